Source: an optimization exercise on an open RTL-to-GDS flow (aim: small area). Production flows keep margins and buffers that such runs may drop.
At most, simulation tests tie the RTL to the original design; equivalence was not proved.
Order is by start time. A run may have started before the one above it ended, and the first run may already hold edits.
The series may have gaps, and a smaller design here may also do less where the tests do not look.
Function not checked in runs 1 and 2: the RTL went through the layout flow alone.
Power and IR drop assume default switching activity.

<file path="flow/run.sh">
#!/bin/bash
# synth_recipe.tcl (not shown) runs the flow's synth.tcl, then flattens the netlist and writes it again
# the make line also repeats each setting of config.mk as NAME=value (left out here)
make -C /OpenROAD-flow-scripts/flow DESIGN_CONFIG=/design/flow/config.mk WORK_HOME=/design/flow/orfs CLKGATE_MAP_FILE= SYNTH_SCRIPT=/design/flow/synth_recipe.tcl finish
</file>
<file path="flow/config.mk">
export PLATFORM = sky130hd
export DESIGN_NAME = breakout
export DESIGN_NICKNAME = breakout
export VERILOG_FILES = /design/flow/design.v
export SDC_FILE = /design/flow/constraint.sdc
export NUM_CORES = 4
export LEC_CHECK = 0
export CAP_MARGIN = 20
export CORE_MARGIN = 2
export CORE_UTILIZATION = 40
export SLEW_MARGIN = 20
</file>
<file path="flow/constraint.sdc">
create_clock -name core_clock -period 8.0 [get_ports {clk}]
set_input_delay 1.6000 -clock core_clock [delete_from_list [all_inputs] [get_ports {clk}]]
set_output_delay 1.6000 -clock core_clock [all_outputs]
set_load 0.01 [all_outputs]
</file>
<file path="flow/design.v">
module breakout(
    input  logic clk,
    input  logic right,
    input  logic left,
    input  logic reset,
    output logic [2:0] red,
    output logic [2:0] green,
    output logic [2:0] blue,
    output logic hsync,
    output logic vsync
    );
function automatic logic geq(input logic [9:0] x, input logic [9:0] k);
  geq = 1'b1;
  for (int i = 0; i < 10; i++) geq = k[i] ? (x[i] & geq) : (x[i] | geq);
endfunction
function automatic logic leq(input logic [9:0] x, input logic [9:0] k);
  leq = !geq(x, k + 10'd1);
endfunction
logic [9:0] hc, vc;
wire hend = hc[9] & hc[8] & (&hc[4:0]);         
wire vend = vc[9] & vc[3];                      
always_ff @(posedge clk)
  if (reset) begin
    hc <= 0; vc <= 0;
  end else if (hend) begin
    hc <= 0;
    vc <= vend ? 10'd0 : vc + 10'd1;
  end else
    hc <= hc + 10'd1;
assign hsync = (|hc[9:7]) | (hc[6] & hc[5]);    
assign vsync = |vc[9:1];                        
wire ax = !(hc[9] & (hc[8] | hc[7]));            
wire ay = !(vc[9] | (&vc[8:5]));                 
wire area = ax & ay;
wire top    = ax & !geq(vc, 10'd11);
wire bottom = ax & (vc[9:2] == 8'b01110111);     
wire lft    = ay & (hc[9:2] == 8'd0);            
wire rgt    = ay & (hc[9:2] == 8'b10011111) & (hc[1] | hc[0]);   
wire border = lft | rgt | top;
wire h0     = (hc == 10'd0);
wire eof    = h0 & (vc == 10'd480);
logic [8:0] padp;
logic [9:0] nbx;       
logic [8:0] ballY;
logic xdir, ydir, xb, yb;
logic [5:0] mt;
logic [95:0] q;
logic hitflag;     
logic filling;     
wire wide = !q[35];    
wire fast = !q[43];    
always_ff @(posedge clk)
  if (reset) padp <= 9'd280;
  else if (right) padp <= padp + 9'd3;
  else if (left) padp <= padp - 9'd3;
logic [10:0] pd;
logic pc;
wire [10:0] pa = {1'b0, hc};
wire [10:0] pb = {2'b11, ~padp};
always_comb begin
  pc = 1'b1;
  for (int i = 0; i < 11; i++) begin
    pd[i] = pa[i] ^ pb[i] ^ pc;
    pc = (pa[i] & pb[i]) | (pa[i] & pc) | (pb[i] & pc);
  end
end
wire pge4 = !pd[10] & (|pd[9:2]);
wire ple  = pd[10] | (wide ? !geq(pd[9:0], 10'd121) : !geq(pd[9:0], 10'd85));
wire paddle = (vc[9:3] == 7'b0110111) & pge4 & ple;
wire xplus = xdir ^ xb;
wire yplus = ydir ^ yb;
wire [9:0] delta = xplus ? (fast ? 10'h3FB : 10'h3FD) : (fast ? 10'd5 : 10'd3);
wire [9:0] xop = eof ? delta : hc;
logic [10:0] xs;
logic xc;
always_comb begin
  xc = !eof;
  for (int i = 0; i < 10; i++) begin
    xs[i] = xop[i] ^ nbx[i] ^ xc;
    xc = (xop[i] & nbx[i]) | (xop[i] & xc) | (nbx[i] & xc);
  end
  xs[10] = xc;
end
wire bx0 = &nbx;                                   
wire xwin = h0 ? bx0 : (xs[10] & (xs[9:3] == 7'd0) & !(xs[2] & xs[1]));
logic [10:0] yd;
logic yc;
wire [10:0] ya = {1'b0, vc};
wire [10:0] yb_ = {2'b11, ~ballY};
always_comb begin
  yc = 1'b1;
  for (int i = 0; i < 11; i++) begin
    yd[i] = ya[i] ^ yb_[i] ^ yc;
    yc = (ya[i] & yb_[i]) | (ya[i] & yc) | (yb_[i] & yc);
  end
end
wire ywin = !yd[10] & (yd[9:3] == 7'd0) & !(yd[2] & yd[1]);
wire ball = xwin & ywin;
logic [7:0] row;
logic incol, tickw, c56;
always_comb begin
  for (int r = 0; r < 8; r++) row[r] = geq(vc, 30 + 30*r) && leq(vc, 50 + 30*r);
  incol = 1'b0;
  tickw = 1'b0;
  for (int c = 0; c < 12; c++) begin
    incol = incol | (geq(hc, 13 + 52*c) && leq(hc, 55 + 52*c));
    tickw = tickw | (geq(hc, 57 + 52*c) && leq(hc, 64 + 52*c));
  end
  c56 = (geq(hc, 273) && leq(hc, 315)) || (geq(hc, 325) && leq(hc, 367));
end
wire inrow = |row;
wire adv = h0 & ((vc == 10'd51) | (vc == 10'd81) | (vc == 10'd111) | (vc == 10'd141) |
                 (vc == 10'd171) | (vc == 10'd201) | (vc == 10'd231));
wire adj = (vc == 10'd0) & !geq(hc, 10'd89);
wire tick = filling | (inrow & tickw) | adv | adj;
wire inbrick = inrow & incol;
wire hit = ball & inbrick;
wire bpix = q[0] & !hitflag & inbrick;
wire bR = bpix & (row[0] | row[1] | row[6] | row[7]);
wire bB = bpix & (row[2] | row[3]);
wire bG = bpix & !row[0] & !row[1] & !(row[2] & c56);
always_ff @(posedge clk) begin
  filling <= reset | (filling & !hend);
  hitflag <= hit | (hitflag & !tick);
  if (tick) q <= {filling | (q[0] & !hitflag), q[95:1]};
end
wire missed = area & (mt != 0);
wire common = missed | border | paddle | ball;
wire ri = common | bR;
wire gi = common | bG;
wire bi = common | bB;
assign red = {3{ri}};
assign green = {3{gi}};
assign blue = {3{bi}};
wire zero = bx0 & (ballY == 0);
wire [8:0] ystep = fast ? 9'd5 : 9'd3;
always_ff @(posedge clk)
  if (reset) begin
    nbx <= 10'h3FF; ballY <= 0;
  end else if (eof) begin
    if (zero) begin
      nbx <= ~10'd25; ballY <= 9'd280;
    end else begin
      nbx <= xs[9:0];
      ballY <= yplus ? ballY + ystep : ballY - ystep;
    end
  end
always_ff @(posedge clk)
  if (reset) begin
    xb <= 0; yb <= 0; mt <= 0; xdir <= 1; ydir <= 1;
  end else if (!eof) begin
    if (ball & (lft | rgt)) xb <= 1;
    if (ball & (top | bottom | (paddle & ydir))) yb <= 1;
    if (ball & bottom) mt <= 6'd60;
  end else if (zero) begin
    xdir <= 1; ydir <= 1; xb <= 0; yb <= 0;
  end else begin
    if (xb) xdir <= ~xdir;
    if (yb) ydir <= ~ydir;
    xb <= 0; yb <= 0;
    if (mt != 0) mt <= mt - 6'd1;
  end
endmodule
</file>
==> results of run 1 <==
[final cells by class]
cell class,count,share of cell area (%)
clock inverter,15,1.868
multi-input combinational,509,40.49
inverter,51,2.056
timing repair buffer,44,3.521
tap,270,3.628
sequential,156,43.87
clock buffer,17,4.569
[flip-flops by register name (all words and copies together), names as in the netlist]
signal   cells
ballY        9
hitflag      1
filling      1
nbx         10
hc          10
xdir         1
ydir         1
vc          10
q           96
mt           6
xb           1
yb           1
padp         9
[what timing repair did]
action                                  CTS  global route
hold endpoints to repair                  0             0
gates resized for setup                  45            25
setup buffers                             0             3
endpoints found under the setup margin    9             9
pin swaps                                 1             4
[cell families after synthesis]
group,after synthesis,share of synthesized area (%)
adder cells (fa/ha/maj),53,10.60
multiplexers,2,0.2450
flip-flops,156,49.98
buffers and inverters,99,5.160
XOR/XNOR,31,3.323
AO/OA/AOI/OAI,168,13.89
AND/OR/NAND/NOR,255,16.81
[path summary, 6_finish.rpt]
path	startpoint	endpoint	depth (start not counted)	slack, ns
min reg2reg	q[20]	q[19]	0	0.42
max reg2reg	vc[0]	mt[1]	26	1.68
min	q[20]	q[19]	0	0.42
max	vc[0]	blue[0]	25	0.19
[cell usage in the layout (no fill, tap or decap), types with 20 or more instances in the layout]
cell type | netlist | final
nand2_1 | 52 | 51
inv_1 | 48 | 44
xnor2_1 | 25 | 24
ha_1 | 26 | 25
nor2_1 | 63 | 63
o21ai_0 | 33 | 32
fa_1 | 27 | 20
buf_4 | 9 | 29
edfxtp_1 | 96 | 96
dfxtp_1 | 60 | 59
a21oi_1 | 39 | 39
[through the flow]
stage	TNS [ns]	power, mW
2_1_floorplan	0	1.006
3_3_place_gp	0	1.038
3_5_place_dp	-1.042	1.045
4_1_cts	0	1.845
5_1_grt	-0.2460	1.902
6_report	0	1.825
[per-layer routing]
metal	GRT usage (%)	wire length [um]
met5	0	0
met4	6.202	376
met3	4.534	831
met2	28.15	8811
met1	23.95	8683
[where the power goes]
group / switching, mW / internal (mW)
registers: 0.0149 / 0.855
clock network: 0.372 / 0.420
logic: 0.0900 / 0.0719
total: 0.477 / 1.35
==> metrics.csv, run 1 <==
stage,metric,value,unit
synth,synth_flop_cell,edfxtp_1,
route,drt-total-wl,18700,um
synth,synth_seq_cells,156,
synth,synth_top_area_share,35.28,%
global_route,grt_usage,17.80,%
finish,drive_above_1_share,14.27,%
cts,h-tree-depth,4,
setup_path,crit_type,register to output port,
synth,synth_nets,821,
synth,ys_warn_count,1,
synth,ys_seq_area_share,49.98,%
synth,synthDistinctLibCells,78,
synth,synth_area_leaders,"edfxtp_1 (35%), dfxtp_1 (15%), fa_1 (6.6%)",
finish,fillers,1875,
cts,cts_tree,yes,
placed_design,placed_area,0.008625,mm2
finish,final_nets,836,
die,boundaryPins,15,
global_route,grt_max_degree,55,
power_and_ir_drop,p_leak,3.391,nW
synth,avgSynthCellArea,10.70,um2
setup_path,slowest_delay,0.44,ns
setup_path,arrival,6.21,ns
setup_path,path_buf_inv,6,
setup_path,crit_path_frequent_cell,fa_2,
setup_path,crit_path_start_kind,register,
setup_path,crit_path_max_fanout,3,
global_route,grt_antenna_before_repair,0,
die,dieArea,0.02159,mm2
synth,synth_cells,764,
finish,antenna_cells,0,
sta,finalCriticalPeriod,7.805,ns
sta,slew_viol_final,0,
synth,synth_edf_count,96,
cts,clk_pin_slew,0.07,ns
placed_design,place_ws,-0.1330,ns
cts,ctsHoldBuffers,0,
placed_design,dpl.hpwl,12820,um
die,coreArea,0.02017,mm2
sta,holdWs,0.4150,ns
sta,clock.fmax,128.1,MHz
die,die_x,146.9,um
setup_path,critPathSlowestCell,or4_4,
route,initialDrtViolationCount,491,
route,drc,0,
sta,worst_pin_slew,0.9243,ns
die,rows,52,
sta,hold_viol_final,0,
placed_design,place_congestion,0.8980,
cts,cts_buffers,17,
setup_path,worstPathRequired,6.40,ns
synth,synth_common_cells,"edfxtp_1 (96), nor2_1 (63), dfxtp_1 (60)",
power_and_ir_drop,power.density,195.9,mW/mm2
route,postRouteAntennaNets,0,
cts,cts.sinks,156,
sta,setup_viol,0,
worst_hold_path,min_path_type,register to register,
flow_run,drv_cap,0,
route,vias,5956,
global_route,grt_pass1_wl,30770,um
finish,utilization,46.17,%
outcome,status,"complete, no violations",
synth,synth.most_common_cell,edfxtp_1,
synth,synth-async-reset-ratio,0,%
sta,rsz0062_at_grt,true,
die,chipHeight,146.9,um
cts,clk_path_buf_depth,2,
cts,cts_root_buffer,clkbuf_16,
die,initial_core_util,40.51,%
finish,layout.cells.non_filler,1062,
global_route,gr-total-overflow,0,
sta,period_share,97.56,%
setup_path,cp_top_family,adder cells,
sta,slew-limit-headroom,38.15,%
route,viasPerCell,5.608,
finish,post-route-cell-area,0.009311,mm2
finish,regArea,0.004085,mm2
placed_design,dpl.cell_count,1027,
sta,worst_slack,0.1950,ns
placed_design,io_buffer_count,14,
setup_path,end_kind,output port,
cts,clock_latency,0.42,ns
power_and_ir_drop,peakVddDrop,0.1301,mV
global_route,grt_pass1_vias,5973,
route,drt_pass1_iterations,5,
route,drt-wirelength-per-cell,17.61,um
finish,area_delta_synth_final,13.95,%
finish,multiInputGateArea,0.003770,mm2
synth,synth_area_leader_cell,edfxtp_1,
synth,synth_area,0.008172,mm2
sta,fin_skew,0.008329,ns
==> run 2: changes to the inputs <==
--- a/flow/design.v
+++ b/flow/design.v
@@ -46,7 +46,7 @@
 logic [5:0] mt;
-logic [95:0] q;
+logic [99:0] q;
+logic cur;         
 logic hitflag;     
 logic filling;     
-wire wide = !q[35];    
-wire fast = !q[43];    
+logic wide, fast;  
 always_ff @(posedge clk)
@@ -99,3 +99,3 @@
 logic [7:0] row;
-logic incol, tickw, c56;
+logic incol, c5, c6;
 always_comb begin
@@ -103,24 +103,36 @@
   incol = 1'b0;
-  tickw = 1'b0;
-  for (int c = 0; c < 12; c++) begin
+  for (int c = 0; c < 12; c++)
     incol = incol | (geq(hc, 13 + 52*c) && leq(hc, 55 + 52*c));
-    tickw = tickw | (geq(hc, 57 + 52*c) && leq(hc, 64 + 52*c));
-  end
-  c56 = (geq(hc, 273) && leq(hc, 315)) || (geq(hc, 325) && leq(hc, 367));
+  c5 = geq(hc, 273) && leq(hc, 315);
+  c6 = geq(hc, 325) && leq(hc, 367);
 end
 wire inrow = |row;
-wire adv = h0 & ((vc == 10'd51) | (vc == 10'd81) | (vc == 10'd111) | (vc == 10'd141) |
-                 (vc == 10'd171) | (vc == 10'd201) | (vc == 10'd231));
-wire adj = (vc == 10'd0) & !geq(hc, 10'd89);
-wire tick = filling | (inrow & tickw) | adv | adj;
 wire inbrick = inrow & incol;
 wire hit = ball & inbrick;
-wire bpix = q[0] & !hitflag & inbrick;
+wire tap = (row[0] & q[0])  | (row[1] & q[1])  | (row[2] & q[2])  | (row[3] & q[3]) |
+           (row[4] & q[24]) | (row[5] & q[25]) | (row[6] & q[26]) | (row[7] & q[27]);
+wire wb = hitflag & !incol;    
+wire bpix = cur & !hitflag & inbrick;
 wire bR = bpix & (row[0] | row[1] | row[6] | row[7]);
 wire bB = bpix & (row[2] | row[3]);
-wire bG = bpix & !row[0] & !row[1] & !(row[2] & c56);
+wire bG = bpix & !row[0] & !row[1] & !(row[2] & (c5 | c6));
+logic [99:0] qn;
+always_comb begin
+  qn = {q[0] | filling, q[99:1]};
+  qn[55] = q[56] & !(wb & row[0]);
+  qn[56] = q[57] & !(wb & row[1]);
+  qn[57] = q[58] & !(wb & row[2]);
+  qn[58] = q[59] & !(wb & row[3]);
+  qn[79] = q[80] & !(wb & row[4]);
+  qn[80] = q[81] & !(wb & row[5]);
+  qn[81] = q[82] & !(wb & row[6]);
+  qn[82] = q[83] & !(wb & row[7]);
+end
 always_ff @(posedge clk) begin
   filling <= reset | (filling & !hend);
-  hitflag <= hit | (hitflag & !tick);
-  if (tick) q <= {filling | (q[0] & !hitflag), q[95:1]};
+  hitflag <= hit | (hitflag & incol);
+  q <= qn;
+  if (!incol) cur <= tap;
+  wide <= !filling & (wide | (hit & row[2] & c5));
+  fast <= !filling & (fast | (hit & row[2] & c6));
 end
==> run 2 against run 1 <==
Maximum frequency fell by 0.77%. First-iteration DRC count fell by 19%. Sequential cell count is 7 higher. Global-route usage increased by 0.32 points. Via count is 10% lower. Wire length decreased by 15%. Total power shrank 1.9%. Non-clock buffer count rose by 9. Critical path depth rose by 3. Clock-buffer cell count is 1 higher. Critical endpoint is now red[2]. Largest cell class is now multi-input gates. Largest power group unchanged. Highest routed layer unchanged.
==> metrics.csv, run 2 <==
stage,metric,value,unit,change
outcome,status,"complete, no violations",,
die,die_x,136.9,um,-6.8%
finish,largest_reg_flops,100,,+4.2%
setup_path,worstReg2RegStart,vc[0],,
synth,synth_common_cells,"dfxtp_1 (162), nor2_1 (66), inv_1 (55)",,
worst_hold_path,min_path_type,register to register,,
setup_path,crit_path_frequent_cell,fa_2,,
power_and_ir_drop,swShare,26.34,%,+0.17 points
route,drt-total-wl,15960,um,-15%
route,postRouteAntennaNets,0,,unchanged
cts,clk_pin_slew,0.07,ns,about the same
route,drt-wirelength-per-cell,16.01,um,-9.1%
finish,final_nets,815,,-2.5%
placed_design,place_congestion,0.9085,,+1.2%
finish,drive_above_1_share,16.06,%,+1.8 points
power_and_ir_drop,power.density,216.8,mW/mm2,+11%
route,drt_pass1_iterations,5,,unchanged
synth,synth_area_leaders,"dfxtp_1 (46%), fa_1 (7.6%), ha_1 (4.4%)",,
finish,largest-register,q,,
setup_path,end_kind,output port,,
route,viasPerCell,5.356,,-4.5%
sta,setup_viol,0,,unchanged
sta,slew_viol_final,0,,unchanged
power_and_ir_drop,pwr-share-seq,46.7,%,-1.0 points
worst_hold_path,hp-start,q[17],,
setup_path,worstPathRequired,6.40,ns,about the same
synth,synth-async-reset-ratio,0,%,unchanged
die,boundaryPins,15,,unchanged
setup_path,critPathSlowestCell,fa_1,,
cts,cts_tree,yes,,
synth,ys_warn_count,1,,unchanged
route,vias,5340,,-10%
power_and_ir_drop,combPwrFrac,8.4,%,-0.5 points
power_and_ir_drop,p_leak,3.245,nW,-4.3%
power_and_ir_drop,peakVddDrop,0.1486,mV,+14%
worst_hold_path,hold_path_end,q[16],,
global_route,grt_pass1_wl,26490,um,-14%
synth,synth.most_common_cell,dfxtp_1,,
setup_path,crit_type,register to output port,,
synth,avgSynthCellArea,9.856,um2,-7.9%
finish,utilization,47.74,%,+1.6 points
global_route,grt_usage,18.12,%,+0.32 points
global_route,grt_max_degree,30,,-45%
synth,synth_cells,717,,-6.2%
setup_path,crit_path_max_fanout,9,,+6
finish,area_delta_synth_final,16.86,%,
placed_design,io_buffer_count,14,,unchanged
die,rows,48,,-7.7%
synth,synth_mux_area_share,0.2833,%,+0.038 points
finish,layout_commonest_cell,dfxtp_1,,
setup_path,r2r_cells,28,,+7.7%
synth,synth-compound-area-share,14.55,%,+0.67 points
finish,layout.cells.non_filler,997,,-6.1%
placed_design,dpl.hpwl,11330,um,-12%
synth,synth_xor_area_share,3.966,%,+0.64 points
finish,antenna_cells,0,,unchanged
cts,cts.sinks,163,,+4.5%
synth,synth_flop_cell,dfxtp_1,,
sta,fin_skew,0.01037,ns,+0.002040 ns
worst_hold_path,worstHoldPathCells,0,,unchanged
cts,cts_root_buffer,clkbuf_16,,
sta,clock.fmax,127.1,MHz,-0.77%
die,coreArea,0.01730,mm2,-14%
sta,hold_viol_final,0,,unchanged
sta,worst_pin_slew,0.9826,ns,+0.05827 ns
power_and_ir_drop,p_int,1.319,mW,-2.1%
synth,ys_seq_area_share,46.32,%,-3.7 points
synth,synth_top_area_share,45.89,%,+11 points
sta,worst_slack,0.1346,ns,-0.06038 ns
route,initialDrtViolationCount,398,,-19%
global_route,grt_pass1_vias,5354,,-10%
synth,synth_nets,773,,-5.8%
sta,slew-limit-headroom,34.02,%,-4.1 points
setup_path,r2r_end,mt[0],,
synth,synth_top_family_by_area,simple AND/OR/NAND/NOR gates,,
global_route,gr-total-overflow,0,,unchanged
setup_path,slowest_delay,0.55,ns,+0.11 ns
cts,clock_latency,0.43,ns,about the same
sta,rsz0062_at_grt,true,,
synth,synth_seq_cells,163,,+4.5%
synth,synthDistinctLibCells,78,,unchanged
cts,clk_path_buf_depth,2,,unchanged
synth,synth_area_leader_cell,dfxtp_1,,
setup_path,worst-r2r-setup-slack,1.71,ns,+0.03 ns
sta,period_share,98.32,%,+0.75 points
synth,yosys.area_share.simple,17.48,%,+0.66 points
placed_design,dpl.cell_count,957,,-6.8%
flow_run,drv_cap,0,,unchanged
sta,tns,0,ns,unchanged
synth,synth_fa_ha_area_share,12.08,%,+1.5 points
power_and_ir_drop,switchingPower,471.5,uW,-1.2%
power_and_ir_drop,clkPwrFrac,44.9,%,+1.5 points
synth,synth_area,0.007067,mm2,-14%
finish,final_cell_mix,"dfxtp_1 (160), nor2_1 (64), inv_1 (49)",,
sta,finalCriticalPeriod,7.865,ns,+0.06038 ns
cts,ctsHoldBuffers,0,,unchanged
sta,holdWs,0.3182,ns,-0.09684 ns
setup_path,arrival,6.27,ns,+0.06 ns
route,drc,0,,unchanged
die,chipHeight,136.9,um,-6.8%
placed_design,place_ws,-0.1762,ns,-0.04320 ns
cts,h-tree-depth,4,,unchanged
die,initial_core_util,40.86,%,+0.34 points
global_route,grt_antenna_before_repair,0,,unchanged
cts,cts_buffers,17,,unchanged
synth,synth_edf_count,1,,-99%
setup_path,crit_path_start_kind,register,,
die,dieArea,0.01875,mm2,-13%
[run 2: repair_timing]
action / 4_1_cts / 5_1_grt
gates cloned: 0 / 0
hold endpoints to repair: 0 / 0
setup endpoints to repair: 9 / 9
resized for setup: 56 / 14
buffers inserted: 4 / 4
pin swaps: 3 / 5
[run 2: layer usage]
layer	wire length [um]	GRT usage, %	part of all wire [%]
met1	7341	23.95	46
met2	7759	29.11	49
met3	609	4.259	3.8
met4	250	6.357	1.6
met5	0	0	0
[run 2: power groups by stage]
stage	registers, mW	logic, mW	clock network [mW]
final	0.836	0.151	0.804
after global routing	0.838	0.173	0.856
after CTS	0.836	0.150	0.827
after detailed placement	0.855	0.148	0
after global placement	0.855	0.142	0
after floorplan	0.852	0.114	0
[run 2: worst max-delay path: cells and delay by family, from the launching register on]
family | cells | cell delay [ns]
AOI/OAI and AO/OA | 3 | 0.69
buffers and inverters | 8 | 0.70
and+or+nand+nor | 6 | 1.28
DFF | 1 | 0.32
adders and majority gates | 10 | 2.67
muxes | 1 | 0.20
[run 2: cells by family after synthesis]
group / after synthesis
buffers and inverters: 85
flip-flops: 163
multiplexers: 2
AO/OA/AOI/OAI: 155
AND/OR/NAND/NOR: 228
adder cells (fa/ha/maj): 52
XOR/XNOR: 32
[run 2: through the flow]
step | area (um2) | power (mW)
floorplan | 7067 | 0.9664
global placement | 7551 | 0.9965
detailed placement | 7551 | 1.003
CTS | 8182 | 1.814
global route | 8258 | 1.867
finish | 8258 | 1.790
[run 2: layout make-up]
class	count	area (um2)
clock buffers	18	439.2
clock inverters	14	161.4
fillers	1615	9039
inverters	55	206.4
multi-input cells	469	3490
flip-flops and latches	163	3276
well taps	225	281.5
repair buffers	53	404.1
[run 2: how the worst max path moves through the flow]
stage	startpoint	endpoint	slack, ns	depth (start not counted)
floorplan	vc[1]	green[0]	0.34	27
global placement	vc[0]	green[0]	0.005	26
detailed placement	vc[0]	red[2]	-0.18	26
CTS	vc[0]	red[2]	-0.05	27
global route	vc[0]	red[2]	-0.06	28
finish	vc[0]	red[2]	0.13	28
==> run 3: changes to the inputs <==
--- a/flow/design.v
+++ b/flow/design.v
@@ -34,3 +34,3 @@
 wire area = ax & ay;
-wire top    = ax & !geq(vc, 10'd11);
+wire top    = ax & !geq(vc, 10'd11);             
 wire bottom = ax & (vc[9:2] == 8'b01110111);     
@@ -40,8 +40,9 @@
 wire h0     = (hc == 10'd0);
-wire eof    = h0 & (vc == 10'd480);
-logic [8:0] padp;
+wire v480   = (vc == 10'd480);
+wire eof    = h0 & v480;
+logic [8:0] padp;      
 logic [9:0] nbx;       
-logic [8:0] ballY;
+logic [8:0] nby;       
 logic xdir, ydir, xb, yb;
-logic [5:0] mt;
+logic [5:0] mt;        
 logic [99:0] q;
@@ -51,24 +52,39 @@
 logic wide, fast;  
+wire pup = right;
+wire pdn = left & !right;
+logic [8:0] pt;
+logic pones, pzeros;
+always_comb begin
+  pt[0] = pup | pdn;
+  pt[1] = pup ? !padp[0] : (pdn & padp[0]);
+  pones  = pup & (padp[1] | padp[0]);
+  pzeros = pdn & !(padp[1] & padp[0]);
+  for (int i = 2; i < 9; i++) begin
+    pt[i] = pones | pzeros;
+    pones  = pones & padp[i];
+    pzeros = pzeros & !padp[i];
+  end
+end
 always_ff @(posedge clk)
   if (reset) padp <= 9'd280;
-  else if (right) padp <= padp + 9'd3;
-  else if (left) padp <= padp - 9'd3;
-logic [10:0] pd;
+  else padp <= padp ^ pt;
+logic [6:0] pe;
 logic pc;
-wire [10:0] pa = {1'b0, hc};
-wire [10:0] pb = {2'b11, ~padp};
 always_comb begin
   pc = 1'b1;
-  for (int i = 0; i < 11; i++) begin
-    pd[i] = pa[i] ^ pb[i] ^ pc;
-    pc = (pa[i] & pb[i]) | (pa[i] & pc) | (pb[i] & pc);
+  for (int i = 0; i < 7; i++) begin
+    pe[i] = hc[i] ^ !padp[i] ^ pc;
+    pc = (hc[i] & !padp[i]) | (hc[i] & pc) | (!padp[i] & pc);
   end
 end
-wire pge4 = !pd[10] & (|pd[9:2]);
-wire ple  = pd[10] | (wide ? !geq(pd[9:0], 10'd121) : !geq(pd[9:0], 10'd85));
-wire paddle = (vc[9:3] == 7'b0110111) & pge4 & ple;
+wire [2:0] phi = {1'b0, padp[8:7]} + {2'b0, !pc};
+wire prange = (|pe[6:2]) & (wide ? !(pe[6] & pe[5] & pe[4] & pe[3] & (pe[2] | pe[1] | pe[0]))
+                                 : !geq({3'b0, pe}, 10'd85));
+wire paddle = (vc[9:3] == 7'b0110111) & (hc[9:7] == phi) & prange;
 wire xplus = xdir ^ xb;
 wire yplus = ydir ^ yb;
-wire [9:0] delta = xplus ? (fast ? 10'h3FB : 10'h3FD) : (fast ? 10'd5 : 10'd3);
-wire [9:0] xop = eof ? delta : hc;
+wire [9:0] xdelta = xplus ? (fast ? 10'h3FB : 10'h3FD) : (fast ? 10'd5 : 10'd3);
+wire [8:0] ydelta = yplus ? (fast ? 9'h1FB : 9'h1FD) : (fast ? 9'd5 : 9'd3);
+wire [9:0] xop = hc | (eof ? xdelta : 10'd0);           
+wire [9:0] yop = eof ? {1'b0, ydelta} : vc;
 logic [10:0] xs;
@@ -83,12 +99,10 @@
 end
-wire bx0 = &nbx;                                   
-wire xwin = h0 ? bx0 : (xs[10] & (xs[9:3] == 7'd0) & !(xs[2] & xs[1]));
-logic [10:0] yd;
+logic [10:0] ys;
 logic yc;
-wire [10:0] ya = {1'b0, vc};
-wire [10:0] yb_ = {2'b11, ~ballY};
+wire [10:0] ya = {1'b0, yop};
+wire [10:0] yb_ = {2'b11, nby};
 always_comb begin
-  yc = 1'b1;
+  yc = !eof;
   for (int i = 0; i < 11; i++) begin
-    yd[i] = ya[i] ^ yb_[i] ^ yc;
+    ys[i] = ya[i] ^ yb_[i] ^ yc;
     yc = (ya[i] & yb_[i]) | (ya[i] & yc) | (yb_[i] & yc);
@@ -96,4 +110,9 @@
 end
-wire ywin = !yd[10] & (yd[9:3] == 7'd0) & !(yd[2] & yd[1]);
+wire bx0 = &nbx;                                   
+wire by0 = &nby;                                   
+wire xwin = h0 ? bx0 : (xs[10] & (xs[9:3] == 7'd0) & !(xs[2] & xs[1]));
+wire ywin = eof ? (geq({1'b0, nby}, 10'd31) & !geq({1'b0, nby}, 10'd37))
+                : (!ys[10] & (ys[9:3] == 7'd0) & !(ys[2] & ys[1]));
 wire ball = xwin & ywin;
+wire zero = bx0 & by0;
 logic [7:0] row;
@@ -146,13 +165,11 @@
 assign blue = {3{bi}};
-wire zero = bx0 & (ballY == 0);
-wire [8:0] ystep = fast ? 9'd5 : 9'd3;
 always_ff @(posedge clk)
   if (reset) begin
-    nbx <= 10'h3FF; ballY <= 0;
+    nbx <= 10'h3FF; nby <= 9'h1FF;
   end else if (eof) begin
     if (zero) begin
-      nbx <= ~10'd25; ballY <= 9'd280;
+      nbx <= ~10'd25; nby <= ~9'd280;
     end else begin
       nbx <= xs[9:0];
-      ballY <= yplus ? ballY + ystep : ballY - ystep;
+      nby <= ys[8:0];
     end
==> run 3 against run 2 <==
Still clean on timing, DRC and antenna. Clock skew decreased by 0.0013 ns. Wire length decreased by 7.3%. Largest cell class is now sequential cells. Final area decreased by 5.8%. Total power decreased by 2.4%. Clock power increased by 5.1%. Die area decreased by 4.3%. Sequential share of layout area increased by 2.5 points. Worst setup slack improved by 0.21 ns. Global-route usage decreased by 0.65 points. Largest power group is now clock. Synthesized cell count decreased by 2.9%. Via count decreased by 6.7%.
==> metrics.csv, run 3 <==
stage,metric,value,unit,change
route,drt-wirelength-per-cell,15.63,um,-2.4%
outcome,status,"complete, no violations",,
synth,synth_area,0.006756,mm2,-4.4%
synth,avgSynthCellArea,9.708,um2,-1.5%
sta,holdWs,0.3228,ns,+0.004653 ns
route,drt_pass1_iterations,7,,+2
die,rows,47,,-2.1%
cts,cts_root_buffer,clkbuf_16,,
sta,finalCriticalPeriod,7.655,ns,-0.2104 ns
global_route,grt_usage,17.47,%,-0.65 points
cts,cts_tree,yes,,
setup_path,path_depth,23,,-18%
setup_path,worstPathCellList,nor3b_2 > nand4_1 > or2_4 > o21ai_2 > fa_1 > inv_1 > fa_1 > inv_1 > fa_1 > fa_1 > inv_1 > fa_1 > fa_1 > fa_2 > fa_1 > inv_1 > fa_1 > or4bb_1 > nor3_2 > mux2_2 > a21oi_2 > o21ai_2 > clkdlybuf4s15_2,,
finish,area_delta_synth_final,15.13,%,
route,initialDrtViolationCount,348,,-13%
sta,rsz0062_at_grt,false,,
route,drc,0,,unchanged
synth,synth_area_leaders,"dfxtp_1 (48%), fa_1 (6.8%), a21oi_1 (3.8%)",,
synth,synth_xor_area_share,4.019,%,+0.053 points
synth,synth_common_cells,"dfxtp_1 (162), nor2_1 (67), inv_1 (54)",,
cts,cts_buffers,17,,unchanged
setup_path,startpoint,vc[9],,
power_and_ir_drop,power,1.747,mW,-2.4%
sta,clock.fmax,130.6,MHz,+2.7%
setup_path,cp_top_family,adder cells,,
synth,synthDistinctLibCells,76,,-2.6%
finish,layout_commonest_cell,dfxtp_1,,
global_route,grt_pass1_wl,24980,um,-5.7%
setup_path,crit_type,register to output port,,
die,die_x,134.0,um,-2.2%
setup_path,end_kind,output port,,
placed_design,place_ws,0.06346,ns,+0.2397 ns
setup_path,worstPathRequired,6.40,ns,about the same
setup_path,r2r_cells,24,,-14%
flow_run,drv_cap,0,,unchanged
synth,synth-async-reset-ratio,0,%,unchanged
synth,synth-compound-area-share,13.06,%,-1.5 points
placed_design,dpl.hpwl,10370,um,-8.5%
power_and_ir_drop,pwr-share-seq,47.4,%,+0.7 points
synth,synth_nets,735,,-4.9%
setup_path,arrival,6.06,ns,-0.21 ns
placed_design,place_congestion,0.8951,,-1.5%
synth,synth_fa_ha_area_share,9.037,%,-3.0 points
sta,fin_skew,0.009097,ns,-0.001273 ns
sta,slew_viol_final,0,,unchanged
cts,clock_latency,0.43,ns,about the same
setup_path,worstReg2RegStart,vc[9],,
cts,clk_path_buf_depth,2,,unchanged
sta,period_share,95.69,%,-2.6 points
power_and_ir_drop,power.density,224.6,mW/mm2,+3.6%
finish,drive_above_1_share,13.89,%,-2.2 points
global_route,grt_pass1_vias,5081,,-5.1%
finish,final_cell_mix,"dfxtp_1 (158), nor2_1 (67), inv_1 (53)",,
die,coreArea,0.01652,mm2,-4.5%
cts,h-tree-depth,4,,unchanged
finish,largest-register,q,,
die,initial_core_util,40.89,%,about the same
sta,setup_viol,0,,unchanged
synth,synth_area_leader_cell,dfxtp_1,,
synth,synth_cells,696,,-2.9%
synth,synth_top_family_by_area,simple AND/OR/NAND/NOR gates,,
setup_path,critPathSlowestCell,or4bb_1,,
synth,ys_seq_area_share,48.44,%,+2.1 points
finish,largest_reg_flops,100,,unchanged
power_and_ir_drop,clkPwrFrac,48.4,%,+3.5 points
global_route,gr-total-overflow,0,,unchanged
route,drt-total-wl,14800,um,-7.3%
synth,ys_warn_count,1,,unchanged
synth,synth.most_common_cell,dfxtp_1,,
route,postRouteAntennaNets,0,,unchanged
placed_design,io_buffer_count,14,,unchanged
synth,synth_seq_cells,163,,unchanged
setup_path,worst-r2r-setup-slack,2.05,ns,+0.34 ns
die,boundaryPins,15,,unchanged
sta,tns,0,ns,unchanged
global_route,grt_max_degree,24,,-20%
power_and_ir_drop,p_leak,3.150,nW,-2.9%
setup_path,r2r_end,mt[1],,
setup_path,crit_end,red[0],,
cts,cts.sinks,163,,unchanged
power_and_ir_drop,p_int,1.335,mW,+1.2%
synth,synth_mux_area_share,0.6852,%,+0.40 points
setup_path,crit_path_start_kind,register,,
worst_hold_path,min_path_type,register to register,,
power_and_ir_drop,switchingPower,412.2,uW,-13%
power_and_ir_drop,peakVddDrop,0.1935,mV,+30%
synth,synth_top_area_share,48.00,%,+2.1 points
die,chipHeight,134.0,um,-2.2%
route,viasPerCell,5.262,,-1.8%
sta,hold_viol_final,0,,unchanged
sta,worst_slack,0.3450,ns,+0.2104 ns
route,vias,4983,,-6.7%
global_route,grt_antenna_before_repair,0,,unchanged
die,dieArea,0.01795,mm2,-4.3%
sta,worst_pin_slew,0.8615,ns,-0.1211 ns
setup_path,path_buf_inv,5,,-3
finish,antenna_cells,0,,unchanged
setup_path,slowest_delay,0.52,ns,-0.03 ns
power_and_ir_drop,combPwrFrac,4.2,%,-4.2 points
sta,slew-limit-headroom,42.04,%,+8.0 points
synth,yosys.area_share.simple,18.13,%,+0.65 points
cts,clk_pin_slew,0.07,ns,about the same
synth,synth_flop_cell,dfxtp_1,,
finish,final_nets,753,,-7.6%
synth,synth_edf_count,1,,unchanged
setup_path,crit_path_frequent_cell,fa_1,,
setup_path,crit_path_max_fanout,8,,-1
power_and_ir_drop,swShare,23.59,%,-2.7 points
## run 3: cell count changes after synthesis, sizes merged, moves of 7 or more
cell    before  now
a21boi       9    2
a21oi       35   51
a31oi        0   11
buf         18   36
ha          25   12
nand3       15   24
o21ai       42   17
## run 3: stage by stage
stage	instance area (um2)	utilization, %	instances
after floorplan	6756	-	696
after global placement	7127	43.13	913
after detailed placement	7127	43.13	913
after CTS	7750	46.90	945
after global routing	7779	47.07	947
final	7779	47.07	947
## run 3: worst min-delay path by stage
stage | from | to | slack, ns | depth (start not counted)
6_report | q[23] | q[22] | 0.32 | 0
3_3_place_gp | q[79] | q[78] | 0.31 | 0
5_1_grt | q[95] | q[94] | 0.33 | 0
3_5_place_dp | q[44] | q[43] | 0.31 | 0
2_1_floorplan | q[11] | q[10] | 0.31 | 0
4_1_cts | q[23] | q[22] | 0.32 | 0
## run 3: power by group through the flow
| stage | logic (mW) | clock network [mW] | registers [mW] |
|---|---|---|---|
| final | 0.0733 | 0.845 | 0.829 |
| after global routing | 0.0831 | 0.892 | 0.830 |
| after CTS | 0.0719 | 0.860 | 0.828 |
| after detailed placement | 0.0710 | 0 | 0.847 |
| after global placement | 0.0687 | 0 | 0.846 |
| after floorplan | 0.0535 | 0 | 0.844 |
## run 3: cells by family (layout without fill, tap and decap cells)
group / Yosys count / count (layout)
adder cells (fa/ha/maj): 35 / 35
multiplexers: 4 / 4
AND/OR/NAND/NOR: 233 / 233
AO/OA/AOI/OAI: 133 / 133
flip-flops: 163 / 163
buffers and inverters: 97 / 128
XOR/XNOR: 31 / 31
## run 3: worst reg2reg max path: stages (launching register included)
cell and delay, ns:
dfxtp_2 0.36, nor3b_2 0.22, nand4_1 0.17, or2_4 0.28, o21ai_2 0.16, fa_1 0.18
inv_1 0.05, fa_1 0.36, inv_1 0.08, fa_1 0.19, fa_1 0.17, inv_1 0.05
fa_1 0.37, fa_1 0.39, fa_2 0.36, fa_1 0.37, inv_1 0.09, fa_1 0.44
or4bb_1 0.52, nor3_2 0.19, mux2_2 0.19, buf_4 0.16, nand3_1 0.24, nand3_1 0.18
a21oi_1 0.08
## run 3: cell type report
class	count	area (um2)
multi-input combinational	436	3082
sequential	163	3278
inverter	54	202.7
clock inverter	14	180.2
timing repair buffer	42	321.6
clock buffer	18	439.2
tap	220	275.3
fill	1500	8746
## run 3: metal layers
layer,GRT usage [%],wire length [um],up-vias
met1,22.71,6703,2381
li1,-,-,2445
met5,0,0,-
met4,7.270,227,0
met3,3.930,685,26
met2,28.15,7183,131
## run 3: what timing repair did
action / 4_1_cts / 5_1_grt
setup buffers: 0 / 2
endpoints found under the setup margin: 9 / 9
gates resized for setup: 23 / 24
pin swaps: 0 / 3
hold buffers: 0 / 0
==> run 4: changes to the inputs <==
--- a/flow/config.mk
+++ b/flow/config.mk
@@ -10,2 +10,3 @@
 export CORE_UTILIZATION = 40
+export CTS_BUF_LIST = sky130_fd_sc_hd__clkbuf_8
 export SLEW_MARGIN = 20
==> run 4 against run 3 <==
Total power is 12% lower. Hold slack better by 0.0011 ns. Wire length fell by 0.74%. Via count barely moved. Critical path depth rose by 1. Maximum frequency about the same.
==> metrics.csv, run 4 <==
stage,metric,value,unit,change
synth,synth_top_area_share,48.00,%,unchanged
power_and_ir_drop,switchingPower,387.1,uW,-6.1%
sta,worst_pin_slew,0.8607,ns,-0.0008475 ns
synth,ys_seq_area_share,48.44,%,unchanged
sta,worst_slack,0.3379,ns,-0.007106 ns
power_and_ir_drop,power.density,202.5,mW/mm2,-9.8%
global_route,grt_pass1_wl,24840,um,-0.55%
setup_path,path_buf_inv,6,,+1
sta,hold_viol_final,0,,unchanged
route,drc,0,,unchanged
power_and_ir_drop,combPwrFrac,4.7,%,+0.5 points
global_route,grt_pass1_vias,5058,,-0.45%
setup_path,worstPathRequired,6.40,ns,about the same
route,vias,4986,,+0.060%
synth,synth_area,0.006756,mm2,unchanged
setup_path,slowest_delay,0.52,ns,about the same
cts,clk_path_buf_depth,2,,unchanged
route,drt_pass1_iterations,5,,-2
placed_design,placed_area,0.007127,mm2,unchanged
synth,synth_common_cells,"dfxtp_1 (162), nor2_1 (67), inv_1 (54)",,
setup_path,crit_path_start_kind,register,,
placed_design,io_buffer_count,14,,unchanged
finish,drive_above_1_share,14.15,%,+0.26 points
setup_path,startpoint,vc[0],,
setup_path,arrival,6.06,ns,about the same
synth,synth_area_leader_cell,dfxtp_1,,
die,dieArea,0.01795,mm2,unchanged
sta,finalCriticalPeriod,7.662,ns,+0.007106 ns
synth,yosys.area_share.simple,18.13,%,unchanged
finish,antenna_cells,0,,unchanged
die,initial_core_util,40.89,%,unchanged
setup_path,worst-r2r-setup-slack,2.10,ns,+0.05 ns
synth,synth_area_leaders,"dfxtp_1 (48%), fa_1 (6.8%), a21oi_1 (3.8%)",,
synth,synth_xor_area_share,4.019,%,unchanged
synth,synth_top_family_by_area,simple AND/OR/NAND/NOR gates,,
setup_path,crit_path_max_fanout,5,,-3
synth,synth-async-reset-ratio,0,%,unchanged
route,postRouteAntennaNets,0,,unchanged
route,viasPerCell,5.259,,about the same
route,highest-signal-layer,met4,,
sta,fin_skew,0.01472,ns,+0.005625 ns
setup_path,worstPathCellList,inv_2 > ha_4 > nand4_1 > or2_1 > o21ai_2 > fa_1 > inv_1 > fa_1 > inv_1 > fa_1 > fa_1 > inv_1 > fa_1 > fa_1 > fa_2 > fa_1 > inv_1 > fa_1 > or4bb_1 > nor3_2 > mux2_4 > a21oi_2 > o21ai_2 > clkdlybuf4s15_2,,
finish,layout_commonest_cell,dfxtp_1,,
placed_design,place_congestion,0.8951,,unchanged
power_and_ir_drop,swShare,25.15,%,+1.6 points
synth,synth_edf_count,1,,unchanged
sta,period_share,95.78,%,about the same
cts,cts_buffers,17,,unchanged
finish,post-route-cell-area,0.007599,mm2,-2.3%
setup_path,worstReg2RegStart,vc[0],,
sta,slew_viol_final,0,,unchanged
setup_path,crit_type,register to output port,,
setup_path,critPathSlowestCell,or4bb_1,,
power_and_ir_drop,pwr-share-seq,53.8,%,+6.4 points
sta,clock.fmax,130.5,MHz,about the same
setup_path,end_kind,output port,,
power_and_ir_drop,p_leak,3.067,nW,-2.7%
synth,synthDistinctLibCells,76,,unchanged
route,drt-total-wl,14690,um,-0.74%
synth,ys_warn_count,1,,unchanged
cts,clk_pin_slew,0.09,ns,+0.02 ns
die,boundaryPins,15,,unchanged
synth,synth.most_common_cell,dfxtp_1,,
cts,cts.sinks,163,,unchanged
cts,cts_root_buffer,clkbuf_8,,
cts,h-tree-depth,4,,unchanged
finish,area_delta_synth_final,12.46,%,
setup_path,r2r_cells,25,,+4.2%
die,coreArea,0.01652,mm2,unchanged
power_and_ir_drop,peakVddDrop,0.1176,mV,-39%
setup_path,crit_end,red[1],,
placed_design,dpl.hpwl,10370,um,unchanged
synth,synth_seq_cells,163,,unchanged
worst_hold_path,hp-start,q[23],,
finish,final_nets,754,,+0.13%
global_route,gr-total-overflow,0,,unchanged
power_and_ir_drop,power,1.539,mW,-12%
sta,slew-limit-headroom,42.09,%,+0.057 points
finish,final_cell_mix,"dfxtp_1 (158), nor2_1 (66), inv_1 (52)",,
flow_run,drv_cap,0,,unchanged
route,initialDrtViolationCount,346,,-0.57%
worst_hold_path,min_path_type,register to register,,
die,die_x,134.0,um,unchanged
outcome,status,"complete, no violations",,
synth,synth_flop_cell,dfxtp_1,,
route,met1Wirelength,6667,um,-0.54%
placed_design,place_ws,0.06346,ns,unchanged
die,rows,47,,unchanged
synth,synth_fa_ha_area_share,9.037,%,unchanged
cts,clock_latency,0.46,ns,+0.03 ns
setup_path,path_depth,24,,+4.3%
synth,synth_cells,696,,unchanged
setup_path,r2r_end,mt[1],,
synth,synth_nets,735,,unchanged
sta,setup_viol,0,,unchanged
finish,largest_reg_flops,100,,unchanged
global_route,grt_max_degree,24,,unchanged
sta,holdWs,0.3239,ns,+0.001098 ns
global_route,grt_usage,17.27,%,-0.20 points
route,wl_met3,818,um,+19%
route,drt-wirelength-per-cell,15.49,um,-0.85%
synth,synth-compound-area-share,13.06,%,unchanged
cts,cts_tree,yes,,
setup_path,cp_top_family,adder cells,,
synth,avgSynthCellArea,9.708,um2,unchanged
synth,synth_mux_area_share,0.6852,%,unchanged
route,routed-wl-met2,6990,um,-2.7%
power_and_ir_drop,p_int,1.152,mW,-14%
setup_path,crit_path_frequent_cell,fa_1,,
die,chipHeight,134.0,um,unchanged
global_route,grt_antenna_before_repair,0,,unchanged
power_and_ir_drop,clkPwrFrac,41.4,%,-7.0 points
finish,largest-register,q,,
[run 4: cell counts after synthesis]
Identical to the previous run, type by type.
[run 4: power by group through the flow]
stage	Sequential, mW	Combinational, mW	Clock [mW]
floorplan	0.844	0.0535	0
global placement	0.846	0.0687	0
detailed placement	0.847	0.0710	0
CTS	0.828	0.0721	0.649
global route	0.830	0.0830	0.685
finish	0.828	0.0731	0.638
[run 4: routing by layer]
| metal | vias to the layer above | GRT usage (%) |
|---|---|---|
| met3 | 25 | 4.611 |
| met5 | - | 0 |
| li1 | 2442 | - |
| met4 | 0 | 4.846 |
| met2 | 141 | 28.03 |
| met1 | 2378 | 22.76 |
[run 4: cells by family after synthesis]
family                   after synthesis
flip-flops                           163
multiplexers                           4
AO/OA/AOI/OAI                        133
adder cells (fa/ha/maj)               35
AND/OR/NAND/NOR                      233
buffers and inverters                 97
XOR/XNOR                              31
[run 4: worst min-delay path by stage]
stage	cells past startpoint	slack, ns	endpoint
3_3_place_gp	0	0.31	q[78]
3_5_place_dp	0	0.31	q[43]
5_1_grt	0	0.33	q[78]
4_1_cts	0	0.32	q[22]
6_report	0	0.32	q[22]
2_1_floorplan	0	0.31	q[10]
[run 4: per-stage QoR]
stage               instances  setup TNS [ns]  util (%)
floorplan                 696               0         -
global placement          913               0     43.13
detailed placement        913               0     43.13
CTS                       945               0     45.82
global route              948       -0.009946     45.98
finish                    948               0     45.98
[run 4: timing repair]
item,CTS,global route
pin swaps,1,3
setup buffers,0,3
endpoints found under the setup margin,9,9
hold buffers,0,0
resized for setup,30,22
hold endpoints to repair,0,0
[run 4: area by class of cell]
type / instances / area, um2
Inverter: 54 / 202.7
Tap cell: 220 / 275.3
Clock buffer: 18 / 247.7
Clock inverter: 14 / 180.2
Multi-Input combinational cell: 436 / 3085
Sequential cell: 163 / 3278
Fill cell: 1516 / 8926
Timing Repair Buffer: 43 / 329.1
==> run 5: changes to the inputs <==
==> flow/flow/run.sh (new file) <==
#!/bin/bash
# Layout flow: the standard synthesis, then the combinational logic is
# mapped again with an area-oriented ABC script (every register, its name and
# its cell are kept), then the standard layout from the floorplan on.
set -euo pipefail
F=$(cd "$(dirname "${BASH_SOURCE[0]}")" && pwd)
W=$(pwd)
R=$W/orfs/results/$FLOW_PLATFORM/breakout/base
LIB=$FLOW_HOME/platforms/sky130hd/lib/sky130_fd_sc_hd__tt_025C_1v80.lib

bash standard.sh synth > synth_standard.log 2>&1
cp $R/1_2_yosys.v $W/netlist_standard.v

python3 $F/gen_models.py $LIB $W/comb_models.v > gen_models.log 2>&1
sed -e "s#LIBFILE#$LIB#g" -e "s#MODELS#$W/comb_models.v#" -e "s#NETLIST#$W/netlist_standard.v#" \
    -e "s#SCRIPT#$F/area.abc#" -e "s#STATFILE#$W/remap_stat.txt#" -e "s#OUTFILE#$W/netlist_remapped.v#" \
    $F/remap.ys.tmpl > $W/remap.ys
yosys -s $W/remap.ys > remap_yosys.log 2>&1

cp $W/netlist_remapped.v $R/1_2_yosys.v
rm -f $R/1_synth.odb $R/1_synth.sdc
bash standard.sh finish > layout.log 2>&1
==> flow/flow/area.abc (new file) <==
strash; dch -f; amap; strash; dch -f; amap; topo
==> flow/flow/gen_models.py (new file) <==
#!/usr/bin/env python3
# Writes Verilog models of the combinational cells of a liberty file.
import re, sys
lib = open(sys.argv[1]).read()
out = open(sys.argv[2], 'w')
i = 0
n = len(lib)
def block_end(s, start):
    depth = 0
    j = start
    while j < len(s):
        c = s[j]
        if c == '{': depth += 1
        elif c == '}':
            depth -= 1
            if depth == 0: return j
        j += 1
    return -1
count = 0
for m in re.finditer(r'\n\s*cell\s*\(\s*"?([\w]+)"?\s*\)\s*\{', lib):
    name = m.group(1)
    b0 = lib.index('{', m.start())
    b1 = block_end(lib, b0)
    body = lib[b0+1:b1]
    if re.search(r'\n\s*(ff|latch|statetable|ff_bank)\s*\(', body): continue
    if 'three_state' in body: continue
    pins = []
    for pm in re.finditer(r'\n\s*pin\s*\(\s*"?([\w]+)"?\s*\)\s*\{', body):
        p0 = body.index('{', pm.start()); p1 = block_end(body, p0)
        pb = body[p0+1:p1]
        d = re.search(r'direction\s*:\s*"?(\w+)"?', pb)
        f = re.search(r'\n\s*function\s*:\s*"([^"]*)"', pb)
        pins.append((pm.group(1), d.group(1) if d else None, f.group(1) if f else None))
    outs = [p for p in pins if p[1] == 'output']
    ins = [p for p in pins if p[1] == 'input']
    if not outs or any(p[2] is None for p in outs): continue
    ports = [p[0] for p in ins] + [p[0] for p in outs]
    out.write('module %s(%s);\n' % (name, ', '.join(ports)))
    for p in ins: out.write('  input %s;\n' % p[0])
    for p in outs:
        e = p[2].replace('+', '|').replace('*', '&')
        out.write('  output %s;\n  assign %s = %s;\n' % (p[0], p[0], e))
    out.write('endmodule\n')
    count += 1
print(count, 'combinational cells')
==> flow/flow/remap.ys.tmpl (new file) <==
read_liberty -lib LIBFILE
read_verilog -overwrite MODELS
read_verilog NETLIST
hierarchy -top breakout
flatten
techmap
opt -purge
abc -liberty LIBFILE -dont_use sky130_fd_sc_hd__probe_p_8 -dont_use sky130_fd_sc_hd__probec_p_8 -dont_use *lpflow* -script SCRIPT
opt_clean -purge
hilomap -singleton -hicell sky130_fd_sc_hd__conb_1 HI -locell sky130_fd_sc_hd__conb_1 LO
splitnets
opt_clean -purge
tee -o STATFILE stat -liberty LIBFILE
write_verilog -noattr -nohex -nodec OUTFILE
==> flow/standard.sh (new file) <==
#!/bin/bash
# synth_recipe.tcl (not shown) runs the flow's synth.tcl, then flattens the netlist and writes it again
# the make line also repeats each setting of config.mk as NAME=value (left out here)
make -C /OpenROAD-flow-scripts/flow DESIGN_CONFIG=/design/flow/config.mk WORK_HOME=/design/flow/orfs CLKGATE_MAP_FILE= SYNTH_SCRIPT=/design/flow/synth_recipe.tcl "${@:-finish}"
removed: flow/run.sh
==> run 5 against run 4 <==
Register-to-register slack gained 0.83 ns. Critical path depth shrank 1. Clock skew shrank 0.0021 ns. Sequential power shrank 0.6%. Clock-buffer cell count is the same. Largest power group unchanged. Total power shrank 4.1%. Synthesized cell count grew 8.8%. Core utilization grew 1.2 points. Maximum frequency grew 2.5%. Via count grew 9.8%.
==> metrics.csv, run 5 <==
stage,metric,value,unit,change
global_route,grt_antenna_before_repair,0,,unchanged
route,highest-signal-layer,met4,,
sta,holdWs,0.3175,ns,-0.006378 ns
finish,final_nets,806,,+6.9%
global_route,gr-total-overflow,0,,unchanged
worst_hold_path,worstHoldPathCells,0,,unchanged
route,met1Wirelength,7542,um,+13%
sta,fin_skew,0.01262,ns,-0.002097 ns
cts,clk_pin_slew,0.10,ns,about the same
cts,cts_buffers,17,,unchanged
global_route,grt_pass1_vias,5064,,+0.12%
setup_path,crit_path_start_kind,register,,
setup_path,worstPathRequired,6.40,ns,about the same
cts,cts_tree,yes,,
die,chipHeight,128.3,um,-4.2%
setup_path,worst-r2r-setup-slack,2.93,ns,+0.83 ns
cts,clk_path_buf_depth,2,,unchanged
sta,setup_viol,0,,unchanged
synth,avgSynthCellArea,8.168,um2,-16%
global_route,grt_usage,19.53,%,+2.3 points
die,dieArea,0.01647,mm2,-8.2%
finish,final_cell_mix,"nor2_1 (167), dfxtp_1 (161), clkinv_1 (73)",,
worst_hold_path,hold_path_end,q[90],,
cts,cts_root_buffer,clkbuf_8,,
finish,antenna_cells,0,,unchanged
power_and_ir_drop,peakVddDrop,0.1246,mV,+6.0%
placed_design,place_ws,0.4606,ns,+0.3971 ns
synth,synth_cells,757,,+8.8%
power_and_ir_drop,power.density,206.6,mW/mm2,+2.0%
setup_path,crit_type,register to output port,,
placed_design,io_buffer_count,14,,unchanged
finish,largest-register,q,,
sta,tns,0,ns,unchanged
setup_path,r2r_end,mt[1],,
route,vias,5477,,+9.8%
route,postRouteAntennaNets,0,,unchanged
sta,worst_pin_slew,0.6539,ns,-0.2068 ns
outcome,status,"complete, no violations",,
setup_path,crit_path_frequent_cell,o21ai_0,,
sta,finalCriticalPeriod,7.475,ns,-0.1867 ns
route,drt-total-wl,15610,um,+6.2%
synth,synth_area,0.006183,mm2,-8.5%
worst_hold_path,min_path_type,register to register,,
synth,synth_nets,761,,+3.5%
route,initialDrtViolationCount,506,,+46%
placed_design,dpl.cell_count,968,,+6.0%
finish,area_delta_synth_final,15.52,%,
global_route,grt_max_degree,22,,-8.3%
route,drc,0,,unchanged
route,viasPerCell,5.461,,+3.8%
cts,clock_latency,0.45,ns,about the same
setup_path,worstReg2RegStart,hc[2],,
route,drt_pass1_iterations,5,,unchanged
sta,rsz0062_at_grt,false,,
setup_path,worstPathCellList,nor2_1 > nand2_1 > or3_4 > nor4_2 > clkinv_1 > o21ai_1 > nor2_1 > o21ai_1 > o21ai_0 > o22ai_1 > nand2_1 > o21ai_0 > nand2_1 > o21ai_0 > o21ai_0 > or4b_1 > or4_1 > o21a_1 > a221oi_2 > buf_4 > nor4_2 > o21ai_0 > clkdlybuf4s50_1,,
route,drt-wirelength-per-cell,15.56,um,+0.41%
setup_path,slowest_delay,0.60,ns,+0.08 ns
setup_path,end_kind,output port,,
setup_path,r2r_cells,22,,-12%
die,die_x,128.3,um,-4.2%
synth,ys_warn_count,1,,unchanged
die,coreArea,0.01515,mm2,-8.3%
placed_design,place_congestion,0.8991,,+0.45%
die,rows,45,,-4.3%
finish,layout_commonest_cell,nor2_1,,
finish,layout.cells.non_filler,1003,,+5.8%
cts,h-tree-depth,4,,unchanged
flow_run,drv_cap,0,,unchanged
setup_path,crit_path_max_fanout,9,,+4
cts,cts.sinks,163,,unchanged
route,routed-wl-met2,6710,um,-4.0%
sta,slew-limit-headroom,56.01,%,+14 points
setup_path,arrival,5.88,ns,-0.18 ns
setup_path,path_buf_inv,3,,-3
finish,largest_reg_flops,100,,unchanged
sta,hold_viol_final,0,,unchanged
sta,period_share,93.44,%,-2.3 points
sta,worst_slack,0.5245,ns,+0.1867 ns
sta,clock.fmax,133.8,MHz,+2.5%
route,wl_met3,905,um,+11%
worst_hold_path,hp-start,q[91],,
finish,fillers,1439,,-5.1%
power_and_ir_drop,p_leak,2.613,nW,-15%
sta,slew_viol_final,0,,unchanged
setup_path,cp_top_family,simple AND/OR/NAND/NOR gates,,
global_route,grt_pass1_wl,25050,um,+0.86%
finish,drive_above_1_share,6.994,%,-7.2 points
setup_path,critPathSlowestCell,clkdlybuf4s50_1,,
placed_design,dpl.hpwl,11500,um,+11%
die,initial_core_util,40.83,%,-0.061 points
die,boundaryPins,15,,unchanged
run 5: cell types whose count changed in the layout (fill, tap and decap cells not counted), sizes merged, moves of 12 or more:
cell | before | now
buf | 32 | 12
clkinv | 3 | 80
fa | 23 | 0
ha | 12 | 0
inv | 63 | 7
nand2 | 44 | 64
nor2 | 68 | 171
o21ai | 17 | 57
xnor2 | 21 | 0
run 5: power breakdown:
group          internal, mW  switching, mW  leakage, nW
logic                0.0206         0.0374         1.08
clock network         0.246          0.349        0.207
registers             0.817        0.00625         1.33
total                  1.08          0.393         2.61
run 5: layer usage:
| layer | up-vias | track usage (%) |
|---|---|---|
| met1 | 2500 | 26.54 |
| met4 | 0 | 7.886 |
| met2 | 179 | 29.72 |
| li1 | 2760 | - |
| met3 | 38 | 5.073 |
| met5 | - | 0 |
run 5: repair_timing:
item	CTS	global route
setup endpoints to repair	9	9
hold buffers	0	0
buffers inserted	0	3
pin swaps	0	2
resized for setup	1	24
run 5: worst max path at each step:
stage / from / endpoint / slack, ns / depth (start not counted)
floorplan: hc[8] / blue[0] / 0.56 / 21
global placement: hc[8] / green[2] / 0.72 / 23
detailed placement: hc[0] / green[0] / 0.46 / 23
CTS: hc[0] / green[0] / 0.01 / 23
global route: hc[6] / red[2] / 0.03 / 27
finish: hc[2] / red[1] / 0.52 / 23
run 5: layout make-up:
type | count | area (um2) | share of cell area, %
Clock buffer | 18 | 247.7 | 3.468
Clock inverter | 14 | 162.7 | 2.277
Inverter | 74 | 281.5 | 3.941
Multi-Input combinational cell | 520 | 2694 | 37.71
Sequential cell | 163 | 3274 | 45.84
Tap cell | 188 | 235.2 | 3.293
Timing Repair Buffer | 26 | 247.7 | 3.468
run 5: metrics by stage:
stage	area, um2	power, mW	util (%)
2_1_floorplan	6183	0.8790	-
6_report	7143	1.476	47.16
3_3_place_gp	6633	0.8970	43.79
3_5_place_dp	6633	0.8974	43.79
4_1_cts	7049	1.492	46.54
5_1_grt	7143	1.538	47.16
==> run 6: changes to the inputs <==
--- a/flow/design.v
+++ b/flow/design.v
@@ -51,3 +51,4 @@
 logic filling;     
-logic wide, fast;  
+logic wide;        
+wire fast = !q[26];    
 wire pup = right;
@@ -99,9 +100,9 @@
 end
-logic [10:0] ys;
+logic [9:0] ys;
 logic yc;
-wire [10:0] ya = {1'b0, yop};
-wire [10:0] yb_ = {2'b11, nby};
+wire [9:0] ya = yop;
+wire [9:0] yb_ = {1'b1, nby};
 always_comb begin
   yc = !eof;
-  for (int i = 0; i < 11; i++) begin
+  for (int i = 0; i < 10; i++) begin
     ys[i] = ya[i] ^ yb_[i] ^ yc;
@@ -114,3 +115,3 @@
 wire ywin = eof ? (geq({1'b0, nby}, 10'd31) & !geq({1'b0, nby}, 10'd37))
-                : (!ys[10] & (ys[9:3] == 7'd0) & !(ys[2] & ys[1]));
+                : ((ys[9:3] == 7'd0) & !(ys[2] & ys[1]));
 wire ball = xwin & ywin;
@@ -118,3 +119,3 @@
 logic [7:0] row;
-logic incol, c5, c6;
+logic incol, c56;
 always_comb begin
@@ -124,4 +125,3 @@
     incol = incol | (geq(hc, 13 + 52*c) && leq(hc, 55 + 52*c));
-  c5 = geq(hc, 273) && leq(hc, 315);
-  c6 = geq(hc, 325) && leq(hc, 367);
+  c56 = geq(hc, 273) && leq(hc, 367);
 end
@@ -136,3 +136,3 @@
 wire bB = bpix & (row[2] | row[3]);
-wire bG = bpix & !row[0] & !row[1] & !(row[2] & (c5 | c6));
+wire bG = bpix & !row[0] & !row[1] & !(row[2] & c56);
 logic [99:0] qn;
@@ -154,4 +154,3 @@
   if (!incol) cur <= tap;
-  wide <= !filling & (wide | (hit & row[2] & c5));
-  fast <= !filling & (fast | (hit & row[2] & c6));
+  if (h0) wide <= !q[74];
 end
--- a/flow/flow/run.sh
+++ b/flow/flow/run.sh
@@ -3,3 +3,4 @@
 # mapped again with an area-oriented ABC script (every register, its name and
-# its cell are kept), then the standard layout from the floorplan on.
+# its cell are kept), then the standard layout from the floorplan on,
+# with the make settings listed in make_args.txt (one per line).
 set -euo pipefail
@@ -21,2 +22,6 @@
 rm -f $R/1_synth.odb $R/1_synth.sdc
-bash standard.sh finish > layout.log 2>&1
+ARGS=()
+if [[ -f $F/make_args.txt ]]; then
+  while IFS= read -r line; do [[ -n "$line" ]] && ARGS+=("$line"); done < $F/make_args.txt
+fi
+bash standard.sh "${ARGS[@]}" finish > layout.log 2>&1
==> flow/flow/make_args.txt (new file) <==
CTS_ARGS=-sink_clustering_enable -repair_clock_nets -buf_list sky130_fd_sc_hd__clkbuf_8 -dont_use_dummy_load
BUFFER_PORTS_ARGS=-buffer_cell sky130_fd_sc_hd__buf_1
==> run 6 against run 5 <==
Critical path depth up 4. Die area fell by 0.23%. Cell count shrank 1.6%. Combinational power about the same. Clock power down 26%. Hold slack better by 0.0023 ns. Maximum frequency grew 3.1%. Largest cell class unchanged. Via count down 0.51%. Sequential power is essentially flat. Clock-buffer cell count decreased by 1.
==> metrics.csv, run 6 <==
stage,metric,value,unit,change
setup_path,worstPathRequired,6.40,ns,about the same
finish,final_nets,805,,-0.12%
route,drt-wirelength-per-cell,15.47,um,-0.56%
setup_path,r2r_cells,27,,+23%
cts,clk_pin_slew,0.10,ns,about the same
worst_hold_path,hold_path_end,q[29],,
finish,layout_commonest_cell,dfxtp_1,,
flow_run,drv_cap,0,,unchanged
sta,setup_viol,0,,unchanged
setup_path,arrival,5.65,ns,-0.23 ns
global_route,grt_antenna_before_repair,0,,unchanged
setup_path,crit_path_max_fanout,12,,+3
cts,cts_root_buffer,clkbuf_8,,
finish,utilization,45.11,%,-2.0 points
cts,clock_latency,0.46,ns,about the same
die,coreArea,0.01515,mm2,unchanged
cts,clk_path_buf_depth,2,,unchanged
setup_path,r2r_end,mt[1],,
sta,finalCriticalPeriod,7.254,ns,-0.2218 ns
worst_hold_path,hp-start,q[30],,
global_route,grt_usage,19.26,%,-0.27 points
cts,cts_buffers,17,,unchanged
cts,cts_tree,yes,,
die,rows,45,,unchanged
finish,final_cell_mix,"dfxtp_1 (159), nor2_1 (154), clkinv_1 (79)",,
finish,largest-register,q,,
cts,h-tree-depth,4,,unchanged
setup_path,cp_top_family,compound AO/OA/AOI/OAI gates,,
placed_design,dpl.cell_count,963,,-0.52%
sta,worst_slack,0.7464,ns,+0.2218 ns
synth,synth_nets,760,,-0.13%
route,drc,0,,unchanged
power_and_ir_drop,power.density,192.4,mW/mm2,-6.9%
worst_hold_path,worstHoldPathCells,0,,unchanged
setup_path,worstReg2RegStart,hc[4],,
die,die_x,128.2,um,-0.12%
synth,avgSynthCellArea,8.159,um2,-0.11%
setup_path,crit_type,register to output port,,
sta,period_share,90.67,%,-2.8 points
placed_design,place_congestion,0.9060,,+0.77%
finish,drive_above_1_share,5.131,%,-1.9 points
placed_design,io_buffer_count,14,,unchanged
setup_path,critPathSlowestCell,or4b_1,,
synth,synth_area,0.006168,mm2,-0.24%
setup_path,end_kind,output port,,
finish,area_delta_synth_final,10.77,%,
sta,worst_pin_slew,0.8210,ns,+0.1671 ns
synth,synth_cells,756,,-0.13%
die,dieArea,0.01643,mm2,-0.23%
sta,clock.fmax,137.9,MHz,+3.1%
die,chipHeight,128.2,um,-0.12%
route,vias,5449,,-0.51%
setup_path,crit_path_start_kind,register,,
power_and_ir_drop,p_leak,2.510,nW,-3.9%
global_route,grt_pass1_wl,24740,um,-1.3%
placed_design,dpl.hpwl,11090,um,-3.6%
global_route,grt_max_degree,21,,-4.5%
setup_path,worst-r2r-setup-slack,2.26,ns,-0.67 ns
setup_path,path_buf_inv,4,,+1
global_route,grt_pass1_vias,5018,,-0.91%
sta,hold_viol_final,0,,unchanged
setup_path,crit_path_frequent_cell,o21ai_0,,
route,drt-total-wl,15270,um,-2.1%
sta,slew_viol_final,0,,unchanged
finish,antenna_cells,0,,unchanged
synth,ys_warn_count,1,,unchanged
route,postRouteAntennaNets,0,,unchanged
cts,cts.sinks,162,,-0.61%
die,boundaryPins,15,,unchanged
sta,tns,0,ns,unchanged
route,initialDrtViolationCount,496,,-2.0%
route,viasPerCell,5.521,,+1.1%
finish,fillers,1471,,+2.2%
sta,slew-limit-headroom,44.76,%,-11 points
finish,largest_reg_flops,100,,unchanged
finish,layout.cells.non_filler,987,,-1.6%
die,initial_core_util,40.73,%,-0.099 points
global_route,gr-total-overflow,0,,unchanged
sta,fin_skew,0.03738,ns,+0.02475 ns
route,drt_pass1_iterations,5,,unchanged
placed_design,place_ws,0.5695,ns,+0.1090 ns
worst_hold_path,min_path_type,register to register,,
sta,holdWs,0.3198,ns,+0.002293 ns
outcome,status,"complete, no violations",,
setup_path,slowest_delay,0.49,ns,-0.11 ns
power_and_ir_drop,peakVddDrop,0.1434,mV,+15%
run 6: cell types whose count changed in the layout (fill, tap and decap cells not counted), sizes merged, moves of 7 or more:
cell | before | now
nor2 | 171 | 159
a31oi | 13 | 6
o21ai | 57 | 69
a21oi | 55 | 48
buf | 12 | 26
dlymetal6s2s | 7 | 0
inv | 7 | 0
clkdlybuf4s50 | 7 | 0
run 6: worst max-delay path by stage:
stage	startpoint	endpoint	slack, ns	cells after the start
finish	hc[4]	blue[2]	0.75	27
global route	hc[4]	green[1]	-0.003	27
CTS	hc[5]	red[0]	0.07	29
detailed placement	hc[5]	red[0]	0.57	29
global placement	hc[5]	blue[1]	0.81	29
floorplan	vc[5]	blue[0]	0.98	24
run 6: through the flow:
step                cell area [um2]  power [mW]
global route                   6833       1.374
detailed placement             6494      0.8939
global placement               6494      0.8926
finish                         6833       1.315
floorplan                      6168      0.8769
CTS                            6728       1.333
run 6: routing by layer:
layer	vias up	part of all wire, %	global-route usage, %
met2	153	45	30.98
li1	2735	-	-
met5	-	0	0
met4	0	3.3	8.662
met1	2524	47	24.49
met3	37	4.7	4.716
run 6: where the power goes:
group          leakage (nW)  internal (mW)  switching (mW)
Combinational          1.07         0.0186          0.0392
Sequential             1.32          0.814         0.00606
Clock                 0.122          0.188           0.250
run 6: final cells by class:
cell class | instances | area (um2) | share of cell area [%]
inverters | 82 | 319.1 | 4.669
repair buffers | 26 | 142.6 | 2.088
clock buffers | 17 | 234.0 | 3.424
flip-flops and latches | 162 | 3264 | 47.78
multi-input cells | 512 | 2638 | 38.60
well taps | 188 | 235.2 | 3.443
run 6: what timing repair did:
item,4_1_cts,5_1_grt
setup endpoints to repair,0,9
resized for setup,0,17
hold buffers,0,0
buffers inserted,0,7
run 6: worst register-to-register path, delay by kind of cell, from the launching register on:
family,cells,cell delay (ns)
simple gates,12,2.41
compound gates,12,2.21
buf+inv,3,0.55
flops,1,0.44
==> run 7: changes to the inputs <==
==> flow/flow/make_args.txt (replaced) <==
CTS_ARGS=-sink_clustering_enable -sink_clustering_size 30 -sink_clustering_max_diameter 100 -repair_clock_nets -buf_list sky130_fd_sc_hd__clkbuf_8 -dont_use_dummy_load
BUFFER_PORTS_ARGS=-buffer_cell sky130_fd_sc_hd__buf_1
==> run 7 against run 6 <==
Still clean. Maximum frequency unchanged. Sequential power hardly changed. Final area unchanged. Critical endpoint unchanged.
==> metrics.csv, run 7 <==
stage,metric,value,unit,change
sta,tns,0,ns,unchanged
global_route,grt_pass1_vias,5018,,unchanged
finish,final_nets,805,,unchanged
global_route,grt_pass1_wl,24740,um,unchanged
cts,clock_latency,0.46,ns,about the same
cts,h-tree-depth,4,,unchanged
cts,cts.sinks,162,,unchanged
worst_hold_path,hold_path_end,q[29],,
setup_path,worst-r2r-setup-slack,2.26,ns,about the same
outcome,status,"complete, no violations",,
power_and_ir_drop,p_leak,2.510,nW,unchanged
finish,drive_above_1_share,5.131,%,unchanged
route,viasPerCell,5.521,,unchanged
setup_path,worstReg2RegStart,hc[4],,
placed_design,dpl.cell_count,963,,unchanged
sta,clock.fmax,137.9,MHz,unchanged
route,postRouteAntennaNets,0,,unchanged
power_and_ir_drop,power.density,192.4,mW/mm2,unchanged
sta,slew-limit-headroom,44.76,%,unchanged
finish,post-route-cell-area,0.006833,mm2,unchanged
synth,ys_warn_count,1,,unchanged
setup_path,crit_path_frequent_cell,o21ai_0,,
setup_path,r2r_cells,27,,unchanged
route,drc,0,,unchanged
global_route,grt_max_degree,21,,unchanged
setup_path,path_buf_inv,4,,unchanged
cts,clk_path_buf_depth,2,,unchanged
synth,synth_nets,760,,unchanged
route,drt-total-wl,15270,um,unchanged
worst_hold_path,hp-start,q[30],,
cts,cts_buffers,17,,unchanged
sta,finalCriticalPeriod,7.254,ns,unchanged
synth,synth_area,0.006168,mm2,unchanged
die,initial_core_util,40.73,%,unchanged
placed_design,dpl.hpwl,11090,um,unchanged
sta,period_share,90.67,%,unchanged
setup_path,worstPathRequired,6.40,ns,about the same
global_route,grt_antenna_before_repair,0,,unchanged
flow_run,drv_cap,0,,unchanged
sta,hold_viol_final,0,,unchanged
setup_path,end_kind,output port,,
finish,layout_commonest_cell,dfxtp_1,,
sta,setup_viol,0,,unchanged
setup_path,slowest_delay,0.49,ns,about the same
finish,layout.cells.non_filler,987,,unchanged
finish,antenna_cells,0,,unchanged
cts,cts_tree,yes,,
setup_path,arrival,5.65,ns,about the same
die,boundaryPins,15,,unchanged
power_and_ir_drop,power,1.315,mW,unchanged
die,chipHeight,128.2,um,unchanged
setup_path,cp_top_family,compound AO/OA/AOI/OAI gates,,
finish,largest-register,q,,
setup_path,crit_path_start_kind,register,,
placed_design,place_ws,0.5695,ns,unchanged
cts,clk_pin_slew,0.10,ns,about the same
global_route,gr-total-overflow,0,,unchanged
setup_path,r2r_end,mt[1],,
sta,worst_pin_slew,0.8210,ns,unchanged
route,initialDrtViolationCount,496,,unchanged
setup_path,crit_path_max_fanout,12,,unchanged
placed_design,io_buffer_count,14,,unchanged
sta,worst_slack,0.7464,ns,unchanged
placed_design,placed_area,0.006494,mm2,unchanged
route,drt-wirelength-per-cell,15.47,um,unchanged
die,rows,45,,unchanged
power_and_ir_drop,peakVddDrop,0.1434,mV,unchanged
placed_design,place_congestion,0.9060,,unchanged
cts,cts_root_buffer,clkbuf_8,,
route,drt_pass1_iterations,5,,unchanged
finish,largest_reg_flops,100,,unchanged
die,coreArea,0.01515,mm2,unchanged
setup_path,crit_type,register to output port,,
sta,slew_viol_final,0,,unchanged
route,vias,5449,,unchanged
finish,final_cell_mix,"dfxtp_1 (159), nor2_1 (154), clkinv_1 (79)",,
global_route,grt_usage,19.26,%,unchanged
synth,avgSynthCellArea,8.159,um2,unchanged
die,die_x,128.2,um,unchanged
synth,synth_cells,756,,unchanged
worst_hold_path,min_path_type,register to register,,
die,dieArea,0.01643,mm2,unchanged
worst_hold_path,worstHoldPathCells,0,,unchanged
setup_path,critPathSlowestCell,or4b_1,,
finish,area_delta_synth_final,10.77,%,unchanged
sta,fin_skew,0.03738,ns,unchanged
cts,ctsHoldBuffers,0,,unchanged
-- run 7: timing repair --
| item | in CTS | in global routing |
|---|---|---|
| setup endpoints to repair | 0 | 9 |
| setup buffers | 0 | 7 |
| gates resized for setup | 0 | 17 |
-- run 7: worst max path at each step --
stage	start	to	slack, ns	cells past startpoint
after global routing	hc[4]	green[1]	-0.003	27
after global placement	hc[5]	blue[1]	0.81	29
final	hc[4]	blue[2]	0.75	27
after CTS	hc[5]	red[0]	0.07	29
after detailed placement	hc[5]	red[0]	0.57	29
after floorplan	vc[5]	blue[0]	0.98	24
-- run 7: layer usage --
layer	global-route usage [%]	vias to the layer above	wire length [um]
li1	-	2735	-
met1	24.49	2524	7121
met2	30.98	153	6928
met3	4.716	37	720
met4	8.662	0	500
met5	0	-	0
-- run 7: layout make-up --
cell class / instances / area [um2]
fill: 1471 / 8313
sequential: 162 / 3264
multi-input combinational: 512 / 2638
inverter: 82 / 319.1
tap: 188 / 235.2
clock buffer: 17 / 234.0
timing repair buffer: 26 / 142.6
-- run 7: per-stage QoR --
stage | util, % | hold WS [ns]
after floorplan | - | 0.3096
after global placement | 42.87 | 0.3098
after detailed placement | 42.87 | 0.3121
after CTS | 44.42 | 0.3233
after global routing | 45.11 | 0.3153
final | 45.11 | 0.3198
-- run 7: power by group --
part / internal [mW] / switching (mW)
Combinational: 0.0186 / 0.0392
Sequential: 0.814 / 0.00606
Clock: 0.188 / 0.250
==> run 8: changes to the inputs <==
==> flow/flow/make_args.txt (replaced) <==
CTS_ARGS=-sink_clustering_enable -sink_clustering_size 40 -sink_clustering_max_diameter 200 -repair_clock_nets -buf_list sky130_fd_sc_hd__clkbuf_16 -dont_use_dummy_load
BUFFER_PORTS_ARGS=-buffer_cell sky130_fd_sc_hd__buf_1
==> run 8 against run 7 <==
Register-to-register slack about the same. Core utilization grew 1.3 points. Global-route usage increased by 0.071 points. Wire length rose by 0.86%. Critical path type unchanged. Critical endpoint unchanged. Highest routed layer unchanged.
==> metrics.csv, run 8 <==
stage,metric,value,unit,change
outcome,status,"complete, no violations",,
cts,cts_root_buffer,clkbuf_16,,
power_and_ir_drop,p_int,1.202,mW,+18%
die,rows,45,,unchanged
power_and_ir_drop,combPwrFrac,3.8,%,-0.6 points
die,initial_core_util,40.73,%,unchanged
setup_path,crit_path_frequent_cell,o21ai_0,,
route,drc,0,,unchanged
finish,fillers,1438,,-2.2%
power_and_ir_drop,pwr-share-seq,53.9,%,-8.4 points
cts,cts.sinks,162,,unchanged
route,postRouteAntennaNets,0,,unchanged
placed_design,placed_area,0.006494,mm2,unchanged
sta,tns,0,ns,unchanged
synth,avgSynthCellArea,8.159,um2,unchanged
global_route,grt_pass1_vias,5056,,+0.76%
cts,h-tree-depth,4,,unchanged
sta,period_share,90.18,%,-0.49 points
sta,rsz0062_at_grt,false,,
setup_path,r2r_end,mt[1],,
placed_design,io_buffer_count,14,,unchanged
worst_hold_path,hp-start,q[79],,
sta,hold_viol_final,0,,unchanged
finish,post-route-cell-area,0.007024,mm2,+2.8%
worst_hold_path,hold_path_end,q[78],,
sta,finalCriticalPeriod,7.215,ns,-0.03899 ns
die,boundaryPins,15,,unchanged
setup_path,slowest_delay,0.49,ns,about the same
worst_hold_path,worstHoldPathCells,0,,unchanged
route,drt-wirelength-per-cell,15.60,um,+0.86%
power_and_ir_drop,power.density,216.8,mW/mm2,+13%
die,coreArea,0.01515,mm2,unchanged
setup_path,crit_path_max_fanout,12,,unchanged
finish,final_cell_mix,"dfxtp_1 (159), nor2_1 (154), clkinv_1 (79)",,
power_and_ir_drop,clkPwrFrac,42.3,%,+9.0 points
worst_hold_path,min_path_type,register to register,,
synth,synth_nets,760,,unchanged
placed_design,dpl.cell_count,963,,unchanged
setup_path,crit_type,register to output port,,
sta,clock.fmax,138.6,MHz,+0.54%
global_route,grt_pass1_wl,24960,um,+0.89%
power_and_ir_drop,p_leak,2.598,nW,+3.5%
finish,largest_reg_flops,100,,unchanged
cts,cts_buffers,17,,unchanged
placed_design,dpl.hpwl,11090,um,unchanged
finish,drive_above_1_share,5.131,%,unchanged
cts,cts_tree,yes,,
sta,slew_viol_final,0,,unchanged
setup_path,worstReg2RegStart,hc[4],,
cts,clock_latency,0.42,ns,-0.04 ns
die,dieArea,0.01643,mm2,unchanged
sta,holdWs,0.3198,ns,-0.00005900 ns
setup_path,worst-r2r-setup-slack,2.27,ns,about the same
finish,final_nets,805,,unchanged
finish,largest-register,q,,
global_route,grt_antenna_before_repair,0,,unchanged
cts,clk_path_buf_depth,2,,unchanged
setup_path,critPathSlowestCell,or4b_1,,
sta,worst_pin_slew,0.8271,ns,+0.006095 ns
route,viasPerCell,5.550,,+0.53%
finish,antenna_cells,0,,unchanged
cts,clk_pin_slew,0.06,ns,-0.04 ns
route,initialDrtViolationCount,504,,+1.6%
synth,synth_cells,756,,unchanged
synth,synth_area,0.006168,mm2,unchanged
placed_design,place_congestion,0.9060,,unchanged
setup_path,arrival,5.61,ns,-0.04 ns
global_route,grt_max_degree,21,,unchanged
finish,area_delta_synth_final,13.87,%,
die,chipHeight,128.2,um,unchanged
setup_path,crit_path_start_kind,register,,
route,drt-total-wl,15400,um,+0.86%
global_route,gr-total-overflow,0,,unchanged
setup_path,end_kind,output port,,
die,die_x,128.2,um,unchanged
finish,layout.cells.non_filler,987,,unchanged
cts,ctsHoldBuffers,0,,unchanged
setup_path,r2r_cells,27,,unchanged
setup_path,path_buf_inv,4,,unchanged
route,drt_pass1_iterations,6,,+1
route,vias,5478,,+0.53%
power_and_ir_drop,power,1.523,mW,+16%
sta,fin_skew,0.02477,ns,-0.01261 ns
finish,layout_commonest_cell,dfxtp_1,,
setup_path,worstPathRequired,6.40,ns,about the same
setup_path,startpoint,hc[4],,
global_route,grt_usage,19.33,%,+0.071 points
sta,slew-limit-headroom,44.35,%,-0.41 points
power_and_ir_drop,peakVddDrop,0.1491,mV,+4.0%
synth,ys_warn_count,1,,unchanged
flow_run,drv_cap,0,,unchanged
power_and_ir_drop,switchingPower,321.4,uW,+9.0%
power_and_ir_drop,swShare,21.10,%,-1.3 points
setup_path,cp_top_family,compound AO/OA/AOI/OAI gates,,
sta,setup_viol,0,,unchanged
==> run 8: power groups by stage <==
stage	Clock [mW]	Combinational (mW)	Sequential [mW]
final	0.644	0.0582	0.821
after global routing	0.694	0.0662	0.821
after CTS	0.662	0.0567	0.820
after detailed placement	0	0.0561	0.838
after global placement	0	0.0551	0.838
after floorplan	0	0.0404	0.837
==> run 8: metal layers <==
metal / vias to the layer above / share of wire (%) / GRT usage [%]
met1: 2528 / 46 / 24.57
li1: 2736 / - / -
met4: 0 / 3.3 / 7.951
met3: 37 / 5.0 / 4.341
met2: 177 / 46 / 31.76
met5: - / 0 / 0
==> run 8: timing repair <==
item	CTS	global route
endpoints found under the setup margin	0	9
gates resized for setup	0	17
setup buffers	0	7
==> run 8: final cells by class <==
type / count / area, um2 / area share [%]
sequential: 162 / 3264 / 46.47
multi-input combinational: 512 / 2638 / 37.55
clock buffer: 17 / 425.4 / 6.056
inverter: 82 / 319.1 / 4.542
tap: 188 / 235.2 / 3.349
timing repair buffer: 26 / 142.6 / 2.031
==> run 8: worst register-to-register path, stage by stage, from the launching register on <==
cell and delay, ns:
dfxtp_1 0.44, nor2_4 0.23, nand4_1 0.15, nor2_2 0.22, clkinv_1 0.13, nor3_1 0.16, buf_4 0.23, clkinvlp_4 0.20
o21ai_1 0.23, nor2_1 0.06, o21ai_1 0.17, o21ai_0 0.16, o22ai_1 0.22, nand2_1 0.08, o21ai_0 0.12, nand2_1 0.08
o21ai_0 0.13, nand2_1 0.08, o21ai_0 0.14, o21ai_0 0.17, or4b_1 0.49, a2111oi_1 0.28, o211ai_1 0.16, o22a_1 0.22
nor4_1 0.64, nor2_1 0.17, a21oi_1 0.20, nor2_1 0.05
==> run 8: worst max-delay path by stage <==
stage | end | slack [ns] | cells after the start
floorplan | blue[0] | 0.98 | 24
global placement | blue[1] | 0.81 | 29
detailed placement | red[0] | 0.57 | 29
CTS | red[0] | 0.12 | 29
global route | green[1] | 0.04 | 27
finish | blue[2] | 0.79 | 27
==> run 8: stage by stage <==
| step | setup WS [ns] | utilization, % |
|---|---|---|
| after detailed placement | 0.5695 | 42.87 |
| after CTS | 0.1178 | 45.68 |
| after global placement | 0.8092 | 42.87 |
| after floorplan | 0.9798 | - |
| after global routing | 0.04407 | 46.38 |
| final | 0.7854 | 46.38 |
==> run 9: changes to the inputs <==
==> flow/flow/make_args.txt (replaced) <==
CTS_ARGS=-sink_clustering_enable -repair_clock_nets -buf_list sky130_fd_sc_hd__clkbuf_8 -dont_use_dummy_load
BUFFER_PORTS_ARGS=-buffer_cell sky130_fd_sc_hd__buf_1
--- a/flow/config.mk
+++ b/flow/config.mk
@@ -9,4 +9,5 @@
 export CORE_MARGIN = 2
-export CORE_UTILIZATION = 40
+export CORE_UTILIZATION = 60
 export CTS_BUF_LIST = sky130_fd_sc_hd__clkbuf_8
+export GPL_TIMING_DRIVEN = 0
 export SLEW_MARGIN = 20
==> run 9 against run 8 <==
Synthesized area is the same. Cell count shrank 6.0%. Synthesized cell count is the same. Maximum frequency shrank 3.8%. Clock-buffer cell count is the same. Combinational power shrank 2%. Critical path type unchanged.
==> metrics.csv, run 9 <==
stage,metric,value,unit,change
setup_path,crit_path_start_kind,register,,
synth,synth_cells,756,,unchanged
finish,largest_reg_flops,100,,unchanged
outcome,status,"complete, no violations",,
route,drt-wirelength-per-cell,15.11,um,-3.2%
setup_path,worstPathRequired,6.40,ns,about the same
finish,largest-register,q,,
placed_design,io_buffer_count,14,,unchanged
power_and_ir_drop,pwr-share-seq,62.8,%,+8.9 points
cts,clk_path_buf_depth,2,,unchanged
global_route,grt_usage,26.05,%,+6.7 points
setup_path,arrival,5.90,ns,+0.29 ns
route,postRouteAntennaNets,0,,unchanged
cts,clock_latency,0.45,ns,+0.03 ns
route,drt-total-wl,14020,um,-9.0%
route,drt_pass1_iterations,6,,unchanged
sta,period_share,93.70,%,+3.5 points
die,die_x,105.4,um,-18%
route,drc,0,,unchanged
global_route,grt_pass1_vias,4995,,-1.2%
global_route,grt_pass1_wl,23000,um,-7.8%
die,rows,37,,-18%
power_and_ir_drop,combPwrFrac,4.3,%,+0.5 points
global_route,gr-total-overflow,0,,unchanged
finish,final_nets,798,,-0.87%
power_and_ir_drop,peakVddDrop,0.2859,mV,+92%
die,boundaryPins,15,,unchanged
cts,clk_pin_slew,0.09,ns,+0.03 ns
sta,hold_viol_final,0,,unchanged
sta,fin_skew,0.02556,ns,+0.0007924 ns
power_and_ir_drop,p_int,1.019,mW,-15%
sta,clock.fmax,133.4,MHz,-3.8%
global_route,grt_max_degree,20,,-4.8%
setup_path,crit_type,register to output port,,
worst_hold_path,min_path_type,register to register,,
placed_design,place_congestion,0.9344,,+3.1%
synth,ys_warn_count,1,,unchanged
finish,area_delta_synth_final,9.331,%,
die,dieArea,0.01111,mm2,-32%
cts,cts_buffers,17,,unchanged
sta,slew-limit-headroom,37.44,%,-6.9 points
cts,cts_tree,yes,,
sta,worst_pin_slew,0.9253,ns,+0.09827 ns
synth,avgSynthCellArea,8.159,um2,unchanged
finish,layout_commonest_cell,dfxtp_1,,
placed_design,dpl.hpwl,10000,um,-9.8%
setup_path,end_kind,output port,,
synth,synth_area,0.006168,mm2,unchanged
power_and_ir_drop,p_leak,2.496,nW,-3.9%
route,viasPerCell,5.869,,+5.7%
cts,cts.sinks,162,,unchanged
global_route,grt_antenna_before_repair,0,,unchanged
finish,drive_above_1_share,4.798,%,-0.33 points
power_and_ir_drop,power.density,193.5,mW/mm2,-11%
sta,finalCriticalPeriod,7.496,ns,+0.2815 ns
sta,setup_viol,0,,unchanged
die,initial_core_util,60.84,%,+20 points
power_and_ir_drop,swShare,21.93,%,+0.83 points
die,coreArea,0.01014,mm2,-33%
cts,cts_root_buffer,clkbuf_8,,
die,chipHeight,105.4,um,-18%
route,initialDrtViolationCount,469,,-6.9%
power_and_ir_drop,power,1.305,mW,-14%
finish,antenna_cells,0,,unchanged
route,vias,5446,,-0.58%
cts,h-tree-depth,4,,unchanged
cts,ctsHoldBuffers,0,,unchanged
power_and_ir_drop,switchingPower,286.3,uW,-11%
synth,synth_nets,760,,unchanged
finish,final_cell_mix,"dfxtp_1 (159), nor2_1 (156), clkinv_1 (79)",,
power_and_ir_drop,clkPwrFrac,32.8,%,-9.5 points
sta,slew_viol_final,0,,unchanged
setup_path,crit_path_max_fanout,12,,unchanged
flow_run,drv_cap,0,,unchanged
sta,tns,0,ns,unchanged
-- run 9: cell count changes in the layout (fill, tap and decap cells not counted), sizes merged --
cell  previous run  this run
buf             26        19
-- run 9: final timing paths --
| check | from | end | slack [ns] | cells after the start |
|---|---|---|---|---|
| max | hc[6] | green[1] | 0.50 | 26 |
| min | q[63] | q[62] | 0.31 | 0 |
| max reg2reg | hc[6] | mt[1] | 2.00 | 26 |
| min reg2reg | q[63] | q[62] | 0.31 | 0 |
-- run 9: stage by stage --
step / cell area, um2 / util (%) / worst slack [ns] / cells / hold WS (ns)
floorplan: 6168 / - / 0.9798 / 756 / 0.3096
detailed placement: 6409 / 63.21 / -0.2886 / 907 / 0.3121
finish: 6744 / 66.52 / 0.5039 / 928 / 0.3149
global route: 6744 / 66.52 / -0.01834 / 928 / 0.3153
global placement: 6391 / 63.04 / -0.7458 / 906 / 0.3098
CTS: 6661 / 65.70 / 0.02100 / 925 / 0.3156
-- run 9: routing by layer --
layer	global-route usage (%)	wire length, um	up-vias
li1	-	-	2721
met1	33.80	6354	2475
met2	41.34	6391	199
met3	6.122	854	51
met4	11.81	418	0
met5	0	0	-
-- run 9: timing repair --
action,in CTS,in global routing
gates resized for setup,3,19
pin swaps,1,0
buffers inserted,1,3
endpoints found under the setup margin,9,9
-- run 9: final cells by class --
class                      count  area [um2]
tap                          136       170.2
fill                         879        3395
sequential                   162        3264
inverter                      82       319.1
clock buffer                  17       234.0
timing repair buffer          19       87.58
multi-input combinational    512        2669
-- run 9: critical path, cell delays in order, from the launching register on --
cell	delay, ns
dfxtp_1	0.48
clkinvlp_4	0.24
nand4_1	0.19
nor2_4	0.22
clkinv_1	0.18
nor3_4	0.27
clkinvlp_4	0.22
o21ai_1	0.24
nor2_1	0.05
o21ai_0	0.23
o21ai_0	0.23
o22ai_2	0.20
nand2_1	0.08
o21ai_0	0.14
nand2_1	0.08
o21ai_0	0.14
nand2_1	0.08
o21ai_0	0.14
o21ai_0	0.17
or4b_1	0.51
a2111oi_1	0.31
o211ai_1	0.15
o22a_1	0.22
nor3_2	0.19
nor4b_2	0.13
o21ai_2	0.17
buf_1	0.19
-- run 9: power groups by stage --
| stage | Sequential, mW | Combinational (mW) | Clock [mW] |
|---|---|---|---|
| 2_1_floorplan | 0.837 | 0.0404 | 0 |
| 3_3_place_gp | 0.838 | 0.0510 | 0 |
| 3_5_place_dp | 0.838 | 0.0536 | 0 |
| 4_1_cts | 0.820 | 0.0544 | 0.443 |
| 5_1_grt | 0.821 | 0.0630 | 0.468 |
| 6_report | 0.820 | 0.0568 | 0.428 |
==> run 10: changes to the inputs <==
==> flow/flow/area.abc (replaced) <==
strash; dc2; &get -n; &deepsyn -T 30; &put; dc2; dch -f; amap; topo
==> run 10 against run 9 <==
Still clean on timing, DRC and antenna. Non-clock buffer count up 1. Global-route usage is essentially flat. Clock power about the same. Clock skew up 0.0033 ns. Worst setup slack got worse by 0.11 ns. Sequential cell count unchanged. Via count is 4.8% lower. Clock-buffer cell count is the same. Sequential share of layout area up 0.39 points. Critical path depth grew 11. Maximum frequency down 1.4%. Critical endpoint is now blue[2]. Largest power group unchanged.
==> metrics.csv, run 10 <==
stage,metric,value,unit,change
cts,clk_path_buf_depth,2,,unchanged
sta,fin_skew,0.02882,ns,+0.003258 ns
route,postRouteAntennaNets,0,,unchanged
setup_path,crit_type,register to output port,,
synth,ys_warn_count,1,,unchanged
placed_design,dpl.hpwl,9533,um,-4.7%
finish,layout.cells.non_filler,886,,-4.5%
die,chipHeight,104.1,um,-1.2%
route,drt-wirelength-per-cell,15.51,um,+2.7%
sta,slew-limit-headroom,28.97,%,-8.5 points
setup_path,crit_path_max_fanout,11,,-1
outcome,status,"complete, no violations",,
die,boundaryPins,15,,unchanged
cts,cts.sinks,162,,unchanged
placed_design,dpl.cell_count,863,,-4.9%
finish,fillers,821,,-6.6%
route,drc,0,,unchanged
sta,slew_viol_final,0,,unchanged
setup_path,worstPathRequired,6.40,ns,about the same
route,drt-total-wl,13750,um,-1.9%
setup_path,crit_path_start_kind,register,,
sta,setup_viol,0,,unchanged
cts,clk_pin_slew,0.08,ns,about the same
flow_run,drv_cap,0,,unchanged
setup_path,crit_path_frequent_cell,o21ai_2,,
cts,cts_tree,yes,,
sta,worst_pin_slew,1.065,ns,+0.1400 ns
power_and_ir_drop,power,1.332,mW,+2.1%
setup_path,worst-r2r-setup-slack,1.93,ns,-0.07 ns
die,initial_core_util,61.81,%,+0.96 points
worst_hold_path,min_path_type,register to register,,
die,dieArea,0.01084,mm2,-2.4%
finish,layout_commonest_cell,dfxtp_1,,
finish,final_cell_mix,"dfxtp_1 (156), nor2_1 (132), clkinv_1 (77)",,
global_route,grt_usage,26.06,%,about the same
finish,area_delta_synth_final,11.46,%,
route,vias,5186,,-4.8%
synth,synth_area,0.006013,mm2,-2.5%
setup_path,critPathSlowestCell,dfxtp_4,,
setup_path,arrival,6.00,ns,+0.10 ns
finish,antenna_cells,0,,unchanged
cts,clock_latency,0.45,ns,about the same
global_route,grt_pass1_wl,22500,um,-2.2%
route,initialDrtViolationCount,392,,-16%
cts,cts_buffers,17,,unchanged
route,viasPerCell,5.853,,-0.26%
route,drt_pass1_iterations,6,,unchanged
setup_path,slowest_delay,0.39,ns,-0.12 ns
die,coreArea,0.009729,mm2,-4.0%
setup_path,end_kind,output port,,
sta,hold_viol_final,0,,unchanged
cts,cts_root_buffer,clkbuf_8,,
placed_design,io_buffer_count,14,,unchanged
finish,final_nets,759,,-4.9%
synth,synth_cells,716,,-5.3%
synth,synth_nets,720,,-5.3%
finish,largest-register,q,,
global_route,gr-total-overflow,0,,unchanged
sta,clock.fmax,131.6,MHz,-1.4%
power_and_ir_drop,peakVddDrop,0.1808,mV,-37%
sta,finalCriticalPeriod,7.601,ns,+0.1053 ns
global_route,grt_antenna_before_repair,1,,+1
finish,largest_reg_flops,100,,unchanged
power_and_ir_drop,power.density,198.8,mW/mm2,+2.7%
cts,h-tree-depth,4,,unchanged
global_route,grt_pass1_vias,4741,,-5.1%
die,rows,36,,-2.7%
die,die_x,104.1,um,-1.2%
global_route,grt_max_degree,22,,+10%
sta,period_share,95.02,%,+1.3 points
placed_design,place_congestion,0.9130,,-2.3%
power_and_ir_drop,p_leak,2.444,nW,-2.1%
synth,avgSynthCellArea,8.398,um2,+2.9%
finish,drive_above_1_share,9.031,%,+4.2 points
run 10: cell count changes in the layout (fill, tap and decap cells not counted), moves of 7 or more:
cell / before / now
o21ai_0: 65 / 47
o21ai_2: 3 / 10
nand2_1: 64 / 56
nor2_1: 156 / 132
nand3_1: 17 / 10
buf_1: 14 / 7
a31oi_1: 6 / 15
run 10: final timing paths:
kind,cells after the start,end,start
min,0,q[59],q[60]
min reg2reg,0,q[59],q[60]
max reg2reg,35,mt[0],hc[9]
max,37,blue[2],hc[9]
run 10: final cells by class:
| class | count | area, um2 | area share, % |
|---|---|---|---|
| inverters | 81 | 316.6 | 4.723 |
| clock buffers | 17 | 234.0 | 3.491 |
| multi-input cells | 473 | 2609 | 38.92 |
| repair buffers | 20 | 106.4 | 1.587 |
| flip-flops and latches | 162 | 3271 | 48.80 |
| well taps | 133 | 166.4 | 2.483 |
run 10: where the power goes:
group | internal [mW] | switching [mW] | total, mW
clock network | 0.187 | 0.244 | 0.431
registers | 0.814 | 0.00642 | 0.820
logic | 0.0286 | 0.0526 | 0.0813
total | 1.03 | 0.303 | 1.33
run 10: repair_timing:
action                                  in CTS  in global routing
endpoints found under the setup margin       9                  9
pin swaps                                    3                 11
buffers inserted                             3                  3
gates resized for setup                     18                 51
hold buffers                                 0                  0
gates cloned                                 0                  0
run 10: worst max-delay path: cells and delay by family (launching register included):
kind	cells	cell delay (ns)
AOI/OAI and AO/OA	17	2.25
and+or+nand+nor	15	2.24
buffers and inverters	5	0.66
DFF	1	0.39
run 10: routing by layer:
layer | wire, um | global-route usage (%) | vias to the layer above
met5 | 13 | 0 | -
met4 | 374 | 11.10 | 2
met3 | 837 | 7.519 | 42
met2 | 6280 | 39.99 | 171
met1 | 6240 | 34.50 | 2375
li1 | - | - | 2596
run 10: through the flow:
| step | setup WS, ns | setup TNS [ns] | hold WS, ns | cell area [um2] | util, % |
|---|---|---|---|---|---|
| 6_report | 0.3986 | 0 | 0.3070 | 6703 | 68.89 |
| 2_1_floorplan | 0.2940 | 0 | 0.3096 | 6013 | - |
| 5_1_grt | -0.08369 | -0.7018 | 0.3200 | 6703 | 68.89 |
| 3_5_place_dp | -0.9932 | -8.869 | 0.3121 | 6243 | 64.17 |
| 4_1_cts | 0.01361 | 0 | 0.3123 | 6535 | 67.17 |
| 3_3_place_gp | -1.472 | -13.39 | 0.3109 | 6232 | 64.06 |
==> run 11: changes to the inputs <==
--- a/flow/design.v
+++ b/flow/design.v
@@ -43,4 +43,4 @@
 logic [8:0] padp;      
-logic [9:0] nbx;       
-logic [8:0] nby;       
+logic [10:0] xcnt;
+logic [9:0] ycnt;
 logic xdir, ydir, xb, yb;
@@ -86,34 +86,23 @@
 wire yplus = ydir ^ yb;
-wire [9:0] xdelta = xplus ? (fast ? 10'h3FB : 10'h3FD) : (fast ? 10'd5 : 10'd3);
-wire [8:0] ydelta = yplus ? (fast ? 9'h1FB : 9'h1FD) : (fast ? 9'd5 : 9'd3);
-wire [9:0] xop = hc | (eof ? xdelta : 10'd0);           
-wire [9:0] yop = eof ? {1'b0, ydelta} : vc;
-logic [10:0] xs;
-logic xc;
-always_comb begin
-  xc = !eof;
-  for (int i = 0; i < 10; i++) begin
-    xs[i] = xop[i] ^ nbx[i] ^ xc;
-    xc = (xop[i] & nbx[i]) | (xop[i] & xc) | (nbx[i] & xc);
-  end
-  xs[10] = xc;
-end
-logic [9:0] ys;
-logic yc;
-wire [9:0] ya = yop;
-wire [9:0] yb_ = {1'b1, nby};
-always_comb begin
-  yc = !eof;
-  for (int i = 0; i < 10; i++) begin
-    ys[i] = ya[i] ^ yb_[i] ^ yc;
-    yc = (ya[i] & yb_[i]) | (ya[i] & yc) | (yb_[i] & yc);
-  end
-end
-wire bx0 = &nbx;                                   
-wire by0 = &nby;                                   
-wire xwin = h0 ? bx0 : (xs[10] & (xs[9:3] == 7'd0) & !(xs[2] & xs[1]));
-wire ywin = eof ? (geq({1'b0, nby}, 10'd31) & !geq({1'b0, nby}, 10'd37))
-                : ((ys[9:3] == 7'd0) & !(ys[2] & ys[1]));
+wire bx0 = (xcnt == 11'd1023);                     
+wire by0 = (ycnt == 10'd480);                      
+wire zero = bx0 & by0;
+wire [9:0] xk = zero ? 10'd1000 : xplus ? (fast ? 10'd1020 : 10'd1022) : (fast ? 10'd6 : 10'd4);
+wire [10:0] xadd = eof ? {1'b0, xk} : hend ? 11'd1249 : 11'd1;    
+wire [10:0] xsum = xcnt + xadd;
+always_ff @(posedge clk)
+  if (reset) xcnt <= 11'd1023;
+  else if (eof) xcnt <= {xsum[9:0] == 10'd0, xsum[9:0]};
+  else xcnt <= xsum;
+wire ywrap = yplus ? (ycnt[9:3] == 7'b1111100) & (fast ? !(ycnt[2] & ycnt[1]) : !ycnt[2])
+                   : (fast ? (ycnt >= 10'd476) & (ycnt <= 10'd480) : (ycnt >= 10'd478) & (ycnt <= 10'd480));
+wire [9:0] yk = zero ? 10'd744 :
+                {ywrap ^ yplus, {6{yplus}}, yplus ? (fast ? 3'b011 : 3'b101) : (fast ? 3'b101 : 3'b011)};
+wire [9:0] yadd = eof ? yk : hend ? (vend ? 10'd504 : 10'd1) : 10'd0;    
+always_ff @(posedge clk)
+  if (reset) ycnt <= 10'd0;
+  else ycnt <= ycnt + yadd;
+wire xwin = (xcnt == 11'd1023) | ((xcnt[10:3] == 8'b10000000) & !(xcnt[2] & (xcnt[1] | xcnt[0])));    
+wire ywin = (ycnt[9:3] == 7'd0) & !(ycnt[2] & ycnt[1]);    
 wire ball = xwin & ywin;
-wire zero = bx0 & by0;
 logic [7:0] row;
@@ -166,13 +155,2 @@
   if (reset) begin
-    nbx <= 10'h3FF; nby <= 9'h1FF;
-  end else if (eof) begin
-    if (zero) begin
-      nbx <= ~10'd25; nby <= ~9'd280;
-    end else begin
-      nbx <= xs[9:0];
-      nby <= ys[8:0];
-    end
-  end
-always_ff @(posedge clk)
-  if (reset) begin
     xb <= 0; yb <= 0; mt <= 0; xdir <= 1; ydir <= 1;
==> run 11 against run 10 <==
Combinational power up 62%. Sequential cell count is 2 higher. Register-to-register slack better by 0.13 ns. Clock-buffer cell count did not move. Global-route usage down 1.4 points. Cell count shrank 1.8%. Via count decreased by 4.9%.
==> metrics.csv, run 11 <==
stage,metric,value,unit,change
die,coreArea,0.009729,mm2,unchanged
placed_design,dpl.cell_count,853,,-1.2%
worst_hold_path,min_path_type,register to register,,
global_route,grt_max_degree,38,,+73%
cts,cts_root_buffer,clkbuf_8,,
power_and_ir_drop,switchingPower,347.3,uW,+15%
setup_path,cp_top_family,simple AND/OR/NAND/NOR gates,,
route,drc,0,,unchanged
setup_path,path_buf_inv,5,,unchanged
placed_design,place_congestion,0.9248,,+1.3%
global_route,gr-total-overflow,0,,unchanged
setup_path,slowest_delay,0.63,ns,+0.24 ns
cts,ctsHoldBuffers,0,,unchanged
finish,post-route-cell-area,0.006450,mm2,-3.8%
global_route,grt_usage,24.65,%,-1.4 points
cts,clk_pin_slew,0.08,ns,about the same
cts,h-tree-depth,4,,unchanged
setup_path,startpoint,hc[7],,
finish,drive_above_1_share,2.442,%,-6.6 points
setup_path,r2r_end,ycnt[7],,
placed_design,placed_area,0.006216,mm2,-0.44%
route,drt_pass1_iterations,5,,-1
cts,cts_tree,yes,,
power_and_ir_drop,swShare,24.47,%,+1.7 points
cts,clock_latency,0.44,ns,about the same
cts,clk_path_buf_depth,2,,unchanged
sta,period_share,74.23,%,-21 points
synth,synth_nets,710,,-1.4%
power_and_ir_drop,p_int,1.072,mW,+4.1%
power_and_ir_drop,clkPwrFrac,30.2,%,-2.2 points
setup_path,crit_end,ycnt[7],,
finish,area_delta_synth_final,7.575,%,
cts,cts_buffers,17,,unchanged
synth,synth_area,0.005996,mm2,-0.29%
sta,clock.fmax,168.4,MHz,+28%
synth,ys_warn_count,1,,unchanged
finish,top_regs,"q: 100 flops, xcnt: 11 flops",,
global_route,grt_pass1_vias,4798,,+1.2%
die,die_x,104.0,um,-0.14%
sta,hold_viol_final,0,,unchanged
route,viasPerCell,5.667,,-3.2%
global_route,grt_pass1_wl,21620,um,-3.9%
sta,finalCriticalPeriod,5.938,ns,-1.663 ns
finish,antenna_cells,0,,unchanged
setup_path,worst-r2r-setup-slack,2.06,ns,+0.13 ns
power_and_ir_drop,p_leak,2.259,nW,-7.6%
setup_path,crit_path_max_fanout,6,,-5
route,drt-wirelength-per-cell,14.24,um,-8.2%
sta,slew-limit-headroom,49.35,%,+20 points
setup_path,worstPathRequired,8.33,ns,+1.93 ns
die,chipHeight,104.0,um,-0.14%
cts,cts.sinks,164,,+1.2%
route,initialDrtViolationCount,276,,-30%
synth,synth_cells,706,,-1.4%
sta,holdWs,0.3213,ns,+0.01430 ns
route,drt-total-wl,12390,um,-9.9%
finish,final_nets,743,,-2.1%
cts,post_cts_buffers,0,,-3
sta,setup_viol,0,,unchanged
finish,layout_commonest_cell,dfxtp_1,,
power_and_ir_drop,peakVddDrop,0.1851,mV,+2.4%
setup_path,worstReg2RegStart,hc[7],,
die,dieArea,0.01081,mm2,-0.28%
cts,cts_resized,0,,-18
sta,tns,0,ns,unchanged
die,rows,36,,unchanged
sta,worst_pin_slew,0.7495,ns,-0.3159 ns
setup_path,r2r_cells,27,,-23%
setup_path,end_kind,register,,
worst_hold_path,worstHoldPathCells,0,,unchanged
setup_path,crit_path_frequent_cell,nor2_1,,
power_and_ir_drop,power.density,220.0,mW/mm2,+11%
flow_run,drv_cap,0,,unchanged
finish,largest-register,q,,
finish,largest_reg_flops,100,,unchanged
die,initial_core_util,61.63,%,-0.18 points
sta,fin_skew,0.02393,ns,-0.004883 ns
setup_path,arrival,6.27,ns,+0.27 ns
setup_path,crit_path_start_kind,register,,
route,vias,4930,,-4.9%
sta,rsz0062_at_grt,false,,
route,postRouteAntennaNets,0,,unchanged
setup_path,path_depth,27,,-27%
power_and_ir_drop,pwr-share-seq,60.5,%,-1.0 points
die,boundaryPins,15,,unchanged
outcome,status,"complete, no violations",,
finish,final_cell_mix,"dfxtp_1 (162), nor2_1 (134), clkinv_1 (86)",,
placed_design,dpl.hpwl,9049,um,-5.1%
setup_path,crit_type,register to register,,
setup_path,critPathSlowestCell,nor4bb_1,,
global_route,grt_antenna_before_repair,0,,-1
finish,layout.cells.non_filler,870,,-1.8%
placed_design,io_buffer_count,14,,unchanged
sta,slew_viol_final,0,,unchanged
power_and_ir_drop,combPwrFrac,9.3,%,+3.2 points
synth,avgSynthCellArea,8.493,um2,+1.1%
-- run 11: power by group through the flow --
stage	registers (mW)	clock network, mW	logic, mW
CTS	0.858	0.441	0.131
global route	0.861	0.472	0.154
global placement	0.875	0	0.124
detailed placement	0.876	0	0.130
finish	0.858	0.429	0.132
floorplan	0.871	0	0.102
-- run 11: worst min path at each step --
stage	from	to	slack [ns]
floorplan	q[11]	q[10]	0.31
global placement	q[85]	q[84]	0.31
detailed placement	q[7]	q[6]	0.31
CTS	q[30]	q[29]	0.32
global route	q[86]	q[85]	0.33
finish	q[21]	q[20]	0.32
-- run 11: per-layer routing --
layer	track usage, %	up-vias	part of all wire [%]
met2	40.41	103	47
li1	-	2528	-
met5	0	-	0
met1	31.57	2275	47
met3	6.328	24	4.0
met4	8.977	0	2.0
-- run 11: layout make-up --
type                       count  area [um2]
sequential                   164        3303
fill                         871        3279
multi-input combinational    456        2370
inverter                      86       322.8
clock buffer                  17       234.0
tap                          133       166.4
timing repair buffer          14       53.80
-- run 11: metrics by stage --
stage                     util, %  setup WS (ns)  total power, mW
after global placement      63.88          2.384           0.9984
after CTS                   66.29          2.109            1.429
after detailed placement    63.89          2.206            1.006
after global routing        66.29          1.349            1.488
after floorplan                 -          3.403           0.9736
final                       66.29          2.062            1.419
==> run 12: changes to the inputs <==
==> flow/flow/make_args.txt (replaced) <==
CTS_ARGS=-repair_clock_nets -buf_list sky130_fd_sc_hd__clkbuf_8 -dont_use_dummy_load
BUFFER_PORTS_ARGS=-buffer_cell sky130_fd_sc_hd__buf_1
==> run 12 against run 11 <==
Still clean. Final area unchanged. Clock power hardly changed. Critical path depth is the same. Clock skew did not move. Register-to-register slack hardly changed.
==> metrics.csv, run 12 <==
stage,metric,value,unit,change
setup_path,crit_type,register to register,,
cts,cts_resized,0,,unchanged
setup_path,cp_top_family,simple AND/OR/NAND/NOR gates,,
cts,ctsHoldBuffers,0,,unchanged
die,boundaryPins,15,,unchanged
global_route,grt_pass1_wl,21620,um,unchanged
route,drt-wirelength-per-cell,14.24,um,unchanged
worst_hold_path,min_path_type,register to register,,
finish,antenna_cells,0,,unchanged
sta,slew_viol_final,0,,unchanged
cts,cts.sinks,164,,unchanged
route,viasPerCell,5.667,,unchanged
sta,finalCriticalPeriod,5.938,ns,unchanged
global_route,gr-total-overflow,0,,unchanged
sta,fin_skew,0.02393,ns,unchanged
finish,final_nets,743,,unchanged
global_route,grt_usage,24.65,%,unchanged
sta,hold_viol_final,0,,unchanged
synth,synth_cells,706,,unchanged
route,drc,0,,unchanged
cts,clk_path_buf_depth,2,,unchanged
synth,avgSynthCellArea,8.493,um2,unchanged
setup_path,slowest_delay,0.63,ns,about the same
sta,setup_viol,0,,unchanged
power_and_ir_drop,p_leak,2.259,nW,unchanged
setup_path,critPathSlowestCell,nor4bb_1,,
setup_path,arrival,6.27,ns,about the same
route,postRouteAntennaNets,0,,unchanged
route,initialDrtViolationCount,276,,unchanged
synth,ys_warn_count,1,,unchanged
global_route,grt_antenna_before_repair,0,,unchanged
route,drt_pass1_iterations,5,,unchanged
global_route,grt_max_degree,38,,unchanged
cts,cts_tree,yes,,
sta,worst_pin_slew,0.7495,ns,unchanged
setup_path,end_kind,register,,
setup_path,crit_path_frequent_cell,nor2_1,,
cts,h-tree-depth,4,,unchanged
cts,clock_latency,0.44,ns,about the same
cts,cts_root_buffer,clkbuf_8,,
placed_design,place_ws,2.206,ns,unchanged
flow_run,drv_cap,0,,unchanged
finish,largest_reg_flops,100,,unchanged
setup_path,path_buf_inv,5,,unchanged
cts,clk_pin_slew,0.08,ns,about the same
route,vias,4930,,unchanged
sta,rsz0062_at_grt,false,,
finish,layout_commonest_cell,dfxtp_1,,
sta,worst_slack,2.062,ns,unchanged
power_and_ir_drop,power.density,220.0,mW/mm2,unchanged
synth,synth_area,0.005996,mm2,unchanged
die,die_x,104.0,um,unchanged
die,rows,36,,unchanged
outcome,status,"complete, no violations",,
sta,clock.fmax,168.4,MHz,unchanged
cts,post_cts_buffers,0,,unchanged
setup_path,crit_path_max_fanout,6,,unchanged
sta,tns,0,ns,unchanged
setup_path,worstPathRequired,8.33,ns,about the same
finish,area_delta_synth_final,7.575,%,unchanged
die,coreArea,0.009729,mm2,unchanged
placed_design,place_congestion,0.9248,,unchanged
finish,top_regs,"q: 100 flops, xcnt: 11 flops",,
finish,final_cell_mix,"dfxtp_1 (162), nor2_1 (134), clkinv_1 (86)",,
sta,period_share,74.23,%,unchanged
finish,drive_above_1_share,2.442,%,unchanged
die,chipHeight,104.0,um,unchanged
route,drt-total-wl,12390,um,unchanged
die,initial_core_util,61.63,%,unchanged
finish,utilization,66.29,%,unchanged
sta,slew-limit-headroom,49.35,%,unchanged
finish,fillers,871,,unchanged
placed_design,io_buffer_count,14,,unchanged
finish,largest-register,q,,
power_and_ir_drop,peakVddDrop,0.1851,mV,unchanged
die,dieArea,0.01081,mm2,unchanged
synth,synth_nets,710,,unchanged
placed_design,dpl.hpwl,9049,um,unchanged
global_route,grt_pass1_vias,4798,,unchanged
cts,cts_buffers,17,,unchanged
setup_path,crit_path_start_kind,register,,
-- run 12: cell counts in the layout (fill, tap and decap cells not counted) --
Identical to the previous run, type by type.
-- run 12: area by class of cell --
cell class              count  area, um2  area share [%]
clock buffers              17      234.0           3.628
repair buffers             14      53.80          0.8341
multi-input cells         456       2370           36.74
flip-flops and latches    164       3303           51.21
inverters                  86      322.8           5.005
well taps                 133      166.4           2.580
-- run 12: worst reg2reg max path: stages, from the launching register on --
cell and delay, ns:
dfxtp_1 0.38, nor2_1 0.17, clkinv_1 0.10, nor2_1 0.18, nand3_1 0.12, nor2_1 0.17
nor4bb_1 0.63, clkinv_1 0.35, a31oi_1 0.53, or2_0 0.21, and2_0 0.19, o21ai_0 0.11
and2_0 0.17, nor2_1 0.19, nor2_1 0.07, a21oi_1 0.18, nand2_1 0.09, o21ai_0 0.12
clkinv_1 0.19, o32ai_1 0.35, clkinv_1 0.20, nor2_1 0.22, clkinv_1 0.11, o21ai_0 0.10
nor2b_1 0.18, or2_0 0.16, o31ai_1 0.10, a211oi_1 0.24
-- run 12: per-stage QoR --
stage | hold slack, ns | cell area [um2] | power, mW | cells
6_report | 0.3213 | 6450 | 1.419 | 870
5_1_grt | 0.3317 | 6450 | 1.488 | 870
4_1_cts | 0.3248 | 6450 | 1.429 | 870
3_5_place_dp | 0.3121 | 6216 | 1.006 | 853
3_3_place_gp | 0.3105 | 6215 | 0.9984 | 853
2_1_floorplan | 0.3096 | 5996 | 0.9736 | 706
-- run 12: path summary, 6_finish.rpt --
| check | from | endpoint | cells past startpoint | slack, ns |
|---|---|---|---|---|
| setup / recovery | hc[7] | ycnt[7] | 27 | 2.06 |
| hold / removal | q[21] | q[20] | 0 | 0.32 |
| setup reg to reg | hc[7] | ycnt[7] | 27 | 2.06 |
| hold reg to reg | q[21] | q[20] | 0 | 0.32 |
-- run 12: routing by layer --
metal	vias to the layer above	track usage (%)	part of all wire [%]
li1	2528	-	-
met1	2275	31.57	47
met2	103	40.41	47
met3	24	6.328	4.0
met4	0	8.977	2.0
met5	-	0	0
-- run 12: power breakdown --
group          switching (mW)  internal (mW)
Sequential             0.0191          0.839
Combinational          0.0863         0.0453
Clock                   0.242          0.187
Total                   0.347           1.07
==> run 13: changes to the inputs <==
==> flow/flow/run.sh (replaced) <==
#!/bin/bash
# Layout flow: the standard synthesis; then the combinational logic is
# mapped again with area-oriented ABC scripts (every register, its name and
# its cell are kept), trying several ABC random seeds and keeping the
# smallest netlist; then the standard layout from the floorplan on, with
# the make settings listed in make_args.txt (one per line).
set -euo pipefail
F=$(cd "$(dirname "${BASH_SOURCE[0]}")" && pwd)
W=$(pwd)
R=$W/orfs/results/$FLOW_PLATFORM/breakout/base
LIB=$FLOW_HOME/platforms/sky130hd/lib/sky130_fd_sc_hd__tt_025C_1v80.lib

bash standard.sh synth > synth_standard.log 2>&1
cp $R/1_2_yosys.v $W/netlist_standard.v

python3 $F/gen_models.py $LIB $W/comb_models.v > gen_models.log 2>&1

remap() {
  local S=$1
  sed -e "s#SEED#$S#" $F/area.abc.tmpl > $W/area_$S.abc
  sed -e "s#LIBFILE#$LIB#g" -e "s#MODELS#$W/comb_models.v#" -e "s#NETLIST#$W/netlist_standard.v#" \
      -e "s#SCRIPT#$W/area_$S.abc#" -e "s#STATFILE#$W/remap_stat_$S.txt#" -e "s#OUTFILE#$W/netlist_remapped_$S.v#" \
      $F/remap.ys.tmpl > $W/remap_$S.ys
  yosys -s $W/remap_$S.ys > remap_yosys_$S.log 2>&1
}
for S in 0 1 2 3; do remap $S & done; wait
for S in 4 5 6 7; do remap $S & done; wait

BEST=""; BESTA=""
for S in 0 1 2 3 4 5 6 7; do
  A=$(awk '/Chip area/ {print $NF}' $W/remap_stat_$S.txt)
  echo "seed $S area $A" >> remap_choice.log
  if [[ -z "$BEST" ]] || awk -v a="$A" -v b="$BESTA" 'BEGIN {exit !(a < b)}'; then BEST=$S; BESTA=$A; fi
done
echo "chosen seed $BEST area $BESTA" >> remap_choice.log

cp $W/netlist_remapped_$BEST.v $R/1_2_yosys.v
rm -f $R/1_synth.odb $R/1_synth.sdc
ARGS=()
if [[ -f $F/make_args.txt ]]; then
  while IFS= read -r line; do [[ -n "$line" ]] && ARGS+=("$line"); done < $F/make_args.txt
fi
bash standard.sh "${ARGS[@]}" finish > layout.log 2>&1
==> flow/flow/area.abc.tmpl (new file) <==
strash; dc2; &get -n; &deepsyn -T 40 -S SEED; &put; dc2; dch -f; amap; topo
==> flow/flow/make_args.txt (replaced) <==
CTS_ARGS=-sink_clustering_enable -repair_clock_nets -buf_list sky130_fd_sc_hd__clkbuf_8 -dont_use_dummy_load
BUFFER_PORTS_ARGS=-buffer_cell sky130_fd_sc_hd__buf_1
removed: flow/flow/area.abc
==> run 13 against run 12 <==
Still clean. First-iteration DRC count decreased by 13%. Synthesized area decreased by 1.4%. Wire length decreased by 1.4%. Register-to-register slack improved by 0.35 ns. Hold slack got worse by 0.032 ns. Sequential power increased by 0.5%. Clock skew increased by 0.0080 ns. Maximum frequency increased by 6.3%.
==> metrics.csv, run 13 <==
stage,metric,value,unit,change
outcome,status,"complete, no violations",,
worst_hold_path,min_path_type,register to register,,
route,postRouteAntennaNets,0,,unchanged
finish,drive_above_1_share,2.473,%,+0.030 points
cts,cts_resized,0,,unchanged
setup_path,arrival,5.91,ns,-0.36 ns
die,die_x,103.3,um,-0.65%
finish,final_nets,734,,-1.2%
sta,finalCriticalPeriod,5.584,ns,-0.3544 ns
finish,area_delta_synth_final,7.679,%,about the same
power_and_ir_drop,peakVddDrop,0.2347,mV,+27%
synth,synth_cells,697,,-1.3%
synth,avgSynthCellArea,8.486,um2,about the same
sta,period_share,69.80,%,-4.4 points
setup_path,worst-r2r-setup-slack,2.42,ns,+0.35 ns
placed_design,place_congestion,0.9447,,+2.2%
finish,largest_reg_flops,100,,unchanged
cts,ctsHoldBuffers,0,,unchanged
global_route,grt_pass1_wl,20460,um,-5.4%
global_route,gr-total-overflow,0,,unchanged
die,coreArea,0.009684,mm2,-0.46%
cts,clock_latency,0.45,ns,about the same
finish,fillers,844,,-3.1%
cts,cts_tree,yes,,
sta,hold_viol_final,0,,unchanged
sta,rsz0062_at_grt,false,,
global_route,grt_max_degree,29,,-24%
route,vias,4834,,-1.9%
sta,setup_viol,0,,unchanged
route,drt_pass1_iterations,7,,+2
die,boundaryPins,15,,unchanged
route,initialDrtViolationCount,241,,-13%
sta,tns,0,ns,unchanged
finish,top_regs,"q: 100 flops, xcnt: 11 flops",,
die,chipHeight,103.3,um,-0.65%
cts,post_cts_buffers,0,,unchanged
sta,slew-limit-headroom,30.85,%,-18 points
die,initial_core_util,61.07,%,-0.55 points
power_and_ir_drop,p_leak,2.273,nW,+0.63%
sta,fin_skew,0.03191,ns,+0.007979 ns
finish,antenna_cells,0,,unchanged
die,rows,36,,unchanged
finish,largest-register,q,,
route,drt-total-wl,12220,um,-1.4%
setup_path,crit_type,register to register,,
cts,clk_pin_slew,0.09,ns,about the same
cts,h-tree-depth,4,,unchanged
flow_run,drv_cap,0,,unchanged
sta,slew_viol_final,0,,unchanged
setup_path,end_kind,register,,
sta,worst_slack,2.416,ns,+0.3544 ns
setup_path,worstPathRequired,8.33,ns,about the same
power_and_ir_drop,power.density,224.2,mW/mm2,+1.9%
cts,clk_path_buf_depth,2,,unchanged
sta,worst_pin_slew,1.028,ns,+0.2782 ns
setup_path,crit_path_max_fanout,10,,+4
finish,final_cell_mix,"dfxtp_1 (162), nor2_1 (127), clkinv_1 (81)",,
sta,clock.fmax,179.1,MHz,+6.3%
synth,ys_warn_count,1,,unchanged
placed_design,dpl.hpwl,8942,um,-1.2%
setup_path,crit_path_start_kind,register,,
die,dieArea,0.01067,mm2,-1.3%
placed_design,place_ws,2.484,ns,+0.2771 ns
cts,cts.sinks,164,,unchanged
placed_design,io_buffer_count,14,,unchanged
route,viasPerCell,5.614,,-0.92%
cts,cts_buffers,17,,unchanged
synth,synth_area,0.005914,mm2,-1.4%
cts,cts_root_buffer,clkbuf_8,,
finish,layout_commonest_cell,dfxtp_1,,
route,drt-wirelength-per-cell,14.19,um,-0.37%
global_route,grt_antenna_before_repair,0,,unchanged
route,drc,0,,unchanged
synth,synth_nets,701,,-1.3%
global_route,grt_usage,24.92,%,+0.27 points
global_route,grt_pass1_vias,4424,,-7.8%
-- run 13: final timing paths --
path	startpoint	to	cells past startpoint
setup / recovery	hc[2]	xcnt[10]	23
hold / removal	q[41]	q[40]	0
setup reg to reg	hc[2]	xcnt[10]	23
hold reg to reg	q[41]	q[40]	0
-- run 13: per-stage QoR --
step                      power [mW]  instances  hold WS (ns)  cell area, um2  util (%)
after floorplan               0.9831        697        0.3096            5914         -
after global placement         1.007        844        0.3119            6133     63.33
after detailed placement       1.015        844        0.3121            6135     63.35
after CTS                      1.439        861        0.2958            6369     65.76
after global routing           1.494        861        0.2973            6369     65.76
final                          1.428        861        0.2894            6369     65.76
-- run 13: power by group --
group          total (mW)  internal, mW  switching (mW)
Combinational       0.136        0.0495          0.0861
Clock               0.430         0.187           0.243
Sequential          0.862         0.842          0.0208
-- run 13: metal layers --
layer | track usage (%) | wire, um
met2 | 38.76 | 5629
met1 | 32.79 | 5773
met3 | 7.997 | 583
met4 | 9.008 | 230
met5 | 0 | 0
-- run 13: final cells by class --
cell class	instances	area, um2	share of cell area (%)
Sequential cell	164	3303	51.87
Tap cell	133	166.4	2.613
Timing Repair Buffer	14	53.80	0.8448
Inverter	81	304.0	4.774
Multi-Input combinational cell	452	2307	36.23
Clock buffer	17	234.0	3.674
-- run 13: critical path: stages, from the launching register on --
cell	delay [ns]
dfxtp_1	0.37
nor2_1	0.33
nand2_1	0.09
nor3_1	0.27
nand2_1	0.17
nor4_1	0.81
o21ai_1	0.56
o22ai_1	0.33
nand2_1	0.14
o22ai_1	0.18
clkinv_1	0.13
a22oi_1	0.29
nor3_1	0.12
nor2_1	0.12
o21ai_0	0.17
or2_0	0.28
o21ai_0	0.08
a21oi_1	0.08
o21ai_0	0.32
nand2_1	0.15
nor2_1	0.22
o21ai_0	0.13
nand2_1	0.07
o21ai_0	0.09
==> run 14: changes to the inputs <==
==> flow/flow/run.sh (replaced) <==
#!/bin/bash
# Layout flow: the standard synthesis, then the combinational logic is
# mapped again with an area-oriented ABC script (every register, its name and
# its cell are kept), then the standard layout from the floorplan on,
# with the make settings listed in make_args.txt (one per line).
set -euo pipefail
F=$(cd "$(dirname "${BASH_SOURCE[0]}")" && pwd)
W=$(pwd)
R=$W/orfs/results/$FLOW_PLATFORM/breakout/base
LIB=$FLOW_HOME/platforms/sky130hd/lib/sky130_fd_sc_hd__tt_025C_1v80.lib

bash standard.sh synth > synth_standard.log 2>&1
cp $R/1_2_yosys.v $W/netlist_standard.v

python3 $F/gen_models.py $LIB $W/comb_models.v > gen_models.log 2>&1
sed -e "s#LIBFILE#$LIB#g" -e "s#MODELS#$W/comb_models.v#" -e "s#NETLIST#$W/netlist_standard.v#" \
    -e "s#SCRIPT#$F/area.abc#" -e "s#STATFILE#$W/remap_stat.txt#" -e "s#OUTFILE#$W/netlist_remapped.v#" \
    $F/remap.ys.tmpl > $W/remap.ys
yosys -s $W/remap.ys > remap_yosys.log 2>&1

cp $W/netlist_remapped.v $R/1_2_yosys.v
rm -f $R/1_synth.odb $R/1_synth.sdc
ARGS=()
if [[ -f $F/make_args.txt ]]; then
  while IFS= read -r line; do [[ -n "$line" ]] && ARGS+=("$line"); done < $F/make_args.txt
fi
bash standard.sh "${ARGS[@]}" finish > layout.log 2>&1
==> flow/flow/area.abc (new file) <==
strash; dc2; &get -n; &deepsyn -T 30; &put; dc2; dch -f; amap; topo
==> flow/flow/make_args.txt (replaced) <==
CTS_ARGS=-sink_clustering_enable -repair_clock_nets -buf_list "sky130_fd_sc_hd__clkbuf_4 sky130_fd_sc_hd__clkbuf_8" -dont_use_dummy_load
BUFFER_PORTS_ARGS=-buffer_cell sky130_fd_sc_hd__buf_1
removed: flow/flow/area.abc.tmpl
==> run 14 against run 13 <==
The flow now stops in clock tree synthesis (4_1_cts). Synthesized area is 1.4% higher. Synthesized cell count is 1.3% higher.
==> metrics.csv, run 14 <==
stage,metric,value,unit,change
die,chipHeight,104.0,um,+0.66%
outcome,error_line,[ERROR STA-0564] clock_tree_synthesis positional arguments not supported.,,
placed_design,io_buffer_count,14,,unchanged
die,initial_core_util,61.63,%,+0.55 points
die,die_x,104.0,um,+0.66%
outcome,status,aborted with a tool error,,
die,boundaryPins,15,,unchanged
placed_design,dpl.cell_count,853,,+1.1%
synth,synth_cells,706,,+1.3%
placed_design,dpl.hpwl,9049,um,+1.2%
outcome,stop_stage,clock tree synthesis (4_1_cts),,
synth,synth_area,0.005996,mm2,+1.4%
synth,avgSynthCellArea,8.493,um2,about the same
placed_design,place_congestion,0.9248,,-2.1%
synth,ys_warn_count,1,,unchanged
die,rows,36,,unchanged
placed_design,place_ws,2.206,ns,-0.2771 ns
placed_design,placed_area,0.006216,mm2,+1.3%
synth,synth_nets,710,,+1.3%
-- run 14: how the worst max path moves through the flow --
stage	from	endpoint	slack (ns)	depth (start not counted)
floorplan	hc[7]	ycnt[7]	3.40	27
global placement	hc[7]	ycnt[7]	2.38	28
detailed placement	hc[7]	ycnt[7]	2.21	27
-- run 14: power by group through the flow --
stage	clock network [mW]	logic [mW]	registers (mW)
after floorplan	0	0.102	0.871
after detailed placement	0	0.130	0.876
after global placement	0	0.124	0.875
==> run 15: changes to the inputs <==
==> flow/flow/run.sh (replaced) <==
#!/bin/bash
# Layout flow: the standard synthesis; then the combinational logic is
# mapped again with area-oriented ABC scripts (every register, its name and
# its cell are kept), trying several ABC random seeds and keeping the
# smallest netlist; then the standard layout from the floorplan on, with
# the make settings listed in make_args.txt (one per line).
set -euo pipefail
F=$(cd "$(dirname "${BASH_SOURCE[0]}")" && pwd)
W=$(pwd)
R=$W/orfs/results/$FLOW_PLATFORM/breakout/base
LIB=$FLOW_HOME/platforms/sky130hd/lib/sky130_fd_sc_hd__tt_025C_1v80.lib

bash standard.sh synth > synth_standard.log 2>&1
cp $R/1_2_yosys.v $W/netlist_standard.v

python3 $F/gen_models.py $LIB $W/comb_models.v > gen_models.log 2>&1

remap() {
  local S=$1 V=$2
  sed -e "s#SEED#$S#" $F/area_$V.abc.tmpl > $W/area_$V$S.abc
  sed -e "s#LIBFILE#$LIB#g" -e "s#MODELS#$W/comb_models.v#" -e "s#NETLIST#$W/netlist_standard.v#" \
      -e "s#SCRIPT#$W/area_$V$S.abc#" -e "s#STATFILE#$W/remap_stat_$V$S.txt#" -e "s#OUTFILE#$W/netlist_remapped_$V$S.v#" \
      $F/remap.ys.tmpl > $W/remap_$V$S.ys
  yosys -s $W/remap_$V$S.ys > remap_yosys_$V$S.log 2>&1
}
CANDS=""
for V in a b; do
  for S in 0 1 2 3; do remap $S $V & done; wait
  for S in 4 5 6 7; do remap $S $V & done; wait
  for S in 0 1 2 3 4 5 6 7; do CANDS="$CANDS $V$S"; done
done

# area of the standard netlist, to reject a candidate that lost logic
yosys -p "read_liberty -lib $LIB; read_verilog $W/netlist_standard.v; hierarchy -top $FLOW_TOP; tee -o $W/standard_stat.txt stat -liberty $LIB" > standard_stat.log 2>&1
STDA=$(awk '/Chip area/ {print $NF}' $W/standard_stat.txt)
echo "standard area $STDA" >> remap_choice.log
BEST=""; BESTA=""
for C in $CANDS; do
  A=$(awk '/Chip area/ {print $NF}' $W/remap_stat_$C.txt 2>/dev/null || true)
  echo "candidate $C area $A" >> remap_choice.log
  [[ -n "$A" ]] || continue
  awk -v a="$A" -v s="$STDA" 'BEGIN {exit !(a > 0.7 * s)}' || continue
  if [[ -z "$BEST" ]] || awk -v a="$A" -v b="$BESTA" 'BEGIN {exit !(a < b)}'; then BEST=$C; BESTA=$A; fi
done
if [[ -z "$BEST" ]]; then
  echo "no usable candidate; keeping the standard netlist" >> remap_choice.log
  bash standard.sh finish > layout.log 2>&1
  exit 0
fi
echo "chosen $BEST area $BESTA" >> remap_choice.log

cp $W/netlist_remapped_$BEST.v $R/1_2_yosys.v
rm -f $R/1_synth.odb $R/1_synth.sdc
ARGS=()
if [[ -f $F/make_args.txt ]]; then
  while IFS= read -r line; do [[ -n "$line" ]] && ARGS+=("$line"); done < $F/make_args.txt
fi
bash standard.sh "${ARGS[@]}" finish > layout.log 2>&1
==> flow/flow/area_a.abc.tmpl (new file) <==
strash; dc2; &get -n; &deepsyn -T 40 -S SEED; &put; dc2; dch -f; amap; topo
==> flow/flow/area_b.abc.tmpl (new file) <==
strash; dc2; &get -n; &deepsyn -T 40 -S SEED; &put; dch -f; amap; topo
==> flow/flow/make_args.txt (replaced) <==
CTS_ARGS=-sink_clustering_enable -repair_clock_nets -buf_list sky130_fd_sc_hd__clkbuf_8 -dont_use_dummy_load
BUFFER_PORTS_ARGS=-buffer_cell sky130_fd_sc_hd__buf_1
removed: flow/flow/area.abc
==> run 15 against run 14 <==
The run now finishes clean. Synthesized area fell by 1.4%. Synthesized cell count fell by 1.3%.
==> metrics.csv, run 15 <==
stage,metric,value,unit,change
setup_path,crit_type,register to register,,
setup_path,end_kind,register,,
global_route,met1_usage,32.79,%,
die,die_x,103.3,um,-0.65%
global_route,use_met3,7.997,%,
sta,clock.fmax,179.1,MHz,
setup_path,crit_path_start_kind,register,,
sta,hold_viol_final,0,,
cts,clk_path_buf_depth,2,,
sta,worst_pin_slew,1.028,ns,
synth,synth_cells,697,,-1.3%
die,rows,36,,unchanged
die,boundaryPins,15,,unchanged
die,initial_core_util,61.07,%,-0.55 points
route,viasPerCell,5.614,,
setup_path,worstPathCellList,nor2_1 > nand2_1 > nor3_1 > nand2_1 > nor4_1 > o21ai_1 > o22ai_1 > nand2_1 > o22ai_1 > clkinv_1 > a22oi_1 > nor3_1 > nor2_1 > o21ai_0 > or2_0 > o21ai_0 > a21oi_1 > o21ai_0 > nand2_1 > nor2_1 > o21ai_0 > nand2_1 > o21ai_0,,
setup_path,cp_top_family,simple AND/OR/NAND/NOR gates,,
finish,layout_commonest_cell,dfxtp_1,,
cts,cts_root_buffer,clkbuf_8,,
cts,post_cts_buffers,0,,
route,postRouteAntennaNets,0,,
global_route,grt_usage,24.92,%,
finish,antenna_cells,0,,
setup_path,startpoint,hc[2],,
sta,tns,0,ns,
finish,final_nets,734,,
global_route,gr-total-overflow,0,,
sta,slew-limit-headroom,30.85,%,
synth,synth_nets,701,,-1.3%
die,coreArea,0.009684,mm2,
setup_path,slowest_delay,0.81,ns,
die,chipHeight,103.3,um,-0.65%
synth,avgSynthCellArea,8.486,um2,about the same
sta,setup_viol,0,,
setup_path,worstPathRequired,8.33,ns,
setup_path,crit_path_max_fanout,10,,
route,drc,0,,
global_route,busiest_layer,met2,,
synth,synth_area,0.005914,mm2,-1.4%
setup_path,arrival,5.91,ns,
finish,largest_reg_flops,100,,
cts,cts_resized,0,,
sta,rsz0062_at_grt,false,,
outcome,status,"complete, no violations",,
setup_path,worstReg2RegStart,hc[2],,
route,vias,4834,,
placed_design,dpl.hpwl,8942,um,-1.2%
route,drt-total-wl,12220,um,
cts,cts_buffers,17,,
global_route,grt_use_met2,38.76,%,
global_route,grt_pass1_wl,20460,um,
global_route,grt_pass1_vias,4424,,
finish,area_delta_synth_final,7.679,%,
setup_path,critPathSlowestCell,nor4_1,,
synth,ys_warn_count,1,,unchanged
placed_design,place_congestion,0.9447,,+2.2%
placed_design,io_buffer_count,14,,unchanged
cts,cts.sinks,164,,
finish,top_regs,"q: 100 flops, xcnt: 11 flops",,
finish,largest-register,q,,
cts,h-tree-depth,4,,
cts,cts_tree,yes,,
worst_hold_path,hp-start,q[41],,
sta,slew_viol_final,0,,
route,drt-wirelength-per-cell,14.19,um,
sta,period_share,69.80,%,
cts,clock_latency,0.45,ns,
setup_path,path_buf_inv,1,,
sta,fin_skew,0.03191,ns,
die,dieArea,0.01067,mm2,
global_route,grt_antenna_before_repair,0,,
cts,clk_pin_slew,0.09,ns,
flow_run,drv_cap,0,,
sta,finalCriticalPeriod,5.584,ns,
route,drt_pass1_iterations,7,,
power_and_ir_drop,power.density,224.2,mW/mm2,
finish,drive_above_1_share,2.473,%,
route,initialDrtViolationCount,241,,
cts,ctsHoldBuffers,0,,
global_route,grt_max_degree,29,,
power_and_ir_drop,p_leak,2.273,nW,
worst_hold_path,min_path_type,register to register,,
finish,final_cell_mix,"dfxtp_1 (162), nor2_1 (127), clkinv_1 (81)",,
power_and_ir_drop,power,1.428,mW,
power_and_ir_drop,peakVddDrop,0.2347,mV,
-- run 15: final cells by class --
cell class	instances	area, um2
Multi-Input combinational cell	452	2307
Fill cell	844	3316
Clock buffer	17	234.0
Sequential cell	164	3303
Tap cell	133	166.4
Timing Repair Buffer	14	53.80
Inverter	81	304.0
-- run 15: metrics by stage --
stage	cell area (um2)	instances	util, %	worst slack [ns]	hold slack [ns]
3_5_place_dp	6135	844	63.35	2.484	0.3121
4_1_cts	6369	861	65.76	2.472	0.2958
3_3_place_gp	6133	844	63.33	2.412	0.3119
6_report	6369	861	65.76	2.416	0.2894
2_1_floorplan	5914	697	-	3.655	0.3096
5_1_grt	6369	861	65.76	1.785	0.2973
-- run 15: metal layers --
layer / routed length [um] / up-vias
met2: 5629 / 106
met5: 0 / -
met3: 583 / 21
met1: 5773 / 2216
li1: - / 2491
met4: 230 / 0
-- run 15: final timing paths --
check | endpoint | slack [ns] | cells after the start
worst max-delay path | xcnt[10] | 2.42 | 23
worst min-delay path | q[40] | 0.29 | 0
worst max register to register | xcnt[10] | 2.42 | 23
worst min register to register | q[40] | 0.29 | 0
-- run 15: power by group --
group | internal [mW] | switching, mW | leakage, nW
Combinational | 0.0495 | 0.0861 | 0.813
Clock | 0.187 | 0.243 | 0.122
Sequential | 0.842 | 0.0208 | 1.34
==> run 16: changes to the inputs <==
--- a/flow/design.v
+++ b/flow/design.v
@@ -154,8 +154,12 @@
 always_ff @(posedge clk)
-  if (reset) begin
-    xb <= 0; yb <= 0; mt <= 0; xdir <= 1; ydir <= 1;
-  end else if (!eof) begin
+  if (reset) mt <= 0;
+  else if (!eof) begin
+    if (ball & bottom) mt <= 6'd60;
+  end else if (!zero) begin
+    if (mt != 0) mt <= mt - 6'd1;
+  end
+always_ff @(posedge clk)
+  if (!eof) begin
     if (ball & (lft | rgt)) xb <= 1;
     if (ball & (top | bottom | (paddle & ydir))) yb <= 1;
-    if (ball & bottom) mt <= 6'd60;
   end else if (zero) begin
@@ -166,3 +170,2 @@
     xb <= 0; yb <= 0;
-    if (mt != 0) mt <= mt - 6'd1;
   end
==> run 16 against run 15 <==
Still clean on timing, DRC and antenna. Critical path depth rose by 4. Global-route usage fell by 0.62 points. Via count fell by 2.0%. Die area fell by 0.57%. Total power fell by 3.6%. First-iteration DRC count rose by 46%. Sequential cell count did not move. Sequential share of layout area rose by 0.59 points. Synthesized cell count fell by 1.6%. Maximum frequency fell by 4.0%. Clock-buffer cell count did not move. Critical endpoint unchanged. Largest power group unchanged.
==> metrics.csv, run 16 <==
stage,metric,value,unit,change
outcome,status,"complete, no violations",,
finish,largest_reg_flops,100,,unchanged
route,vias,4735,,-2.0%
finish,final_nets,723,,-1.5%
route,drt-total-wl,12080,um,-1.1%
cts,clock_latency,0.45,ns,about the same
synth,ys_warn_count,1,,unchanged
power_and_ir_drop,peakVddDrop,0.1848,mV,-21%
sta,setup_viol,0,,unchanged
synth,avgSynthCellArea,8.571,um2,+1.0%
global_route,grt_usage,24.30,%,-0.62 points
setup_path,crit_path_max_fanout,9,,-1
die,coreArea,0.009639,mm2,-0.47%
sta,tns,0,ns,unchanged
sta,slew-limit-headroom,41.04,%,+10 points
cts,h-tree-depth,4,,unchanged
die,dieArea,0.01061,mm2,-0.57%
cts,cts.sinks,164,,unchanged
cts,clk_pin_slew,0.09,ns,about the same
placed_design,place_congestion,0.9015,,-4.6%
route,viasPerCell,5.571,,-0.78%
global_route,gr-total-overflow,0,,unchanged
die,rows,36,,unchanged
setup_path,crit_path_start_kind,register,,
cts,cts_resized,0,,unchanged
worst_hold_path,min_path_type,register to register,,
die,die_x,103.0,um,-0.29%
placed_design,io_buffer_count,14,,unchanged
global_route,grt_pass1_vias,4218,,-4.7%
synth,synth_nets,690,,-1.6%
finish,utilization,65.72,%,about the same
power_and_ir_drop,power.density,217.3,mW/mm2,-3.1%
synth,synth_area,0.005879,mm2,-0.59%
sta,clock.fmax,172.0,MHz,-4.0%
route,drt-wirelength-per-cell,14.21,um,+0.17%
die,chipHeight,103.0,um,-0.29%
placed_design,placed_area,0.006100,mm2,-0.57%
finish,area_delta_synth_final,7.746,%,about the same
die,initial_core_util,60.99,%,-0.078 points
sta,slew_viol_final,0,,unchanged
power_and_ir_drop,power,1.377,mW,-3.6%
cts,cts_root_buffer,clkbuf_8,,
sta,fin_skew,0.03262,ns,+0.0007081 ns
cts,post_cts_buffers,0,,unchanged
global_route,grt_max_degree,31,,+6.9%
global_route,grt_pass1_wl,19780,um,-3.3%
setup_path,crit_type,register to register,,
sta,rsz0062_at_grt,false,,
finish,top_regs,"q: 100 flops, xcnt: 11 flops",,
finish,drive_above_1_share,2.510,%,+0.038 points
route,drt_pass1_iterations,4,,-3
setup_path,end_kind,register,,
finish,largest-register,q,,
sta,period_share,72.68,%,+2.9 points
setup_path,worstPathRequired,8.36,ns,+0.03 ns
sta,holdWs,0.2928,ns,+0.003456 ns
global_route,grt_antenna_before_repair,0,,unchanged
finish,post-route-cell-area,0.006335,mm2,-0.53%
die,boundaryPins,15,,unchanged
setup_path,arrival,6.18,ns,+0.27 ns
route,drc,0,,unchanged
route,initialDrtViolationCount,352,,+46%
finish,antenna_cells,0,,unchanged
sta,worst_pin_slew,0.8821,ns,-0.1456 ns
power_and_ir_drop,p_leak,2.285,nW,+0.52%
cts,ctsHoldBuffers,0,,unchanged
sta,finalCriticalPeriod,5.814,ns,+0.2306 ns
sta,hold_viol_final,0,,unchanged
placed_design,dpl.hpwl,8755,um,-2.1%
synth,synth_cells,686,,-1.6%
cts,clk_path_buf_depth,2,,unchanged
cts,cts_tree,yes,,
cts,cts_buffers,17,,unchanged
route,postRouteAntennaNets,0,,unchanged
finish,layout_commonest_cell,dfxtp_1,,
finish,final_cell_mix,"dfxtp_1 (160), nor2_1 (130), clkinv_1 (82)",,
flow_run,drv_cap,0,,unchanged
run 16: cell types whose count changed in the layout (fill, tap and decap cells not counted), moves of 4 or more:
| cell | delta |
|---|---|
| a21oi_1 | -5 |
| a2111oi_0 | +4 |
| nand2_1 | -5 |
| and3_1 | +4 |
| o211ai_1 | +5 |
| nor3_1 | -4 |
| or4_1 | -4 |
| nor4_1 | -6 |
| or3_1 | +6 |
| nor2b_1 | -5 |
run 16: worst paths after layout:
path,start,endpoint,slack [ns],depth (start not counted)
worst min-delay path,q[15],q[14],0.29,0
worst max register to register,hc[5],xcnt[10],2.19,27
worst min register to register,q[15],q[14],0.29,0
worst max-delay path,hc[5],xcnt[10],2.19,27
run 16: final cells by class:
| class | instances | area [um2] |
|---|---|---|
| flip-flops and latches | 164 | 3323 |
| fillers | 811 | 3304 |
| multi-input cells | 440 | 2250 |
| inverters | 82 | 307.8 |
| clock buffers | 17 | 234.0 |
| well taps | 133 | 166.4 |
| repair buffers | 14 | 53.80 |
run 16: report_power, final:
part | internal (mW) | switching, mW | leakage (nW)
Combinational | 0.0347 | 0.0571 | 0.820
Clock | 0.187 | 0.244 | 0.122
Sequential | 0.836 | 0.0175 | 1.34
Total | 1.06 | 0.319 | 2.28
run 16: worst max-delay path: stages (launching register included):
cell and delay (ns):
dfxtp_1 0.36, nor2_1 0.22, clkinv_1 0.16, nor2_1 0.16, nand2_1 0.07, nor2_1 0.13
nand2_1 0.13, nor3_1 0.52, clkinv_1 0.42, nor2_1 0.42, clkinv_1 0.28, o21ai_0 0.30
nand2_1 0.14, nand2_1 0.16, o21ai_0 0.14, nor2_1 0.17, clkinv_1 0.12, and3_1 0.19
nor2_1 0.15, clkinv_1 0.09, o21ai_0 0.11, nor2_1 0.08, nor2_1 0.21, o221a_1 0.27
and3_1 0.21, nor2_1 0.05, a2111oi_0 0.35, o21bai_1 0.16
run 16: stage by stage:
step           instances  setup slack, ns
5_1_grt              850            1.457
3_5_place_dp         833            2.271
4_1_cts              850            2.273
2_1_floorplan        686            3.487
6_report             850            2.186
3_3_place_gp         833            2.448
run 16: metal layers:
metal | track usage [%] | vias up | wire (um)
met5 | 0 | - | 0
met4 | 9.413 | 0 | 170
met3 | 6.441 | 13 | 527
met2 | 37.96 | 118 | 5696
met1 | 32.40 | 2162 | 5685
li1 | - | 2442 | -
==> run 17: changes to the inputs <==
==> flow/flow/run.sh (replaced) <==
#!/bin/bash
# Layout flow: the standard synthesis, then the combinational logic is
# mapped again with an area-oriented ABC script (every register, its name and
# its cell are kept), then the standard layout from the floorplan on,
# with the make settings listed in make_args.txt (one per line).
set -euo pipefail
F=$(cd "$(dirname "${BASH_SOURCE[0]}")" && pwd)
W=$(pwd)
R=$W/orfs/results/$FLOW_PLATFORM/breakout/base
LIB=$FLOW_HOME/platforms/sky130hd/lib/sky130_fd_sc_hd__tt_025C_1v80.lib

bash standard.sh synth > synth_standard.log 2>&1
cp $R/1_2_yosys.v $W/netlist_standard.v

python3 $F/gen_models.py $LIB $W/comb_models.v > gen_models.log 2>&1
sed -e "s#LIBFILE#$LIB#g" -e "s#MODELS#$W/comb_models.v#" -e "s#NETLIST#$W/netlist_standard.v#" \
    -e "s#SCRIPT#$F/area.abc#" -e "s#STATFILE#$W/remap_stat.txt#" -e "s#OUTFILE#$W/netlist_remapped.v#" \
    $F/remap.ys.tmpl > $W/remap.ys
yosys -s $W/remap.ys > remap_yosys.log 2>&1

cp $W/netlist_remapped.v $R/1_2_yosys.v
rm -f $R/1_synth.odb $R/1_synth.sdc
ARGS=()
if [[ -f $F/make_args.txt ]]; then
  while IFS= read -r line; do [[ -n "$line" ]] && ARGS+=("$line"); done < $F/make_args.txt
fi
bash standard.sh "${ARGS[@]}" finish > layout.log 2>&1
==> flow/flow/area.abc (new file) <==
strash; dc2; &get -n; &deepsyn -T 30; &put; dc2; dch -f; amap; topo
==> flow/flow/make_args.txt (replaced) <==
CTS_ARGS=-repair_clock_nets -buf_list sky130_fd_sc_hd__clkbuf_8 -sink_clustering_enable -balance_levels -sink_clustering_size 25 -sink_clustering_max_diameter 200 -dont_use_dummy_load
BUFFER_PORTS_ARGS=-buffer_cell sky130_fd_sc_hd__buf_1
removed: flow/flow/area_a.abc.tmpl
removed: flow/flow/area_b.abc.tmpl
==> run 17 against run 16 <==
Die area is 1.2% higher. Total power is 2.0% higher. Worst setup slack improved by 0.068 ns. Sequential power rose by 0.6%. Global-route usage decreased by 0.68 points. Synthesized area rose by 1.3%. Non-clock buffer count did not move. Register-to-register slack improved by 0.85 ns. Critical path depth down 11. Sequential cell count unchanged. Critical endpoint is now blue[0]. Largest power group unchanged.
==> metrics.csv, run 17 <==
stage,metric,value,unit,change
outcome,status,"complete, no violations",,
worst_hold_path,hold_path_end,q[84],,
worst_hold_path,worstHoldPathCells,0,,unchanged
sta,worst_pin_slew,0.6746,ns,-0.2075 ns
route,drt-wirelength-per-cell,14.08,um,-0.90%
cts,ctsHoldBuffers,0,,unchanged
finish,layout_commonest_cell,dfxtp_1,,
synth,avgSynthCellArea,8.519,um2,-0.61%
route,drt_pass1_iterations,5,,+1
finish,utilization,66.18,%,+0.46 points
sta,hold_viol_final,0,,unchanged
synth,synth_nets,703,,+1.9%
global_route,grt_pass1_vias,4478,,+6.2%
sta,fin_skew,0.02511,ns,-0.007507 ns
die,initial_core_util,61.49,%,+0.49 points
die,boundaryPins,15,,unchanged
finish,top_regs,"q: 100 flops, xcnt: 11 flops",,
sta,tns,0,ns,unchanged
route,viasPerCell,5.691,,+2.2%
setup_path,arrival,4.15,ns,-2.03 ns
power_and_ir_drop,power,1.404,mW,+2.0%
placed_design,place_congestion,0.9450,,+4.8%
global_route,grt_usage,23.62,%,-0.68 points
sta,slew-limit-headroom,54.55,%,+14 points
sta,clock.fmax,174.0,MHz,+1.2%
cts,post_cts_buffers,0,,unchanged
die,coreArea,0.009684,mm2,+0.47%
placed_design,io_buffer_count,14,,unchanged
synth,synth_cells,699,,+1.9%
route,postRouteAntennaNets,0,,unchanged
worst_hold_path,min_path_type,register to register,,
worst_hold_path,hp-start,q[85],,
setup_path,r2r_cells,24,,-11%
global_route,grt_pass1_wl,20510,um,+3.7%
cts,cts_resized,0,,unchanged
die,die_x,103.6,um,+0.61%
sta,period_share,71.83,%,-0.85 points
setup_path,r2r_end,xcnt[9],,
setup_path,crit_path_start_kind,register,,
sta,worst_slack,2.254,ns,+0.06802 ns
synth,synth_area,0.005954,mm2,+1.3%
cts,cts.sinks,164,,unchanged
finish,largest_reg_flops,100,,unchanged
route,vias,4911,,+3.7%
power_and_ir_drop,power.density,219.1,mW/mm2,+0.83%
route,initialDrtViolationCount,381,,+8.2%
cts,cts_buffers,17,,unchanged
global_route,grt_max_degree,33,,+6.5%
die,chipHeight,103.6,um,+0.61%
setup_path,worstPathRequired,6.40,ns,-1.96 ns
die,rows,36,,unchanged
finish,regArea,0.003323,mm2,unchanged
cts,clk_path_buf_depth,2,,unchanged
finish,final_cell_mix,"dfxtp_1 (160), nor2_1 (144), clkinv_1 (78)",,
finish,fillers,828,,+2.1%
power_and_ir_drop,peakVddDrop,0.1705,mV,-7.8%
sta,finalCriticalPeriod,5.746,ns,-0.06802 ns
power_and_ir_drop,p_leak,2.314,nW,+1.3%
cts,clk_pin_slew,0.08,ns,about the same
global_route,gr-total-overflow,0,,unchanged
finish,largest-register,q,,
setup_path,worstReg2RegStart,hc[8],,
setup_path,worst-r2r-setup-slack,3.04,ns,+0.85 ns
die,dieArea,0.01074,mm2,+1.2%
finish,final_nets,736,,+1.8%
sta,rsz0062_at_grt,false,,
placed_design,place_ws,2.631,ns,+0.3603 ns
finish,multiInputGateArea,0.002338,mm2,+3.9%
cts,h-tree-depth,4,,unchanged
cts,cts_root_buffer,clkbuf_8,,
cts,cts_tree,yes,,
setup_path,crit_path_max_fanout,10,,+1
sta,holdWs,0.3118,ns,+0.01899 ns
finish,area_delta_synth_final,7.628,%,
route,drt-total-wl,12150,um,+0.61%
cts,clock_latency,0.44,ns,about the same
sta,setup_viol,0,,unchanged
route,drc,0,,unchanged
global_route,grt_antenna_before_repair,0,,unchanged
placed_design,dpl.hpwl,8784,um,+0.33%
setup_path,crit_type,register to output port,,
finish,antenna_cells,0,,unchanged
finish,drive_above_1_share,2.466,%,-0.045 points
setup_path,end_kind,output port,,
flow_run,drv_cap,0,,unchanged
synth,ys_warn_count,1,,unchanged
sta,slew_viol_final,0,,unchanged
## run 17: how the worst max path moves through the flow
| stage | from | end | slack, ns | cells past startpoint |
|---|---|---|---|---|
| 3_5_place_dp | hc[3] | blue[0] | 2.63 | 16 |
| 2_1_floorplan | hc[3] | blue[0] | 3.55 | 15 |
| 5_1_grt | hc[3] | blue[0] | 1.67 | 16 |
| 6_report | hc[3] | blue[0] | 2.25 | 16 |
| 3_3_place_gp | hc[3] | red[0] | 2.76 | 16 |
| 4_1_cts | hc[3] | blue[0] | 2.13 | 16 |
## run 17: layout make-up
| cell class | count | area share, % |
|---|---|---|
| clock buffers | 17 | 3.651 |
| multi-input cells | 457 | 36.49 |
| inverters | 78 | 4.569 |
| repair buffers | 14 | 0.8395 |
| well taps | 133 | 2.597 |
| flip-flops and latches | 164 | 51.85 |
## run 17: per-layer routing
| layer | wire length [um] | track usage, % | vias to the layer above |
|---|---|---|---|
| met2 | 5446 | 35.86 | 142 |
| li1 | - | - | 2501 |
| met5 | 0 | 0 | - |
| met3 | 701 | 5.979 | 28 |
| met1 | 5662 | 31.62 | 2240 |
| met4 | 345 | 11.49 | 0 |
## run 17: worst max-delay path, cell delays in order (launching register included)
cell and delay (ns):
dfxtp_1 0.50, clkinv_1 0.23, a22oi_1 0.32, o21ai_0 0.18, o21ai_0 0.14, nand2_1 0.10, o21ai_0 0.10, nand2_1 0.09
o21ai_0 0.13, o21ai_0 0.20, nor4b_1 0.38, a2111oi_0 0.16, nand4_1 0.13, o31ai_1 0.10, nor4b_1 0.48, o21ai_0 0.27
buf_1 0.19
## run 17: metrics by stage
step	area, um2	cells
after floorplan	5954	699
after global placement	6173	846
after detailed placement	6175	846
after CTS	6409	863
after global routing	6409	863
final	6409	863
## run 17: power breakdown
| part | total [mW] | internal, mW | switching (mW) |
|---|---|---|---|
| logic | 0.125 | 0.0449 | 0.0801 |
| registers | 0.859 | 0.840 | 0.0188 |
| clock network | 0.420 | 0.187 | 0.233 |
| total | 1.40 | 1.07 | 0.332 |
==> run 18: changes to the inputs <==
==> flow/flow/make_args.txt (replaced) <==
CTS_ARGS=-sink_clustering_enable -sink_clustering_levels 1 -sink_clustering_size 25 -sink_clustering_max_diameter 150 -repair_clock_nets -buf_list sky130_fd_sc_hd__clkbuf_8 -dont_use_dummy_load
BUFFER_PORTS_ARGS=-buffer_cell sky130_fd_sc_hd__buf_1
==> run 18 against run 17 <==
Critical path type unchanged. Clock-buffer cell count did not move. Cell count did not move. Still clean. Largest cell class unchanged. Global-route usage unchanged. Via count stayed put. Hold slack unchanged. Core utilization is the same. Synthesized cell count stayed put. Clock skew unchanged. Wire length unchanged. Final area unchanged.
==> metrics.csv, run 18 <==
stage,metric,value,unit,change
global_route,grt_pass1_vias,4478,,unchanged
global_route,grt_max_degree,33,,unchanged
finish,layout_commonest_cell,dfxtp_1,,
synth,synth_cells,699,,unchanged
cts,cts_tree,yes,,
route,wl_met3,701,um,unchanged
cts,cts_resized,0,,unchanged
sta,setup_viol,0,,unchanged
route,viasPerCell,5.691,,unchanged
worst_hold_path,min_path_type,register to register,,
outcome,status,"complete, no violations",,
flow_run,drv_cap,0,,unchanged
finish,final_nets,736,,unchanged
cts,clk_path_buf_depth,2,,unchanged
synth,avgSynthCellArea,8.519,um2,unchanged
cts,cts.sinks,164,,unchanged
cts,ctsHoldBuffers,0,,unchanged
route,drt-total-wl,12150,um,unchanged
finish,top_regs,"q: 100 flops, xcnt: 11 flops",,
sta,fin_skew,0.02511,ns,unchanged
sta,holdWs,0.3118,ns,unchanged
die,coreArea,0.009684,mm2,unchanged
global_route,grt_antenna_before_repair,0,,unchanged
route,routed-wl-met2,5446,um,unchanged
cts,clk_pin_slew,0.08,ns,about the same
setup_path,crit_path_frequent_cell,o21ai_0,,
cts,post_cts_buffers,0,,unchanged
die,initial_core_util,61.49,%,unchanged
sta,clock.fmax,174.0,MHz,unchanged
power_and_ir_drop,p_leak,2.314,nW,unchanged
finish,utilization,66.18,%,unchanged
finish,area_delta_synth_final,7.628,%,unchanged
synth,ys_warn_count,1,,unchanged
sta,rsz0062_at_grt,false,,
route,highest-signal-layer,met4,,
route,vias,4911,,unchanged
power_and_ir_drop,power.density,219.1,mW/mm2,unchanged
route,met1Wirelength,5662,um,unchanged
cts,cts_buffers,17,,unchanged
global_route,grt_pass1_wl,20510,um,unchanged
setup_path,cp_top_family,compound AO/OA/AOI/OAI gates,,
setup_path,crit_path_max_fanout,10,,unchanged
die,die_x,103.6,um,unchanged
finish,final_cell_mix,"dfxtp_1 (160), nor2_1 (144), clkinv_1 (78)",,
route,drt-wirelength-per-cell,14.08,um,unchanged
placed_design,place_congestion,0.9450,,unchanged
placed_design,dpl.cell_count,846,,unchanged
setup_path,crit_type,register to output port,,
global_route,gr-total-overflow,0,,unchanged
route,postRouteAntennaNets,0,,unchanged
finish,antenna_cells,0,,unchanged
placed_design,io_buffer_count,14,,unchanged
setup_path,end_kind,output port,,
cts,clock_latency,0.44,ns,about the same
sta,finalCriticalPeriod,5.746,ns,unchanged
placed_design,dpl.hpwl,8784,um,unchanged
sta,worst_pin_slew,0.6746,ns,unchanged
route,initialDrtViolationCount,381,,unchanged
setup_path,slowest_delay,0.50,ns,about the same
setup_path,crit_path_start_kind,register,,
die,rows,36,,unchanged
synth,synth_area,0.005954,mm2,unchanged
sta,hold_viol_final,0,,unchanged
sta,slew_viol_final,0,,unchanged
sta,period_share,71.83,%,unchanged
finish,drive_above_1_share,2.466,%,unchanged
cts,h-tree-depth,4,,unchanged
die,dieArea,0.01074,mm2,unchanged
die,chipHeight,103.6,um,unchanged
setup_path,arrival,4.15,ns,about the same
setup_path,critPathSlowestCell,dfxtp_1,,
finish,largest_reg_flops,100,,unchanged
sta,tns,0,ns,unchanged
finish,largest-register,q,,
die,boundaryPins,15,,unchanged
power_and_ir_drop,peakVddDrop,0.1705,mV,unchanged
sta,slew-limit-headroom,54.55,%,unchanged
route,drc,0,,unchanged
synth,synth_nets,703,,unchanged
setup_path,worstPathCellList,clkinv_1 > a22oi_1 > o21ai_0 > o21ai_0 > nand2_1 > o21ai_0 > nand2_1 > o21ai_0 > o21ai_0 > nor4b_1 > a2111oi_0 > nand4_1 > o31ai_1 > nor4b_1 > o21ai_0 > buf_1,,
global_route,grt_usage,23.62,%,unchanged
setup_path,worstPathRequired,6.40,ns,about the same
cts,cts_root_buffer,clkbuf_8,,
finish,layout.cells.non_filler,863,,unchanged
route,drt_pass1_iterations,5,,unchanged
setup_path,path_buf_inv,2,,unchanged
## run 18: worst paths after layout
kind / startpoint / endpoint / slack, ns / depth (start not counted)
worst min register to register: q[85] / q[84] / 0.31 / 0
worst min-delay path: q[85] / q[84] / 0.31 / 0
worst max register to register: hc[8] / xcnt[9] / 3.04 / 24
worst max-delay path: hc[3] / blue[0] / 2.25 / 16
## run 18: per-layer routing
layer | up-vias | GRT usage, %
li1 | 2501 | -
met2 | 142 | 35.86
met1 | 2240 | 31.62
met4 | 0 | 11.49
met5 | - | 0
met3 | 28 | 5.979
## run 18: worst reg2reg max path, delay by kind of cell (launching register included)
family / cells / cell delay, ns
simple gates: 11 / 2.13
compound gates: 9 / 1.66
buf+inv: 4 / 0.64
flops: 1 / 0.41
## run 18: layout make-up
type | instances | area [um2]
tap | 133 | 166.4
clock buffer | 17 | 234.0
timing repair buffer | 14 | 53.80
inverter | 78 | 292.8
sequential | 164 | 3323
multi-input combinational | 457 | 2338
fill | 828 | 3276
## run 18: through the flow
stage	total power, mW	setup WS [ns]	cell area [um2]
floorplan	0.9690	3.550	5954
global placement	0.9924	2.759	6173
detailed placement	0.9988	2.631	6175
CTS	1.416	2.126	6409
global route	1.468	1.666	6409
finish	1.404	2.254	6409
## run 18: where the power goes
group,total (mW),internal (mW),leakage [nW],switching (mW)
Combinational,0.125,0.0449,0.848,0.0801
Sequential,0.859,0.840,1.34,0.0188
Clock,0.420,0.187,0.122,0.233
Total,1.40,1.07,2.31,0.332

[afterwards: timing with drivers on the ports]
Ports are ideal in the flow. The routed layouts listed here were re-timed in OpenROAD. Step 1, drivers: a clkbuf_16 drives clk and a buf_2 each remaining input, both assumed. Step 2 times the ports against the registers' clock, not the clock port: input delays grow and output delays shrink by t, the midpoint of the rising clock arrivals with the driver on. Three values: ideal, step 1, step 2; two values: the first two.
run	t, ns	setup WS [ns]	worst hold slack (ns)
run 1	0.461	0.195 / 0.154 / 0.615	0.415 / 0.415 / 0.415
run 2	0.462	0.135 / 0.094 / 0.555	0.318 / 0.318 / 0.318
run 3	0.471	0.345 / 0.297 / 0.768	0.323 / 0.323 / 0.323
run 4	0.491	0.338 / 0.302 / 0.794	0.324 / 0.324 / 0.324
run 5	0.485	0.525 / 0.486 / 0.972	0.318 / 0.318 / 0.318
run 6	0.477	0.746 / 0.709 / 1.186	0.320 / 0.320 / 0.320
run 7	0.477	0.746 / 0.709 / 1.186	0.320 / 0.320 / 0.320
run 8	0.451	0.785 / 0.746 / 1.197	0.320 / 0.320 / 0.320
run 9	0.471	0.504 / 0.469 / 0.940	0.315 / 0.315 / 0.315
run 10	0.473	0.399 / 0.363 / 0.836	0.307 / 0.307 / 0.307
run 11	0.465	2.062 / 2.062 / 2.062	0.321 / 0.321 / 0.321
run 12	0.465	2.062 / 2.062 / 2.062	0.321 / 0.321 / 0.321
run 13	0.475	2.416 / 2.416 / 2.416	0.289 / 0.289 / 0.289
run 15	0.475	2.416 / 2.416 / 2.416	0.289 / 0.289 / 0.289
run 16	0.466	2.186 / 2.186 / 2.186	0.293 / 0.293 / 0.293
run 17	0.462	2.254 / 2.219 / 2.681	0.312 / 0.312 / 0.312
run 18	0.462	2.254 / 2.219 / 2.681	0.312 / 0.312 / 0.312
After both steps every run listed still meets setup and hold.
